Context: an optimization exercise on an open-source flow, tuned for small area and a short achievable clock period. The choices shown serve that exercise and are no tape-out recipe. Function was checked by simulation only, so behaviour that the tests miss may differ from the original. Runs are listed by start time; runs that overlapped did not see each other's results, and the first one shown may already differ from the original design. Not every run is shown, and edits may drop behaviour that the tests do not exercise. Power and IR drop assume default switching activity.

--- flow/design.v ---
module pow2_LUT(
    input logic [1:0] selector, 
    output logic [31:0] out
);
always_comb 
begin
    case(selector)
        2'b00: out = 32'b1_0000000000000000000000000000000;
        2'b01: out = 32'b0_1101011101000100111111001100101;
        2'b10: out = 32'b0_1011010100000100111100110011001;
        2'b11: out = 32'b0_1001100000110111111100000101000;
        default: out = 'b0;
    endcase
end
endmodule
module LPW_pow2 #(
    parameter POW_FW = 15, 
    parameter POW_BW = 16,
    parameter BW = 8, 
    parameter FW = 2
)(
    input [BW-1:0] vec_in,
    output [POW_BW-1:0] vec_out
);
wire [BW-1:FW] int_part;
wire [FW-1:0] frac_part;
wire [BW-1:FW] shift_int;
wire [31:0] LUT_out;
wire [31:0] LUT_inter;
wire [BW-1:0] comp_in;
assign comp_in = ~vec_in + 1;
assign int_part = comp_in[BW-1:FW];
assign frac_part = comp_in[FW-1:0];
pow2_LUT LUT(
    .selector(frac_part),
    .out(LUT_out)
);
assign LUT_inter = LUT_out >> int_part;
assign vec_out = LUT_inter[31:16];
endmodule
module pow2 #(
    parameter BW = 8,
    parameter VEC_SIZE = 5,
    parameter FW = 2,
    parameter POW_BW = 16,
    parameter POW_FW = 15
)(
    input [VEC_SIZE-1:0][BW-1:0] vec_in,
    input [BW-1:0] max_in,
    output [VEC_SIZE-1:0][POW_BW-1:0] pow_out
);
wire [VEC_SIZE-1:0][BW-1:0] normed_in;
genvar i;
generate
    for(i = 0; i < VEC_SIZE; i++)
    begin : c
        assign normed_in[i] = vec_in[i] - max_in;
    end
endgenerate
generate
    for (i = 0; i < VEC_SIZE; i++)
    begin : pow_gen
        LPW_pow2 #(.BW(BW), .FW(FW), .POW_BW(POW_BW), .POW_FW(POW_FW)) power_linear (
            .vec_in(normed_in[i]),
            .vec_out(pow_out[i])
        );
    end
endgenerate
endmodule
module int_max #(
    parameter BW = 8,
    parameter FW = 2,
    parameter VEC_SIZE = 5
    )(
    input wire [VEC_SIZE-1:0][BW-1:0] int_max_in,
    output wire [BW-1:0] max_out
);
wire [2*VEC_SIZE-1:1][BW-1:0] int_max_tree;
function [BW-1:0] ciel;
    input [BW-1:0] in_val;
    begin
        if(in_val[FW-1:0] != 0)
        begin
            ciel = {in_val[BW-1:FW], 2'b00} + {{BW-3{1'b0}},3'b100};
        end
        else
        begin
            ciel = {in_val[BW-1:FW], 2'b00};
        end
    end
endfunction
genvar i;
generate
    for(i = 0; i < VEC_SIZE; i = i + 1)
    begin : base
        assign int_max_tree[i + VEC_SIZE] = ciel(int_max_in[i]);
    end
    for(i = VEC_SIZE-1; i > 0; i = i - 1)
    begin : rest
        assign int_max_tree[i] = ($signed(int_max_tree[i*2]) < $signed(int_max_tree[i*2 + 1]))? int_max_tree[i*2+1] : int_max_tree[i*2];
    end
endgenerate
assign max_out = int_max_tree[1];
endmodule
module reduction #(
    parameter BW = 16,
    parameter FW = 15,
    parameter OUT_BW = 16,
    parameter OUT_FW = 6,
    parameter VEC_SIZE = 5
)(
    input wire [VEC_SIZE-1:0][BW-1:0] vec_in,
    output wire [OUT_BW-1:0] vec_out
);
    wire [2*VEC_SIZE-1:1][31:0] tree;
    genvar i;
    generate
        for(i = 0; i < VEC_SIZE; i++)
        begin : a
            assign tree[i + VEC_SIZE] = {{(32-BW){1'b0}}, vec_in[i]};
        end
        for(i = VEC_SIZE-1; i > 0; i--)
        begin : b
            assign tree[i] = tree[2*i] + tree[2*i+1];
        end
    endgenerate
    assign vec_out = tree[1][24:9];
endmodule
module unnormed_softmax #(
    parameter BW = 8,
    parameter FW = 2,
    parameter POW_BW = 16,
    parameter POW_FW = 15,
    parameter ACCUM_BW = 16,
    parameter ACCUM_FW = 6,
    parameter VEC_SIZE = 4
)(
    input [VEC_SIZE-1:0][BW-1:0] vec_in,
    output [VEC_SIZE-1:0][POW_BW-1:0] vec_out,
    output [BW-1:0] max_out,
    output [ACCUM_BW-1:0] sum_out
);
    wire [BW-1:0] max_val;
    int_max #(.BW(BW), .FW(FW), .VEC_SIZE(VEC_SIZE)) max_instance(
        .int_max_in(vec_in),
        .max_out(max_val)
    );
    wire [VEC_SIZE-1:0][POW_BW-1:0] pow_vals;
    pow2 #( .BW(BW), .VEC_SIZE(VEC_SIZE), .FW(FW), .POW_BW(POW_BW), .POW_FW(POW_FW)) pow_2_unit(
        .vec_in(vec_in),
        .max_in(max_val),
        .pow_out(pow_vals)
    );
    wire [ACCUM_BW-1:0] sum;
    reduction #(.BW(POW_BW), .FW(POW_FW), .OUT_BW(ACCUM_BW), .OUT_FW(ACCUM_FW), .VEC_SIZE(VEC_SIZE)) accum_unit(
        .vec_in(pow_vals),
        .vec_out(sum)
    );
    assign vec_out = pow_vals;
    assign sum_out = sum;
    assign max_out = max_val;
endmodule
module reciep_MLUT (
    input logic [3:0] selector,
    output logic [15:0] value
);
always_comb 
begin  
    case(selector)
        'd0: value = 16'b1000000001000001;
        'd1: value = 16'b1111111111100000;
        'd2: value = 16'b1111111111110110;
        'd3: value = 16'b1111111111111011;
        'd4: value = 16'b1111111111111101;
        'd5: value = 16'b1111111111111110;
        'd6: value = 16'b1111111111111111;
        'd7: value = 16'b1111111111111111;
        'd8: value = 16'b0;
        'd9: value = 16'b0; 
        default:
        value = 'b0;
    endcase
end
endmodule
module reciep_CLUT (
    input logic [3:0] selector,
    output logic [31:0] value
);
always_comb 
begin  
    case(selector)
        'd0: value = 32'b00000000000111111111111111000000;
        'd1: value = 32'b00000000000000000001100000000000;
        'd2: value = 32'b00000000000000000000110101010101;
        'd3: value = 32'b00000000000000000000100101010101;
        'd4: value = 32'b00000000000000000000011100110011;
        'd5: value = 32'b00000000000000000000010111011101;
        'd6: value = 32'b00000000000000000000010001001001;
        'd7: value = 32'b00000000000000000000110101010101;
        'd8: value = 32'b00000000000000000000001111000111;
        'd9: value = 32'b00000000000000000000001101100000;
        default:
        value = 'b0;
    endcase
end
endmodule
module norm #(
    parameter BW = 8,
    parameter ACCUM_BW = 16,
    parameter ACCUM_FW = 6,
    parameter VEC_SIZE = 10
)(
    input [VEC_SIZE-1:0][ACCUM_BW-1:0] vec_in,
    input [ACCUM_BW-1:0] denom_in,
    input [BW-1:0] max,
    output [VEC_SIZE-1:0][31:0] vec_out
);
logic [3:0] sel_wire;
assign sel_wire = denom_in[ACCUM_FW+3:ACCUM_FW];
wire [15:0] m_val;
wire [31:0] c_val;
wire [31:0] reciep_val_mult;
wire [31:0] reciep_val;
reciep_MLUT MLUT(
    .selector(sel_wire),
    .value(m_val)
);
reciep_CLUT CLUT(
    .selector(sel_wire),
    .value(c_val)
);
assign reciep_val_mult = m_val *  denom_in;
assign reciep_val = reciep_val_mult + c_val;
wire [VEC_SIZE-1:0][31:0] div_out;
genvar i;
generate
    for(i = 0; i < VEC_SIZE; i++) 
    begin : a
        assign div_out[i] = vec_in[i] * reciep_val;
    end
endgenerate
generate
    for(i = 0; i < VEC_SIZE; i++) 
    begin : p
        assign vec_out[i] = div_out[i];
    end
endgenerate
endmodule
module softermax #(
    parameter BW = 8,
    parameter FW = 2,
    parameter POW_BW = 16,
    parameter POW_FW = 6,
    parameter ACCUM_BW = 16,
    parameter ACCUM_FW = 6,
    parameter VEC_SIZE = 10
)(
    input clk,
    input  [VEC_SIZE*BW-1:0] unnormed_in,
    output [VEC_SIZE*32-1:0] final_softmax
);
    logic [ACCUM_BW-1:0] sum_out;
    logic [VEC_SIZE-1:0][POW_BW-1:0] pow_out;
    logic [BW-1:0] max_out;
    logic [ACCUM_BW-1:0] sum_out_q;
    logic [VEC_SIZE-1:0][POW_BW-1:0] pow_out_q;
    logic [BW-1:0] max_out_q;
    logic [VEC_SIZE-1:0][31:0] soft_out;
    logic [VEC_SIZE-1:0][31:0] soft_out_q;
    logic [VEC_SIZE-1:0][BW-1:0] unnormed_in_q;
    always_ff @(posedge clk)
    begin
        unnormed_in_q <= unnormed_in;
        sum_out_q <= sum_out;
        pow_out_q <= pow_out;
        max_out_q <= max_out;
        soft_out_q <= soft_out;
    end
    unnormed_softmax #(.VEC_SIZE(VEC_SIZE), .BW(BW), .FW(FW), .POW_BW(POW_BW), .POW_FW(POW_FW), .ACCUM_BW(ACCUM_BW), .ACCUM_FW(ACCUM_FW)) unnormed_instance(
        .vec_in(unnormed_in_q),
        .vec_out(pow_out),
        .sum_out(sum_out),
        .max_out(max_out)
    );
    norm #(.VEC_SIZE(VEC_SIZE), .BW(BW), .ACCUM_BW(ACCUM_BW), .ACCUM_FW(ACCUM_FW)) norm_unit(
        .vec_in(pow_out_q),
        .denom_in(sum_out_q),
        .max(max_out_q),
        .vec_out(soft_out)
    );
    assign final_softmax = soft_out_q;
endmodule
--- flow/run.sh ---
#!/bin/bash
# synth_recipe.tcl (not shown) runs the flow's synth.tcl, then flattens the netlist and writes it again
# the make line also repeats each setting of config.mk as NAME=value (left out here)
make -C /OpenROAD-flow-scripts/flow DESIGN_CONFIG=/design/flow/config.mk WORK_HOME=/design/flow/orfs CLKGATE_MAP_FILE= SYNTH_SCRIPT=/design/flow/synth_recipe.tcl finish
--- flow/config.mk ---
export PLATFORM = sky130hd
export DESIGN_NAME = softermax
export DESIGN_NICKNAME = softermax
export VERILOG_FILES = /design/flow/design.v
export SDC_FILE = /design/flow/constraint.sdc
export NUM_CORES = 4
export LEC_CHECK = 0
export CAP_MARGIN = 20
export CORE_MARGIN = 2
export CORE_UTILIZATION = 40
export SLEW_MARGIN = 20
--- flow/constraint.sdc ---
create_clock -name core_clock -period 17.5 [get_ports {clk}]
set_input_delay 3.5000 -clock core_clock [delete_from_list [all_inputs] [get_ports {clk}]]
set_output_delay 3.5000 -clock core_clock [all_outputs]
set_load 0.01 [all_outputs]
==> results.yml, run 1 <==
sta:
  fmax_mhz: 59.3
  slew_headroom_pct: 18.5
  slew_violations: 0
  rsz0062_at_grt: "yes"
  post-route-min-period_ns: 16.86
  hold_viol: 0
  setup_violations: 0
  worst_clock_skew_ns: 0.0926
  worstMarginPinSlew_ns: 1.21
  finalCritPeriodShare_pct: 96.3
floorplan:
  start_util_pct: 40.1
  die_height_um: 607
  io_pins: 401
  core_area_mm2: 0.362
  die_x_um: 607
  die_area_mm2: 0.368
  rows: 221
route:
  wirelength_um: 431000
  dr_total_vias: 109000
  antenna_left: 0
  first_pass_iters: 6
  vias_per_cell: 5.07
  first_iter_violations: 6736
  route.detailed.wl_per_inst_um: 20.1
  drcViolationCount: 0
place:
  gp_congestion: 0.916
  place.detailed.hpwl_um: 326000
  port_buffers: 400
cts:
  cts_max_path_buffers: 4
  cts-root-buf: "clkbuf_16"
  insertion_delay_ns: 0.88
  cts_inserted_buffers: 86
  clk_pin_slew_ns: 0.06
  cts_tree: "built"
  h-tree-depth: 3
  cts_sinks: 592
grt:
  grt_first_pass_wirelength_um: 684000
  antenna_found_initial: 42
  overflow: 0
  grt_pass1_vias: 116000
  grt_use_total_pct: 24.1
  grt_max_degree: 116
cells_and_area:
  layout-drive-gt1-share_pct: 6.38
  final_common_cell: "inv_1"
  syn2layout_area_growth_pct: 11.0
  fin_nets: 20900
  final_util_pct: 44.5
  layout_common_cells: "3502 x inv_1, 3247 x fa_1, 2940 x nand2_1, 1180 x and2_1, 973 x ha_1"
logic_synthesis:
  yosysWarningCount: 5
  yosys.cell_types.count: 98
  synth-seq-cells: 592
  yosysSeqAreaShare_pct: 8.16
  synth_nets: 20700
  async_reset_ff_share_pct: 0
  syn_area_per_cell_um2: 8.87
  synth-edff-count: 0
  synth_ff_type: "dfxtp_1"
  mappedNetlistArea_mm2: 0.145
  synth_cells: 16400
setup_path:
  crit_path_frequent_cell: "inv_1"
  cp_max_fo: 8
  slowest_delay_ns: 0.56
  critical-path-slowest-cell: "fa_1"
  start_kind: "register"
  r2r_cells: 92
  endpoint_kind: "register"
  path_class: "reg2reg"
  crit_required_ns: 18.22
  critPathArrivalTime_ns: 17.57
status:
  outcome: "finished clean"
hold_path:
  hold_depth: 1
  min_path_type: "reg2reg"
run:
  drv_cap: 0
cells in the mapped netlist (68+ instances only):
library cell  number  area, um^2
xor2_1           149        1310
o21bai_1          95         713
inv_1           3512       13200
nand2b_1         141         882
nor2b_1          143         895
nor3_1           136         681
xnor2_1          505        4420
ha_1             997       12500
fa_1            3253       65100
o21ai_0          183         916
nand3_1          124         621
mux2i_1          111        1110
nor2_1           352        1320
a21o_1            68         510
a21oi_1          372        1860
clkbuf_1         831        3120
and2_1          1181        7390
dfxtp_1          592       11900
nand2_1         2945       11100
final cells by class:
cell class	count	area, um^2
Clock buffer	107	2400
Fill cell	35500	201000
Inverter	3515	13200
Multi-Input combinational cell	11400	118000
Sequential cell	592	11900
Clock inverter	44	687
Tap cell	4794	6000
Antenna cell	21	52.6
Timing Repair Buffer	986	8760
cell families after synthesis:
| group | synth area share (%) |
|---|---|
| AO/OA/AOI/OAI | 4.80 |
| XOR/XNOR | 4.48 |
| adder cells (fa/ha/maj) | 53.4 |
| buffers and inverters | 11.4 |
| flip-flops | 8.16 |
| multiplexers | 1.09 |
| AND/OR/NAND/NOR | 16.7 |
flip-flops by register name, indices dropped and copies added, names as in the netlist:
name,count
norm_unit.c_val,14
soft_out_q,320
unnormed_in_q,80
sum_out_q,11
norm_unit.m_val,7
pow_out_q,160
timing repair:
action	CTS	global route
setup endpoints to repair	21	29
setup buffers	9	38
pin swaps	14	82
hold buffers	0	0
gates resized for setup	38	188
metal layers:
layer / routed length, um / vias up / GRT usage (%)
li1: - / 48500 / -
met1: 187000 / 56400 / 33.2
met3: 25800 / 597 / 2.56
met5: 55 / - / 0
met4: 16100 / 8 / 8.19
met2: 202000 / 3260 / 39.7
final timing paths:
kind / from / to / slack, ns
min reg2reg: pow_out_q[128]$_DFF_P_ / soft_out_q[256]$_DFF_P_ / 0.79
max reg2reg: unnormed_in_q[49]$_DFF_P_ / norm_unit.c_val[8]$_DFF_P_ / 0.64
min: pow_out_q[128]$_DFF_P_ / soft_out_q[256]$_DFF_P_ / 0.79
max: unnormed_in_q[49]$_DFF_P_ / norm_unit.c_val[8]$_DFF_P_ / 0.64
worst max-delay path, delay by kind of cell (launching register included):
| kind | cells | cell delay, ns |
|---|---|---|
| simple gates | 17 | 2.32 |
| mux | 5 | 1.41 |
| flops | 1 | 0.31 |
| xor+xnor | 3 | 0.56 |
| buf+inv | 19 | 1.85 |
| fa+ha+maj | 16 | 5.30 |
| compound gates | 32 | 4.95 |
per-stage QoR:
step                worst slack (ns)  area (um^2)  hold slack (ns)  TNS (ns)  cells
global placement              -0.427       157000            0.777     -3.66  21200
detailed placement            -0.581       157000            0.778     -6.55  21200
finish                         0.643       161000            0.789         0  21400
CTS                           0.0113       160000            0.803         0  21400
global route                  -0.230       161000            0.804     -1.08  21400
floorplan                    0.00489       145000            0.571         0  16400
Power of run 1 is not shown: default switching activity piles up to over one toggle a cycle in this logic, so the estimate is an artifact.
==> run 2, diff against run 1 <==
==> flow/design.v (replaced) <==
module softermax (
    input clk,
    input  [79:0] unnormed_in,
    output [319:0] final_softmax
);
    function automatic [15:0] pow_val(input [1:0] f, input [3:0] s, input z);
        logic [15:0] h;
        begin
            case (f)
                2'd0: h = 16'h8000;
                2'd1: h = 16'h6BA2;
                2'd2: h = 16'h5A82;
                default: h = 16'h4C1B;
            endcase
            pow_val = z ? 16'd0 : (h >> s);
        end
    endfunction
    genvar i;
    logic [9:0][5:0] u0;
    logic [9:0][1:0] f0;
    generate
        for (i = 0; i < 10; i++) begin : g_in
            wire [5:0] w = unnormed_in[8*i+2 +: 6] ^ 6'h20;
            wire       nz = |unnormed_in[8*i +: 2];
            assign u0[i][0] = w[0] ^ nz;
            assign u0[i][1] = w[1] ^ (nz & w[0]);
            assign u0[i][2] = w[2] ^ (nz & w[0] & w[1]);
            assign u0[i][3] = w[3] ^ (nz & w[0] & w[1] & w[2]);
            assign u0[i][4] = w[4] ^ ((nz & w[0]) & (w[1] & w[2] & w[3]));
            assign u0[i][5] = w[5] ^ ((nz & w[0]) & (w[1] & w[2]) & (w[3] & w[4]));
            assign f0[i] = 2'd0 - unnormed_in[8*i +: 2];
        end
    endgenerate
    logic [9:0] top;
    logic [5:0] mx0;
    generate
        for (i = 0; i < 10; i++) begin : g_top
            wire [9:0] ge;
            genvar j;
            for (j = 0; j < 10; j++) begin : g_ge
                if (j == i) begin : g_self
                    assign ge[j] = 1'b1;
                end else begin : g_other
                    assign ge[j] = u0[i] >= u0[j];
                end
            end
            assign top[i] = &ge;
        end
    endgenerate
    always_comb begin
        mx0 = 6'd0;
        for (int j = 0; j < 10; j++) mx0 = mx0 | ({6{top[j]}} & u0[j]);
    end
    logic [9:0][5:0] u_q;
    logic [9:0][1:0] f_q;
    logic [5:0]      mx;
    always_ff @(posedge clk) begin
        u_q <= u0;
        f_q <= f0;
        mx  <= mx0;
    end
    logic [9:0][15:0] p1;
    generate
        for (i = 0; i < 10; i++) begin : g_p
            wire [5:0] s = mx - u_q[i];
            assign p1[i] = pow_val(f_q[i], s[3:0], |s[5:4]);
        end
    endgenerate
    wire [18:0] sum1 = p1[0] + p1[1] + p1[2] + p1[3] + p1[4]
                     + p1[5] + p1[6] + p1[7] + p1[8] + p1[9];
    logic [9:0][15:0] p_q;
    logic [9:0]       d_q;
    always_ff @(posedge clk) begin
        p_q <= p1;
        d_q <= sum1[18:9];
    end
    logic [3:0]  k2;
    logic [5:0]  dl;
    logic [9:0]  rh;
    logic [12:0] rl;
    logic [12:0] rbase, rsub;
    assign k2 = d_q[9:6];
    assign dl = d_q[5:0];
    always_comb begin
        rbase = 13'd0;
        rsub  = 13'd0;
        case (k2)
            4'd1: begin rbase = 13'd4096; rsub = {2'd0, dl, 5'd0}; end
            4'd2: begin rbase = 13'd2133; rsub = {4'd0, dl, 3'd0} + {6'd0, dl, 1'd0}; end
            4'd3: begin rbase = 13'd1429; rsub = {5'd0, dl, 2'd0} + {7'd0, dl}; end
            4'd4: begin rbase = 13'd1075; rsub = {6'd0, dl, 1'd0} + {7'd0, dl}; end
            4'd5: begin rbase = 13'd861;  rsub = {6'd0, dl, 1'd0}; end
            4'd6: begin rbase = 13'd713;  rsub = {7'd0, dl}; end
            4'd7: begin rbase = 13'd2965; rsub = {7'd0, dl}; end
            4'd8: rbase = 13'd967;
            4'd9: rbase = 13'd864;
            default: ;
        endcase
    end
    always_comb begin
        if (k2 == 4'd0) begin
            rh = {4'd1, dl};
            rl = {1'b0, dl - 6'd1, dl};
        end else if (k2 <= 4'd7) begin
            rh = {d_q[8:0], 1'b0};
            rl = rbase - rsub;
        end else begin
            rh = 10'd0;
            rl = rbase;
        end
    end
    logic [11:0] rh3;
    logic [14:0] rl3;
    logic [14:0] rbase3, rsub3;
    always_comb begin
        rbase3 = 15'd0;
        rsub3  = 15'd0;
        case (k2)
            4'd1: begin rbase3 = 15'd12288; rsub3 = {3'd0, dl, 6'd0} + {4'd0, dl, 5'd0}; end
            4'd2: begin rbase3 = 15'd6399;  rsub3 = {4'd0, dl, 5'd0} - {8'd0, dl, 1'd0}; end
            4'd3: begin rbase3 = 15'd4287;  rsub3 = {5'd0, dl, 4'd0} - {9'd0, dl}; end
            4'd4: begin rbase3 = 15'd3225;  rsub3 = {6'd0, dl, 3'd0} + {9'd0, dl}; end
            4'd5: begin rbase3 = 15'd2583;  rsub3 = {7'd0, dl, 2'd0} + {8'd0, dl, 1'd0}; end
            4'd6: begin rbase3 = 15'd2139;  rsub3 = {8'd0, dl, 1'd0} + {9'd0, dl}; end
            4'd7: begin rbase3 = 15'd8895;  rsub3 = {8'd0, dl, 1'd0} + {9'd0, dl}; end
            4'd8: rbase3 = 15'd2901;
            4'd9: rbase3 = 15'd2592;
            default: ;
        endcase
    end
    always_comb begin
        if (k2 == 4'd0) begin
            rh3 = {4'd0, 2'b11, dl} + {5'd0, dl, 1'b0};   
            rl3 = {3'd0, dl - 6'd1, dl} + {2'd0, dl - 6'd1, dl, 1'b0};
        end else if (k2 <= 4'd7) begin
            rh3 = {2'b00, d_q[8:0], 1'b0} + {1'b0, d_q[8:0], 2'b00};
            rl3 = rbase3 - rsub3;
        end else begin
            rh3 = 12'd0;
            rl3 = rbase3;
        end
    end
    wire [24:0] r1 = {rh, 2'b00, rl};
    wire [26:0] r3 = {rh3, rl3};
    logic [9:0][31:0] y2;
    logic [9:0][7:0][31:0] rows;
    generate
        for (i = 0; i < 10; i++) begin : g_mul
            genvar t;
            for (t = 0; t < 8; t++) begin : g_row
                wire [1:0] dg = p_q[i][2*t+1 -: 2];
                wire sel1 = dg == 2'd1;
                wire sel2 = dg == 2'd2;
                wire sel3 = dg == 2'd3;
                wire [26:0] m = ({27{sel1}} & {2'b00, r1})
                              | ({27{sel2}} & {1'b0, r1, 1'b0})
                              | ({27{sel3}} & r3);
                assign rows[i][t] = {5'd0, m} << (2*t);
            end
            assign y2[i] = rows[i][0] + rows[i][1] + rows[i][2] + rows[i][3]
                         + rows[i][4] + rows[i][5] + rows[i][6] + rows[i][7];
        end
    endgenerate
    logic [319:0] y_q;
    always_ff @(posedge clk) y_q <= y2;
    assign final_softmax = y_q;
endmodule
==> results.yml, run 2 <==
cells_and_area:
  syn2layout_area_growth_pct: 9.21
  largest-register: "y_q"
  reg.largest.list: "y_q: 320 flops, p_q: 160 flops, u_q: 60 flops"
  fin_nets: 17000
  layout-drive-gt1-share_pct: 5.86
  layout_common_cells: "1900 x inv_1, 1399 x fa_1, 1265 x nand2_1, 1246 x o21ai_0, 1044 x a21oi_1"
  final_common_cell: "inv_1"
  stdcell_area_mm2: 0.128
  largest_reg_flops: 320
setup_path:
  cp_num_cells: 36
  path_class: "reg2reg"
  cp_top_family: "compound AO/OA/AOI/OAI gates"
  crit_required_ns: 18.20
  slowest_delay_ns: 0.71
  r2r_cells: 36
  critPathArrivalTime_ns: 12.51
  path_buf_inv: 7
  critical-path-slowest-cell: "buf_4"
  crit_path_frequent_cell: "fa_1"
  start_kind: "register"
  endpoint_kind: "register"
  cp_max_fo: 43
logic_synthesis:
  synth_most_common_cell: "inv_1"
  yosys-top-cells-count: "1900 x inv_1, 1399 x fa_1, 1273 x nand2_1"
  async_reset_ff_share_pct: 0
  synth_ff_type: "dfxtp_1"
  synth_top_family_by_area: "adder cells"
  synth_largest_area_cell: "fa_1"
  synth-compound-area-share_pct: 25.3
  yosys.area_share.simple_pct: 13.1
  synthAdderAreaFrac_pct: 34.5
  mappedNetlistArea_mm2: 0.117
  syn_area_per_cell_um2: 7.81
  synth-edff-count: 0
  synth_xor_area_share_pct: 3.44
  yosys.cell_types.count: 108
  muxShareOfSynthArea_pct: 3.21
  yosysWarningCount: 1
  yosysSeqAreaShare_pct: 9.87
  synth-seq-cells: 576
  synth_largest_type_area_fraction_pct: 24.0
  synth_nets: 17400
  synth_cells: 15000
  synth_area_leaders: "fa_1 24%, ha_1 11%, dfxtp_1 9.9%"
floorplan:
  core_area_mm2: 0.291
  rows: 198
  start_util_pct: 40.2
  io_pins: 401
  die_height_um: 544
  die_x_um: 544
  die_area_mm2: 0.296
place:
  port_buffers: 400
  gp_congestion: 1.02
  place.detailed.hpwl_um: 353000
  place_ws_ns: 6.14
  place_area_mm2: 0.125
hold_path:
  min_path_type: "reg2reg"
  hold_depth: 3
route:
  wirelength_um: 503000
  vias_per_cell: 6.14
  drcViolationCount: 0
  first_iter_violations: 15400
  dr_total_vias: 114000
  first_pass_iters: 9
  antenna_left: 0
  route.detailed.wl_per_inst_um: 27.2
grt:
  grt_first_pass_wirelength_um: 737000
  overflow: 0
  grt_max_degree: 97
  grt_use_total_pct: 33.1
  antenna_found_initial: 32
  grt_pass1_vias: 109000
status:
  outcome: "finished clean"
cts:
  ctsHoldBuffers: 0
  cts_inserted_buffers: 85
  cts-root-buf: "clkbuf_16"
  cts_max_path_buffers: 4
  cts_tree: "built"
  cts.repair.resized: 0
  postCtsSetupRepairBufs: 0
  h-tree-depth: 3
  cts_sinks: 576
  clk_pin_slew_ns: 0.08
  insertion_delay_ns: 0.90
power_and_ir_drop:
  powerDensity_mw_per_mm2: 169
  ir_drop_uv: 429
  leakagePower_nw: 55.6
sta:
  finalCritPeriodShare_pct: 67.5
  setup_violations: 0
  fmax_mhz: 84.6
  worst_clock_skew_ns: 0.0953
  fin_ws_ns: 5.68
  slew_headroom_pct: 11.1
  hold_viol: 0
  rsz0062_at_grt: "no"
  post-route-min-period_ns: 11.82
  tns_ns: 0
  worstMarginPinSlew_ns: 1.33
  slew_violations: 0
run:
  drv_cap: 0
## run 2: layout make-up
type	count	area, um^2
multi-input combinational	11100	93700
sequential	576	11500
tap	3900	4880
timing repair buffer	812	7290
antenna	19	47.5
clock buffer	103	2310
fill	29500	163000
inverter	1913	7180
clock inverter	48	573
## run 2: final timing paths
path	slack, ns	from	endpoint
setup / recovery	5.68	d_q[9]$_DFF_P_	y_q[254]$_DFF_P_
hold / removal	0.82	p_q[129]$_DFF_P_	y_q[257]$_DFF_P_
setup reg to reg	5.68	d_q[9]$_DFF_P_	y_q[254]$_DFF_P_
hold reg to reg	0.82	p_q[129]$_DFF_P_	y_q[257]$_DFF_P_
## run 2: worst min-delay path, stage by stage, from the launching register on
cell	delay, ns
dfxtp_1	0.29
buf_4	0.23
o211ai_1	0.12
o21ai_0	0.10
## run 2: through the flow
| step | instances | hold slack (ns) | util, % | power, mW |
|---|---|---|---|---|
| after global routing | 18500 | 0.835 | 43.8 | 22.5 |
| after floorplan | 15000 | 0.546 | - | 11.8 |
| after global placement | 18300 | 0.761 | 42.8 | 18.8 |
| after CTS | 18500 | 0.805 | 43.8 | 20.8 |
| after detailed placement | 18300 | 0.782 | 42.8 | 18.8 |
| final | 18500 | 0.825 | 43.9 | 21.5 |
## run 2: routing by layer
layer	vias up	share of wire (%)	global-route usage, %
met5	-	0.018	0
met4	16	5.9	16.5
met3	1733	13	9.58
met2	7762	42	48.9
met1	54200	40	44.0
li1	50000	-	-
## run 2: power breakdown
group | internal [mW] | switching, mW
Clock | 1.07 | 0.764
Combinational | 5.04 | 12.8
Sequential | 1.69 | 0.155
## run 2: cell families after synthesis
logic type / Yosys count
flip-flops: 576
AO/OA/AOI/OAI: 4609
buffers and inverters: 3241
multiplexers: 369
AND/OR/NAND/NOR: 3334
adder cells (fa/ha/maj): 2383
XOR/XNOR: 443
==> run 3, diff against run 2 <==
==> flow/design.v (replaced) <==
module softermax (
    input clk,
    input  [79:0] unnormed_in,
    output [319:0] final_softmax
);
    function automatic [15:0] pow_val(input [1:0] f, input [3:0] s, input z);
        logic [15:0] h;
        begin
            case (f)
                2'd0: h = 16'h8000;
                2'd1: h = 16'h6BA2;
                2'd2: h = 16'h5A82;
                default: h = 16'h4C1B;
            endcase
            pow_val = z ? 16'd0 : (h >> s);
        end
    endfunction
    genvar i, j;
    logic [9:0][6:0] key0;
    logic [9:0][5:0] u0;
    logic [9:0][1:0] f0;
    generate
        for (i = 0; i < 10; i++) begin : g_in
            wire [5:0] w = unnormed_in[8*i+2 +: 6] ^ 6'h20;
            wire       nz = |unnormed_in[8*i +: 2];
            wire       wrap = (&w) & nz;
            assign key0[i] = wrap ? 7'd0 : {w, nz};
            assign u0[i] = w + {5'd0, nz};
            assign f0[i] = 2'd0 - unnormed_in[8*i +: 2];
        end
    endgenerate
    logic [9:0] top;
    logic [6:0] kmx;
    logic [9:0][9:0] gt;    
    generate
        for (i = 0; i < 10; i++) begin : g_gt
            for (j = i + 1; j < 10; j++) begin : g_pair
                assign gt[j][i] = key0[j] > key0[i];
            end
        end
        for (i = 0; i < 10; i++) begin : g_top
            wire [9:0] ok;
            for (j = 0; j < 10; j++) begin : g_ok
                if (j < i) begin : g_before
                    assign ok[j] = gt[i][j];
                end else if (j > i) begin : g_after
                    assign ok[j] = ~gt[j][i];
                end else begin : g_self
                    assign ok[j] = 1'b1;
                end
            end
            assign top[i] = &ok;
        end
    endgenerate
    always_comb begin
        kmx = 7'd0;
        for (int k = 0; k < 10; k++) kmx = kmx | ({7{top[k]}} & key0[k]);
    end
    logic [9:0][3:0] s0;
    logic [9:0]      z0;
    generate
        for (i = 0; i < 10; i++) begin : g_s
            wire [5:0] s = kmx[6:1] - u0[i] + {5'd0, kmx[0]};
            assign s0[i] = s[3:0];
            assign z0[i] = |s[5:4];
        end
    endgenerate
    logic [9:0][1:0] f_q;
    logic [9:0][3:0] s_q;
    logic [9:0]      z_q;
    always_ff @(posedge clk) begin
        f_q <= f0;
        s_q <= s0;
        z_q <= z0;
    end
    logic [9:0][15:0] p1;
    generate
        for (i = 0; i < 10; i++) begin : g_p
            assign p1[i] = pow_val(f_q[i], s_q[i], z_q[i]);
        end
    endgenerate
    wire [18:0] sum1 = p1[0] + p1[1] + p1[2] + p1[3] + p1[4]
                     + p1[5] + p1[6] + p1[7] + p1[8] + p1[9];
    wire [9:0] d1 = sum1[18:9];
    logic [3:0]  k1;
    logic [5:0]  dl;
    assign k1 = d1[9:6];
    assign dl = d1[5:0];
    wire [12:0] rl_1 = 13'd4096 - {2'd0, dl, 5'd0};
    wire [12:0] rl_2 = 13'd2133 - ({4'd0, dl, 3'd0} + {6'd0, dl, 1'd0});
    wire [12:0] rl_3 = 13'd1429 - ({5'd0, dl, 2'd0} + {7'd0, dl});
    wire [12:0] rl_4 = 13'd1075 - ({6'd0, dl, 1'd0} + {7'd0, dl});
    wire [12:0] rl_5 = 13'd861  - {6'd0, dl, 1'd0};
    wire [12:0] rl_6 = 13'd713  - {7'd0, dl};
    wire [12:0] rl_7 = 13'd2965 - {7'd0, dl};
    wire [14:0] rl3_1 = 15'd12288 - ({3'd0, dl, 6'd0} + {4'd0, dl, 5'd0});
    wire [14:0] rl3_2 = 15'd6399  - ({4'd0, dl, 5'd0} - {8'd0, dl, 1'd0});
    wire [14:0] rl3_3 = 15'd4287  - ({5'd0, dl, 4'd0} - {9'd0, dl});
    wire [14:0] rl3_4 = 15'd3225  - ({6'd0, dl, 3'd0} + {9'd0, dl});
    wire [14:0] rl3_5 = 15'd2583  - ({7'd0, dl, 2'd0} + {8'd0, dl, 1'd0});
    wire [14:0] rl3_6 = 15'd2139  - ({8'd0, dl, 1'd0} + {9'd0, dl});
    wire [14:0] rl3_7 = 15'd8895  - ({8'd0, dl, 1'd0} + {9'd0, dl});
    wire [5:0]  dm1   = dl - 6'd1;
    wire [12:0] rl_0  = {1'b0, dm1, dl};
    wire [14:0] rl3_0 = {3'd0, dm1, dl} + {2'd0, dm1, dl, 1'b0};
    wire [11:0] rh3_0 = {4'd0, 2'b11, dl} + {5'd0, dl, 1'b0};
    wire [11:0] rh3_d = {2'b00, d1[8:0], 1'b0} + {1'b0, d1[8:0], 2'b00};
    logic [9:0]  rh;
    logic [12:0] rl;
    logic [11:0] rh3;
    logic [14:0] rl3;
    always_comb begin
        rh = 10'd0;
        rh3 = 12'd0;
        rl = 13'd0;
        rl3 = 15'd0;
        case (k1)
            4'd0: begin rh = {4'd1, dl}; rh3 = rh3_0; rl = rl_0; rl3 = rl3_0; end
            4'd1: begin rh = {d1[8:0], 1'b0}; rh3 = rh3_d; rl = rl_1; rl3 = rl3_1; end
            4'd2: begin rh = {d1[8:0], 1'b0}; rh3 = rh3_d; rl = rl_2; rl3 = rl3_2; end
            4'd3: begin rh = {d1[8:0], 1'b0}; rh3 = rh3_d; rl = rl_3; rl3 = rl3_3; end
            4'd4: begin rh = {d1[8:0], 1'b0}; rh3 = rh3_d; rl = rl_4; rl3 = rl3_4; end
            4'd5: begin rh = {d1[8:0], 1'b0}; rh3 = rh3_d; rl = rl_5; rl3 = rl3_5; end
            4'd6: begin rh = {d1[8:0], 1'b0}; rh3 = rh3_d; rl = rl_6; rl3 = rl3_6; end
            4'd7: begin rh = {d1[8:0], 1'b0}; rh3 = rh3_d; rl = rl_7; rl3 = rl3_7; end
            4'd8: begin rl = 13'd967; rl3 = 15'd2901; end
            4'd9: begin rl = 13'd864; rl3 = 15'd2592; end
            default: ;
        endcase
    end
    logic [9:0][15:0] p_q;
    logic [9:0]  rh_q;
    logic [12:0] rl_q;
    logic [11:0] rh3_q;
    logic [14:0] rl3_q;
    always_ff @(posedge clk) begin
        p_q   <= p1;
        rh_q  <= rh;
        rl_q  <= rl;
        rh3_q <= rh3;
        rl3_q <= rl3;
    end
    wire [24:0] r2 = {rh_q, 2'b00, rl_q};
    wire [26:0] r3 = {rh3_q, rl3_q};
    logic [9:0][31:0] y2;
    logic [9:0][7:0][31:0] rows;
    generate
        for (i = 0; i < 10; i++) begin : g_mul
            genvar t;
            for (t = 0; t < 8; t++) begin : g_row
                wire [1:0] dg = p_q[i][2*t+1 -: 2];
                wire sel1 = dg == 2'd1;
                wire sel2 = dg == 2'd2;
                wire sel3 = dg == 2'd3;
                wire [26:0] m = ({27{sel1}} & {2'b00, r2})
                              | ({27{sel2}} & {1'b0, r2, 1'b0})
                              | ({27{sel3}} & r3);
                assign rows[i][t] = {5'd0, m} << (2*t);
            end
            assign y2[i] = rows[i][0] + rows[i][1] + rows[i][2] + rows[i][3]
                         + rows[i][4] + rows[i][5] + rows[i][6] + rows[i][7];
        end
    endgenerate
    logic [319:0] y_q;
    always_ff @(posedge clk) y_q <= y2;
    assign final_softmax = y_q;
endmodule
--- a/flow/config.mk
+++ b/flow/config.mk
@@ -7,2 +7,3 @@
 export LEC_CHECK = 0
+export ABC_AREA = 1
 export CAP_MARGIN = 20
==> results.yml, run 3 <==
status:
  outcome: "finished clean"
sta:
  worstMarginPinSlew_ns: 1.34
  setup_violations: 0
  finalCritPeriodShare_pct: 55.2
  worst_clock_skew_ns: 0.0669
  slew_headroom_pct: 9.58
  tns_ns: 0
  post-route-min-period_ns: 9.65
  rsz0062_at_grt: "no"
  fmax_mhz: 104
  slew_violations: 0
  hold_viol: 0
hold_path:
  worstHoldStart: "s_q[39]$_DFF_P_"
  min_path_type: "reg2reg"
setup_path:
  cp-endpoint: "rl3_q[11]$_SDFF_PN0_"
  crit_required_ns: 18.13
  critical-path-slowest-cell: "a211oi_1"
  path_class: "reg2reg"
  r2r_end: "rl3_q[11]$_SDFF_PN0_"
  rr_startpoint: "f_q[6]$_DFF_P_"
  regToRegSetupSlack_ns: 7.85
  slowest_delay_ns: 0.73
  start_kind: "register"
  cp-startpoint: "f_q[6]$_DFF_P_"
  cp_max_fo: 20
  r2r_cells: 41
  critPathArrivalTime_ns: 10.28
  endpoint_kind: "register"
logic_synthesis:
  yosys-top-cells-count: "2262 x inv_1, 2058 x nand2_1, 1447 x a21oi_1"
  yosysWarningCount: 1
  synth_most_common_cell: "inv_1"
  async_reset_ff_share_pct: 0
  synth_xor_area_share_pct: 3.35
  syn_area_per_cell_um2: 7.68
  synth_area_leaders: "fa_1 25%, ha_1 13%, dfxtp_1 11%"
  synth_largest_area_cell: "fa_1"
  synth-compound-area-share_pct: 22.3
  synth_largest_type_area_fraction_pct: 25.5
  synthAdderAreaFrac_pct: 38.9
  synth_cells: 13700
  mappedNetlistArea_mm2: 0.105
  yosysSeqAreaShare_pct: 11.4
  synth_ff_type: "dfxtp_1"
  yosys.area_share.simple_pct: 12.3
  synth-edff-count: 0
  synth_nets: 16200
  synth-seq-cells: 597
  synth_top_family_by_area: "adder cells"
  yosys.cell_types.count: 73
  muxShareOfSynthArea_pct: 0.00953
cts:
  insertion_delay_ns: 0.81
  clk_pin_slew_ns: 0.07
  h-tree-depth: 3
  postCtsSetupRepairBufs: 0
  cts_max_path_buffers: 3
  cts_sinks: 597
  cts-root-buf: "clkbuf_16"
  cts_inserted_buffers: 82
  ctsHoldBuffers: 0
  cts_tree: "built"
  cts.repair.resized: 0
route:
  dr_total_vias: 107000
  route.detailed.wl_per_inst_um: 27.6
  drcViolationCount: 0
  first_pass_iters: 8
  antenna_left: 0
  vias_per_cell: 6.22
  wirelength_um: 472000
  first_iter_violations: 15000
grt:
  grt_first_pass_wirelength_um: 690000
  overflow: 0
  grt_max_degree: 88
  antenna_found_initial: 40
  gr-max-usage-layer: "met2"
  gr-usage-met1_pct: 44.8
  met2_usage_pct: 49.1
  grt_pass1_vias: 104000
  gr-usage-met3_pct: 11.9
  grt_use_total_pct: 34.5
floorplan:
  io_pins: 401
  start_util_pct: 40.1
  rows: 188
  die_x_um: 516
  die_height_um: 516
  die_area_mm2: 0.267
  core_area_mm2: 0.262
cells_and_area:
  final_common_cell: "inv_1"
  largest_reg_flops: 320
  layout-drive-gt1-share_pct: 4.79
  fin_nets: 16100
  reg.largest.list: "y_q: 320 flops, p_q: 160 flops, s_q: 40 flops"
  largest-register: "y_q"
  layout_common_cells: "2241 x inv_1, 2058 x nand2_1, 1447 x a21oi_1, 1336 x fa_1, 1132 x ha_1"
  syn2layout_area_growth_pct: 9.96
place:
  place.detailed.hpwl_um: 340000
  port_buffers: 400
  gp_congestion: 1.03
run:
  drv_cap: 0
==> run 3: cell types whose count changed after synthesis, moves of 189 or more <==
cell / previous run / this run
a21oi_1: 1051 / 1447
o22ai_1: 172 / 1066
nor2_1: 848 / 548
o221ai_1: 18 / 593
a21o_1: 224 / 20
inv_1: 1900 / 2262
o211ai_1: 213 / 24
o21ai_0: 1249 / 360
clkbuf_1: 1084 / 773
nor2b_1: 225 / 0
mux2i_1: 334 / 1
nand2_1: 1273 / 2058
a22oi_1: 671 / 20
a22o_1: 329 / 1
==> run 3: final cells by class <==
cell class | instances | area, um^2
clock buffer | 103 | 2230
tap | 3515 | 4400
fill | 26500 | 146000
inverter | 2312 | 8720
antenna | 20 | 50.0
multi-input combinational | 9824 | 80900
sequential | 597 | 12000
clock inverter | 45 | 678
timing repair buffer | 720 | 6490
==> run 3: routing by layer <==
layer	wire, um	part of all wire, %
met1	181000	38
met2	190000	40
met3	67600	14
met4	33600	7.1
met5	383	0.081
==> run 3: worst min-delay path by stage <==
| stage | to | cells past startpoint | slack, ns |
|---|---|---|---|
| after CTS | p_q[144]$_DFF_P_ | 1 | 0.63 |
| after global routing | p_q[144]$_DFF_P_ | 1 | 0.66 |
| after detailed placement | p_q[144]$_DFF_P_ | 1 | 0.61 |
| after global placement | p_q[144]$_DFF_P_ | 1 | 0.61 |
| after floorplan | p_q[5]$_DFF_P_ | 1 | 0.42 |
| final | p_q[144]$_DFF_P_ | 1 | 0.67 |
==> run 3: cell families after synthesis <==
| logic type | after synthesis |
|---|---|
| compound gates | 3801 |
| buf+inv | 3259 |
| simple gates | 3155 |
| fa+ha+maj | 2468 |
| flops | 597 |
| xor+xnor | 399 |
| mux | 1 |
==> run 3: stage by stage <==
step	setup WS [ns]	instances	cell area, um^2	utilization [%]	hold slack [ns]
5_1_grt	7.39	17100	115000	44.1	0.660
2_1_floorplan	8.68	13700	105000	-	0.424
6_report	7.85	17100	115000	44.1	0.666
4_1_cts	8.10	17100	115000	44.1	0.633
3_5_place_dp	7.32	17000	113000	43.0	0.611
3_3_place_gp	7.44	17000	113000	43.0	0.613
==> run 3: critical path: cells and delay by family (launching register included) <==
family	cells	cell delay, ns
AO/OA/AOI/OAI	3	0.89
XOR/XNOR	1	0.06
adder cells (fa/ha/maj)	9	3.79
buffers and inverters	9	1.43
flip-flops	1	0.69
AND/OR/NAND/NOR	19	2.59
Power of run 3 is not shown: the default activity estimate is doubtful for this run.
==> run 4, diff against run 3 <==
==> flow/design.v (replaced) <==
module softermax (
    input clk,
    input  [79:0] unnormed_in,
    output [319:0] final_softmax
);
    function automatic [15:0] pow_val(input [1:0] f, input [3:0] s, input z);
        logic [15:0] h;
        begin
            case (f)
                2'd0: h = 16'h8000;
                2'd1: h = 16'h6BA2;
                2'd2: h = 16'h5A82;
                default: h = 16'h4C1B;
            endcase
            pow_val = z ? 16'd0 : (h >> s);
        end
    endfunction
    function automatic [39:0] rk0(input [5:0] dl);
        case (dl)
            6'd0: rk0 = 40'h0c05e80fc0;
            6'd1: rk0 = 40'h0c30006001;
            6'd2: rk0 = 40'h0c6018c042;
            6'd3: rk0 = 40'h0c90312083;
            6'd4: rk0 = 40'h0cc04980c4;
            6'd5: rk0 = 40'h0cf061e105;
            6'd6: rk0 = 40'h0d207a4146;
            6'd7: rk0 = 40'h0d5092a187;
            6'd8: rk0 = 40'h0d80ab01c8;
            6'd9: rk0 = 40'h0db0c36209;
            6'd10: rk0 = 40'h0de0dbc24a;
            6'd11: rk0 = 40'h0e10f4228b;
            6'd12: rk0 = 40'h0e410c82cc;
            6'd13: rk0 = 40'h0e7124e30d;
            6'd14: rk0 = 40'h0ea13d434e;
            6'd15: rk0 = 40'h0ed155a38f;
            6'd16: rk0 = 40'h0f016e03d0;
            6'd17: rk0 = 40'h0f31866411;
            6'd18: rk0 = 40'h0f619ec452;
            6'd19: rk0 = 40'h0f91b72493;
            6'd20: rk0 = 40'h0fc1cf84d4;
            6'd21: rk0 = 40'h0ff1e7e515;
            6'd22: rk0 = 40'h1022004556;
            6'd23: rk0 = 40'h105218a597;
            6'd24: rk0 = 40'h10823105d8;
            6'd25: rk0 = 40'h10b2496619;
            6'd26: rk0 = 40'h10e261c65a;
            6'd27: rk0 = 40'h11127a269b;
            6'd28: rk0 = 40'h11429286dc;
            6'd29: rk0 = 40'h1172aae71d;
            6'd30: rk0 = 40'h11a2c3475e;
            6'd31: rk0 = 40'h11d2dba79f;
            6'd32: rk0 = 40'h1202f407e0;
            6'd33: rk0 = 40'h12330c6821;
            6'd34: rk0 = 40'h126324c862;
            6'd35: rk0 = 40'h12933d28a3;
            6'd36: rk0 = 40'h12c35588e4;
            6'd37: rk0 = 40'h12f36de925;
            6'd38: rk0 = 40'h1323864966;
            6'd39: rk0 = 40'h13539ea9a7;
            6'd40: rk0 = 40'h1383b709e8;
            6'd41: rk0 = 40'h13b3cf6a29;
            6'd42: rk0 = 40'h13e3e7ca6a;
            6'd43: rk0 = 40'h1414002aab;
            6'd44: rk0 = 40'h1444188aec;
            6'd45: rk0 = 40'h147430eb2d;
            6'd46: rk0 = 40'h14a4494b6e;
            6'd47: rk0 = 40'h14d461abaf;
            6'd48: rk0 = 40'h15047a0bf0;
            6'd49: rk0 = 40'h1534926c31;
            6'd50: rk0 = 40'h1564aacc72;
            6'd51: rk0 = 40'h1594c32cb3;
            6'd52: rk0 = 40'h15c4db8cf4;
            6'd53: rk0 = 40'h15f4f3ed35;
            6'd54: rk0 = 40'h16250c4d76;
            6'd55: rk0 = 40'h165524adb7;
            6'd56: rk0 = 40'h16853d0df8;
            6'd57: rk0 = 40'h16b5556e39;
            6'd58: rk0 = 40'h16e56dce7a;
            6'd59: rk0 = 40'h1715862ebb;
            6'd60: rk0 = 40'h17459e8efc;
            6'd61: rk0 = 40'h1775b6ef3d;
            6'd62: rk0 = 40'h17a5cf4f7e;
            6'd63: rk0 = 40'h17d5e7afbf;
            default: rk0 = 40'h0;
        endcase
    endfunction
    function automatic [39:0] rk1(input [5:0] dl);
        case (dl)
            6'd0: rk1 = 40'h1806001000;
            6'd1: rk1 = 40'h1865f40fe0;
            6'd2: rk1 = 40'h18c5e80fc0;
            6'd3: rk1 = 40'h1925dc0fa0;
            6'd4: rk1 = 40'h1985d00f80;
            6'd5: rk1 = 40'h19e5c40f60;
            6'd6: rk1 = 40'h1a45b80f40;
            6'd7: rk1 = 40'h1aa5ac0f20;
            6'd8: rk1 = 40'h1b05a00f00;
            6'd9: rk1 = 40'h1b65940ee0;
            6'd10: rk1 = 40'h1bc5880ec0;
            6'd11: rk1 = 40'h1c257c0ea0;
            6'd12: rk1 = 40'h1c85700e80;
            6'd13: rk1 = 40'h1ce5640e60;
            6'd14: rk1 = 40'h1d45580e40;
            6'd15: rk1 = 40'h1da54c0e20;
            6'd16: rk1 = 40'h1e05400e00;
            6'd17: rk1 = 40'h1e65340de0;
            6'd18: rk1 = 40'h1ec5280dc0;
            6'd19: rk1 = 40'h1f251c0da0;
            6'd20: rk1 = 40'h1f85100d80;
            6'd21: rk1 = 40'h1fe5040d60;
            6'd22: rk1 = 40'h2044f80d40;
            6'd23: rk1 = 40'h20a4ec0d20;
            6'd24: rk1 = 40'h2104e00d00;
            6'd25: rk1 = 40'h2164d40ce0;
            6'd26: rk1 = 40'h21c4c80cc0;
            6'd27: rk1 = 40'h2224bc0ca0;
            6'd28: rk1 = 40'h2284b00c80;
            6'd29: rk1 = 40'h22e4a40c60;
            6'd30: rk1 = 40'h2344980c40;
            6'd31: rk1 = 40'h23a48c0c20;
            6'd32: rk1 = 40'h2404800c00;
            6'd33: rk1 = 40'h2464740be0;
            6'd34: rk1 = 40'h24c4680bc0;
            6'd35: rk1 = 40'h25245c0ba0;
            6'd36: rk1 = 40'h2584500b80;
            6'd37: rk1 = 40'h25e4440b60;
            6'd38: rk1 = 40'h2644380b40;
            6'd39: rk1 = 40'h26a42c0b20;
            6'd40: rk1 = 40'h2704200b00;
            6'd41: rk1 = 40'h2764140ae0;
            6'd42: rk1 = 40'h27c4080ac0;
            6'd43: rk1 = 40'h2823fc0aa0;
            6'd44: rk1 = 40'h2883f00a80;
            6'd45: rk1 = 40'h28e3e40a60;
            6'd46: rk1 = 40'h2943d80a40;
            6'd47: rk1 = 40'h29a3cc0a20;
            6'd48: rk1 = 40'h2a03c00a00;
            6'd49: rk1 = 40'h2a63b409e0;
            6'd50: rk1 = 40'h2ac3a809c0;
            6'd51: rk1 = 40'h2b239c09a0;
            6'd52: rk1 = 40'h2b83900980;
            6'd53: rk1 = 40'h2be3840960;
            6'd54: rk1 = 40'h2c43780940;
            6'd55: rk1 = 40'h2ca36c0920;
            6'd56: rk1 = 40'h2d03600900;
            6'd57: rk1 = 40'h2d635408e0;
            6'd58: rk1 = 40'h2dc34808c0;
            6'd59: rk1 = 40'h2e233c08a0;
            6'd60: rk1 = 40'h2e83300880;
            6'd61: rk1 = 40'h2ee3240860;
            6'd62: rk1 = 40'h2f43180840;
            6'd63: rk1 = 40'h2fa30c0820;
            default: rk1 = 40'h0;
        endcase
    endfunction
    function automatic [39:0] rk2(input [5:0] dl);
        case (dl)
            6'd0: rk2 = 40'h30031fe855;
            6'd1: rk2 = 40'h30631c284b;
            6'd2: rk2 = 40'h30c3186841;
            6'd3: rk2 = 40'h312314a837;
            6'd4: rk2 = 40'h318310e82d;
            6'd5: rk2 = 40'h31e30d2823;
            6'd6: rk2 = 40'h3243096819;
            6'd7: rk2 = 40'h32a305a80f;
            6'd8: rk2 = 40'h330301e805;
            6'd9: rk2 = 40'h3362fe27fb;
            6'd10: rk2 = 40'h33c2fa67f1;
            6'd11: rk2 = 40'h3422f6a7e7;
            6'd12: rk2 = 40'h3482f2e7dd;
            6'd13: rk2 = 40'h34e2ef27d3;
            6'd14: rk2 = 40'h3542eb67c9;
            6'd15: rk2 = 40'h35a2e7a7bf;
            6'd16: rk2 = 40'h3602e3e7b5;
            6'd17: rk2 = 40'h3662e027ab;
            6'd18: rk2 = 40'h36c2dc67a1;
            6'd19: rk2 = 40'h3722d8a797;
            6'd20: rk2 = 40'h3782d4e78d;
            6'd21: rk2 = 40'h37e2d12783;
            6'd22: rk2 = 40'h3842cd6779;
            6'd23: rk2 = 40'h38a2c9a76f;
            6'd24: rk2 = 40'h3902c5e765;
            6'd25: rk2 = 40'h3962c2275b;
            6'd26: rk2 = 40'h39c2be6751;
            6'd27: rk2 = 40'h3a22baa747;
            6'd28: rk2 = 40'h3a82b6e73d;
            6'd29: rk2 = 40'h3ae2b32733;
            6'd30: rk2 = 40'h3b42af6729;
            6'd31: rk2 = 40'h3ba2aba71f;
            6'd32: rk2 = 40'h3c02a7e715;
            6'd33: rk2 = 40'h3c62a4270b;
            6'd34: rk2 = 40'h3cc2a06701;
            6'd35: rk2 = 40'h3d229ca6f7;
            6'd36: rk2 = 40'h3d8298e6ed;
            6'd37: rk2 = 40'h3de29526e3;
            6'd38: rk2 = 40'h3e429166d9;
            6'd39: rk2 = 40'h3ea28da6cf;
            6'd40: rk2 = 40'h3f0289e6c5;
            6'd41: rk2 = 40'h3f628626bb;
            6'd42: rk2 = 40'h3fc28266b1;
            6'd43: rk2 = 40'h40227ea6a7;
            6'd44: rk2 = 40'h40827ae69d;
            6'd45: rk2 = 40'h40e2772693;
            6'd46: rk2 = 40'h4142736689;
            6'd47: rk2 = 40'h41a26fa67f;
            6'd48: rk2 = 40'h42026be675;
            6'd49: rk2 = 40'h426268266b;
            6'd50: rk2 = 40'h42c2646661;
            6'd51: rk2 = 40'h432260a657;
            6'd52: rk2 = 40'h43825ce64d;
            6'd53: rk2 = 40'h43e2592643;
            6'd54: rk2 = 40'h4442556639;
            6'd55: rk2 = 40'h44a251a62f;
            6'd56: rk2 = 40'h45024de625;
            6'd57: rk2 = 40'h45624a261b;
            6'd58: rk2 = 40'h45c2466611;
            6'd59: rk2 = 40'h462242a607;
            6'd60: rk2 = 40'h46823ee5fd;
            6'd61: rk2 = 40'h46e23b25f3;
            6'd62: rk2 = 40'h47423765e9;
            6'd63: rk2 = 40'h47a233a5df;
            default: rk2 = 40'h0;
        endcase
    endfunction
    function automatic [39:0] rk3(input [5:0] dl);
        case (dl)
            6'd0: rk3 = 40'h480217e595;
            6'd1: rk3 = 40'h4862160590;
            6'd2: rk3 = 40'h48c214258b;
            6'd3: rk3 = 40'h4922124586;
            6'd4: rk3 = 40'h4982106581;
            6'd5: rk3 = 40'h49e20e857c;
            6'd6: rk3 = 40'h4a420ca577;
            6'd7: rk3 = 40'h4aa20ac572;
            6'd8: rk3 = 40'h4b0208e56d;
            6'd9: rk3 = 40'h4b62070568;
            6'd10: rk3 = 40'h4bc2052563;
            6'd11: rk3 = 40'h4c2203455e;
            6'd12: rk3 = 40'h4c82016559;
            6'd13: rk3 = 40'h4ce1ff8554;
            6'd14: rk3 = 40'h4d41fda54f;
            6'd15: rk3 = 40'h4da1fbc54a;
            6'd16: rk3 = 40'h4e01f9e545;
            6'd17: rk3 = 40'h4e61f80540;
            6'd18: rk3 = 40'h4ec1f6253b;
            6'd19: rk3 = 40'h4f21f44536;
            6'd20: rk3 = 40'h4f81f26531;
            6'd21: rk3 = 40'h4fe1f0852c;
            6'd22: rk3 = 40'h5041eea527;
            6'd23: rk3 = 40'h50a1ecc522;
            6'd24: rk3 = 40'h5101eae51d;
            6'd25: rk3 = 40'h5161e90518;
            6'd26: rk3 = 40'h51c1e72513;
            6'd27: rk3 = 40'h5221e5450e;
            6'd28: rk3 = 40'h5281e36509;
            6'd29: rk3 = 40'h52e1e18504;
            6'd30: rk3 = 40'h5341dfa4ff;
            6'd31: rk3 = 40'h53a1ddc4fa;
            6'd32: rk3 = 40'h5401dbe4f5;
            6'd33: rk3 = 40'h5461da04f0;
            6'd34: rk3 = 40'h54c1d824eb;
            6'd35: rk3 = 40'h5521d644e6;
            6'd36: rk3 = 40'h5581d464e1;
            6'd37: rk3 = 40'h55e1d284dc;
            6'd38: rk3 = 40'h5641d0a4d7;
            6'd39: rk3 = 40'h56a1cec4d2;
            6'd40: rk3 = 40'h5701cce4cd;
            6'd41: rk3 = 40'h5761cb04c8;
            6'd42: rk3 = 40'h57c1c924c3;
            6'd43: rk3 = 40'h5821c744be;
            6'd44: rk3 = 40'h5881c564b9;
            6'd45: rk3 = 40'h58e1c384b4;
            6'd46: rk3 = 40'h5941c1a4af;
            6'd47: rk3 = 40'h59a1bfc4aa;
            6'd48: rk3 = 40'h5a01bde4a5;
            6'd49: rk3 = 40'h5a61bc04a0;
            6'd50: rk3 = 40'h5ac1ba249b;
            6'd51: rk3 = 40'h5b21b84496;
            6'd52: rk3 = 40'h5b81b66491;
            6'd53: rk3 = 40'h5be1b4848c;
            6'd54: rk3 = 40'h5c41b2a487;
            6'd55: rk3 = 40'h5ca1b0c482;
            6'd56: rk3 = 40'h5d01aee47d;
            6'd57: rk3 = 40'h5d61ad0478;
            6'd58: rk3 = 40'h5dc1ab2473;
            6'd59: rk3 = 40'h5e21a9446e;
            6'd60: rk3 = 40'h5e81a76469;
            6'd61: rk3 = 40'h5ee1a58464;
            6'd62: rk3 = 40'h5f41a3a45f;
            6'd63: rk3 = 40'h5fa1a1c45a;
            default: rk3 = 40'h0;
        endcase
    endfunction
    function automatic [39:0] rk4(input [5:0] dl);
        case (dl)
            6'd0: rk4 = 40'h6001932433;
            6'd1: rk4 = 40'h6061920430;
            6'd2: rk4 = 40'h60c190e42d;
            6'd3: rk4 = 40'h61218fc42a;
            6'd4: rk4 = 40'h61818ea427;
            6'd5: rk4 = 40'h61e18d8424;
            6'd6: rk4 = 40'h62418c6421;
            6'd7: rk4 = 40'h62a18b441e;
            6'd8: rk4 = 40'h63018a241b;
            6'd9: rk4 = 40'h6361890418;
            6'd10: rk4 = 40'h63c187e415;
            6'd11: rk4 = 40'h642186c412;
            6'd12: rk4 = 40'h648185a40f;
            6'd13: rk4 = 40'h64e184840c;
            6'd14: rk4 = 40'h6541836409;
            6'd15: rk4 = 40'h65a1824406;
            6'd16: rk4 = 40'h6601812403;
            6'd17: rk4 = 40'h6661800400;
            6'd18: rk4 = 40'h66c17ee3fd;
            6'd19: rk4 = 40'h67217dc3fa;
            6'd20: rk4 = 40'h67817ca3f7;
            6'd21: rk4 = 40'h67e17b83f4;
            6'd22: rk4 = 40'h68417a63f1;
            6'd23: rk4 = 40'h68a17943ee;
            6'd24: rk4 = 40'h69017823eb;
            6'd25: rk4 = 40'h69617703e8;
            6'd26: rk4 = 40'h69c175e3e5;
            6'd27: rk4 = 40'h6a2174c3e2;
            6'd28: rk4 = 40'h6a8173a3df;
            6'd29: rk4 = 40'h6ae17283dc;
            6'd30: rk4 = 40'h6b417163d9;
            6'd31: rk4 = 40'h6ba17043d6;
            6'd32: rk4 = 40'h6c016f23d3;
            6'd33: rk4 = 40'h6c616e03d0;
            6'd34: rk4 = 40'h6cc16ce3cd;
            6'd35: rk4 = 40'h6d216bc3ca;
            6'd36: rk4 = 40'h6d816aa3c7;
            6'd37: rk4 = 40'h6de16983c4;
            6'd38: rk4 = 40'h6e416863c1;
            6'd39: rk4 = 40'h6ea16743be;
            6'd40: rk4 = 40'h6f016623bb;
            6'd41: rk4 = 40'h6f616503b8;
            6'd42: rk4 = 40'h6fc163e3b5;
            6'd43: rk4 = 40'h702162c3b2;
            6'd44: rk4 = 40'h708161a3af;
            6'd45: rk4 = 40'h70e16083ac;
            6'd46: rk4 = 40'h71415f63a9;
            6'd47: rk4 = 40'h71a15e43a6;
            6'd48: rk4 = 40'h72015d23a3;
            6'd49: rk4 = 40'h72615c03a0;
            6'd50: rk4 = 40'h72c15ae39d;
            6'd51: rk4 = 40'h732159c39a;
            6'd52: rk4 = 40'h738158a397;
            6'd53: rk4 = 40'h73e1578394;
            6'd54: rk4 = 40'h7441566391;
            6'd55: rk4 = 40'h74a155438e;
            6'd56: rk4 = 40'h750154238b;
            6'd57: rk4 = 40'h7561530388;
            6'd58: rk4 = 40'h75c151e385;
            6'd59: rk4 = 40'h762150c382;
            6'd60: rk4 = 40'h76814fa37f;
            6'd61: rk4 = 40'h76e14e837c;
            6'd62: rk4 = 40'h77414d6379;
            6'd63: rk4 = 40'h77a14c4376;
            default: rk4 = 40'h0;
        endcase
    endfunction
    function automatic [39:0] rk5(input [5:0] dl);
        case (dl)
            6'd0: rk5 = 40'h780142e35d;
            6'd1: rk5 = 40'h786142235b;
            6'd2: rk5 = 40'h78c1416359;
            6'd3: rk5 = 40'h792140a357;
            6'd4: rk5 = 40'h79813fe355;
            6'd5: rk5 = 40'h79e13f2353;
            6'd6: rk5 = 40'h7a413e6351;
            6'd7: rk5 = 40'h7aa13da34f;
            6'd8: rk5 = 40'h7b013ce34d;
            6'd9: rk5 = 40'h7b613c234b;
            6'd10: rk5 = 40'h7bc13b6349;
            6'd11: rk5 = 40'h7c213aa347;
            6'd12: rk5 = 40'h7c8139e345;
            6'd13: rk5 = 40'h7ce1392343;
            6'd14: rk5 = 40'h7d41386341;
            6'd15: rk5 = 40'h7da137a33f;
            6'd16: rk5 = 40'h7e0136e33d;
            6'd17: rk5 = 40'h7e6136233b;
            6'd18: rk5 = 40'h7ec1356339;
            6'd19: rk5 = 40'h7f2134a337;
            6'd20: rk5 = 40'h7f8133e335;
            6'd21: rk5 = 40'h7fe1332333;
            6'd22: rk5 = 40'h8041326331;
            6'd23: rk5 = 40'h80a131a32f;
            6'd24: rk5 = 40'h810130e32d;
            6'd25: rk5 = 40'h816130232b;
            6'd26: rk5 = 40'h81c12f6329;
            6'd27: rk5 = 40'h82212ea327;
            6'd28: rk5 = 40'h82812de325;
            6'd29: rk5 = 40'h82e12d2323;
            6'd30: rk5 = 40'h83412c6321;
            6'd31: rk5 = 40'h83a12ba31f;
            6'd32: rk5 = 40'h84012ae31d;
            6'd33: rk5 = 40'h84612a231b;
            6'd34: rk5 = 40'h84c1296319;
            6'd35: rk5 = 40'h852128a317;
            6'd36: rk5 = 40'h858127e315;
            6'd37: rk5 = 40'h85e1272313;
            6'd38: rk5 = 40'h8641266311;
            6'd39: rk5 = 40'h86a125a30f;
            6'd40: rk5 = 40'h870124e30d;
            6'd41: rk5 = 40'h876124230b;
            6'd42: rk5 = 40'h87c1236309;
            6'd43: rk5 = 40'h882122a307;
            6'd44: rk5 = 40'h888121e305;
            6'd45: rk5 = 40'h88e1212303;
            6'd46: rk5 = 40'h8941206301;
            6'd47: rk5 = 40'h89a11fa2ff;
            6'd48: rk5 = 40'h8a011ee2fd;
            6'd49: rk5 = 40'h8a611e22fb;
            6'd50: rk5 = 40'h8ac11d62f9;
            6'd51: rk5 = 40'h8b211ca2f7;
            6'd52: rk5 = 40'h8b811be2f5;
            6'd53: rk5 = 40'h8be11b22f3;
            6'd54: rk5 = 40'h8c411a62f1;
            6'd55: rk5 = 40'h8ca119a2ef;
            6'd56: rk5 = 40'h8d0118e2ed;
            6'd57: rk5 = 40'h8d611822eb;
            6'd58: rk5 = 40'h8dc11762e9;
            6'd59: rk5 = 40'h8e2116a2e7;
            6'd60: rk5 = 40'h8e8115e2e5;
            6'd61: rk5 = 40'h8ee11522e3;
            6'd62: rk5 = 40'h8f411462e1;
            6'd63: rk5 = 40'h8fa113a2df;
            default: rk5 = 40'h0;
        endcase
    endfunction
    function automatic [39:0] rk6(input [5:0] dl);
        case (dl)
            6'd0: rk6 = 40'h90010b62c9;
            6'd1: rk6 = 40'h90610b02c8;
            6'd2: rk6 = 40'h90c10aa2c7;
            6'd3: rk6 = 40'h91210a42c6;
            6'd4: rk6 = 40'h918109e2c5;
            6'd5: rk6 = 40'h91e10982c4;
            6'd6: rk6 = 40'h92410922c3;
            6'd7: rk6 = 40'h92a108c2c2;
            6'd8: rk6 = 40'h93010862c1;
            6'd9: rk6 = 40'h93610802c0;
            6'd10: rk6 = 40'h93c107a2bf;
            6'd11: rk6 = 40'h94210742be;
            6'd12: rk6 = 40'h948106e2bd;
            6'd13: rk6 = 40'h94e10682bc;
            6'd14: rk6 = 40'h95410622bb;
            6'd15: rk6 = 40'h95a105c2ba;
            6'd16: rk6 = 40'h96010562b9;
            6'd17: rk6 = 40'h96610502b8;
            6'd18: rk6 = 40'h96c104a2b7;
            6'd19: rk6 = 40'h97210442b6;
            6'd20: rk6 = 40'h978103e2b5;
            6'd21: rk6 = 40'h97e10382b4;
            6'd22: rk6 = 40'h98410322b3;
            6'd23: rk6 = 40'h98a102c2b2;
            6'd24: rk6 = 40'h99010262b1;
            6'd25: rk6 = 40'h99610202b0;
            6'd26: rk6 = 40'h99c101a2af;
            6'd27: rk6 = 40'h9a210142ae;
            6'd28: rk6 = 40'h9a8100e2ad;
            6'd29: rk6 = 40'h9ae10082ac;
            6'd30: rk6 = 40'h9b410022ab;
            6'd31: rk6 = 40'h9ba0ffc2aa;
            6'd32: rk6 = 40'h9c00ff62a9;
            6'd33: rk6 = 40'h9c60ff02a8;
            6'd34: rk6 = 40'h9cc0fea2a7;
            6'd35: rk6 = 40'h9d20fe42a6;
            6'd36: rk6 = 40'h9d80fde2a5;
            6'd37: rk6 = 40'h9de0fd82a4;
            6'd38: rk6 = 40'h9e40fd22a3;
            6'd39: rk6 = 40'h9ea0fcc2a2;
            6'd40: rk6 = 40'h9f00fc62a1;
            6'd41: rk6 = 40'h9f60fc02a0;
            6'd42: rk6 = 40'h9fc0fba29f;
            6'd43: rk6 = 40'ha020fb429e;
            6'd44: rk6 = 40'ha080fae29d;
            6'd45: rk6 = 40'ha0e0fa829c;
            6'd46: rk6 = 40'ha140fa229b;
            6'd47: rk6 = 40'ha1a0f9c29a;
            6'd48: rk6 = 40'ha200f96299;
            6'd49: rk6 = 40'ha260f90298;
            6'd50: rk6 = 40'ha2c0f8a297;
            6'd51: rk6 = 40'ha320f84296;
            6'd52: rk6 = 40'ha380f7e295;
            6'd53: rk6 = 40'ha3e0f78294;
            6'd54: rk6 = 40'ha440f72293;
            6'd55: rk6 = 40'ha4a0f6c292;
            6'd56: rk6 = 40'ha500f66291;
            6'd57: rk6 = 40'ha560f60290;
            6'd58: rk6 = 40'ha5c0f5a28f;
            6'd59: rk6 = 40'ha620f5428e;
            6'd60: rk6 = 40'ha680f4e28d;
            6'd61: rk6 = 40'ha6e0f4828c;
            6'd62: rk6 = 40'ha740f4228b;
            6'd63: rk6 = 40'ha7a0f3c28a;
            default: rk6 = 40'h0;
        endcase
    endfunction
    function automatic [39:0] rk7(input [5:0] dl);
        case (dl)
            6'd0: rk7 = 40'ha80457eb95;
            6'd1: rk7 = 40'ha864578b94;
            6'd2: rk7 = 40'ha8c4572b93;
            6'd3: rk7 = 40'ha92456cb92;
            6'd4: rk7 = 40'ha984566b91;
            6'd5: rk7 = 40'ha9e4560b90;
            6'd6: rk7 = 40'haa4455ab8f;
            6'd7: rk7 = 40'haaa4554b8e;
            6'd8: rk7 = 40'hab0454eb8d;
            6'd9: rk7 = 40'hab64548b8c;
            6'd10: rk7 = 40'habc4542b8b;
            6'd11: rk7 = 40'hac2453cb8a;
            6'd12: rk7 = 40'hac84536b89;
            6'd13: rk7 = 40'hace4530b88;
            6'd14: rk7 = 40'had4452ab87;
            6'd15: rk7 = 40'hada4524b86;
            6'd16: rk7 = 40'hae0451eb85;
            6'd17: rk7 = 40'hae64518b84;
            6'd18: rk7 = 40'haec4512b83;
            6'd19: rk7 = 40'haf2450cb82;
            6'd20: rk7 = 40'haf84506b81;
            6'd21: rk7 = 40'hafe4500b80;
            6'd22: rk7 = 40'hb0444fab7f;
            6'd23: rk7 = 40'hb0a44f4b7e;
            6'd24: rk7 = 40'hb1044eeb7d;
            6'd25: rk7 = 40'hb1644e8b7c;
            6'd26: rk7 = 40'hb1c44e2b7b;
            6'd27: rk7 = 40'hb2244dcb7a;
            6'd28: rk7 = 40'hb2844d6b79;
            6'd29: rk7 = 40'hb2e44d0b78;
            6'd30: rk7 = 40'hb3444cab77;
            6'd31: rk7 = 40'hb3a44c4b76;
            6'd32: rk7 = 40'hb4044beb75;
            6'd33: rk7 = 40'hb4644b8b74;
            6'd34: rk7 = 40'hb4c44b2b73;
            6'd35: rk7 = 40'hb5244acb72;
            6'd36: rk7 = 40'hb5844a6b71;
            6'd37: rk7 = 40'hb5e44a0b70;
            6'd38: rk7 = 40'hb64449ab6f;
            6'd39: rk7 = 40'hb6a4494b6e;
            6'd40: rk7 = 40'hb70448eb6d;
            6'd41: rk7 = 40'hb764488b6c;
            6'd42: rk7 = 40'hb7c4482b6b;
            6'd43: rk7 = 40'hb82447cb6a;
            6'd44: rk7 = 40'hb884476b69;
            6'd45: rk7 = 40'hb8e4470b68;
            6'd46: rk7 = 40'hb94446ab67;
            6'd47: rk7 = 40'hb9a4464b66;
            6'd48: rk7 = 40'hba0445eb65;
            6'd49: rk7 = 40'hba64458b64;
            6'd50: rk7 = 40'hbac4452b63;
            6'd51: rk7 = 40'hbb2444cb62;
            6'd52: rk7 = 40'hbb84446b61;
            6'd53: rk7 = 40'hbbe4440b60;
            6'd54: rk7 = 40'hbc4443ab5f;
            6'd55: rk7 = 40'hbca4434b5e;
            6'd56: rk7 = 40'hbd0442eb5d;
            6'd57: rk7 = 40'hbd64428b5c;
            6'd58: rk7 = 40'hbdc4422b5b;
            6'd59: rk7 = 40'hbe2441cb5a;
            6'd60: rk7 = 40'hbe84416b59;
            6'd61: rk7 = 40'hbee4410b58;
            6'd62: rk7 = 40'hbf4440ab57;
            6'd63: rk7 = 40'hbfa4404b56;
            default: rk7 = 40'h0;
        endcase
    endfunction
    genvar i, j;
    logic [9:0][6:0] key0;
    logic [9:0][5:0] u0;
    logic [9:0][1:0] f0;
    generate
        for (i = 0; i < 10; i++) begin : g_in
            wire [5:0] w = unnormed_in[8*i+2 +: 6] ^ 6'h20;
            wire       nz = |unnormed_in[8*i +: 2];
            wire       wrap = (&w) & nz;
            assign key0[i] = wrap ? 7'd0 : {w, nz};
            assign u0[i] = w + {5'd0, nz};
            assign f0[i] = 2'd0 - unnormed_in[8*i +: 2];
        end
    endgenerate
    logic [9:0] top;
    logic [6:0] kmx0;
    logic [9:0][9:0] gt;    
    generate
        for (i = 0; i < 10; i++) begin : g_gt
            for (j = i + 1; j < 10; j++) begin : g_pair
                assign gt[j][i] = key0[j] > key0[i];
            end
        end
        for (i = 0; i < 10; i++) begin : g_top
            wire [9:0] ok;
            for (j = 0; j < 10; j++) begin : g_ok
                if (j < i) begin : g_before
                    assign ok[j] = gt[i][j];
                end else if (j > i) begin : g_after
                    assign ok[j] = ~gt[j][i];
                end else begin : g_self
                    assign ok[j] = 1'b1;
                end
            end
            assign top[i] = &ok;
        end
    endgenerate
    always_comb begin
        kmx0 = 7'd0;
        for (int k = 0; k < 10; k++) kmx0 = kmx0 | ({7{top[k]}} & key0[k]);
    end
    wire [5:0] m0 = kmx0[6:1] + {5'd0, kmx0[0]};
    logic [9:0][5:0] u_q;
    logic [9:0][1:0] f_q;
    logic [5:0]      m_q;
    always_ff @(posedge clk) begin
        u_q <= u0;
        f_q <= f0;
        m_q <= m0;
    end
    logic [9:0][15:0] p1;
    generate
        for (i = 0; i < 10; i++) begin : g_p
            wire [5:0] s = m_q - u_q[i];
            assign p1[i] = pow_val(f_q[i], s[3:0], |s[5:4]);
        end
    endgenerate
    wire [18:0] sum1 = p1[0] + p1[1] + p1[2] + p1[3] + p1[4]
                     + p1[5] + p1[6] + p1[7] + p1[8] + p1[9];
    wire [5:0] dl1 = sum1[14:9];
    logic [7:0][39:0] tk1;
    assign tk1[0] = rk0(dl1);
    assign tk1[1] = rk1(dl1);
    assign tk1[2] = rk2(dl1);
    assign tk1[3] = rk3(dl1);
    assign tk1[4] = rk4(dl1);
    assign tk1[5] = rk5(dl1);
    assign tk1[6] = rk6(dl1);
    assign tk1[7] = rk7(dl1);
    logic [9:0][15:0] p_q;
    logic [9:0]       d_q;
    logic [7:0][39:0] tk_q;
    always_ff @(posedge clk) begin
        p_q  <= p1;
        d_q  <= sum1[18:9];
        tk_q <= tk1;
    end
    wire [3:0] k2 = d_q[9:6];
    wire [5:0] dl = d_q[5:0];
    logic [9:0]  rh;
    logic [12:0] rl;
    logic [11:0] rh3;
    logic [14:0] rl3;
    always_comb begin
        rh = 10'd0;
        {rh3, rl3, rl} = 40'd0;
        if (k2 <= 4'd7) begin
            rh = (k2 == 4'd0) ? {4'd1, dl} : {d_q[8:0], 1'b0};
            {rh3, rl3, rl} = tk_q[k2[2:0]];
        end else if (k2 == 4'd8) begin
            rl3 = 15'd2901;
            rl  = 13'd967;
        end else if (k2 == 4'd9) begin
            rl3 = 15'd2592;
            rl  = 13'd864;
        end
    end
    wire [24:0] r2 = {rh, 2'b00, rl};
    wire [26:0] r3 = {rh3, rl3};
    logic [9:0][31:0] y2;
    logic [9:0][7:0][31:0] rows;
    generate
        for (i = 0; i < 10; i++) begin : g_mul
            genvar t;
            for (t = 0; t < 8; t++) begin : g_row
                wire [1:0] dg = p_q[i][2*t+1 -: 2];
                wire sel1 = dg == 2'd1;
                wire sel2 = dg == 2'd2;
                wire sel3 = dg == 2'd3;
                wire [26:0] m = ({27{sel1}} & {2'b00, r2})
                              | ({27{sel2}} & {1'b0, r2, 1'b0})
                              | ({27{sel3}} & r3);
                assign rows[i][t] = {5'd0, m} << (2*t);
            end
            assign y2[i] = rows[i][0] + rows[i][1] + rows[i][2] + rows[i][3]
                         + rows[i][4] + rows[i][5] + rows[i][6] + rows[i][7];
        end
    endgenerate
    logic [319:0] y_q;
    always_ff @(posedge clk) y_q <= y2;
    assign final_softmax = y_q;
endmodule
==> flow/flow/run.sh (new file) <==
#!/bin/bash
set -euo pipefail
bash standard.sh SETUP_SLACK_MARGIN=11.5 TNS_END_PERCENT=10 finish > standard_flow.log 2>&1
==> flow/standard.sh (new file) <==
#!/bin/bash
# synth_recipe.tcl (not shown) runs the flow's synth.tcl, then flattens the netlist and writes it again
# the make line also repeats each setting of config.mk as NAME=value (left out here)
make -C /OpenROAD-flow-scripts/flow DESIGN_CONFIG=/design/flow/config.mk WORK_HOME=/design/flow/orfs CLKGATE_MAP_FILE= SYNTH_SCRIPT=/design/flow/synth_recipe.tcl "${@:-finish}"
--- a/flow/config.mk
+++ b/flow/config.mk
@@ -10,3 +10,4 @@
 export CORE_MARGIN = 2
-export CORE_UTILIZATION = 40
+export CORE_UTILIZATION = 60
+export PLACE_DENSITY = 0.72
 export SLEW_MARGIN = 20
removed: flow/run.sh
==> results.yml, run 4 <==
logic_synthesis:
  synth_most_common_cell: "nand2_1"
  synth_largest_type_area_fraction_pct: 24.0
  synth_nets: 16900
  yosys.cell_types.count: 71
  synth_area_leaders: "fa_1 24%, dfxtp_1 12%, ha_1 12%"
  yosysWarningCount: 1
  synth_largest_area_cell: "fa_1"
  mappedNetlistArea_mm2: 0.110
  synth_ff_type: "dfxtp_1"
  synth-seq-cells: 682
  syn_area_per_cell_um2: 7.57
  synth-edff-count: 0
  synth_cells: 14500
  async_reset_ff_share_pct: 0
  yosys-top-cells-count: "2676 x nand2_1, 2341 x inv_1, 1314 x fa_1"
  yosysSeqAreaShare_pct: 12.5
grt:
  grt_max_degree: 140
  overflow: 9
  grt_use_total_pct: 64.4
status:
  error: "[ERROR GRT-0232] Routing congestion too high. Check the congestion heatmap in the GUI."
  failed_stage: "global routing (5_1_grt)"
  outcome: "stopped before the end"
floorplan:
  io_pins: 401
  die_x_um: 431
  die_height_um: 431
  rows: 156
  start_util_pct: 60.5
place:
  port_buffers: 400
  place.detailed.hpwl_um: 361000
  gp_congestion: 1.09
  placedCellCount: 16600
cts:
  cts_max_path_buffers: 3
  cts_inserted_buffers: 83
  cts-root-buf: "clkbuf_16"
  cts_sinks: 682
  h-tree-depth: 3
  ctsHoldBuffers: 0
sta:
  crit_endpoint: "tk_q[101]$_DFF_P_/D"
  worst_path_end_type: "register input"
-- run 4: cell count changes after synthesis, sizes merged, moves of 195 or more --
| cell | before | now |
|---|---|---|
| a21oi | 1448 | 1008 |
| nor2 | 558 | 753 |
| o22ai | 1068 | 506 |
| o21ai | 398 | 661 |
| a22oi | 20 | 287 |
| nand2 | 2104 | 2714 |
-- run 4: routing by layer --
| metal | GRT overflow | track usage [%] |
|---|---|---|
| met1 | 0 | 70.0 |
| met4 | 4 | 52.6 |
| met2 | 3 | 80.5 |
| met3 | 2 | 47.8 |
| met5 | 0 | 20.2 |
-- run 4: worst min path at each step --
stage / from / endpoint / slack, ns / depth (start not counted)
3_5_place_dp: p_q[80]$_DFF_P_ / y_q[160]$_DFF_P_ / 0.52 / 2
3_3_place_gp: p_q[80]$_DFF_P_ / y_q[160]$_DFF_P_ / 0.52 / 2
4_1_cts: p_q[80]$_DFF_P_ / y_q[160]$_DFF_P_ / 0.53 / 2
2_1_floorplan: p_q[144]$_DFF_P_ / y_q[288]$_DFF_P_ / 0.46 / 2
-- run 4: cells by family after synthesis --
group	share of synthesized area [%]
buf+inv	11.7
xor+xnor	3.28
compound gates	21.0
mux	0.128
fa+ha+maj	36.1
flops	12.5
simple gates	15.3
-- run 4: timing repair --
item / 4_1_cts
cloned: 42
gates resized for setup: 610
setup endpoints to repair: 388
pin swaps: 111
buffers inserted: 188
-- run 4: through the flow --
| stage | utilization, % | area (um^2) | hold WS (ns) | worst slack (ns) |
|---|---|---|---|---|
| floorplan | - | 110000 | 0.464 | 11.10 |
| global placement | 63.9 | 116000 | 0.518 | 8.80 |
| detailed placement | 63.9 | 116000 | 0.525 | 8.76 |
| CTS | 68.2 | 123000 | 0.534 | 10.32 |
==> run 5, diff against run 4 <==
--- a/flow/design.v
+++ b/flow/design.v
@@ -584,3 +584,2 @@
     logic [9:0] top;
-    logic [6:0] kmx0;
     logic [9:0][9:0] gt;    
@@ -606,14 +605,23 @@
     endgenerate
+    logic [5:0] m0;
     always_comb begin
-        kmx0 = 7'd0;
-        for (int k = 0; k < 10; k++) kmx0 = kmx0 | ({7{top[k]}} & key0[k]);
+        m0 = 6'd0;
+        for (int k = 0; k < 10; k++) m0 = m0 | ({6{top[k]}} & u0[k]);
     end
-    wire [5:0] m0 = kmx0[6:1] + {5'd0, kmx0[0]};
-    logic [9:0][5:0] u_q;
+    logic [9:0][3:0] s0;
+    logic [9:0]      z0;
+    generate
+        for (i = 0; i < 10; i++) begin : g_s
+            wire [6:0] u16 = {1'b0, u0[i]} + 7'd16;
+            assign s0[i] = m0[3:0] - u0[i][3:0];
+            assign z0[i] = {1'b0, m0} >= u16;
+        end
+    endgenerate
     logic [9:0][1:0] f_q;
-    logic [5:0]      m_q;
+    logic [9:0][3:0] s_q;
+    logic [9:0]      z_q;
     always_ff @(posedge clk) begin
-        u_q <= u0;
         f_q <= f0;
-        m_q <= m0;
+        s_q <= s0;
+        z_q <= z0;
     end
@@ -622,4 +630,3 @@
         for (i = 0; i < 10; i++) begin : g_p
-            wire [5:0] s = m_q - u_q[i];
-            assign p1[i] = pow_val(f_q[i], s[3:0], |s[5:4]);
+            assign p1[i] = pow_val(f_q[i], s_q[i], z_q[i]);
         end
@@ -628,3 +635,5 @@
                      + p1[5] + p1[6] + p1[7] + p1[8] + p1[9];
-    wire [5:0] dl1 = sum1[14:9];
+    wire [9:0] d1 = sum1[18:9];
+    wire [3:0] k1 = d1[9:6];
+    wire [5:0] dl1 = d1[5:0];
     logic [7:0][39:0] tk1;
@@ -638,12 +647,2 @@
     assign tk1[7] = rk7(dl1);
-    logic [9:0][15:0] p_q;
-    logic [9:0]       d_q;
-    logic [7:0][39:0] tk_q;
-    always_ff @(posedge clk) begin
-        p_q  <= p1;
-        d_q  <= sum1[18:9];
-        tk_q <= tk1;
-    end
-    wire [3:0] k2 = d_q[9:6];
-    wire [5:0] dl = d_q[5:0];
     logic [9:0]  rh;
@@ -655,9 +654,9 @@
         {rh3, rl3, rl} = 40'd0;
-        if (k2 <= 4'd7) begin
-            rh = (k2 == 4'd0) ? {4'd1, dl} : {d_q[8:0], 1'b0};
-            {rh3, rl3, rl} = tk_q[k2[2:0]];
-        end else if (k2 == 4'd8) begin
+        if (k1 <= 4'd7) begin
+            rh = (k1 == 4'd0) ? {4'd1, dl1} : {d1[8:0], 1'b0};
+            {rh3, rl3, rl} = tk1[k1[2:0]];
+        end else if (k1 == 4'd8) begin
             rl3 = 15'd2901;
             rl  = 13'd967;
-        end else if (k2 == 4'd9) begin
+        end else if (k1 == 4'd9) begin
             rl3 = 15'd2592;
@@ -666,4 +665,16 @@
     end
-    wire [24:0] r2 = {rh, 2'b00, rl};
-    wire [26:0] r3 = {rh3, rl3};
+    logic [9:0][15:0] p_q;
+    logic [9:0]  rh_q;
+    logic [12:0] rl_q;
+    logic [11:0] rh3_q;
+    logic [14:0] rl3_q;
+    always_ff @(posedge clk) begin
+        p_q   <= p1;
+        rh_q  <= rh;
+        rl_q  <= rl;
+        rh3_q <= rh3;
+        rl3_q <= rl3;
+    end
+    wire [24:0] r2 = {rh_q, 2'b00, rl_q};
+    wire [26:0] r3 = {rh3_q, rl3_q};
     logic [9:0][31:0] y2;
==> flow/flow/run.sh (replaced) <==
#!/bin/bash
set -euo pipefail
bash standard.sh SETUP_SLACK_MARGIN=10.5 TNS_END_PERCENT=0 finish > standard_flow.log 2>&1
--- a/flow/config.mk
+++ b/flow/config.mk
@@ -10,4 +10,3 @@
 export CORE_MARGIN = 2
-export CORE_UTILIZATION = 60
-export PLACE_DENSITY = 0.72
+export CORE_UTILIZATION = 40
 export SLEW_MARGIN = 20
==> results.yml, run 5 <==
status:
  outcome: "finished clean"
logic_synthesis:
  yosysWarningCount: 1
  yosysSeqAreaShare_pct: 11.4
  synth_nets: 16300
  synth_largest_type_area_fraction_pct: 25.1
  synth_largest_area_cell: "fa_1"
  synth_cells: 13900
  synth_ff_type: "dfxtp_1"
  mappedNetlistArea_mm2: 0.105
  async_reset_ff_share_pct: 0
  syn_area_per_cell_um2: 7.57
  synth_most_common_cell: "inv_1"
  yosys.cell_types.count: 62
  yosys-top-cells-count: "2302 x inv_1, 2106 x nand2_1, 1489 x a21oi_1"
  synth-seq-cells: 598
  synth-edff-count: 0
  synth_area_leaders: "fa_1 25%, ha_1 13%, dfxtp_1 11%"
setup_path:
  slowest_delay_ns: 0.54
  crit_required_ns: 18.13
  start_kind: "input port"
  critPathArrivalTime_ns: 7.89
  cp_max_fo: 6
  endpoint_kind: "register"
  critical-path-slowest-cell: "clkdlybuf4s50_1"
  path_class: "in2reg"
sta:
  setup_violations: 0
  slew_headroom_pct: 13.9
  hold_viol: 0
  slew_violations: 0
  worst_clock_skew_ns: 0.0473
  worstMarginPinSlew_ns: 1.28
  finalCritPeriodShare_pct: 41.5
  rsz0062_at_grt: "yes"
  tns_ns: 0
  post-route-min-period_ns: 7.26
  fmax_mhz: 138
cts:
  cts_sinks: 598
  cts-root-buf: "clkbuf_16"
  cts_max_path_buffers: 3
  cts_inserted_buffers: 82
  cts_tree: "built"
  h-tree-depth: 3
  insertion_delay_ns: 0.78
  clk_pin_slew_ns: 0.07
grt:
  grt_first_pass_wirelength_um: 719000
  overflow: 0
  grt_use_total_pct: 36.1
  antenna_found_initial: 22
  grt_pass1_vias: 107000
  grt_max_degree: 61
cells_and_area:
  layout_common_cells: "2228 x inv_1, 1993 x nand2_1, 1463 x a21oi_1, 1313 x fa_1, 1131 x o22ai_1"
  fill_cells: 26200
  largest_reg_flops: 320
  final_util_pct: 45.7
  fin_nets: 16300
  layout-drive-gt1-share_pct: 9.01
  final_common_cell: "inv_1"
  reg.largest.list: "y_q: 320 flops, p_q: 160 flops, s_q: 40 flops"
  syn2layout_area_growth_pct: 14.0
  stdcell_area_mm2: 0.120
  largest-register: "y_q"
route:
  vias_per_cell: 6.27
  antenna_left: 0
  wirelength_um: 497000
  dr_total_vias: 109000
  first_iter_violations: 15500
  first_pass_iters: 9
  drcViolationCount: 0
  route.detailed.wl_per_inst_um: 28.5
floorplan:
  core_area_mm2: 0.262
  io_pins: 401
  die_area_mm2: 0.267
  rows: 188
  die_height_um: 516
  start_util_pct: 40.1
  die_x_um: 516
place:
  place.detailed.hpwl_um: 352000
  gp_congestion: 1.07
  place_area_mm2: 0.112
  port_buffers: 400
hold_path:
  min_path_type: "reg2reg"
run:
  drv_cap: 0
-- run 5: cell type report --
class	count	area (um^2)	area share, %
diodes	11	27.5	0.0230
clock buffers	102	2210	1.84
clock inverters	50	562	0.470
inverters	2348	8980	7.51
multi-input cells	9924	83100	69.4
flip-flops and latches	598	12100	10.1
well taps	3515	4400	3.68
repair buffers	890	8300	6.94
-- run 5: through the flow --
step | worst slack, ns | std cells | hold slack, ns
6_report | 10.24 | 17400 | 0.589
5_1_grt | 10.03 | 17400 | 0.596
4_1_cts | 10.41 | 17400 | 0.567
3_5_place_dp | 8.31 | 17100 | 0.566
3_3_place_gp | 8.40 | 17100 | 0.560
2_1_floorplan | 10.50 | 13900 | 0.427
-- run 5: routing by layer --
layer	GRT usage [%]	routed length, um	vias to the layer above
met4	24.5	42000	12
met5	0.126	85	-
met2	51.0	197000	8765
met3	13.0	71600	2401
met1	45.7	186000	51300
li1	-	-	46900
-- run 5: repair_timing --
action                     4_1_cts  5_1_grt
pin swaps                       74       66
buffers inserted               125       43
setup endpoints to repair      103      142
hold buffers                     0        0
gates resized for setup        562      247
cloned                           5        3
-- run 5: logic make-up after synthesis --
kind of cell               count (synthesis)  share of synthesized area [%]
AOI/OAI and AO/OA                       3965                           23.1
buffers and inverters                   3339                           12.0
and+or+nand+nor                         3183                           12.3
adders and majority gates               2386                           37.8
DFF                                      598                           11.4
xor gates and xnor gates                 387                           3.26
muxes                                      1                        0.00954
-- run 5: final timing paths --
check / slack (ns) / to / depth (start not counted) / from
setup / recovery: 10.24 / z_q[0]$_DFF_P_ / 27 / unnormed_in[66]
hold / removal: 0.59 / p_q[38]$_DFF_P_ / 1 / z_q[2]$_DFF_P_
setup reg to reg: 10.26 / rl3_q[5]$_DFF_P_ / 25 / z_q[1]$_DFF_P_
hold reg to reg: 0.59 / p_q[38]$_DFF_P_ / 1 / z_q[2]$_DFF_P_
-- run 5: critical path, delay by kind of cell --
family | cells | cell delay [ns]
compound gates | 8 | 0.90
fa+ha+maj | 2 | 0.55
buf+inv | 6 | 1.41
simple gates | 11 | 1.52
Power of run 5 is left out: the tool's default activity adds up to more than one toggle a clock period on the data nets, which glitch-free logic cannot reach.
==> run 6, diff against run 5 <==
==> flow/flow/run.sh (replaced) <==
#!/bin/bash
set -euo pipefail
bash standard.sh SETUP_SLACK_MARGIN=12 TNS_END_PERCENT=0 finish > standard_flow.log 2>&1
==> results.yml, run 6 <==
grt:
  antenna_found_initial: 22
  grt_first_pass_wirelength_um: 725000
  grt_pass1_vias: 107000
  grt_use_total_pct: 36.4
  grt_max_degree: 68
  overflow: 0
logic_synthesis:
  mappedNetlistArea_mm2: 0.105
  syn_area_per_cell_um2: 7.57
  synth_ff_type: "dfxtp_1"
  synth_largest_area_cell: "fa_1"
  synth_cells: 13900
  yosys.cell_types.count: 62
  synth_largest_type_area_fraction_pct: 25.1
  synth_area_leaders: "fa_1 25%, ha_1 13%, dfxtp_1 11%"
  synth_most_common_cell: "inv_1"
  yosys-top-cells-count: "2302 x inv_1, 2106 x nand2_1, 1489 x a21oi_1"
  yosysSeqAreaShare_pct: 11.4
  synth-edff-count: 0
  synth_nets: 16300
  async_reset_ff_share_pct: 0
  synth-seq-cells: 598
  yosysWarningCount: 1
cts:
  ctsHoldBuffers: 0
  cts_inserted_buffers: 79
  cts_max_path_buffers: 3
  cts-root-buf: "clkbuf_16"
  clk_pin_slew_ns: 0.06
  cts_sinks: 598
  h-tree-depth: 3
  insertion_delay_ns: 0.80
  cts_tree: "built"
floorplan:
  rows: 188
  die_area_mm2: 0.267
  start_util_pct: 40.1
  io_pins: 401
  die_x_um: 516
  die_height_um: 516
  core_area_mm2: 0.262
cells_and_area:
  final_common_cell: "inv_1"
  layout-drive-gt1-share_pct: 13.3
  syn2layout_area_growth_pct: 18.1
  stdcell_area_mm2: 0.124
  reg.largest.list: "y_q: 320 flops, p_q: 160 flops, s_q: 40 flops"
  final_cells: 17600
  largest_reg_flops: 320
  multi_input_area_mm2: 0.0854
  fill_cells: 25900
  fin_nets: 16500
  regArea_mm2: 0.0121
  layout_common_cells: "2148 x inv_1, 1937 x nand2_1, 1441 x a21oi_1, 1296 x fa_1, 1129 x o22ai_1"
  largest-register: "y_q"
place:
  place.detailed.hpwl_um: 355000
  gp_congestion: 1.04
  place_area_mm2: 0.112
  port_buffers: 400
  placedCellCount: 17100
setup_path:
  critPathArrivalTime_ns: 7.65
  crit_required_ns: 18.18
  path_buf_inv: 7
  slowest_delay_ns: 0.31
  path_class: "in2reg"
  endpoint_kind: "register"
  start_kind: "input port"
  cp_max_fo: 8
  cp_top_family: "simple AND/OR/NAND/NOR gates"
  critical-path-slowest-cell: "dlygate4sd2_1"
sta:
  finalCritPeriodShare_pct: 39.8
  worst_clock_skew_ns: 0.0684
  hold_viol: 0
  rsz0062_at_grt: "yes"
  setup_violations: 0
  slew_violations: 0
  tns_ns: 0
  slew_headroom_pct: 18.4
  fmax_mhz: 144
  worstMarginPinSlew_ns: 1.22
  post-route-min-period_ns: 6.96
  holdWs_ns: 0.588
route:
  drcViolationCount: 0
  vias_per_cell: 6.29
  antenna_left: 0
  dr_total_vias: 111000
  first_pass_iters: 10
  wirelength_um: 507000
  route.detailed.wl_per_inst_um: 28.8
  first_iter_violations: 15200
run:
  drv_cap: 0
status:
  outcome: "finished clean"
hold_path:
  min_path_type: "reg2reg"
==> run 6: worst register-to-register path, delay by kind of cell (launching register included) <==
| family | cells | cell delay (ns) |
|---|---|---|
| adder cells (fa/ha/maj) | 5 | 2.38 |
| AO/OA/AOI/OAI | 8 | 1.81 |
| buffers and inverters | 3 | 1.01 |
| XOR/XNOR | 1 | 0.47 |
| AND/OR/NAND/NOR | 4 | 0.47 |
| flip-flops | 1 | 0.63 |
==> run 6: logic make-up (layout without fill, tap and decap cells) <==
group                    count (synthesis)  after routing  synth area share [%]
XOR/XNOR                               387            387                  3.26
multiplexers                             1              1               0.00954
flip-flops                             598            598                  11.4
AND/OR/NAND/NOR                       3183           3189                  12.3
other                                    0             15                     0
adder cells (fa/ha/maj)               2386           2386                  37.8
AO/OA/AOI/OAI                         3965           3965                  23.1
buffers and inverters                 3339           3579                  12.0
==> run 6: repair_timing <==
action | CTS | global route
buffers inserted | 142 | 214
resized for setup | 679 | 951
pin swaps | 116 | 298
cloned | 6 | 11
setup endpoints to repair | 289 | 294
==> run 6: stage by stage <==
stage	utilization, %	worst slack [ns]
global route	47.3	10.36
finish	47.4	10.54
CTS	45.4	10.44
detailed placement	42.9	8.19
floorplan	-	10.56
global placement	42.9	8.27
==> run 6: layout make-up <==
class                   instances  area share (%)
multi-input cells            9928            68.9
flip-flops and latches        598            9.79
repair buffers               1081            8.02
inverters                    2348            7.36
well taps                    3515            3.55
clock buffers                  95            1.71
clock inverters                53           0.628
diodes                         15          0.0303
repair inverters                2          0.0101
==> run 6: layer usage <==
layer / up-vias / wire (um) / GRT usage (%)
met4: 22 / 40800 / 23.3
met2: 8844 / 204000 / 51.8
met1: 52500 / 190000 / 46.1
met5: - / 160 / 0
li1: 47300 / - / -
met3: 2388 / 72800 / 13.7
==> run 6: path summary, 6_finish.rpt <==
kind / endpoint / slack [ns] / start / depth (start not counted)
max: z_q[4]$_DFF_P_ / 10.54 / unnormed_in[0] / 27
min: p_q[38]$_DFF_P_ / 0.59 / z_q[2]$_DFF_P_ / 1
max reg2reg: y_q[95]$_DFF_P_ / 10.56 / rl_q[3]$_SDFF_PP0_ / 21
min reg2reg: p_q[38]$_DFF_P_ / 0.59 / z_q[2]$_DFF_P_ / 1
Power of run 6 is left out for the same reason.
==> run 7, diff against run 6 <==
==> flow/run.sh (new file) <==
#!/bin/bash
# synth_recipe.tcl (not shown) runs the flow's synth.tcl, then flattens the netlist and writes it again
# the make line also repeats each setting of config.mk as NAME=value (left out here)
make -C /OpenROAD-flow-scripts/flow DESIGN_CONFIG=/design/flow/config.mk WORK_HOME=/design/flow/orfs CLKGATE_MAP_FILE= SYNTH_SCRIPT=/design/flow/synth_recipe.tcl finish
removed: flow/flow/run.sh
removed: flow/standard.sh
==> results.yml, run 7 <==
setup_path:
  rr_startpoint: "f_q[10]$_DFF_P_"
  critPathArrivalTime_ns: 9.64
  r2r_end: "rl3_q[9]$_DFF_P_"
  critical-path-slowest-cell: "nor2_1"
  cp_top_family: "simple AND/OR/NAND/NOR gates"
  start_kind: "register"
  regToRegSetupSlack_ns: 8.59
  crit_path_frequent_cell: "nand2_1"
  endpoint_kind: "register"
  cp_max_fo: 19
  r2r_cells: 36
  path_buf_inv: 7
  path_class: "reg2reg"
  slowest_delay_ns: 0.63
  crit_required_ns: 18.23
floorplan:
  die_x_um: 516
  core_area_mm2: 0.262
  rows: 188
  io_pins: 401
  die_height_um: 516
  start_util_pct: 40.1
  die_area_mm2: 0.267
route:
  first_pass_iters: 10
  vias_per_cell: 6.27
  route.detailed.wl_per_inst_um: 28.8
  first_iter_violations: 16200
  antenna_left: 0
  drcViolationCount: 0
  dr_total_vias: 108000
  wirelength_um: 496000
hold_path:
  worstHoldStart: "p_q[32]$_DFF_P_"
  min_path_type: "reg2reg"
  hold_depth: 2
  hold-path-endpoint: "y_q[64]$_DFF_P_"
sta:
  post-route-min-period_ns: 8.91
  finalCritPeriodShare_pct: 50.9
  setup_violations: 0
  slew_headroom_pct: 15.7
  rsz0062_at_grt: "no"
  fmax_mhz: 112
  fin_ws_ns: 8.59
  hold_viol: 0
  worst_clock_skew_ns: 0.0788
  tns_ns: 0
  worstMarginPinSlew_ns: 1.26
  slew_violations: 0
logic_synthesis:
  yosys.area_share.simple_pct: 12.3
  syn_area_per_cell_um2: 7.57
  synth_most_common_cell: "inv_1"
  synth_cells: 13900
  yosysWarningCount: 1
  synth_nets: 16300
  synth_ff_type: "dfxtp_1"
  synth_largest_type_area_fraction_pct: 25.1
  synth_xor_area_share_pct: 3.26
  synth-edff-count: 0
  yosys-top-cells-count: "2302 x inv_1, 2106 x nand2_1, 1489 x a21oi_1"
  synth_largest_area_cell: "fa_1"
  synth_area_leaders: "fa_1 25%, ha_1 13%, dfxtp_1 11%"
  synth-seq-cells: 598
  synthAdderAreaFrac_pct: 37.8
  yosys.cell_types.count: 62
  synth_top_family_by_area: "adder cells"
  mappedNetlistArea_mm2: 0.105
  synth-compound-area-share_pct: 23.1
  async_reset_ff_share_pct: 0
  muxShareOfSynthArea_pct: 0.00953
  yosysSeqAreaShare_pct: 11.4
cts:
  h-tree-depth: 3
  cts_tree: "built"
  ctsHoldBuffers: 0
  cts_max_path_buffers: 3
  cts-root-buf: "clkbuf_16"
  postCtsSetupRepairBufs: 0
  cts_inserted_buffers: 79
  cts_sinks: 598
  clk_pin_slew_ns: 0.08
  insertion_delay_ns: 0.80
  cts.repair.resized: 0
cells_and_area:
  multi_input_area_mm2: 0.0804
  fill_cells: 26900
  largest_reg_flops: 320
  final_util_pct: 43.9
  reg.largest.list: "y_q: 320 flops, p_q: 160 flops, s_q: 40 flops"
  fin_nets: 16100
  syn2layout_area_growth_pct: 9.42
  final_common_cell: "inv_1"
  layout_common_cells: "2286 x inv_1, 2105 x nand2_1, 1489 x a21oi_1, 1314 x fa_1, 1140 x o22ai_1"
  largest-register: "y_q"
  regArea_mm2: 0.0120
  layout-drive-gt1-share_pct: 4.28
run:
  drv_cap: 0
grt:
  grt_pass1_vias: 105000
  grt_first_pass_wirelength_um: 716000
  antenna_found_initial: 27
  grt_max_degree: 54
  overflow: 0
  grt_use_total_pct: 36.2
status:
  outcome: "finished clean"
place:
  port_buffers: 400
  place_ws_ns: 8.02
  gp_congestion: 1.03
  place.detailed.hpwl_um: 359000
==> run 7: cell count changes in the layout (fill, tap and decap cells not counted), moves of 71 or more <==
cell | before | now
clkdlybuf4s50_1 | 322 | 400
ha_4 | 106 | 0
nand2_1 | 1937 | 2105
nor2_1 | 387 | 493
ha_1 | 946 | 1072
inv_1 | 2148 | 2286
o21ai_0 | 296 | 424
buf_4 | 582 | 321
o21ai_1 | 84 | 13
inv_2 | 99 | 21
==> run 7: worst max path at each step <==
stage / from / end / slack [ns] / depth (start not counted)
3_3_place_gp: unnormed_in[56] / z_q[0]$_DFF_P_ / 8.14 / 25
4_1_cts: unnormed_in[56] / z_q[3]$_DFF_P_ / 8.81 / 25
3_5_place_dp: unnormed_in[56] / z_q[3]$_DFF_P_ / 8.02 / 25
6_report: f_q[10]$_DFF_P_ / rl3_q[9]$_DFF_P_ / 8.59 / 36
2_1_floorplan: unnormed_in[21] / z_q[8]$_DFF_P_ / 10.12 / 23
5_1_grt: f_q[8]$_DFF_P_ / rl3_q[9]$_DFF_P_ / 8.32 / 37
==> run 7: layer usage <==
| metal | global-route usage (%) | part of all wire [%] |
|---|---|---|
| met2 | 52.0 | 40 |
| met3 | 12.1 | 14 |
| met4 | 22.8 | 7.7 |
| met5 | 0.306 | 0.051 |
| met1 | 46.3 | 38 |
==> run 7: area by class of cell <==
cell class | instances | area share (%)
timing repair buffer | 722 | 5.60
inverter | 2348 | 7.71
clock inverter | 39 | 0.479
sequential | 598 | 10.5
multi-input combinational | 9922 | 70.0
antenna | 13 | 0.0283
tap | 3515 | 3.83
clock buffer | 100 | 1.86
==> run 7: through the flow <==
step	hold WS (ns)	area (um^2)	cells
after floorplan	0.427	105000	13900
after global placement	0.539	112000	17100
after detailed placement	0.543	112000	17100
after CTS	0.558	115000	17200
after global routing	0.564	115000	17200
final	0.554	115000	17300
==> run 7: logic make-up (layout without fill, tap and decap cells) <==
group	Yosys count	after routing
buf+inv	3339	3209
xor+xnor	387	387
fa+ha+maj	2386	2386
flops	598	598
other cells	0	13
simple gates	3183	3183
compound gates	3965	3965
mux	1	1
==> run 7: worst reg2reg max path, delay by kind of cell, from the launching register on <==
family | cells | cell delay, ns
AOI/OAI and AO/OA | 3 | 0.41
xor gates and xnor gates | 1 | 0.57
DFF | 1 | 0.58
and+or+nand+nor | 18 | 3.14
adders and majority gates | 7 | 3.07
buffers and inverters | 7 | 1.06
Power of run 7 is left out for the same reason.
==> run 8, diff against run 7 <==
==> flow/flow/run.sh (new file) <==
#!/bin/bash
# The standard layout (standard.sh: the standard synthesis, then ORFS from
# floorplan to finish) with two changes to how it is made:
#  - ORFS's timing repair is asked to keep a setup margin, so that it sizes and
#    buffers the worst paths (the SDC and clock period stay the design's);
#  - every port is still buffered, but with a plain buffer cell rather than the
#    delay cell buffer_ports picks on its own.
# Each tool's output is in standard_flow.log and in ORFS's own logs under orfs/logs.
set -euo pipefail
bash standard.sh SETUP_SLACK_MARGIN=11 TNS_END_PERCENT=0 \
  "BUFFER_PORTS_ARGS=-buffer_cell sky130_fd_sc_hd__buf_1" finish > standard_flow.log 2>&1
==> flow/standard.sh (new file) <==
#!/bin/bash
# synth_recipe.tcl (not shown) runs the flow's synth.tcl, then flattens the netlist and writes it again
# the make line also repeats each setting of config.mk as NAME=value (left out here)
make -C /OpenROAD-flow-scripts/flow DESIGN_CONFIG=/design/flow/config.mk WORK_HOME=/design/flow/orfs CLKGATE_MAP_FILE= SYNTH_SCRIPT=/design/flow/synth_recipe.tcl "${@:-finish}"
removed: flow/run.sh
==> results.yml, run 8 <==
status:
  outcome: "finished clean"
floorplan:
  rows: 188
  start_util_pct: 40.1
  die_area_mm2: 0.267
  io_pins: 401
  die_height_um: 516
  die_x_um: 516
  core_area_mm2: 0.262
route:
  dr_total_vias: 110000
  drcViolationCount: 0
  vias_per_cell: 6.26
  first_pass_iters: 9
  antenna_left: 0
  route.detailed.wl_per_inst_um: 28.8
  wirelength_um: 505000
  first_iter_violations: 15500
logic_synthesis:
  synth_nets: 16300
  yosys.cell_types.count: 62
  synth_most_common_cell: "inv_1"
  yosysWarningCount: 1
  mappedNetlistArea_mm2: 0.105
  synth_cells: 13900
  synth_largest_area_cell: "fa_1"
  syn_area_per_cell_um2: 7.57
  synth_ff_type: "dfxtp_1"
  yosys-top-cells-count: "2302 x inv_1, 2106 x nand2_1, 1489 x a21oi_1"
  synth-seq-cells: 598
  synth_area_leaders: "fa_1 25%, ha_1 13%, dfxtp_1 11%"
  synth-edff-count: 0
  yosysSeqAreaShare_pct: 11.4
  synth_largest_type_area_fraction_pct: 25.1
  async_reset_ff_share_pct: 0
sta:
  worst_clock_skew_ns: 0.0674
  tns_ns: 0
  slew_violations: 0
  rsz0062_at_grt: "yes"
  holdWs_ns: 0.593
  fmax_mhz: 139
  worstMarginPinSlew_ns: 1.19
  post-route-min-period_ns: 7.17
  slew_headroom_pct: 20.6
  setup_violations: 0
  finalCritPeriodShare_pct: 41.0
  hold_viol: 0
cts:
  h-tree-depth: 3
  ctsHoldBuffers: 0
  insertion_delay_ns: 0.82
  cts_inserted_buffers: 80
  cts_tree: "built"
  cts-root-buf: "clkbuf_16"
  clk_pin_slew_ns: 0.07
  cts_sinks: 598
  cts_max_path_buffers: 3
grt:
  overflow: 0
  grt_use_total_pct: 36.4
  grt_max_degree: 74
  grt_first_pass_wirelength_um: 723000
  grt_pass1_vias: 106000
  antenna_found_initial: 29
cells_and_area:
  syn2layout_area_growth_pct: 14.2
  fin_nets: 16400
  fill_cells: 26300
  layout_common_cells: "2189 x inv_1, 1950 x nand2_1, 1441 x a21oi_1, 1299 x fa_1, 1127 x o22ai_1"
  layout-drive-gt1-share_pct: 11.6
  largest_reg_flops: 320
  reg.largest.list: "y_q: 320 flops, p_q: 160 flops, s_q: 40 flops"
  largest-register: "y_q"
  final_cells: 17500
  final_common_cell: "inv_1"
setup_path:
  slowest_delay_ns: 0.87
  critPathArrivalTime_ns: 7.80
  cp_max_fo: 33
  cp_top_family: "adder cells"
  crit_path_frequent_cell: "fa_1"
  critical-path-slowest-cell: "dfxtp_4"
  crit_required_ns: 18.12
  path_buf_inv: 4
  worstPathCellList: "clkinv_4, buf_4, o221ai_1, fa_1, fa_1, inv_1, fa_1, inv_1, fa_1, ha_1, nand2_1, nor2_1, nor2_1, o221ai_1, a21oi_1, nor3_1, nand2_1, o2111ai_1, a21oi_1, o21bai_1, xnor2_1"
  start_kind: "register"
  path_class: "reg2reg"
  endpoint_kind: "register"
place:
  port_buffers: 400
  placedCellCount: 17100
  place.detailed.hpwl_um: 358000
  gp_congestion: 1.03
hold_path:
  min_path_type: "reg2reg"
run:
  drv_cap: 0
-- run 8: cell types whose count changed in the layout (fill, tap and decap cells not counted), moves of 97 or more --
cell,delta
buf_1,+361
buf_4,+165
clkdlybuf4s50_1,-400
inv_1,-97
nand2_1,-155
o21ai_0,-122
-- run 8: stage by stage --
| stage | instance area (um^2) | worst slack (ns) | utilization (%) |
|---|---|---|---|
| after floorplan | 105000 | 10.56 | - |
| after global placement | 110000 | 8.28 | 41.9 |
| after detailed placement | 110000 | 8.36 | 41.9 |
| after CTS | 117000 | 10.53 | 44.5 |
| after global routing | 120000 | 10.35 | 45.8 |
| final | 120000 | 10.33 | 45.8 |
-- run 8: cell type report --
| type | instances | area (um^2) | share of cell area [%] |
|---|---|---|---|
| Clock inverter | 42 | 569 | 0.475 |
| Tap cell | 3515 | 4400 | 3.67 |
| Antenna cell | 26 | 65.1 | 0.0543 |
| Sequential cell | 598 | 12100 | 10.1 |
| Clock buffer | 104 | 2240 | 1.87 |
| Multi-Input combinational cell | 9923 | 84400 | 70.4 |
| Inverter | 2348 | 9100 | 7.59 |
| Timing Repair inverter | 4 | 25.0 | 0.0209 |
| Timing Repair Buffer | 982 | 6940 | 5.78 |
-- run 8: repair_timing --
item,CTS,global route
buffers inserted,158,109
endpoints found under the hold margin,0,0
resized for setup,667,569
endpoints found under the setup margin,195,197
pin swaps,103,137
cloned,9,9
-- run 8: final timing paths --
check	from	end	slack (ns)	depth (start not counted)
worst max-delay path	rl_q[10]$_SDFF_PP0_	y_q[95]$_DFF_P_	10.33	21
worst min register to register	z_q[2]$_DFF_P_	p_q[38]$_DFF_P_	0.59	1
worst max register to register	rl_q[10]$_SDFF_PP0_	y_q[95]$_DFF_P_	10.33	21
worst min-delay path	z_q[2]$_DFF_P_	p_q[38]$_DFF_P_	0.59	1
-- run 8: logic make-up (layout without fill, tap and decap cells) --
logic type | count (synthesis) | after routing | synth area share, %
flip-flops | 598 | 598 | 11.4
AO/OA/AOI/OAI | 3965 | 3965 | 23.1
XOR/XNOR | 387 | 387 | 3.26
AND/OR/NAND/NOR | 3183 | 3184 | 12.3
other | 0 | 26 | 0
multiplexers | 1 | 1 | 0.00954
buffers and inverters | 3339 | 3480 | 12.0
adder cells (fa/ha/maj) | 2386 | 2386 | 37.8
-- run 8: metal layers --
layer  GRT usage (%)  wire [um]
met5               0        358
met4            23.6      41800
met3            12.3      71500
met2            52.5     203000
met1            46.1     188000
Power of run 8 is left out for the same reason.
==> run 9, diff against run 8 <==
==> flow/flow/run.sh (replaced) <==
#!/bin/bash
# The standard layout (standard.sh: the standard synthesis, then ORFS from
# floorplan to finish) with these changes to how it is made:
#  - after the standard synthesis, fapol.py sets the polarity of each full adder
#    (a full adder is self-dual) so that fewer inverters sit between adders; it
#    touches only inverters and adder input wiring, never a register or port;
#  - every port is still buffered, but with a plain buffer cell rather than the
#    delay cell buffer_ports picks on its own;
#  - ORFS's timing repair is asked to keep a setup margin, so that it sizes and
#    buffers the worst paths (the SDC and clock period stay the design's).
# Each tool's output goes to a log of its own here (synth.log, fapol.log,
# layout.log) and to ORFS's logs under orfs/logs.
set -euo pipefail
RES=orfs/results/${FLOW_PLATFORM:-sky130hd}/softermax/base
bash standard.sh synth > synth.log 2>&1
if python3 flow/fapol.py "$RES/1_2_yosys.v" "$RES/1_2_yosys.fapol.v" > fapol.log 2>&1; then
  cp "$RES/1_2_yosys.v" "$RES/1_2_yosys.standard.v"
  mv "$RES/1_2_yosys.fapol.v" "$RES/1_2_yosys.v"
  rm -f "$RES/1_synth.odb" "$RES/1_synth.sdc"
fi
bash standard.sh SETUP_SLACK_MARGIN=11 TNS_END_PERCENT=0 \
  "BUFFER_PORTS_ARGS=-buffer_cell sky130_fd_sc_hd__buf_1" finish > layout.log 2>&1
==> flow/flow/fapol.py (new file) <==
#!/usr/bin/env python3
"""Re-balance the polarity of full adders in a flat gate netlist.

A full adder is self-dual: FA(~a, ~b, ~c) = (~sum, ~cout). Yosys' adder
extraction leaves an inverter between many adders. This script removes every
inverter, picks for each full adder whether it works on true or complemented
signals (greedy local search that lowers the number of signals needed in both
polarities), and puts back one inverter for each signal that some pin needs
complemented. Registers, ports and all other cells are kept as they are.

usage: fapol.py IN.v OUT.v  (used by run.sh on the standard synthesis netlist)
"""
import re, sys, random

src = open(sys.argv[1]).read()
cell_re = re.compile(r'^  (sky130_fd_sc_hd__\w+) (\S+)\s+\((.*?)\n  \);\n', re.S | re.M)
pin_re = re.compile(r'\.(\w+)\(([^()]*)\)')
OUTPINS = {'X', 'Y', 'Q', 'Q_N', 'SUM', 'COUT', 'HI', 'LO'}

cells = []
for m in cell_re.finditer(src):
    typ, name, body = m.group(1), m.group(2), m.group(3)
    pins = [(p, n.strip()) for p, n in pin_re.findall(body)]
    cells.append([typ, name, pins, m.start(), m.end()])

def is_inv(typ):
    return re.fullmatch(r'sky130_fd_sc_hd__(inv|clkinv)_\d+', typ) is not None
def is_fa(typ):
    return typ == 'sky130_fd_sc_hd__fa_1' or re.fullmatch(r'sky130_fd_sc_hd__fa_\d+', typ)

hdr = src[:src.index(');') + 2]
portnames = set(re.findall(r'\b(\w+)\b', hdr.split('(', 1)[1]))
def is_port_net(n):
    base = n.split('[')[0].strip().lstrip('\\')
    return base in portnames

driver = {}
loads = {}
for ci, (typ, name, pins, s, e) in enumerate(cells):
    for p, n in pins:
        if p in OUTPINS:
            driver[n] = (ci, p)
        else:
            loads.setdefault(n, []).append((ci, p))

inv_cells = set()
for ci, c in enumerate(cells):
    if is_inv(c[0]):
        outn = dict(c[2])['Y']
        if is_port_net(outn):
            continue  # keep inverters that drive ports
        inv_cells.add(ci)

# root and parity of each net seen through removable inverters
memo = {}
def root(n):
    if n in memo:
        return memo[n]
    seen = 0
    r, par = n, 0
    while r in driver and driver[r][0] in inv_cells:
        ci = driver[r][0]
        r = dict(cells[ci][2])['A']
        par ^= 1
        seen += 1
        if seen > 1000:
            raise SystemExit('inverter loop')
    memo[n] = (r, par)
    return memo[n]

fa_cells = [ci for ci, c in enumerate(cells) if is_fa(c[0])]
fa_set = set(fa_cells)
mode = {ci: 0 for ci in fa_cells}

# consumers of each root: list of (ci, pin, parity)
cons = {}
for ci, c in enumerate(cells):
    if ci in inv_cells:
        continue
    for p, n in c[2]:
        if p in OUTPINS:
            continue
        r, par = root(n)
        cons.setdefault(r, []).append((ci, p, par))
# ports that read a net (outputs): nets that are ports and are read through inverters
# are handled by keeping such inverters (above); a port net read directly is a root.

def drv_q(r):
    d = driver.get(r)
    if d and d[0] in fa_set:
        return mode[d[0]]
    return 0

def root_cost(r):
    q = drv_q(r)
    for ci, p, par in cons.get(r, ()):
        m = mode[ci] if ci in fa_set else 0
        if par ^ m ^ q:
            return 1
    return 0

# roots touched by each FA (its inputs' roots and its outputs)
touch = {}
for ci in fa_cells:
    rs = set()
    for p, n in cells[ci][2]:
        if p in OUTPINS:
            rs.add(n)
        else:
            rs.add(root(n)[0])
    touch[ci] = rs

before = sum(root_cost(r) for r in cons)
random.seed(1)
for it in range(20):
    changed = 0
    order = fa_cells[:]
    random.shuffle(order)
    for ci in order:
        rs = touch[ci]
        c0 = sum(root_cost(r) for r in rs)
        mode[ci] ^= 1
        c1 = sum(root_cost(r) for r in rs)
        if c1 < c0:
            changed += 1
        else:
            mode[ci] ^= 1
    if not changed:
        break
after = sum(root_cost(r) for r in cons)
sys.stderr.write(f'inverters kept for ports: {sum(1 for ci, c in enumerate(cells) if is_inv(c[0])) - len(inv_cells)}; removable {len(inv_cells)}; '
                 f'signals needing an inverter: before {before}, after {after}; adders flipped {sum(mode.values())}\n')

# rewrite
def esc(n):
    return n + ' ' if n.startswith('\\') else n
newnets = []
newcells = []
neg = {}
def negnet(r):
    if r not in neg:
        base = r.lstrip('\\').replace('[', '_').replace(']', '_').replace('.', '_').replace(' ', '')
        nn = f'_fapol_n{len(neg)}_'
        neg[r] = nn
        newnets.append(nn)
        newcells.append(f'  sky130_fd_sc_hd__inv_1 _fapol_i{len(neg)}_ (\n    .A({esc(r)}),\n    .Y({nn})\n  );\n')
    return neg[r]

out = []
pos = 0
for ci, (typ, name, pins, s, e) in enumerate(cells):
    out.append(src[pos:s])
    pos = e
    if ci in inv_cells:
        continue
    newpins = []
    for p, n in pins:
        if p in OUTPINS:
            newpins.append((p, n))
        else:
            r, par = root(n)
            m = mode[ci] if ci in fa_set else 0
            need = par ^ m ^ drv_q(r)
            newpins.append((p, negnet(r) if need else r))
    body = ',\n'.join(f'    .{p}({esc(n)})' for p, n in newpins)
    out.append(f'  {typ} {esc(name)} (\n{body}\n  );\n')
out.append(src[pos:])
res = ''.join(out)
# declare new nets and add new cells before endmodule
decl = ''.join(f'  wire {n};\n' for n in newnets)
i = res.index(';', res.index('module')) + 1
res = res[:i] + '\n' + decl + res[i + 1:]
j = res.rindex('endmodule')
res = res[:j] + ''.join(newcells) + res[j:]
open(sys.argv[2], 'w').write(res)
==> results.yml, run 9 <==
route:
  antenna_left: 0
  drcViolationCount: 0
  wl_met2_um: 195000
  first_pass_iters: 8
  wl_met1_um: 181000
  first_iter_violations: 15700
  dr_total_vias: 108000
  route.detailed.wl_per_inst_um: 29.5
  vias_per_cell: 6.44
  dr_wl_met3_um: 75800
  wirelength_um: 494000
  top_layer_used: "met5"
floorplan:
  die_area_mm2: 0.260
  die_x_um: 510
  io_pins: 401
  start_util_pct: 40.3
  die_height_um: 510
  rows: 185
  core_area_mm2: 0.254
logic_synthesis:
  synth_nets: 15700
  mappedNetlistArea_mm2: 0.102
  syn_area_per_cell_um2: 7.77
  yosysWarningCount: 1
  synth_cells: 13200
cts:
  cts_sinks: 598
  h-tree-depth: 3
  clk_pin_slew_ns: 0.06
  insertion_delay_ns: 0.78
  cts_inserted_buffers: 81
  cts-root-buf: "clkbuf_16"
  cts_max_path_buffers: 3
  cts_tree: "built"
  ctsHoldBuffers: 0
cells_and_area:
  final_common_cell: "nand2_1"
  fin_nets: 15700
  fill_cells: 25400
  syn2layout_area_growth_pct: 13.3
  layout_common_cells: "1980 x nand2_1, 1547 x inv_1, 1461 x a21oi_1, 1300 x fa_1, 1125 x o22ai_1"
  layout-drive-gt1-share_pct: 11.2
  reg.largest.list: "y_q: 320 flops, p_q: 160 flops, s_q: 40 flops"
  largest_reg_flops: 320
  largest-register: "y_q"
sta:
  worst_clock_skew_ns: 0.0726
  hold_viol: 0
  finalCritPeriodShare_pct: 40.9
  fmax_mhz: 140
  setup_violations: 0
  worstMarginPinSlew_ns: 1.36
  post-route-min-period_ns: 7.16
  tns_ns: 0
  slew_violations: 0
  rsz0062_at_grt: "yes"
  slew_headroom_pct: 9.59
run:
  drv_cap: 0
grt:
  grt_use_total_pct: 36.6
  grt_first_pass_wirelength_um: 713000
  antenna_found_initial: 39
  overflow: 0
  grt_pass1_vias: 105000
  grt_max_degree: 98
hold_path:
  hold_depth: 1
  min_path_type: "reg2reg"
  worstHoldStart: "z_q[2]$_DFF_P_"
  hold-path-endpoint: "p_q[38]$_DFF_P_"
setup_path:
  crit_required_ns: 18.04
  rr_startpoint: "rl_q[10]$_SDFF_PP0_"
  regToRegSetupSlack_ns: 10.34
  start_kind: "register"
  r2r_cells: 20
  path_class: "reg2reg"
  cp_max_fo: 28
  r2r_end: "y_q[94]$_DFF_P_"
  critPathArrivalTime_ns: 7.70
  endpoint_kind: "register"
place:
  place.detailed.hpwl_um: 347000
  gp_congestion: 1.12
  port_buffers: 400
status:
  outcome: "finished clean"
==> run 9: cell types whose count changed in the layout (fill, tap and decap cells not counted), sizes merged, moves of 4 or more <==
cell	before	now
inv	2301	1642
clkbuf	126	119
clkinvlp	42	37
diode	26	40
buf	953	962
clkinv	45	39
bufbuf	7	3
==> run 9: worst max-delay path: stages (launching register included) <==
cell and delay (ns):
dfxtp_4 0.49, clkinv_4 0.32, buf_6 0.42, buf_4 0.56, o22ai_1 0.18, a21oi_1 0.15, inv_1 0.07, fa_1 0.50
fa_1 0.57, fa_1 0.45, fa_1 0.49, ha_1 0.42, nand2_1 0.09, inv_1 0.08, nand3_1 0.09, nor3_1 0.30
nand4_1 0.15, nand3_1 0.37, nand4_1 0.16, nand3_1 0.12, xor2_1 0.91
==> run 9: timing repair <==
item                                    in CTS  in global routing
gates resized for setup                    680                308
setup buffers                              179                 74
pin swaps                                  128                109
endpoints found under the hold margin        0                  0
endpoints found under the setup margin     181                186
gates cloned                                 8                  3
==> run 9: worst max-delay path by stage <==
stage / startpoint / to / slack, ns / depth (start not counted)
finish: rl_q[10]$_SDFF_PP0_ / y_q[94]$_DFF_P_ / 10.34 / 20
global placement: unnormed_in[8] / z_q[2]$_DFF_P_ / 8.57 / 22
detailed placement: unnormed_in[8] / z_q[2]$_DFF_P_ / 8.61 / 22
floorplan: unnormed_in[72] / z_q[8]$_DFF_P_ / 10.56 / 25
CTS: unnormed_in[27] / z_q[1]$_DFF_P_ / 10.67 / 28
global route: f_q[10]$_DFF_P_ / rl3_q[9]$_DFF_P_ / 10.21 / 35
==> run 9: cell type report <==
cell class | instances | area (um^2) | area share (%)
multi-input combinational | 9925 | 83500 | 72.0
sequential | 598 | 12100 | 10.4
timing repair buffer | 979 | 6720 | 5.79
inverter | 1682 | 6520 | 5.61
tap | 3366 | 4210 | 3.63
clock buffer | 105 | 2300 | 1.98
clock inverter | 43 | 554 | 0.478
antenna | 40 | 100 | 0.0862
==> run 9: per-stage QoR <==
step	setup WS, ns	hold slack (ns)	area (um^2)	utilization [%]	cells
finish	10.34	0.502	116000	45.6	16700
global placement	8.57	0.518	107000	42.1	16300
floorplan	10.56	0.430	103000	-	13200
CTS	10.67	0.494	114000	44.9	16600
global route	10.21	0.529	116000	45.6	16700
detailed placement	8.61	0.498	107000	42.1	16300
==> run 9: metal layers <==
layer,vias to the layer above,GRT usage (%)
met5,-,0.0365
met4,26,25.3
met3,2488,15.0
met2,9069,51.2
met1,50500,45.7
li1,45700,-
Power of run 9 is left out for the same reason.
==> run 10, diff against run 9 <==
--- a/flow/config.mk
+++ b/flow/config.mk
@@ -8,5 +8,5 @@
 export ABC_AREA = 1
-export CAP_MARGIN = 20
+export CAP_MARGIN = 10
 export CORE_MARGIN = 2
 export CORE_UTILIZATION = 40
-export SLEW_MARGIN = 20
+export SLEW_MARGIN = 10
==> results.yml, run 10 <==
cells_and_area:
  fill_cells: 25400
  fin_nets: 15700
  reg.largest.list: "y_q: 320 flops, p_q: 160 flops, s_q: 40 flops"
  multi_input_area_mm2: 0.0835
  final_cells: 16700
  regArea_mm2: 0.0121
  largest_reg_flops: 320
  layout-drive-gt1-share_pct: 11.2
  final_common_cell: "nand2_1"
  syn2layout_area_growth_pct: 13.3
  final_util_pct: 45.6
  layout_common_cells: "1980 x nand2_1, 1547 x inv_1, 1461 x a21oi_1, 1300 x fa_1, 1125 x o22ai_1"
  largest-register: "y_q"
route:
  wl_met2_um: 194000
  wirelength_um: 494000
  vias_per_cell: 6.45
  route.detailed.wl_per_inst_um: 29.5
  wl_met1_um: 182000
  first_iter_violations: 15400
  drcViolationCount: 0
  top_layer_used: "met5"
  dr_wl_met3_um: 75200
  dr_total_vias: 108000
  first_pass_iters: 10
  antenna_left: 0
sta:
  post-route-min-period_ns: 7.30
  slew_violations: 0
  tns_ns: 0
  setup_violations: 0
  slew_headroom_pct: 4.58
  hold_viol: 0
  fmax_mhz: 137
  finalCritPeriodShare_pct: 41.7
  worst_clock_skew_ns: 0.0715
  rsz0062_at_grt: "yes"
  fin_ws_ns: 10.20
  worstMarginPinSlew_ns: 1.42
floorplan:
  io_pins: 401
  die_area_mm2: 0.260
  die_x_um: 510
  core_area_mm2: 0.254
  start_util_pct: 40.3
  die_height_um: 510
  rows: 185
setup_path:
  r2r_cells: 17
  rr_startpoint: "rl_q[11]$_SDFF_PP0_"
  slowest_delay_ns: 0.70
  start_kind: "register"
  path_class: "reg2reg"
  endpoint_kind: "register"
  cp-startpoint: "rl_q[11]$_SDFF_PP0_"
  critical-path-slowest-cell: "a21oi_1"
  cp_max_fo: 43
  r2r_end: "y_q[91]$_DFF_P_"
  crit_required_ns: 18.04
  worstPathCellList: "clkinv_2, buf_6, buf_4, o221ai_1, ha_1, inv_1, fa_1, inv_1, fa_1, fa_1, ha_1, a21oi_1, o21ai_0, a21oi_1, inv_1, a21oi_1, xnor2_1"
  regToRegSetupSlack_ns: 10.20
  critPathArrivalTime_ns: 7.84
logic_synthesis:
  mappedNetlistArea_mm2: 0.102
  yosysWarningCount: 1
  synth_nets: 15700
  syn_area_per_cell_um2: 7.77
  synth_cells: 13200
hold_path:
  hold-path-endpoint: "p_q[38]$_DFF_P_"
  min_path_type: "reg2reg"
  worstHoldStart: "z_q[2]$_DFF_P_"
  hold_depth: 1
grt:
  grt_max_degree: 98
  overflow: 0
  antenna_found_initial: 39
  grt_use_total_pct: 36.6
  grt_pass1_vias: 105000
  grt_first_pass_wirelength_um: 713000
run:
  drv_cap: 0
place:
  port_buffers: 400
  place_ws_ns: 8.61
  place.detailed.hpwl_um: 347000
  placedCellCount: 16300
  gp_congestion: 1.12
cts:
  h-tree-depth: 3
  cts_sinks: 598
  clk_pin_slew_ns: 0.06
  cts-root-buf: "clkbuf_16"
  insertion_delay_ns: 0.78
  cts_tree: "built"
  cts_max_path_buffers: 3
  ctsHoldBuffers: 0
  cts_inserted_buffers: 81
status:
  outcome: "finished clean"
[run 10: worst max-delay path by stage]
stage	to	slack, ns
2_1_floorplan	z_q[8]$_DFF_P_	10.56
6_report	y_q[91]$_DFF_P_	10.20
5_1_grt	rl3_q[9]$_DFF_P_	10.21
3_5_place_dp	z_q[2]$_DFF_P_	8.61
4_1_cts	z_q[1]$_DFF_P_	10.67
3_3_place_gp	z_q[2]$_DFF_P_	8.57
[run 10: worst max-delay path, delay by kind of cell (launching register included)]
kind	cells	cell delay (ns)
adder cells (fa/ha/maj)	5	2.22
flip-flops	1	0.50
buffers and inverters	6	1.72
AO/OA/AOI/OAI	5	2.02
XOR/XNOR	1	0.54
[run 10: per-stage QoR]
step	cell area [um^2]	hold slack, ns
6_report	116000	0.498
5_1_grt	116000	0.529
4_1_cts	114000	0.494
3_5_place_dp	107000	0.498
3_3_place_gp	107000	0.518
2_1_floorplan	103000	0.430
[run 10: routing by layer]
metal | track usage (%) | up-vias
met5 | 0.0365 | -
met3 | 15.0 | 2544
met4 | 25.3 | 22
li1 | - | 45700
met1 | 45.7 | 50600
met2 | 51.2 | 9089
[run 10: layout make-up]
| type | instances | share of cell area, % |
|---|---|---|
| antenna | 44 | 0.0949 |
| clock buffer | 105 | 1.98 |
| clock inverter | 43 | 0.478 |
| inverter | 1682 | 5.61 |
| multi-input combinational | 9925 | 72.0 |
| sequential | 598 | 10.4 |
| tap | 3366 | 3.63 |
| timing repair buffer | 978 | 5.79 |
[run 10: what timing repair did]
action	4_1_cts	5_1_grt
pin swaps	128	109
endpoints found under the setup margin	181	186
hold endpoints to repair	0	0
setup buffers	179	74
resized for setup	680	308
gates cloned	8	3
Power of run 10 is left out for the same reason.
==> run 11, diff against run 10 <==
--- a/flow/design.v
+++ b/flow/design.v
@@ -688,3 +688,3 @@
                 wire sel2 = dg == 2'd2;
-                wire sel3 = dg == 2'd3;
+                wire sel3 = (t < 7) && (dg == 2'd3);
                 wire [26:0] m = ({27{sel1}} & {2'b00, r2})
--- a/flow/config.mk
+++ b/flow/config.mk
@@ -8,5 +8,5 @@
 export ABC_AREA = 1
-export CAP_MARGIN = 10
+export CAP_MARGIN = 20
 export CORE_MARGIN = 2
 export CORE_UTILIZATION = 40
-export SLEW_MARGIN = 10
+export SLEW_MARGIN = 20
==> results.yml, run 11 <==
cts:
  h-tree-depth: 3
  clk_pin_slew_ns: 0.06
  cts_inserted_buffers: 79
  ctsHoldBuffers: 0
  cts_max_path_buffers: 3
  cts_sinks: 598
  cts-root-buf: "clkbuf_16"
  cts_tree: "built"
  insertion_delay_ns: 0.82
place:
  place_area_mm2: 0.106
  port_buffers: 400
  place.detailed.hpwl_um: 338000
  gp_congestion: 1.07
  place_ws_ns: 8.66
grt:
  grt_first_pass_wirelength_um: 703000
  grt_use_total_pct: 36.5
  grt_max_degree: 64
  antenna_found_initial: 33
  grt_pass1_vias: 104000
  overflow: 0
route:
  first_pass_iters: 10
  wirelength_um: 489000
  vias_per_cell: 6.44
  drcViolationCount: 0
  route.detailed.wl_per_inst_um: 29.5
  first_iter_violations: 16000
  dr_total_vias: 107000
  antenna_left: 0
sta:
  hold_viol: 0
  finalCritPeriodShare_pct: 40.0
  slew_violations: 0
  tns_ns: 0
  worst_clock_skew_ns: 0.0644
  rsz0062_at_grt: "yes"
  slew_headroom_pct: 21.2
  fin_ws_ns: 10.51
  setup_violations: 0
  post-route-min-period_ns: 6.99
  worstMarginPinSlew_ns: 1.18
  fmax_mhz: 143
cells_and_area:
  layout-drive-gt1-share_pct: 13.0
  syn2layout_area_growth_pct: 14.6
  stdcell_area_mm2: 0.116
  final_common_cell: "nand2_1"
  layout_common_cells: "1853 x nand2_1, 1563 x inv_1, 1390 x a21oi_1, 1293 x fa_1, 1251 x o22ai_1"
  largest-register: "y_q"
  reg.largest.list: "y_q: 320 flops, p_q: 160 flops, s_q: 40 flops"
  largest_reg_flops: 320
  fin_nets: 15600
logic_synthesis:
  yosysWarningCount: 1
  synth_cells: 13000
  mappedNetlistArea_mm2: 0.101
  synth_nets: 15500
  syn_area_per_cell_um2: 7.78
floorplan:
  rows: 184
  io_pins: 401
  core_area_mm2: 0.252
  start_util_pct: 40.3
  die_area_mm2: 0.257
  die_x_um: 507
  die_height_um: 507
setup_path:
  r2r_cells: 33
  critPathArrivalTime_ns: 7.67
  start_kind: "input port"
  rr_startpoint: "f_q[6]$_DFF_P_"
  r2r_end: "rl_q[7]$_DFF_P_"
  cp-startpoint: "unnormed_in[48]"
  cp_max_fo: 10
  crit_required_ns: 18.17
  endpoint_kind: "register"
  regToRegSetupSlack_ns: 10.61
  path_class: "in2reg"
hold_path:
  hold_depth: 1
  worstHoldStart: "z_q[5]$_DFF_P_"
  min_path_type: "reg2reg"
  hold-path-endpoint: "p_q[83]$_DFF_P_"
run:
  drv_cap: 0
status:
  outcome: "finished clean"
-- run 11: worst max-delay path: stages --
cell and delay (ns):
buf_2 0.16, inv_1 0.07, ha_1 0.23, inv_2 0.12, nand2_8 0.12, nand2_4 0.13
clkinvlp_4 0.18, buf_4 0.17, ha_1 0.28, nand2_1 0.10, nor2_4 0.14, nand2_1 0.11
a32oi_4 0.25, inv_1 0.11, nor2_1 0.14, nand2_1 0.10, nor2_1 0.14, nand2_2 0.11
inv_1 0.09, nand2_1 0.07, nand2_1 0.10, nor2_2 0.05, nand2_1 0.09, nor2_4 0.05
buf_12 0.14, ha_2 0.21, fa_2 0.60, inv_2 0.07
-- run 11: how the worst max path moves through the flow --
stage,end,slack [ns],cells after the start
2_1_floorplan,z_q[1]$_DFF_P_,10.34,31
3_3_place_gp,rh_q[2]$_SDFF_PP0_,8.67,32
3_5_place_dp,rh_q[5]$_SDFF_PP0_,8.66,32
4_1_cts,z_q[9]$_DFF_P_,10.68,27
5_1_grt,z_q[2]$_DFF_P_,10.40,32
6_report,s_q[1]$_DFF_P_,10.51,28
-- run 11: cell type report --
cell class | instances | area (um^2)
clock inverters | 52 | 654
fillers | 25000 | 135000
inverters | 1724 | 6770
multi-input cells | 9730 | 83400
repair inverters | 5 | 33.8
clock buffers | 90 | 2130
diodes | 42 | 105
flip-flops and latches | 598 | 12100
repair buffers | 990 | 6730
well taps | 3348 | 4190
-- run 11: metal layers --
metal  vias to the layer above  part of all wire, %  GRT usage, %
li1                      45000                    -             -
met1                     50200                   37          46.6
met2                      8953                   40          51.4
met3                      2507                   15          13.4
met4                        20                  8.2          24.2
met5                         -                0.025        0.0741
-- run 11: what timing repair did --
item | CTS | global route
buffers inserted | 204 | 109
cloned | 10 | 5
setup endpoints to repair | 175 | 174
resized for setup | 784 | 524
pin swaps | 129 | 201
-- run 11: per-stage QoR --
stage	hold WS, ns	instances	util (%)
2_1_floorplan	0.430	13000	-
3_3_place_gp	0.565	16100	42.0
3_5_place_dp	0.571	16100	42.0
4_1_cts	0.548	16400	45.0
5_1_grt	0.557	16600	46.1
6_report	0.544	16600	46.2
Power of run 11 is left out for the same reason.
==> run 12, diff against run 11 <==
--- a/flow/design.v
+++ b/flow/design.v
@@ -688,3 +688,3 @@
                 wire sel2 = dg == 2'd2;
-                wire sel3 = (t < 7) && (dg == 2'd3);
+                wire sel3 = dg == 2'd3;
                 wire [26:0] m = ({27{sel1}} & {2'b00, r2})
--- a/flow/flow/run.sh
+++ b/flow/flow/run.sh
@@ -20,3 +20,3 @@
 fi
-bash standard.sh SETUP_SLACK_MARGIN=11 TNS_END_PERCENT=0 \
+bash standard.sh SETUP_SLACK_MARGIN=12 TNS_END_PERCENT=0 \
   "BUFFER_PORTS_ARGS=-buffer_cell sky130_fd_sc_hd__buf_1" finish > layout.log 2>&1
==> results.yml, run 12 <==
status:
  outcome: "finished clean"
sta:
  post-route-min-period_ns: 7.16
  setup_violations: 0
  slew_headroom_pct: 9.59
  worst_clock_skew_ns: 0.0726
  fmax_mhz: 140
  worstMarginPinSlew_ns: 1.36
  hold_viol: 0
  tns_ns: 0
  finalCritPeriodShare_pct: 40.9
  rsz0062_at_grt: "yes"
  slew_violations: 0
setup_path:
  crit_required_ns: 18.04
  path_buf_inv: 5
  critPathArrivalTime_ns: 7.70
  r2r_end: "y_q[94]$_DFF_P_"
  slowest_delay_ns: 0.91
  path_class: "reg2reg"
  cp_max_fo: 28
  worstPathCellList: "clkinv_4, buf_6, buf_4, o22ai_1, a21oi_1, inv_1, fa_1, fa_1, fa_1, fa_1, ha_1, nand2_1, inv_1, nand3_1, nor3_1, nand4_1, nand3_1, nand4_1, nand3_1, xor2_1"
  critical-path-slowest-cell: "xor2_1"
  rr_startpoint: "rl_q[10]$_SDFF_PP0_"
  crit_path_frequent_cell: "fa_1"
  start_kind: "register"
  r2r_cells: 20
  regToRegSetupSlack_ns: 10.34
  cp_top_family: "adder cells"
  endpoint_kind: "register"
cts:
  cts_inserted_buffers: 81
  insertion_delay_ns: 0.78
  cts_sinks: 598
  cts-root-buf: "clkbuf_16"
  ctsHoldBuffers: 0
  cts_max_path_buffers: 3
  clk_pin_slew_ns: 0.06
  h-tree-depth: 3
  cts_tree: "built"
cells_and_area:
  syn2layout_area_growth_pct: 13.3
  layout_common_cells: "1980 x nand2_1, 1547 x inv_1, 1461 x a21oi_1, 1300 x fa_1, 1125 x o22ai_1"
  regArea_mm2: 0.0121
  reg.largest.list: "y_q: 320 flops, p_q: 160 flops, s_q: 40 flops"
  final_cells: 16700
  fill_cells: 25400
  fin_nets: 15700
  final_common_cell: "nand2_1"
  largest-register: "y_q"
  multi_input_area_mm2: 0.0835
  layout-drive-gt1-share_pct: 11.2
  largest_reg_flops: 320
logic_synthesis:
  synth_nets: 15700
  syn_area_per_cell_um2: 7.77
  mappedNetlistArea_mm2: 0.102
  synth_cells: 13200
  yosysWarningCount: 1
grt:
  overflow: 0
  grt_use_total_pct: 36.6
  grt_pass1_vias: 105000
  grt_first_pass_wirelength_um: 713000
  grt_max_degree: 98
  antenna_found_initial: 39
hold_path:
  min_path_type: "reg2reg"
  hold-path-endpoint: "p_q[38]$_DFF_P_"
  hold_depth: 1
  worstHoldStart: "z_q[2]$_DFF_P_"
floorplan:
  core_area_mm2: 0.254
  die_height_um: 510
  io_pins: 401
  rows: 185
  die_area_mm2: 0.260
  start_util_pct: 40.3
  die_x_um: 510
route:
  route.detailed.wl_per_inst_um: 29.5
  antenna_left: 0
  drcViolationCount: 0
  first_pass_iters: 8
  vias_per_cell: 6.44
  first_iter_violations: 15700
  wirelength_um: 494000
  dr_total_vias: 108000
place:
  port_buffers: 400
  placedCellCount: 16300
  gp_congestion: 1.12
  place.detailed.hpwl_um: 347000
run:
  drv_cap: 0
-- run 12: cell count changes in the layout (fill, tap and decap cells not counted), sizes merged, moves of 18 or more --
cell / previous run / this run
inv: 1676 / 1642
nor3: 59 / 87
nand2: 2034 / 2129
clkinvlp: 55 / 37
o221ai: 468 / 602
nand4: 52 / 70
a21oi: 1438 / 1489
o22ai: 1272 / 1140
-- run 12: layout make-up --
type | instances | area share (%)
Clock buffer | 105 | 1.98
Multi-Input combinational cell | 9925 | 72.0
Antenna cell | 40 | 0.0862
Timing Repair Buffer | 979 | 5.79
Inverter | 1682 | 5.61
Tap cell | 3366 | 3.63
Clock inverter | 43 | 0.478
Sequential cell | 598 | 10.4
-- run 12: worst reg2reg max path: cells and delay by family (launching register included) --
family	cells	cell delay [ns]
buffers and inverters	5	1.50
adder cells (fa/ha/maj)	5	2.43
AO/OA/AOI/OAI	2	0.33
AND/OR/NAND/NOR	7	1.28
flip-flops	1	0.49
XOR/XNOR	1	0.91
-- run 12: how the worst max path moves through the flow --
stage	startpoint	depth (start not counted)	end
after CTS	unnormed_in[27]	28	z_q[1]$_DFF_P_
after floorplan	unnormed_in[72]	25	z_q[8]$_DFF_P_
after global routing	f_q[10]$_DFF_P_	35	rl3_q[9]$_DFF_P_
after detailed placement	unnormed_in[8]	22	z_q[2]$_DFF_P_
final	rl_q[10]$_SDFF_PP0_	20	y_q[94]$_DFF_P_
after global placement	unnormed_in[8]	22	z_q[2]$_DFF_P_
-- run 12: per-layer routing --
metal	track usage (%)	share of wire [%]	vias up	wire, um
li1	-	-	45700	-
met1	45.7	37	50500	181000
met2	51.2	39	9069	195000
met3	15.0	15	2488	75800
met4	25.3	8.5	26	42200
met5	0.0365	0.035	-	173
-- run 12: stage by stage --
stage / worst slack (ns) / hold WS [ns] / cell area, um^2 / utilization, %
2_1_floorplan: 10.56 / 0.430 / 103000 / -
3_3_place_gp: 8.57 / 0.518 / 107000 / 42.1
3_5_place_dp: 8.61 / 0.498 / 107000 / 42.1
4_1_cts: 10.67 / 0.494 / 114000 / 44.9
5_1_grt: 10.21 / 0.529 / 116000 / 45.6
6_report: 10.34 / 0.502 / 116000 / 45.6
-- run 12: timing repair --
item,in CTS,in global routing
setup buffers,179,74
pin swaps,128,109
gates cloned,8,3
resized for setup,680,308
endpoints found under the setup margin,288,287
Power of run 12 is left out for the same reason.
==> run 13, diff against run 12 <==
--- a/flow/design.v
+++ b/flow/design.v
@@ -688,3 +688,3 @@
                 wire sel2 = dg == 2'd2;
-                wire sel3 = dg == 2'd3;
+                wire sel3 = (t < 7) && (dg == 2'd3);
                 wire [26:0] m = ({27{sel1}} & {2'b00, r2})
--- a/flow/flow/run.sh
+++ b/flow/flow/run.sh
@@ -20,3 +20,3 @@
 fi
-bash standard.sh SETUP_SLACK_MARGIN=12 TNS_END_PERCENT=0 \
+bash standard.sh SETUP_SLACK_MARGIN=11.5 TNS_END_PERCENT=5 \
   "BUFFER_PORTS_ARGS=-buffer_cell sky130_fd_sc_hd__buf_1" finish > layout.log 2>&1
==> results.yml, run 13 <==
route:
  dr_total_vias: 106000
  wl_met2_um: 193000
  first_pass_iters: 10
  wl_met1_um: 183000
  top_layer_used: "met5"
  antenna_left: 0
  drcViolationCount: 0
  route.detailed.wl_per_inst_um: 29.1
  first_iter_violations: 15200
  wirelength_um: 482000
  vias_per_cell: 6.39
  dr_wl_met3_um: 67900
cells_and_area:
  fill_cells: 25100
  layout-drive-gt1-share_pct: 12.8
  fin_nets: 15600
  final_common_cell: "nand2_1"
  syn2layout_area_growth_pct: 14.3
  final_cells: 16600
  largest_reg_flops: 320
  largest-register: "y_q"
  layout_common_cells: "1854 x nand2_1, 1560 x inv_1, 1396 x a21oi_1, 1295 x fa_1, 1250 x o22ai_1"
  reg.largest.list: "y_q: 320 flops, p_q: 160 flops, s_q: 40 flops"
sta:
  holdWs_ns: 0.517
  slew_violations: 0
  setup_violations: 0
  finalCritPeriodShare_pct: 40.9
  post-route-min-period_ns: 7.16
  rsz0062_at_grt: "yes"
  slew_headroom_pct: 20.0
  hold_viol: 0
  tns_ns: 0
  worstMarginPinSlew_ns: 1.20
  fmax_mhz: 140
  worst_clock_skew_ns: 0.0455
grt:
  grt_first_pass_wirelength_um: 694000
  overflow: 0
  grt_pass1_vias: 102000
  grt_use_total_pct: 35.9
  grt_max_degree: 69
  antenna_found_initial: 32
setup_path:
  crit_required_ns: 18.10
  critPathArrivalTime_ns: 7.76
  cp-startpoint: "unnormed_in[39]"
  path_buf_inv: 7
  critical-path-slowest-cell: "fa_2"
  endpoint_kind: "register"
  path_class: "in2reg"
  start_kind: "input port"
  slowest_delay_ns: 0.41
  cp_max_fo: 10
  crit_path_frequent_cell: "nand2_1"
  cp_top_family: "simple AND/OR/NAND/NOR gates"
  rr_startpoint: "f_q[6]$_DFF_P_"
cts:
  cts-root-buf: "clkbuf_16"
  cts_sinks: 598
  ctsHoldBuffers: 0
  clk_pin_slew_ns: 0.06
  insertion_delay_ns: 0.76
  h-tree-depth: 3
  cts_tree: "built"
  cts_inserted_buffers: 76
  cts_max_path_buffers: 3
floorplan:
  rows: 184
  core_area_mm2: 0.252
  io_pins: 401
  die_x_um: 507
  die_area_mm2: 0.257
  start_util_pct: 40.3
  die_height_um: 507
place:
  gp_congestion: 1.06
  place.detailed.hpwl_um: 338000
  placedCellCount: 16100
  port_buffers: 400
logic_synthesis:
  yosysWarningCount: 1
  synth_nets: 15500
  mappedNetlistArea_mm2: 0.101
  synth_cells: 13000
  syn_area_per_cell_um2: 7.78
status:
  outcome: "finished clean"
hold_path:
  min_path_type: "reg2reg"
  worstHoldStart: "z_q[5]$_DFF_P_"
run:
  drv_cap: 0
[run 13: cell types whose count changed in the layout (fill, tap and decap cells not counted), moves of 40 or more]
cell and delta:
o221ai_1 -134, nand2_1 -126, o22ai_1 +125, a21oi_1 -65
nand3_1 -40
[run 13: final timing paths]
check / to / slack, ns / cells after the start
min reg2reg: p_q[83]$_DFF_P_ / 0.52 / 1
max: s_q[2]$_DFF_P_ / 10.34 / 25
max reg2reg: rl_q[2]$_DFF_P_ / 10.47 / 31
min: p_q[83]$_DFF_P_ / 0.52 / 1
[run 13: metrics by stage]
step | instance area (um^2) | util, % | setup slack [ns]
after global placement | 106000 | 42.0 | 8.70
after floorplan | 102000 | - | 10.34
after detailed placement | 106000 | 42.0 | 8.64
final | 116000 | 46.0 | 10.34
after global routing | 116000 | 46.0 | 10.26
after CTS | 112000 | 44.6 | 10.54
[run 13: per-layer routing]
layer | global-route usage (%) | vias up
li1 | - | 44900
met4 | 22.8 | 24
met3 | 12.4 | 2296
met5 | 0.463 | -
met2 | 50.6 | 8483
met1 | 46.6 | 50100
[run 13: repair_timing]
action | CTS | global route
pin swaps | 79 | 211
setup endpoints to repair | 234 | 241
gates resized for setup | 652 | 607
buffers inserted | 169 | 118
gates cloned | 8 | 6
[run 13: layout make-up]
type / count / area (um^2) / share of cell area, %
clock inverters: 45 / 504 / 0.435
flip-flops and latches: 598 / 12100 / 10.5
repair inverters: 3 / 23.8 / 0.0205
diodes: 42 / 105 / 0.0908
multi-input cells: 9729 / 83400 / 72.0
repair buffers: 968 / 6650 / 5.74
clock buffers: 93 / 2090 / 1.80
inverters: 1724 / 6760 / 5.84
well taps: 3348 / 4190 / 3.62
[run 13: worst reg2reg max path: cells and delay by family (launching register included)]
| family | cells | cell delay (ns) |
|---|---|---|
| DFF | 1 | 0.37 |
| and+or+nand+nor | 16 | 1.90 |
| buffers and inverters | 4 | 0.67 |
| adders and majority gates | 6 | 2.91 |
| AOI/OAI and AO/OA | 5 | 1.04 |
Power of run 13 is left out for the same reason.
==> run 14, diff against run 13 <==
--- a/flow/flow/run.sh
+++ b/flow/flow/run.sh
@@ -20,3 +20,3 @@
 fi
-bash standard.sh SETUP_SLACK_MARGIN=11.5 TNS_END_PERCENT=5 \
+bash standard.sh SETUP_SLACK_MARGIN=11 TNS_END_PERCENT=0 \
   "BUFFER_PORTS_ARGS=-buffer_cell sky130_fd_sc_hd__buf_1" finish > layout.log 2>&1
--- a/flow/config.mk
+++ b/flow/config.mk
@@ -11,2 +11,3 @@
 export CORE_UTILIZATION = 40
+export CTS_BUF_LIST = sky130_fd_sc_hd__clkbuf_8
 export SLEW_MARGIN = 20
==> results.yml, run 14 <==
setup_path:
  worstPathCellList: "clkinv_2, buf_4, o22ai_1, a21oi_1, fa_1, fa_1, inv_1, fa_1, fa_1, ha_1, nand2_1, o31ai_1, a31oi_1, o21ai_0, a21oi_1, inv_1, a21oi_1, o21ai_0, xor2_1"
  path_class: "reg2reg"
  endpoint_kind: "register"
  crit_path_frequent_cell: "fa_1"
  start_kind: "register"
  r2r_end: "y_q[61]$_DFF_P_"
  crit_required_ns: 18.34
  critical-path-slowest-cell: "dfxtp_4"
  cp_max_fo: 29
  regToRegSetupSlack_ns: 10.61
  critPathArrivalTime_ns: 7.73
  rr_startpoint: "rl_q[9]$_DFF_P_"
  r2r_cells: 19
  slowest_delay_ns: 0.63
route:
  wirelength_um: 488000
  antenna_left: 0
  dr_total_vias: 107000
  route.detailed.wl_per_inst_um: 29.4
  first_iter_violations: 15600
  vias_per_cell: 6.42
  drcViolationCount: 0
  first_pass_iters: 9
cells_and_area:
  multi_input_area_mm2: 0.0827
  fin_nets: 15600
  syn2layout_area_growth_pct: 13.4
  largest_reg_flops: 320
  regArea_mm2: 0.0121
  layout_common_cells: "1858 x nand2_1, 1603 x inv_1, 1404 x a21oi_1, 1294 x fa_1, 1253 x o22ai_1"
  fill_cells: 25100
  layout-drive-gt1-share_pct: 12.3
  largest-register: "y_q"
  reg.largest.list: "y_q: 320 flops, p_q: 160 flops, s_q: 40 flops"
  final_common_cell: "nand2_1"
status:
  outcome: "finished clean"
logic_synthesis:
  synth_nets: 15500
  syn_area_per_cell_um2: 7.78
  synth_cells: 13000
  yosysWarningCount: 1
  mappedNetlistArea_mm2: 0.101
place:
  place.detailed.hpwl_um: 338000
  port_buffers: 400
  gp_congestion: 1.07
hold_path:
  hold-path-endpoint: "p_q[83]$_DFF_P_"
  min_path_type: "reg2reg"
  hold_depth: 1
  worstHoldStart: "z_q[5]$_DFF_P_"
floorplan:
  die_height_um: 507
  rows: 184
  die_area_mm2: 0.257
  core_area_mm2: 0.252
  die_x_um: 507
  start_util_pct: 40.3
  io_pins: 401
sta:
  slew_headroom_pct: 21.8
  rsz0062_at_grt: "yes"
  slew_violations: 0
  setup_violations: 0
  hold_viol: 0
  tns_ns: 0
  fmax_mhz: 145
  worstMarginPinSlew_ns: 1.17
  post-route-min-period_ns: 6.89
  worst_clock_skew_ns: 0.0984
  finalCritPeriodShare_pct: 39.4
grt:
  grt_max_degree: 64
  grt_use_total_pct: 36.7
  grt_pass1_vias: 104000
  grt_first_pass_wirelength_um: 706000
  overflow: 0
  antenna_found_initial: 33
cts:
  cts_inserted_buffers: 112
  ctsHoldBuffers: 0
  insertion_delay_ns: 1.00
  clk_pin_slew_ns: 0.06
  h-tree-depth: 3
  cts_max_path_buffers: 3
  cts-root-buf: "clkbuf_8"
  cts_tree: "built"
  cts_sinks: 598
run:
  drv_cap: 0
-- run 14: changes by cell type in the layout (fill, tap and decap cells not counted), sizes merged, moves of 4 or more --
cell | previous run | this run
buf | 929 | 939
diode | 42 | 37
bufinv | 6 | 10
clkinvlp | 55 | 62
clkbuf | 132 | 150
inv | 1670 | 1688
-- run 14: metal layers --
| layer | wire length, um | up-vias | part of all wire [%] | GRT usage, % |
|---|---|---|---|---|
| met5 | 184 | - | 0.038 | 0.204 |
| met4 | 41600 | 20 | 8.5 | 25.1 |
| met3 | 70000 | 2464 | 14 | 12.9 |
| met2 | 193000 | 8880 | 40 | 51.4 |
| met1 | 184000 | 50100 | 38 | 47.0 |
| li1 | - | 45000 | - | - |
-- run 14: worst max-delay path by stage --
stage / from / to / slack, ns / cells past startpoint
2_1_floorplan: unnormed_in[77] / z_q[1]$_DFF_P_ / 10.34 / 31
3_3_place_gp: f_q[2]$_DFF_P_ / rh_q[2]$_SDFF_PP0_ / 8.67 / 32
3_5_place_dp: f_q[2]$_DFF_P_ / rh_q[5]$_SDFF_PP0_ / 8.66 / 32
4_1_cts: f_q[10]$_DFF_P_ / rl_q[4]$_SDFF_PP0_ / 10.78 / 34
5_1_grt: f_q[9]$_DFF_P_ / rl_q[6]$_DFF_P_ / 10.37 / 41
6_report: rl_q[9]$_DFF_P_ / y_q[61]$_DFF_P_ / 10.61 / 19
-- run 14: metrics by stage --
stage	setup WS, ns	cells	hold WS (ns)	area, um^2	utilization [%]
after global routing	10.37	16600	0.557	115000	45.7
after global placement	8.67	16100	0.565	106000	42.0
after detailed placement	8.66	16100	0.571	106000	42.0
after CTS	10.78	16500	0.545	114000	45.1
final	10.61	16600	0.549	115000	45.7
after floorplan	10.34	13000	0.430	102000	-
-- run 14: layout make-up --
type | count | area share (%)
multi-input cells | 9731 | 72.0
repair buffers | 962 | 5.67
inverters | 1724 | 5.90
clock inverters | 75 | 0.597
well taps | 3348 | 3.64
clock buffers | 130 | 1.56
flip-flops and latches | 598 | 10.6
diodes | 37 | 0.0806
repair inverters | 1 | 0.00653
-- run 14: worst max-delay path: cells and delay by family, from the launching register on --
kind | cells | cell delay (ns)
compound gates | 8 | 2.04
fa+ha+maj | 5 | 2.39
buf+inv | 4 | 1.14
flops | 1 | 0.63
xor+xnor | 1 | 0.41
simple gates | 1 | 0.08
-- run 14: timing repair --
action                                  in CTS  in global routing
cloned                                      13                  0
pin swaps                                  183                 81
endpoints found under the setup margin     177                162
endpoints found under the hold margin        0                  0
resized for setup                          881                236
buffers inserted                           229                 53
Power of run 14 is left out for the same reason.
==> run 15, diff against run 14 <==
--- a/flow/flow/fapol.py
+++ b/flow/flow/fapol.py
@@ -6,3 +6,3 @@
 inverter, picks for each full adder whether it works on true or complemented
-signals (greedy local search that lowers the number of signals needed in both
+signals (greedy local search, then a short annealing that lowers the number of signals needed in both
 polarities), and puts back one inverter for each signal that some pin needs
@@ -129,2 +129,21 @@
         break
+# a little annealing after the greedy passes; keep the best modes seen
+import math
+cur = sum(root_cost(r) for r in cons)
+best, best_mode = cur, dict(mode)
+steps = 300000
+for step in range(steps):
+    ci = random.choice(fa_cells)
+    rs = touch[ci]
+    c0 = sum(root_cost(r) for r in rs)
+    mode[ci] ^= 1
+    dlt = sum(root_cost(r) for r in rs) - c0
+    temp = max(0.05, 1.0 - step / steps)
+    if dlt <= 0 or random.random() < math.exp(-dlt / temp):
+        cur += dlt
+        if cur < best:
+            best, best_mode = cur, dict(mode)
+    else:
+        mode[ci] ^= 1
+mode = best_mode
 after = sum(root_cost(r) for r in cons)
--- a/flow/config.mk
+++ b/flow/config.mk
@@ -8,3 +8,3 @@
 export ABC_AREA = 1
-export CAP_MARGIN = 20
+export CAP_MARGIN = 10
 export CORE_MARGIN = 2
@@ -12,2 +12,2 @@
 export CTS_BUF_LIST = sky130_fd_sc_hd__clkbuf_8
-export SLEW_MARGIN = 20
+export SLEW_MARGIN = 10
==> results.yml, run 15 <==
cts:
  cts_tree: "built"
  insertion_delay_ns: 0.96
  clk_pin_slew_ns: 0.07
  cts_inserted_buffers: 110
  cts_max_path_buffers: 3
  h-tree-depth: 3
  cts_sinks: 598
  cts-root-buf: "clkbuf_8"
logic_synthesis:
  syn_area_per_cell_um2: 7.81
  yosysWarningCount: 1
  synth_cells: 12900
  synth_nets: 15400
  mappedNetlistArea_mm2: 0.101
sta:
  worst_clock_skew_ns: 0.0948
  tns_ns: 0
  hold_viol: 0
  rsz0062_at_grt: "yes"
  finalCritPeriodShare_pct: 40.5
  slew_headroom_pct: 7.93
  setup_violations: 0
  post-route-min-period_ns: 7.09
  fmax_mhz: 141
  worstMarginPinSlew_ns: 1.38
  slew_violations: 0
grt:
  grt_pass1_vias: 102000
  gr-usage-met3_pct: 13.4
  overflow: 0
  grt_use_total_pct: 36.3
  antenna_found_initial: 34
  grt_first_pass_wirelength_um: 698000
  gr-usage-met1_pct: 47.1
  grt_max_degree: 57
  gr-max-usage-layer: "met2"
  met2_usage_pct: 50.9
hold_path:
  min_path_type: "reg2reg"
route:
  dr_total_vias: 105000
  vias_per_cell: 6.39
  first_iter_violations: 15400
  antenna_left: 0
  first_pass_iters: 10
  drcViolationCount: 0
  wirelength_um: 483000
  route.detailed.wl_per_inst_um: 29.4
setup_path:
  path_class: "reg2reg"
  critPathArrivalTime_ns: 7.89
  cp_top_family: "compound AO/OA/AOI/OAI gates"
  worstPathCellList: "inv_4, buf_4, buf_6, o22ai_1, a21oi_1, fa_1, fa_1, inv_1, fa_1, ha_1, ha_1, a21oi_1, inv_1, a31oi_1, o21ai_1, a21oi_1, o21ai_1, a21boi_0, o21ai_0, a21boi_1, o21ai_0, xor2_1"
  crit_required_ns: 18.30
  endpoint_kind: "register"
  cp_max_fo: 39
  path_buf_inv: 5
  critical-path-slowest-cell: "dfxtp_4"
  start_kind: "register"
  slowest_delay_ns: 0.60
floorplan:
  core_area_mm2: 0.251
  die_height_um: 507
  die_x_um: 507
  io_pins: 401
  start_util_pct: 40.2
  die_area_mm2: 0.257
  rows: 184
cells_and_area:
  fill_cells: 25400
  final_cells: 16400
  syn2layout_area_growth_pct: 11.9
  largest-register: "y_q"
  layout_common_cells: "1882 x nand2_1, 1513 x inv_1, 1413 x a21oi_1, 1293 x fa_1, 1253 x o22ai_1"
  layout-drive-gt1-share_pct: 10.9
  final_common_cell: "nand2_1"
  fin_nets: 15400
  final_util_pct: 45.0
  largest_reg_flops: 320
  reg.largest.list: "y_q: 320 flops, p_q: 160 flops, s_q: 40 flops"
place:
  gp_congestion: 1.05
  place.detailed.hpwl_um: 345000
  placedCellCount: 16000
  port_buffers: 400
run:
  drv_cap: 0
status:
  outcome: "finished clean"
## run 15: changes by cell type in the layout (fill, tap and decap cells not counted), moves of 16 or more
cell / change
buf_4: -71
inv_1: -90
nand2_1: +24
nand2_2: -16
nand3_1: +16
nand3_2: -16
nor2_1: +17
## run 15: path summary, 6_finish.rpt
path | start | to | slack [ns] | cells after the start
hold / removal | z_q[3]$_DFF_P_ | p_q[51]$_DFF_P_ | 0.54 | 1
setup / recovery | rl_q[0]$_DFF_P_ | y_q[254]$_DFF_P_ | 10.41 | 22
hold reg to reg | z_q[3]$_DFF_P_ | p_q[51]$_DFF_P_ | 0.54 | 1
setup reg to reg | rl_q[0]$_DFF_P_ | y_q[254]$_DFF_P_ | 10.41 | 22
## run 15: area by class of cell
type | count | area (um^2) | area share [%]
Antenna cell | 41 | 103 | 0.0907
Clock buffer | 132 | 1820 | 1.61
Clock inverter | 72 | 802 | 0.709
Inverter | 1637 | 6410 | 5.67
Multi-Input combinational cell | 9730 | 82000 | 72.5
Sequential cell | 598 | 12100 | 10.7
Tap cell | 3348 | 4190 | 3.70
Timing Repair Buffer | 874 | 5640 | 4.99
Timing Repair inverter | 3 | 22.5 | 0.0199
## run 15: stage by stage
| stage | hold slack, ns | instance area, um^2 | setup WS (ns) |
|---|---|---|---|
| detailed placement | 0.549 | 105000 | 8.76 |
| CTS | 0.536 | 112000 | 10.61 |
| floorplan | 0.430 | 101000 | 10.34 |
| global placement | 0.561 | 105000 | 8.78 |
| global route | 0.564 | 113000 | 10.26 |
| finish | 0.537 | 113000 | 10.41 |
## run 15: repair_timing
item / 4_1_cts / 5_1_grt
gates cloned: 11 / 3
endpoints found under the setup margin: 174 / 176
hold buffers: 0 / 0
pin swaps: 129 / 81
gates resized for setup: 700 / 209
setup buffers: 158 / 36
## run 15: layer usage
layer,vias to the layer above,part of all wire [%]
met1,49800,38
met4,20,7.6
met2,8401,40
li1,44700,-
met3,2189,15
met5,-,0.064
Power of run 15 is left out for the same reason.
==> run 16, diff against run 15 <==
--- a/flow/config.mk
+++ b/flow/config.mk
@@ -12,2 +12,4 @@
 export CTS_BUF_LIST = sky130_fd_sc_hd__clkbuf_8
+export CTS_CLUSTER_DIAMETER = 60
+export CTS_CLUSTER_SIZE = 12
 export SLEW_MARGIN = 10
==> results.yml, run 16 <==
setup_path:
  r2r_end: "y_q[29]$_DFF_P_"
  crit_path_frequent_cell: "fa_1"
  critPathArrivalTime_ns: 7.74
  crit_required_ns: 18.28
  path_class: "reg2reg"
  start_kind: "register"
  regToRegSetupSlack_ns: 10.54
  cp_max_fo: 30
  slowest_delay_ns: 0.83
  r2r_cells: 21
  path_buf_inv: 4
  worstPathCellList: "clkinv_2, buf_4, buf_4, o221ai_1, fa_1, fa_1, fa_1, fa_1, ha_1, nand2_1, inv_1, nand3_1, o221ai_1, a21oi_1, o21ai_0, nand3_1, nand2_1, nand3_1, nand2_1, a21oi_1, xnor2_1"
  endpoint_kind: "register"
  cp_top_family: "adder cells"
  critical-path-slowest-cell: "clkinv_2"
  rr_startpoint: "rh_q[2]$_SDFF_PP0_"
route:
  vias_per_cell: 6.41
  dr_total_vias: 105000
  first_iter_violations: 15300
  route.detailed.wl_per_inst_um: 29.5
  first_pass_iters: 9
  drcViolationCount: 0
  wirelength_um: 485000
  antenna_left: 0
cells_and_area:
  final_common_cell: "nand2_1"
  largest-register: "y_q"
  largest_reg_flops: 320
  layout_common_cells: "1864 x nand2_1, 1494 x inv_1, 1401 x a21oi_1, 1286 x fa_1, 1252 x o22ai_1"
  reg.largest.list: "y_q: 320 flops, p_q: 160 flops, s_q: 40 flops"
  syn2layout_area_growth_pct: 12.3
  stdcell_area_mm2: 0.114
  layout-drive-gt1-share_pct: 12.0
  fin_nets: 15400
sta:
  setup_violations: 0
  slew_violations: 0
  fmax_mhz: 144
  slew_headroom_pct: 8.57
  worstMarginPinSlew_ns: 1.37
  worst_clock_skew_ns: 0.0511
  fin_ws_ns: 10.54
  post-route-min-period_ns: 6.96
  finalCritPeriodShare_pct: 39.8
  hold_viol: 0
  tns_ns: 0
  rsz0062_at_grt: "yes"
floorplan:
  die_area_mm2: 0.257
  io_pins: 401
  die_height_um: 507
  rows: 184
  die_x_um: 507
  start_util_pct: 40.2
  core_area_mm2: 0.251
cts:
  clk_pin_slew_ns: 0.08
  cts_inserted_buffers: 80
  cts_sinks: 598
  h-tree-depth: 3
  ctsHoldBuffers: 0
  cts-root-buf: "clkbuf_8"
  cts_max_path_buffers: 3
  insertion_delay_ns: 0.94
  cts_tree: "built"
place:
  place_ws_ns: 8.76
  place_area_mm2: 0.105
  gp_congestion: 1.05
  place.detailed.hpwl_um: 345000
  port_buffers: 400
grt:
  antenna_found_initial: 39
  gr-usage-met1_pct: 47.3
  gr-usage-met3_pct: 13.1
  grt_max_degree: 57
  grt_pass1_vias: 102000
  grt_first_pass_wirelength_um: 698000
  overflow: 0
  met2_usage_pct: 50.9
  grt_use_total_pct: 36.3
  gr-max-usage-layer: "met2"
logic_synthesis:
  yosysWarningCount: 1
  synth_cells: 12900
  synth_nets: 15400
  mappedNetlistArea_mm2: 0.101
  syn_area_per_cell_um2: 7.81
hold_path:
  min_path_type: "reg2reg"
  hold_depth: 1
  worstHoldStart: "z_q[3]$_DFF_P_"
  hold-path-endpoint: "p_q[51]$_DFF_P_"
status:
  outcome: "finished clean"
run:
  drv_cap: 0
-- run 16: cell type report --
type	count	area (um^2)
sequential	598	12200
tap	3348	4190
clock buffer	88	1210
timing repair inverter	3	20.0
clock inverter	49	519
multi-input combinational	9730	82700
antenna	41	103
timing repair buffer	924	6130
inverter	1637	6430
fill	25300	138000
-- run 16: timing repair --
| item | in CTS | in global routing |
|---|---|---|
| buffers inserted | 153 | 91 |
| pin swaps | 135 | 169 |
| gates cloned | 9 | 5 |
| resized for setup | 767 | 383 |
| endpoints found under the setup margin | 168 | 173 |
-- run 16: through the flow --
stage / utilization (%) / hold WS (ns) / instances
2_1_floorplan: - / 0.430 / 12900
3_3_place_gp: 42.0 / 0.561 / 16000
3_5_place_dp: 42.0 / 0.549 / 16000
4_1_cts: 44.3 / 0.532 / 16300
5_1_grt: 45.2 / 0.556 / 16400
6_report: 45.2 / 0.523 / 16400
-- run 16: worst max-delay path by stage --
| stage | from | endpoint | slack (ns) | depth (start not counted) |
|---|---|---|---|---|
| 6_report | rh_q[2]$_SDFF_PP0_ | y_q[29]$_DFF_P_ | 10.54 | 21 |
| 3_3_place_gp | unnormed_in[59] | z_q[7]$_DFF_P_ | 8.78 | 29 |
| 3_5_place_dp | unnormed_in[59] | z_q[7]$_DFF_P_ | 8.76 | 29 |
| 4_1_cts | f_q[10]$_DFF_P_ | rl3_q[1]$_SDFF_PP0_ | 10.64 | 30 |
| 5_1_grt | f_q[6]$_DFF_P_ | rl_q[9]$_DFF_P_ | 10.34 | 29 |
| 2_1_floorplan | unnormed_in[77] | z_q[1]$_DFF_P_ | 10.34 | 31 |
-- run 16: per-layer routing --
layer / routed length [um] / share of wire, %
met2: 192000 / 40
met1: 186000 / 38
met3: 69800 / 14
met4: 37300 / 7.7
met5: 255 / 0.053
Power of run 16 is left out for the same reason.

[static timing again, ports no longer ideal]
The flow's constraints put no driver on any port. The routed layouts listed below were extracted and timed again, unchanged, in two steps.
Step 1 assumes that a clkbuf_16 drives the clock port and a buf_2 every other input.
Step 2 also shifts input and output timing later by t, the mid clock arrival at the registers, as if the neighbouring blocks saw the same clock.
Three values: no drivers, after step 1, after step 2; two values: the first two.
run | t (ns) | setup WS [ns] | worst setup path after step 2 | slew at the worst register clock pin (ns)
run 1 | 0.942 | 0.643 / 0.643 / 0.643 | register to register | 0.09 / 0.09
run 2 | 0.960 | 5.684 / 5.684 / 5.684 | register to register | 0.08 / 0.08
run 3 | 0.864 | 7.847 / 7.847 / 7.361 | input to register | 0.07 / 0.07
run 5 | 0.865 | 10.238 / 10.256 / 9.458 | input to register | 0.08 / 0.08
run 6 | 0.869 | 10.537 / 10.560 / 9.716 | input to register | 0.08 / 0.08
run 7 | 0.866 | 8.595 / 8.595 / 7.930 | input to register | 0.09 / 0.09
run 8 | 0.872 | 10.327 / 10.327 / 9.717 | input to register | 0.08 / 0.08
run 9 | 0.854 | 10.339 / 10.339 / 9.695 | input to register | 0.09 / 0.09
run 10 | 0.855 | 10.202 / 10.202 / 9.700 | input to register | 0.09 / 0.09
run 11 | 0.873 | 10.506 / 10.579 / 9.706 | input to register | 0.10 / 0.10
run 12 | 0.854 | 10.339 / 10.339 / 9.695 | input to register | 0.09 / 0.09
run 13 | 0.837 | 10.336 / 10.375 / 9.537 | input to register | 0.08 / 0.08
run 14 | 1.042 | 10.606 / 10.606 / 9.648 | input to register | 0.09 / 0.09
run 15 | 1.006 | 10.407 / 10.407 / 9.513 | input to register | 0.09 / 0.09
run 16 | 1.009 | 10.536 / 10.536 / 9.614 | input to register | 0.09 / 0.09
After both steps setup and hold are still met in every run listed. For run 14, which loses most, drivers alone change the setup slack by 0.000 ns; drivers and shift together by -0.958 ns.
